What follows belongs to an exercise in optimizing a design on an open flow for small area; a production flow would make more cautious choices. At most, simulation tests tie the RTL to the original design; equivalence was not proved. Order is by start time. A run may have started before the one above it ended, and the first run may already hold edits. Not every run is shown, and edits may drop behaviour that the tests do not exercise. The RTL of run 1 was laid out without a check of its function. In runs 9 to 20 the design's own scripts or RTL, not TritonCTS, make the clock network. The clock port is modelled as an ideal driver, which makes a skipped or thinned clock tree look cheaper than it is; a real chip needs a root buffer or a tree. Power figures rest on the tool's default switching activity, not on a simulated workload.

`run.sh`:
```
#!/bin/bash
# synth_recipe.tcl (not shown) runs the flow's synth.tcl, then flattens the netlist and writes it again
# the make line also repeats each setting of config.mk as NAME=value (left out here)
make -C /OpenROAD-flow-scripts/flow DESIGN_CONFIG=/design/flow/config.mk WORK_HOME=/design/flow/orfs CLKGATE_MAP_FILE= SYNTH_SCRIPT=/design/flow/synth_recipe.tcl finish
```
`constraint.sdc`:
```
create_clock -name core_clock -period 10.0 [get_ports {clk}]
set_input_delay 2.0000 -clock core_clock [delete_from_list [all_inputs] [get_ports {clk}]]
set_output_delay 2.0000 -clock core_clock [all_outputs]
set_load 0.01 [all_outputs]
```
`config.mk`:
```
export PLATFORM = sky130hd
export DESIGN_NAME = manchester_top
export DESIGN_NICKNAME = manchester_top
export VERILOG_FILES = /design/flow/design.v
export SDC_FILE = /design/flow/constraint.sdc
export NUM_CORES = 4
export LEC_CHECK = 0
export CAP_MARGIN = 20
export CORE_MARGIN = 2
export CORE_UTILIZATION = 40
export PLACE_DENSITY = 0.6
export SLEW_MARGIN = 20
```
`design.v`:
```
module Man_encoder(_input_reg, _output_wire, _clk, _en, _rst, _divide_freq);
  input[8 - 1:0] _input_reg;
  input[31:0] _divide_freq;
  input _clk, _en, _rst;
  output _output_wire;
  reg[1:0] _state;
  reg[1:0] _next_state;
  reg[4:0] _trans_cnt;
  reg _end_of_transfer;
  reg[10 - 1:0] _latch_input;
  reg _latch_output;
  integer _divide_cnt;
  integer _eot_cnt;
  always @ (posedge _clk)
    begin
      if(_rst)
        _state <= 2'b00;
      else
        _state <= _next_state;
    end
  always @ (_rst or _en or _end_of_transfer or _state)
    begin
      _next_state = _state;
      if(_state == 2'b00)
        _next_state = 2'b10;
      else if(_state == 2'b10 && _en && !_end_of_transfer)
        _next_state = 2'b11;
      else if(_state == 2'b11 && _end_of_transfer)
        _next_state = 2'b10;
	  else if(_state != 2'b10 && _state != 2'b00 && _state != 2'b11)
		_next_state = 2'b00;
    end
  always @ (posedge _clk)
    begin
	  case(_state)
		2'b00:
          begin
			_trans_cnt <= 0;
            _latch_input <= 0;
			_divide_cnt <= 0;
			_end_of_transfer <= 0;
			_latch_output <= 0;
		  end
		2'b10:
		  begin
			if(_eot_cnt > 0)
              _eot_cnt <= _eot_cnt - 1;
            else
              _end_of_transfer <= 0;
			_latch_input <= {2'b00, _input_reg};
		  end
		2'b11:
		  begin
			if(_trans_cnt == 0)
              begin
                _trans_cnt <= _trans_cnt + 1;
              end
            else
              begin
                if(_divide_cnt > 0)
                  _divide_cnt <= _divide_cnt - 1;
                else if(_trans_cnt <= 2 * 10)
                  begin
                    if(_trans_cnt != 2 * 10)
                      _divide_cnt <= _divide_freq;
                    _trans_cnt <= _trans_cnt + 1;
                    if(_trans_cnt[0] == 1)
                      begin
                        _latch_output <= _latch_input[10 - 1];
                      end
                    else
                      begin
                        _latch_output <= ~_latch_input[10 - 1];
                        _latch_input <= _latch_input << 1;
                      end
                  end
                else  
                  begin
                    _end_of_transfer <= 1;
                    _trans_cnt <= 0;
                    _eot_cnt <= 10;
                  end
              end
		  end
	  endcase
    end
  assign _output_wire = _latch_output;
endmodule
module Man_decoder(input_wire, output_wire, clk, rst, state_out);
  input input_wire;
  output[8 - 1:0] output_wire;
  input clk, rst;
  output[2:0] state_out;
  reg[2:0] state;
  reg[2:0] next_state;
  reg end_of_convert;
  reg read_one_bit;
  reg clock_last_input;
  reg masked_input;
  integer mask_cnt;
  integer clock_cnt;
  integer decoded_cnt;
  reg[8 - 1:0] latch_output;
  always @ (posedge clk)
    begin
      if(rst)
        state <= 3'b001;
      else
        state <= next_state;
    end
  always @ (state or masked_input or rst or mask_cnt or end_of_convert or read_one_bit)
    begin
      if(state == 3'b001)
        if(!rst)
          next_state = 3'b010;
        else
          next_state = 3'b001;
      else if(state == 3'b010)
        if(masked_input)
          next_state = 3'b010;
        else
          next_state = 3'b100;
      else if(state == 3'b100)
        if(masked_input)
          next_state = 3'b011;
        else
          next_state = 3'b100;
      else if(state == 3'b011)
        if(masked_input)
          next_state = 3'b011;
        else
          next_state = 3'b101;
      else if(state == 3'b101)
        if(masked_input)
          next_state = 3'b110;
        else
          next_state = 3'b101;
      else if(state == 3'b110)
        if(mask_cnt <= 0)
          next_state = 3'b000;
        else
          next_state = 3'b110;
      else if(state == 3'b000)
        if(end_of_convert == 1)
          if(masked_input)
            next_state = 3'b010;
          else
            next_state = 3'b100;
        else if(read_one_bit == 1)
          next_state = 3'b110;
        else
          next_state = 3'b000;
      else
        next_state = 3'b001;
    end
  always @ (posedge clk)
    begin
      case(state)
        3'b001:
          begin
            latch_output <= 0;
            mask_cnt <= 0;
            clock_cnt <= 0;
            decoded_cnt <= 0;
            end_of_convert <= 0;
            read_one_bit <= 0;
          end
        3'b010, 3'b100:
          begin
            read_one_bit <= 0;
            clock_cnt <= 0;
            mask_cnt <= 0;
            decoded_cnt <= 0;
          end
        3'b011, 3'b101:
          begin
            latch_output <= 0;
            end_of_convert <= 0;
            clock_cnt <= clock_cnt + 1;
            mask_cnt <= ((clock_cnt >> 1) + (clock_cnt >> 2));
          end
        3'b110:
          begin
            if(mask_cnt < 0)
              mask_cnt <= 0;
            else if(mask_cnt > 0)
              mask_cnt <= mask_cnt - 1;
            read_one_bit <= 0;
          end
        3'b000:
          begin
            if(read_one_bit == 0)
              begin
                if(clock_last_input != input_wire)
                  begin
                    latch_output <= latch_output << 1;
                    latch_output[0] <= ~input_wire;
                    read_one_bit <= 1;
                    decoded_cnt <= decoded_cnt + 1;
                    if(decoded_cnt == 8 - 1)
                      end_of_convert <= 1;
                    else
                      mask_cnt <= ((clock_cnt >> 1) + (clock_cnt >> 2));
                  end
              end
          end
        default:
          begin
          end
      endcase
      clock_last_input <= input_wire;
    end
  always @ (input_wire)
    begin
      masked_input = input_wire;
    end
  assign output_wire = latch_output;
  assign state_out = ~state;
endmodule
module manchester_top(
  input  wire       clk,
  input  wire       rst,
  input  wire       tx_en,
  input  wire [7:0] tx_data,
  input  wire [7:0] tx_div,
  output wire       line,
  output wire [7:0] rx_data,
  output wire [2:0] rx_state
);
  wire [31:0] divide_freq = {24'd0, tx_div};
  Man_encoder ME(._input_reg(tx_data), ._output_wire(line), ._clk(clk), ._en(tx_en), ._rst(rst), ._divide_freq(divide_freq));
  Man_decoder MD(.input_wire(line), .output_wire(rx_data), .clk(clk), .rst(rst), .state_out(rx_state));
endmodule
```
==> run_results.csv, run 1 <==
group,metric,value,unit
status,status,"timing/DRC/antenna clean",
worst_setup_path,critical_path_required,10.07,ns
final_layout,fin_cells,1613,
floorplanning,start_util,0.4053,
timing,whs,0.4110,ns
worst_setup_path,r2r_end,"ME._latch_input[6]$_DFFE_PP_",
synth,ys.flop_type,"edfxtp_1",
timing,hold_viol,0,
worst_setup_path,critPathTopFamily,"simple AND/OR/NAND/NOR gates",
detailed_routing,wl_per_cell,15.49,microns
synth,synth-async-reset-ratio,0,
timing,relSlewSlack,0.3429,
timing,post-route-period-util,0.3837,
clock_network,post_cts_buffers,0,
worst_setup_path,critPathMaxFanout,20,
hold_path,hold_depth,1,
detailed_routing,ant_nets,0,
clock_network,cts_sinks,193,
synth,seq_area_frac_synth,0.4775,
hold_path,hp-class,"flop to flop",
detailed_routing,viasPerCell,5.438,
clock_network,postCtsHoldBufs,0,
global_route,grt-ovfl-total,0,
hold_path,hold_path_startpoint,"ME._end_of_transfer$_DFFE_PP_",
floorplanning,pin_count,31,
final_layout,drive_above_1_share,0.05315,
synth,syn_area,0.01201,sq mm
detailed_routing,drt-initial-drc-count,606,
worst_setup_path,cp_slowest_cell,"o31ai_2",
clock_network,ctsRootBufferMaster,"clkbuf_16",
synth,avgSynthCellArea,10.00,sq um
worst_setup_path,crit_buf_inv,0,
timing,finalSetupViolCount,0,
synth,synthCells,1201,
placed_design,dp.cells,1580,
detailed_routing,vias,8772,
global_route,grt_pass1_vias,8513,
power,swShare,0.3921,
detailed_routing,drc,0,
detailed_routing,met2WireLength,11.92,mm
global_route,grt_usage,0.1635,
detailed_routing,drt_wl_total,24.99,mm
clock_network,cts_buffers,17,
clock_network,htree_levels,4,
floorplanning,dieArea,0.03143,sq mm
worst_setup_path,reg2reg_slack,6.16,ns
worst_setup_path,startpoint_type,"flop",
global_route,antenna_found_initial,0,
power,p_int,2.064,mW
job,drv_cap,0,
worst_setup_path,critPathMaxStageDelay,0.75,ns
placed_design,dp_hpwl,17.67,mm
clock_network,clk_latency,0.44,ns
worst_setup_path,crit_chain,"or4_1 -> or3_1 -> nor3_1 -> a41oi_2 -> nor2_1 -> nand2_1 -> o31ai_2",
final_layout,final_cell_mix,"187 x edfxtp_1, 185 x nor2_1, 75 x nand2_1, 75 x xnor2_1, 74 x xor2_1",
floorplanning,die_width,177.3,microns
clock_network,cts-resized-gates,0,
power,pwr-share-clk,0.204,
final_layout,layout.cells.most_common,"edfxtp_1",
placed_design,gp_congestion,0.7986,
worst_setup_path,crit_type,"flop to flop",
worst_setup_path,end_kind,"flop",
clock_network,tritoncts,"yes",
detailed_routing,drt-met1-wl,12.27,mm
power,power_switching,1.331,mW
timing,slew_violations,0,
final_layout,syn2layout_area_growth,10.58,%
floorplanning,core_area,0.02964,sq mm
power,pwr_density_cell,255.6,mW/mm^2
detailed_routing,wl_met3,547,microns
final_layout,final_nets,1274,
worst_setup_path,reg2reg_depth,7,
worst_setup_path,rr_startpoint,"ME._divide_cnt[17]$_SDFFCE_PN0P_",
global_route,grt_max_degree,38,
power,p_leak,4.647,nW
synth,yosys_warnings,2,
hold_path,holdPathEnd,"ME._state[0]$_SDFFE_PP0P_",
timing,rsz0062_at_grt,"no",
placed_design,port_buffers,30,
detailed_routing,routed.top_layer,"met4",
power,p_comb_frac,0.382,
synth,synth_edf_count,187,
floorplanning,rows,63,
timing,min_period,3.837,ns
power,peakVddDrop,0.1209,mV
synth,ys_ff_latch,193,
timing,worstMarginPinSlew,0.9834,ns
global_route,grt_pass1_wl,42.24,mm
synth,synth_nets,1265,
timing,fmax,0.2607,GHz
clock_network,cts_buffer_depth,2,
detailed_routing,first_pass_iters,5,
power,seq_power_share,0.414,
timing,fin_skew,0.01239,ns
timing,setup-tns-final,0,ns
worst_setup_path,cp.arrival,3.90,ns
final_layout,diodes,0,
floorplanning,die_h,177.3,microns
synth,synth_cell_types,71,
clock_network,path_clk_slew,0.08,ns
-- worst max-delay path by stage --
| stage | start | cells after the start | slack [ns] | endpoint |
|---|---|---|---|---|
| 4_1_cts | ME._divide_cnt[17]$_SDFFCE_PN0P_ | 7 | 6.17 | ME._latch_input[3]$_DFFE_PP_ |
| 5_1_grt | ME._divide_cnt[17]$_SDFFCE_PN0P_ | 7 | 5.90 | ME._latch_input[3]$_DFFE_PP_ |
| 3_3_place_gp | ME._divide_cnt[17]$_SDFFCE_PN0P_ | 7 | 6.31 | ME._latch_input[3]$_DFFE_PP_ |
| 2_1_floorplan | ME._divide_cnt[9]$_SDFFCE_PN0P_ | 8 | 6.15 | ME._eot_cnt[0]$_SDFFCE_PP0P_ |
| 3_5_place_dp | ME._divide_cnt[17]$_SDFFCE_PN0P_ | 7 | 6.18 | ME._latch_input[3]$_DFFE_PP_ |
| 6_report | ME._divide_cnt[17]$_SDFFCE_PN0P_ | 7 | 6.16 | ME._latch_input[6]$_DFFE_PP_ |
-- state kept, by name (all words and copies together), names as in the netlist --
signal / flops
MD.clock_cnt: 32
MD.decoded_cnt: 32
MD.mask_cnt: 32
ME._divide_cnt: 32
ME._eot_cnt: 32
ME._latch_input: 10
MD.latch_output: 8
ME._trans_cnt: 5
MD.state: 3
ME._state: 2
MD.clock_last_input: 1
MD.end_of_convert: 1
MD.read_one_bit: 1
ME._end_of_transfer: 1
ME._latch_output: 1
-- synth_stat cells, types with 4 or more instances --
master | count | area [sq um]
nor3_1 | 38 | 190.2
clkbuf_1 | 41 | 153.9
nand2_1 | 75 | 281.5
o211ai_1 | 4 | 30.03
o21bai_1 | 4 | 30.03
ha_1 | 43 | 538.0
o21a_1 | 6 | 45.04
nand2b_1 | 6 | 37.54
a31oi_1 | 6 | 37.54
buf_2 | 4 | 20.02
a21oi_1 | 53 | 265.3
and4_1 | 8 | 70.07
nand4_1 | 25 | 156.4
or3_1 | 26 | 162.7
or4_1 | 13 | 97.59
nand3_1 | 44 | 220.2
o21ai_0 | 40 | 200.2
a211oi_1 | 12 | 90.09
inv_1 | 29 | 108.9
nor4_1 | 23 | 143.9
xor2_1 | 74 | 648.1
xnor2_1 | 75 | 656.9
nor2_1 | 186 | 698.2
a21o_1 | 16 | 120.1
o31ai_1 | 6 | 45.04
and2_1 | 24 | 150.1
a31o_2 | 5 | 43.79
edfxtp_1 | 187 | 5615
and3_1 | 19 | 118.9
mux2i_1 | 11 | 110.1
dfxtp_1 | 6 | 120.1
o22ai_1 | 19 | 118.9
nor2b_1 | 9 | 56.30
-- area by class of cell --
type / count / area (sq um)
tap: 390 / 488.0
multi-input combinational: 930 / 5997
sequential: 193 / 5736
inverter: 31 / 116.4
fill: 2904 / 16350
clock buffer: 19 / 442.9
clock inverter: 13 / 143.9
timing repair buffer: 37 / 360.3
-- kinds of logic after synthesis --
group,Yosys count,share of synthesized area
AOI/OAI and AO/OA,209,0.1142
xor gates and xnor gates,149,0.1086
adders and majority gates,45,0.04812
buffers and inverters,78,0.02541
DFF,193,0.4775
muxes,11,0.009166
and+or+nand+nor,516,0.2171
-- worst reg2reg max path, stage by stage, from the launching register on --
cell      delay [ns]
edfxtp_1        0.45
or4_1           0.58
or3_1           0.39
nor3_1          0.32
a41oi_2         0.55
nor2_1          0.32
nand2_1         0.09
o31ai_2         0.75
-- power by group through the flow --
stage / Sequential [mW] / Combinational, mW / Clock, mW
6_report: 1.41 / 1.30 / 0.693
3_3_place_gp: 1.41 / 1.27 / 0
3_5_place_dp: 1.42 / 1.28 / 0
2_1_floorplan: 1.37 / 0.986 / 0
4_1_cts: 1.41 / 1.29 / 0.709
5_1_grt: 1.45 / 1.46 / 0.735
-- layer usage --
metal / up-vias / GRT usage
li1: 4460 / -
met1: 4197 / 0.2244
met2: 93 / 0.2717
met3: 22 / 0.02207
met4: 0 / 0.04406
met5: - / 0
-- stage by stage --
step	instance area, sq um	setup slack, ns	total power, mW	utilization
floorplan	12010	6.150	2.354	-
global placement	12680	6.311	2.686	0.4279
detailed placement	12680	6.176	2.704	0.4279
CTS	13270	6.171	3.411	0.4477
global route	13280	5.903	3.638	0.4482
finish	13280	6.163	3.395	0.4482
==> run 2, diff against run 1 <==
==> design.v (replaced) <==
module Man_encoder(
  input  wire       clk,
  input  wire       rst,
  input  wire       en,
  input  wire [7:0] data_in,
  input  wire [7:0] div,
  output reg        line
);
  localparam [4:0] S_T0  = 5'd0;    
  localparam [4:0] S_T21 = 5'd21;   
  localparam [4:0] S_TX  = 5'd22;   
  localparam [4:0] S_I1  = 5'd23;   
  localparam [4:0] S_I0  = 5'd24;   
  localparam [4:0] S_R   = 5'd25;   
  reg [4:0] s;
  reg [7:0] cnt;
  reg [7:0] sh;
  wire cnt_z = (cnt == 8'd0);
  wire half  = (s >= 5'd1) && (s <= 5'd20);
  wire pre   = (s <= 5'd4);         
  wire bitv  = pre ? 1'b0 : sh[7];
  always @(posedge clk) begin
    if (rst)
      s <= S_R;
    else if (s == S_R)
      s <= S_I0;
    else if (s == S_I0) begin
      if (en) s <= S_T0;
    end else if (s == S_I1) begin
      if (en && cnt_z) s <= 5'd1;
    end else if (s == S_TX)
      s <= S_I1;
    else if (s == S_T0)
      s <= 5'd1;
    else if (s == S_T21)
      s <= S_TX;
    else if (half) begin
      if (cnt_z) s <= s + 5'd1;
    end else
      s <= S_R;
    if (s == S_R) begin
      cnt  <= 8'd0;
      line <= 1'b0;
    end else if (s == S_I0 || s == S_I1) begin
      if (!cnt_z) cnt <= cnt - 8'd1;
      sh <= data_in;
    end else if (s == S_T21)
      cnt <= 8'd11;
    else if (half) begin
      if (!cnt_z)
        cnt <= cnt - 8'd1;
      else begin
        if (s != 5'd20) cnt <= div;
        if (s[0])
          line <= bitv;
        else begin
          line <= ~bitv;
          if (!pre) sh <= {sh[6:0], 1'b0};
        end
      end
    end
  end
endmodule
module Man_decoder(
  input  wire       clk,
  input  wire       rst,
  input  wire       line,
  output reg  [7:0] data_out,
  output wire [2:0] state_out
);
  localparam [2:0] RESET          = 3'b001;
  localparam [2:0] IDLE_HIGH      = 3'b010;
  localparam [2:0] IDLE_LOW       = 3'b100;
  localparam [2:0] CLOCKSYNC_HIGH = 3'b011;
  localparam [2:0] CLOCKSYNC_LOW  = 3'b101;
  localparam [2:0] MASK           = 3'b110;
  localparam [2:0] READ           = 3'b000;
  reg [2:0]  state;
  reg [2:0]  next_state;
  reg [15:0] f;           
  reg [1:0]  c_lo;        
  reg [15:0] mask_cnt;
  reg [3:0]  decoded_cnt;
  reg        read_one_bit;
  reg        last_line;
  wire end_of_convert = decoded_cnt[3];
  wire mask_z = (mask_cnt == 16'd0);
  always @(*) begin
    case (state)
      RESET:          next_state = rst ? RESET : IDLE_HIGH;
      IDLE_HIGH:      next_state = line ? IDLE_HIGH : IDLE_LOW;
      IDLE_LOW:       next_state = line ? CLOCKSYNC_HIGH : IDLE_LOW;
      CLOCKSYNC_HIGH: next_state = line ? CLOCKSYNC_HIGH : CLOCKSYNC_LOW;
      CLOCKSYNC_LOW:  next_state = line ? MASK : CLOCKSYNC_LOW;
      MASK:           next_state = mask_z ? READ : MASK;
      READ:           next_state = end_of_convert ? (line ? IDLE_HIGH : IDLE_LOW)
                                 : read_one_bit ? MASK : READ;
      default:        next_state = RESET;
    endcase
  end
  always @(posedge clk) begin
    if (rst)
      state <= RESET;
    else
      state <= next_state;
    case (state)
      RESET:
        data_out <= 8'd0;
      IDLE_HIGH, IDLE_LOW: begin
        read_one_bit <= 1'b0;
        f <= 16'd0;
        c_lo <= 2'd0;
        decoded_cnt <= 4'd0;
      end
      CLOCKSYNC_HIGH, CLOCKSYNC_LOW: begin
        data_out <= 8'd0;
        c_lo <= c_lo + 2'd1;
        f <= f + {14'd0, c_lo == 2'd3, c_lo == 2'd1};
        mask_cnt <= f;
      end
      MASK: begin
        if (!mask_z) mask_cnt <= mask_cnt - 16'd1;
        read_one_bit <= 1'b0;
      end
      READ:
        if (!read_one_bit && last_line != line) begin
          data_out <= {data_out[6:0], ~line};
          read_one_bit <= 1'b1;
          decoded_cnt <= decoded_cnt + 4'd1;
          if (decoded_cnt != 4'd7) mask_cnt <= f;
        end
      default: ;
    endcase
    last_line <= line;
  end
  assign state_out = ~state;
endmodule
module manchester_top(
  input  wire       clk,
  input  wire       rst,
  input  wire       tx_en,
  input  wire [7:0] tx_data,
  input  wire [7:0] tx_div,
  output wire       line,
  output wire [7:0] rx_data,
  output wire [2:0] rx_state
);
  Man_encoder ME(.clk(clk), .rst(rst), .en(tx_en), .data_in(tx_data), .div(tx_div), .line(line));
  Man_decoder MD(.clk(clk), .rst(rst), .line(line), .data_out(rx_data), .state_out(rx_state));
endmodule
==> run 2 against run 1 <==
Against the previous run: synthesized cell count is 61% lower; fmax is 7.6% higher; area after synthesis down 63%; total power down 51%; worst setup slack gained 0.27 ns; first-iteration DRC count fell by 67%; via count shrank 60%; combinational power decreased by about 40%; critical path type is now flop to output pin; critical endpoint is now rx_state[1]; largest cell class unchanged; highest routed layer unchanged.
==> run_results.csv, run 2 <==
group,metric,value,unit
status,status,"timing/DRC/antenna clean",
synth,synthMuxAreaShare,0.004531,
synth,yosys_warnings,2,
final_layout,layout.cells.most_common,"nand2_1",
timing,fin_ws,6.434,ns
timing,fmax,0.2805,GHz
floorplanning,rows,38,
global_route,antenna_found_initial,0,
synth,avgSynthCellArea,9.321,sq um
synth,synth-async-reset-ratio,0,
clock_network,post_cts_buffers,0,
clock_network,cts_sinks,73,
final_layout,syn2layout_area_growth,12.89,%
floorplanning,dieArea,0.01190,sq mm
placed_design,place_area,0.004820,sq mm
timing,slew_violations,0,
worst_setup_path,startpoint_type,"flop",
timing,rsz0062_at_grt,"no",
timing,worstMarginPinSlew,0.7839,ns
placed_design,gp_congestion,0.8428,
final_layout,final_cell_mix,"69 x nand2_1, 55 x edfxtp_1, 46 x nor2_1",
clock_network,path_clk_slew,0.08,ns
power,p_total,1.652,mW
timing,post-route-period-util,0.3566,
synth,synth_area_leader_cell,"edfxtp_1",
power,power_switching,0.7138,mW
clock_network,ctsRootBufferMaster,"clkbuf_8",
worst_setup_path,critical_path_required,8.00,ns
worst_setup_path,end_kind,"output pin",
worst_setup_path,critPathMaxFanout,8,
job,drv_cap,0,
floorplanning,pin_count,31,
hold_path,hp-class,"flop to flop",
detailed_routing,wl_per_cell,14.86,microns
synth,synth_area_leaders,"edfxtp_1 37%, dfxtp_1 8.2%, nand2_1 5.9%, nor2_1 3.9%, o21ai_0 3.7%",
global_route,grt-ovfl-total,0,
placed_design,dp_worst_setup_slack,6.452,ns
detailed_routing,drt_wl_total,9.512,mm
power,p_leak,1.763,nW
global_route,grt_usage,0.1699,
final_layout,drive_above_1_share,0.05800,
synth,synth-simple-area-share,0.2339,
power,peakVddDrop,0.1099,mV
synth,synth_most_common_cell,"nand2_1",
timing,fin_skew,0.01151,ns
floorplanning,die_h,109.1,microns
timing,relSlewSlack,0.4774,
power,swShare,0.4320,
power,p_int,0.9386,mW
detailed_routing,vias,3536,
global_route,grt_max_degree,35,
final_layout,diodes,0,
timing,finalSetupViolCount,0,
final_layout,final_nets,527,
clock_network,clk_latency,0.35,ns
timing,min_period,3.566,ns
clock_network,cts_buffer_depth,2,
clock_network,htree_levels,3,
detailed_routing,drc,0,
worst_setup_path,cp.arrival,1.57,ns
synth,synth_top_family_by_area,"simple AND/OR/NAND/NOR gates",
floorplanning,die_width,109.1,microns
detailed_routing,first_pass_iters,5,
power,p_comb_frac,0.469,
floorplanning,core_area,0.01079,sq mm
clock_network,tritoncts,"yes",
synth,ys.flop_type,"edfxtp_1",
synth,synthTopCellsByCount,"69 x nand2_1, 55 x edfxtp_1, 46 x nor2_1",
placed_design,port_buffers,30,
synth,synth_edf_count,55,
clock_network,postCtsHoldBufs,0,
synth,synth_adder_area_share,0.03852,
synth,syn_area,0.004418,sq mm
detailed_routing,drt-initial-drc-count,201,
floorplanning,start_util,0.4093,
placed_design,dp_hpwl,6.617,mm
final_layout,utilization,0.4621,
synth,synth_compound_area_frac,0.1637,
global_route,grt_pass1_vias,3357,
final_layout,top_regs,"MD.f x16, MD.mask_cnt x16",
power,seq_power_share,0.412,
detailed_routing,ant_nets,0,
synth,seq_area_frac_synth,0.4554,
clock_network,cts-resized-gates,0,
synth,ys_ff_latch,73,
synth,synth_cell_types,68,
synth,synth_xor_area_frac,0.06344,
synth,synthCells,474,
timing,hold_viol,0,
timing,setup-tns-final,0,ns
synth,synth_top_area_frac,0.3738,
global_route,grt_pass1_wl,15.94,mm
synth,synth_nets,506,
power,pwr_density_cell,331.3,mW/mm^2
detailed_routing,viasPerCell,5.525,
clock_network,cts_buffers,9,
final_layout,fin_area,0.004987,sq mm
worst_setup_path,crit_type,"flop to output pin",
power,pwr-share-clk,0.118,
## run 2: area by class of cell
| cell class | instances | area (sq um) |
|---|---|---|
| clock buffer | 15 | 146.4 |
| clock inverter | 1 | 5.005 |
| fill | 1029 | 5806 |
| inverter | 20 | 75.07 |
| multi-input combinational | 358 | 2251 |
| sequential | 73 | 2012 |
| tap | 140 | 175.2 |
| timing repair buffer | 33 | 322.8 |
## run 2: final timing paths
kind	from	end	slack (ns)	cells past startpoint
setup / recovery	MD.state[1]$_SDFF_PP0_	rx_state[1]	6.43	2
hold / removal	ME.line$_SDFFE_PN0P_	MD.last_line$_DFF_P_	0.50	0
setup reg to reg	ME.s[0]$_SDFFE_PP1P_	ME.sh[3]$_DFFE_PP_	6.85	5
hold reg to reg	ME.line$_SDFFE_PN0P_	MD.last_line$_DFF_P_	0.50	0
## run 2: metal layers
layer | vias up | track usage | wire length, microns
met1 | 1635 | 0.2436 | 4635
met2 | 114 | 0.2480 | 4113
li1 | 1773 | - | -
met3 | 14 | 0.02570 | 588
met5 | - | 0 | 0
met4 | 0 | 0.08516 | 174
## run 2: kinds of logic after synthesis
family / Yosys count
and+or+nand+nor: 204
xor gates and xnor gates: 32
adders and majority gates: 13
buffers and inverters: 43
DFF: 73
AOI/OAI and AO/OA: 107
muxes: 2
## run 2: critical path, stage by stage (launching register included)
cell and delay (ns):
dfxtp_1 0.56, inv_1 0.15, clkdlybuf4s50_1 0.50
## run 2: power by group through the flow
stage | registers (mW) | logic [mW] | clock network [mW]
2_1_floorplan | 0.635 | 0.592 | 0
3_3_place_gp | 0.679 | 0.758 | 0
3_5_place_dp | 0.685 | 0.766 | 0
4_1_cts | 0.679 | 0.772 | 0.202
5_1_grt | 0.708 | 0.874 | 0.213
6_report | 0.681 | 0.775 | 0.196
## run 2: through the flow
| stage | hold WS [ns] | instances |
|---|---|---|
| 6_report | 0.5021 | 640 |
| 4_1_cts | 0.5025 | 640 |
| 5_1_grt | 0.5312 | 640 |
| 3_5_place_dp | 0.4895 | 624 |
| 2_1_floorplan | 0.3922 | 474 |
| 3_3_place_gp | 0.4875 | 624 |
==> run 3, diff against run 2 <==
--- a/design.v
+++ b/design.v
@@ -79,12 +79,20 @@
   reg [2:0]  next_state;
   reg [15:0] f;           
   reg [1:0]  c_lo;        
-  reg [15:0] mask_cnt;
+  reg [15:0] mask_cnt;    
   reg [3:0]  decoded_cnt;
   reg        read_one_bit;
   reg        last_line;
+  function [15:0] lfsr_fwd(input [15:0] x);
+    lfsr_fwd = {x[14:0], ~(x[15] ^ x[14] ^ x[12] ^ x[3])};
+  endfunction
+  function [15:0] lfsr_bwd(input [15:0] x);
+    lfsr_bwd = {~(x[0] ^ x[15] ^ x[13] ^ x[4]), x[15:1]};
+  endfunction
   wire end_of_convert = decoded_cnt[3];
-  wire mask_z = (mask_cnt == 16'd0);
+  wire first  = (decoded_cnt == 4'd0);
+  wire short  = first ? (c_lo == 2'd0) : (c_lo == 2'd3);
+  wire mask_z = (mask_cnt == 16'd0) || (short && mask_cnt == 16'd1);
   always @(*) begin
     case (state)
       RESET:          next_state = rst ? RESET : IDLE_HIGH;
@@ -115,11 +123,11 @@
       CLOCKSYNC_HIGH, CLOCKSYNC_LOW: begin
         data_out <= 8'd0;
         c_lo <= c_lo + 2'd1;
-        f <= f + {14'd0, c_lo == 2'd3, c_lo == 2'd1};
+        if (c_lo != 2'd0) f <= lfsr_fwd(f);
         mask_cnt <= f;
       end
       MASK: begin
-        if (!mask_z) mask_cnt <= mask_cnt - 16'd1;
+        if (mask_cnt != 16'd0) mask_cnt <= lfsr_bwd(mask_cnt);
         read_one_bit <= 1'b0;
       end
       READ:
==> run 3 against run 2 <==
Against the previous run: still clean on timing, DRC and antenna; die area is 9.9% lower; fmax is 7.0% lower; worst setup slack worse by 0.27 ns; final cell count is 16% lower; clock skew is 0.0016 ns higher; utilization is 0.77 points higher; register-to-register slack better by 0.10 ns; flip-flop and latch count stayed put; worst hold slack worse by 0.019 ns; highest routed layer unchanged.
==> run_results.csv, run 3 <==
group,metric,value,unit
power,swShare,0.4058,
synth,synth-async-reset-ratio,0,
timing,finalSetupViolCount,0,
power,pwr_density_cell,340.9,mW/mm^2
power,power_switching,0.6294,mW
synth,synth_nets,409,
power,p_leak,1.703,nW
synth,yosys_warnings,2,
floorplanning,rows,36,
synth,ys.flop_type,"edfxtp_1",
clock_network,ctsRootBufferMaster,"clkbuf_8",
synth,seq_area_frac_synth,0.5073,
floorplanning,start_util,0.4096,
detailed_routing,met2WireLength,3.839,mm
hold_path,hp-class,"flop to flop",
global_route,antenna_found_initial,0,
timing,fin_ws,6.166,ns
worst_setup_path,critical_path_required,8.00,ns
power,p_int,0.9216,mW
placed_design,port_buffers,30,
detailed_routing,first_pass_iters,5,
final_layout,diodes,0,
timing,post-route-period-util,0.3834,
worst_setup_path,end_kind,"output pin",
final_layout,utilization,0.4698,
synth,synth_most_common_cell,"edfxtp_1",
clock_network,post_cts_buffers,0,
global_route,grt-ovfl-total,0,
synth,synth_edf_count,55,
clock_network,tritoncts,"yes",
detailed_routing,routed.top_layer,"met4",
timing,min_period,3.834,ns
hold_path,hold_path_startpoint,"ME.cnt[5]$_SDFFE_PN0P_",
floorplanning,dieArea,0.01073,sq mm
timing,fin_skew,0.01316,ns
floorplanning,core_area,0.009684,sq mm
worst_setup_path,critPathMaxFanout,25,
final_layout,top_regs,"MD.f x16, MD.mask_cnt x16",
detailed_routing,drt-met1-wl,4.051,mm
synth,synth_area_leader_cell,"edfxtp_1",
final_layout,drive_above_1_share,0.1032,
synth,syn_area,0.003966,sq mm
floorplanning,pin_count,31,
synth,ys_ff_latch,73,
detailed_routing,wl_met3,427,microns
detailed_routing,drt-initial-drc-count,213,
final_layout,fin_area,0.004549,sq mm
timing,relSlewSlack,0.3829,
clock_network,cts-resized-gates,0,
synth,avgSynthCellArea,10.44,sq um
detailed_routing,drt_wl_total,8.422,mm
floorplanning,die_h,103.6,microns
detailed_routing,drc,0,
final_layout,syn2layout_area_growth,14.70,%
clock_network,cts_sinks,73,
timing,worstMarginPinSlew,0.9231,ns
clock_network,htree_levels,3,
synth,synth_cell_types,63,
worst_setup_path,cp.arrival,1.83,ns
global_route,grt_pass1_vias,2772,
worst_setup_path,rr_startpoint,"MD.state[0]$_SDFF_PP1_",
clock_network,cts_buffers,9,
power,peakVddDrop,0.1279,mV
timing,rsz0062_at_grt,"no",
global_route,grt_max_degree,26,
placed_design,dp_hpwl,5.805,mm
floorplanning,die_width,103.6,microns
placed_design,gp_congestion,0.8620,
final_layout,final_cell_mix,"55 x edfxtp_1, 44 x nand2_1, 30 x clkdlybuf4s50_1",
power,p_comb_frac,0.437,
global_route,grt_pass1_wl,13.86,mm
synth,synthCells,380,
detailed_routing,ant_nets,0,
synth,synthTopCellsByCount,"55 x edfxtp_1, 44 x nand2_1, 24 x nor2_1",
final_layout,final_nets,431,
worst_setup_path,startpoint_type,"flop",
detailed_routing,viasPerCell,5.526,
power,seq_power_share,0.411,
final_layout,layout.cells.most_common,"edfxtp_1",
status,status,"timing/DRC/antenna clean",
timing,fmax,0.2608,GHz
detailed_routing,vias,2984,
worst_setup_path,critPathLaunch,"MD.state[0]$_SDFF_PP1_",
job,drv_cap,0,
timing,slew_violations,0,
synth,synth_top_area_frac,0.4164,
clock_network,cts_buffer_depth,2,
clock_network,postCtsHoldBufs,0,
detailed_routing,wl_per_cell,15.60,microns
synth,synth_area_leaders,"edfxtp_1 42%, dfxtp_1 9.1%, mux2_2 4.3%, nand2_1 4.2%, ha_1 3.2%",
clock_network,path_clk_slew,0.08,ns
power,pwr-share-clk,0.152,
clock_network,clk_latency,0.34,ns
worst_setup_path,crit_type,"flop to output pin",
timing,setup-tns-final,0,ns
timing,hold_viol,0,
placed_design,dp_worst_setup_slack,6.531,ns
global_route,grt_usage,0.1579,
placed_design,place_area,0.004348,sq mm
[run 3: cell count changes after synthesis, moves of 5 or more]
| cell | delta |
|---|---|
| a21oi_1 | +5 |
| and3_1 | +16 |
| mux2_2 | +15 |
| nand2_1 | -25 |
| nand3_1 | -5 |
| nor2_1 | -22 |
| o21ai_0 | -24 |
| o21ai_1 | +5 |
| xnor2_1 | -5 |
| xor2_1 | -13 |
[run 3: kinds of logic after synthesis]
family	count (synthesis)	synth area share
xor+xnor	14	0.03091
flops	73	0.5073
fa+ha+maj	10	0.03155
mux	16	0.04511
simple gates	145	0.1968
buf+inv	39	0.04227
compound gates	83	0.1461
[run 3: power by group through the flow]
stage / registers (mW) / clock network (mW) / logic, mW
2_1_floorplan: 0.590 / 0 / 0.526
3_3_place_gp: 0.640 / 0 / 0.666
3_5_place_dp: 0.644 / 0 / 0.675
4_1_cts: 0.639 / 0.243 / 0.678
5_1_grt: 0.660 / 0.254 / 0.758
6_report: 0.638 / 0.235 / 0.678
[run 3: path summary, 6_finish.rpt]
kind | to | cells after the start | slack (ns)
worst min register to register | ME.cnt[5]$_SDFFE_PN0P_ | 2 | 0.48
worst min-delay path | ME.cnt[5]$_SDFFE_PN0P_ | 2 | 0.48
worst max register to register | MD.mask_cnt[5]$_DFFE_PP_ | 5 | 6.95
worst max-delay path | rx_state[0] | 2 | 6.17
[run 3: stage by stage]
stage / hold WS [ns] / cells / total power, mW
after CTS: 0.4793 / 540 / 1.561
final: 0.4833 / 540 / 1.551
after detailed placement: 0.4653 / 524 / 1.320
after global placement: 0.4603 / 524 / 1.306
after floorplan: 0.3922 / 380 / 1.116
after global routing: 0.4904 / 540 / 1.671
[run 3: critical path, cell delays in order (launching register included)]
cell             delay, ns
dfxtp_1               0.78
inv_2                 0.16
clkdlybuf4s50_1       0.55
[run 3: final cells by class]
| cell class | count | area, sq um |
|---|---|---|
| Multi-Input combinational cell | 268 | 1787 |
| Timing Repair Buffer | 32 | 315.3 |
| Clock inverter | 7 | 77.57 |
| Sequential cell | 73 | 2012 |
| Tap cell | 133 | 166.4 |
| Clock buffer | 9 | 123.9 |
| Inverter | 18 | 67.56 |
| Fill cell | 933 | 5135 |
[run 3: layer usage]
| layer | track usage | up-vias |
|---|---|---|
| li1 | - | 1472 |
| met1 | 0.2278 | 1420 |
| met2 | 0.2356 | 84 |
| met3 | 0.03021 | 8 |
| met4 | 0.06081 | 0 |
| met5 | 0 | - |
==> run 4, diff against run 3 <==
==> design.v (replaced) <==
module Man_encoder(
  input  wire       clk,
  input  wire       rst,
  input  wire       en,
  input  wire [7:0] data_in,
  input  wire [7:0] div,
  output reg        line
);
  localparam [4:0] S_T21 = 5'd0;    
  localparam [4:0] S_TX  = 5'd1;    
  localparam [4:0] S_I1  = 5'd2;    
  localparam [4:0] S_R   = 5'd9;    
  localparam [4:0] S_I0  = 5'd10;   
  localparam [4:0] S_T0  = 5'd11;   
  localparam [4:0] S_T1  = 5'd12;   
  reg [4:0] s;
  reg [7:0] cnt;
  reg [7:0] data;
  wire cnt_z = (cnt == 8'd0);
  wire [7:0] cnt_dec = cnt - 8'd1;
  wire [4:0] s_inc = s + 5'd1;
  wire st_r   = (s == S_R);
  wire st_i0  = (s == S_I0);
  wire st_i1  = (s == S_I1);
  wire st_t21 = (s == S_T21);
  wire half   = s[4] | (s[3] & s[2]);           
  wire step   = half & cnt_z;
  wire adv    = st_r | (s == S_T0) | st_t21 | (s == S_TX) | (st_i0 & en) | step;
  wire bitv   = s[4] & data[~s[3:1]];
  always @(posedge clk) begin
    if (rst)
      s <= S_R;
    else if (adv)
      s <= s_inc;
    else if (st_i1 && en && cnt_z)
      s <= S_T1;
    if (st_r)
      cnt <= 8'd0;
    else if (st_t21)
      cnt <= 8'd12;
    else if (!cnt_z)
      cnt <= cnt_dec;
    else if (half)
      cnt <= div;
    if (st_i0 || st_i1)
      data <= data_in;
    if (st_r)
      line <= 1'b0;
    else if (step)
      line <= bitv ^ s[0];
  end
endmodule
module Man_decoder(
  input  wire       clk,
  input  wire       rst,
  input  wire       line,
  output reg  [7:0] data_out,
  output wire [2:0] state_out
);
  localparam [2:0] RESET          = 3'b001;
  localparam [2:0] IDLE_HIGH      = 3'b010;
  localparam [2:0] IDLE_LOW       = 3'b100;
  localparam [2:0] CLOCKSYNC_HIGH = 3'b011;
  localparam [2:0] CLOCKSYNC_LOW  = 3'b101;
  localparam [2:0] MASK           = 3'b110;
  localparam [2:0] READ           = 3'b000;
  reg [2:0]  state;
  reg [2:0]  next_state;
  reg [15:0] f;             
  reg [15:0] mask_cnt;      
  reg [3:0]  decoded_cnt;   
  reg        read_one_bit;
  reg        last_line;
  function [15:0] lfsr_fwd(input [15:0] x);
    lfsr_fwd = {x[14:0], ~(x[15] ^ x[14] ^ x[12] ^ x[3])};
  endfunction
  function [15:0] lfsr_bwd(input [15:0] x);
    lfsr_bwd = {~(x[0] ^ x[15] ^ x[13] ^ x[4]), x[15:1]};
  endfunction
  wire end_of_convert = decoded_cnt[3];
  wire [3:0] dc_inc = decoded_cnt + 4'd1;
  wire [1:0] c_lo = decoded_cnt[1:0];
  wire mask_z = (mask_cnt == 16'd0) || (read_one_bit && mask_cnt == 16'd1);
  wire sync = (state == CLOCKSYNC_HIGH) || (state == CLOCKSYNC_LOW);
  wire sync_end = (state == CLOCKSYNC_LOW) && line;
  wire edge_seen = !read_one_bit && last_line != line;
  always @(*) begin
    case (state)
      RESET:          next_state = rst ? RESET : IDLE_HIGH;
      IDLE_HIGH:      next_state = line ? IDLE_HIGH : IDLE_LOW;
      IDLE_LOW:       next_state = line ? CLOCKSYNC_HIGH : IDLE_LOW;
      CLOCKSYNC_HIGH: next_state = line ? CLOCKSYNC_HIGH : CLOCKSYNC_LOW;
      CLOCKSYNC_LOW:  next_state = line ? MASK : CLOCKSYNC_LOW;
      MASK:           next_state = mask_z ? READ : MASK;
      READ:           next_state = end_of_convert ? (line ? IDLE_HIGH : IDLE_LOW)
                                 : read_one_bit ? MASK : READ;
      default:        next_state = RESET;
    endcase
  end
  always @(posedge clk) begin
    if (rst)
      state <= RESET;
    else
      state <= next_state;
    if (state == MASK)
      mask_cnt <= lfsr_bwd(mask_cnt);
    else
      mask_cnt <= f;
    case (state)
      RESET:
        data_out <= 8'd0;
      IDLE_HIGH, IDLE_LOW: begin
        f <= 16'd0;
        decoded_cnt <= 4'd0;
      end
      CLOCKSYNC_HIGH, CLOCKSYNC_LOW: begin
        data_out <= 8'd0;
        decoded_cnt <= sync_end ? 4'd0 : {2'b00, dc_inc[1:0]};
        if (c_lo != 2'd0 && !(sync_end && c_lo == 2'd2)) f <= lfsr_fwd(f);
        read_one_bit <= (c_lo == 2'd3);
      end
      MASK:
        if (mask_z) read_one_bit <= 1'b0;
      READ:
        if (read_one_bit)
          read_one_bit <= 1'b0;
        else if (last_line != line) begin
          data_out <= {data_out[6:0], ~line};
          read_one_bit <= 1'b1;
          decoded_cnt <= dc_inc;
        end
      default: ;
    endcase
    last_line <= line;
  end
  assign state_out = ~state;
endmodule
module manchester_top(
  input  wire       clk,
  input  wire       rst,
  input  wire       tx_en,
  input  wire [7:0] tx_data,
  input  wire [7:0] tx_div,
  output wire       line,
  output wire [7:0] rx_data,
  output wire [2:0] rx_state
);
  Man_encoder ME(.clk(clk), .rst(rst), .en(tx_en), .data_in(tx_data), .div(tx_div), .line(line));
  Man_decoder MD(.clk(clk), .rst(rst), .line(line), .data_out(rx_data), .state_out(rx_state));
endmodule
==> run 4 against run 3 <==
Against the previous run: critical path depth did not move; still clean on timing, DRC and antenna; utilization rose by 0.97 points; wire length fell by 28%; combinational power fell by about 30%; clock power fell by 7%.
==> run_results.csv, run 4 <==
group,metric,value,unit
status,status,"timing/DRC/antenna clean",
placed_design,dp_hpwl,4.176,mm
synth,synth_compound_area_frac,0.1116,
global_route,antenna_found_initial,0,
synth,synth_top_family_by_area,"simple AND/OR/NAND/NOR gates",
detailed_routing,wl_per_cell,14.18,microns
clock_network,cts_buffer_depth,2,
floorplanning,dieArea,0.009132,sq mm
synth,synth_edf_count,37,
global_route,grt_max_degree,28,
global_route,grt_pass1_vias,2204,
power,p_leak,1.482,nW
global_route,grt_usage,0.1456,
synth,avgSynthCellArea,11.77,sq um
synth,ys.flop_type,"edfxtp_1",
synth,synth_cell_types,58,
clock_network,cts_buffers,9,
synth,synthTopCellsByCount,"37 x edfxtp_1, 34 x dfxtp_1, 19 x mux2_2",
synth,synth_area_leader_cell,"edfxtp_1",
worst_setup_path,critPathMaxStageDelay,0.82,ns
floorplanning,start_util,0.4102,
final_layout,multi_input_area,0.001448,sq mm
synth,synth_adder_area_share,0.03358,
synth,synth_area_leaders,"edfxtp_1 33%, dfxtp_1 20%, mux2_2 6.4%, ha_1 3.4%, and3_1 2.8%",
floorplanning,core_area,0.008175,sq mm
detailed_routing,drt-initial-drc-count,49,
clock_network,htree_levels,3,
worst_setup_path,crit_type,"flop to output pin",
clock_network,tritoncts,"yes",
detailed_routing,drt_wl_total,6.042,mm
worst_setup_path,startpoint_type,"flop",
floorplanning,die_width,95.56,microns
synth,ys_ff_latch,71,
timing,hold_viol,0,
worst_setup_path,end_kind,"output pin",
synth,synth-simple-area-share,0.1694,
final_layout,final_nets,344,
timing,fin_ws,6.074,ns
placed_design,dp_worst_setup_slack,6.393,ns
worst_setup_path,cp_slowest_cell,"dfxtp_1",
timing,post-route-period-util,0.3926,
placed_design,gp_congestion,0.7648,
clock_network,cts_sinks,71,
clock_network,path_clk_slew,0.10,ns
final_layout,seq_area,0.001792,sq mm
placed_design,port_buffers,30,
synth,synth_top_area_frac,0.3313,
clock_network,ctsRootBufferMaster,"clkbuf_8",
job,drv_cap,0,
timing,rsz0062_at_grt,"no",
detailed_routing,vias,2222,
floorplanning,rows,33,
final_layout,final_cell_mix,"37 x edfxtp_1, 34 x dfxtp_1, 30 x clkdlybuf4s50_1",
timing,fmax,0.2547,GHz
worst_setup_path,critPathMaxFanout,27,
hold_path,hp-class,"flop to flop",
synth,synthCells,285,
power,pwr_density_cell,322.9,mW/mm^2
timing,worstMarginPinSlew,1.012,ns
worst_setup_path,critical_path_required,8.00,ns
timing,slew_violations,0,
timing,relSlewSlack,0.3229,
final_layout,drive_above_1_share,0.1589,
global_route,grt-ovfl-total,0,
clock_network,cts-resized-gates,0,
floorplanning,die_h,95.56,microns
synth,synth-async-reset-ratio,0,
detailed_routing,drc,0,
worst_setup_path,cp.arrival,1.93,ns
timing,finalSetupViolCount,0,
final_layout,layout.cells.most_common,"edfxtp_1",
synth,synth_nets,313,
global_route,grt_pass1_wl,10.22,mm
clock_network,postCtsHoldBufs,0,
final_layout,fill_cells,753,
clock_network,clk_latency,0.36,ns
final_layout,top_regs,"MD.f x16, MD.mask_cnt x16",
clock_network,post_cts_buffers,0,
synth,synthMuxAreaShare,0.08246,
synth,seq_area_frac_synth,0.5343,
detailed_routing,viasPerCell,5.216,
detailed_routing,first_pass_iters,4,
synth,yosys_warnings,2,
synth,synth_most_common_cell,"edfxtp_1",
final_layout,syn2layout_area_growth,16.90,%
synth,syn_area,0.003353,sq mm
detailed_routing,ant_nets,0,
worst_setup_path,crit_chain,"inv_1 -> clkdlybuf4s50_1",
power,peakVddDrop,0.1476,mV
timing,fin_skew,0.01425,ns
timing,setup-tns-final,0,ns
timing,min_period,3.926,ns
final_layout,diodes,0,
synth,synth_xor_area_frac,0.03134,
floorplanning,pin_count,31,
-- run 4: changes by cell type in the layout (fill, tap and decap cells not counted), moves of 7 or more --
cell      before  now
o21ai_1        7    0
edfxtp_1      55   37
nor2_1        24   12
dfxtp_1       18   34
nand2_1       44    6
a21oi_1       20   13
nor3_1        11    4
-- run 4: where the power goes --
part	internal (mW)	total [mW]	switching (mW)
registers	0.463	0.572	0.108
clock network	0.0954	0.218	0.123
logic	0.236	0.476	0.240
-- run 4: layout make-up --
cell class	instances	share of cell area
multi-input cells	189	0.3693
clock inverters	7	0.01532
well taps	105	0.03351
inverters	12	0.01149
clock buffers	9	0.03160
repair buffers	33	0.08171
flip-flops and latches	71	0.4571
-- run 4: layer usage --
metal  part of all wire  global-route usage
met1               0.48              0.1851
met3              0.036             0.04822
met2               0.47              0.2308
met4              0.015             0.05357
met5                  0                   0
-- run 4: metrics by stage --
step	utilization	instances	cell area (sq um)	power [mW]	hold WS [ns]
after floorplan	-	285	3353	0.9086	0.3922
after global placement	0.4558	409	3726	1.051	0.4699
after detailed placement	0.4564	409	3731	1.057	0.4770
after CTS	0.4789	425	3915	1.278	0.4826
after global routing	0.4795	426	3920	1.362	0.5057
final	0.4795	426	3920	1.266	0.4780
-- run 4: worst max-delay path: cells and delay by family, from the launching register on --
kind	cells	cell delay (ns)
buffers and inverters	2	0.76
DFF	1	0.82
-- run 4: worst paths after layout --
check / from / to / slack (ns) / depth (start not counted)
min: MD.mask_cnt[5]$_DFF_P_ / MD.mask_cnt[4]$_DFF_P_ / 0.48 / 1
min reg2reg: MD.mask_cnt[5]$_DFF_P_ / MD.mask_cnt[4]$_DFF_P_ / 0.48 / 1
max reg2reg: ME.s[0]$_SDFFE_PP1P_ / ME.s[0]$_SDFFE_PP1P_ / 7.72 / 6
max: MD.state[0]$_SDFF_PP1_ / rx_state[0] / 6.07 / 2
-- run 4: kinds of logic after synthesis --
family                   after synthesis
buffers and inverters                 25
AO/OA/AOI/OAI                         54
flip-flops                            71
multiplexers                          24
AND/OR/NAND/NOR                       90
adder cells (fa/ha/maj)                9
XOR/XNOR                              12
==> run 5, diff against run 4 <==
==> flow/run.sh (new file) <==
#!/bin/bash
# Own layout flow: the standard flow (standard.sh) with three changes:
#  - synthesis is the standard synthesis script, but ABC maps the logic with
#    an area-oriented script (flow/abc_area.script) instead of the speed one;
#    registers are untouched (ABC only maps combinational logic);
#  - the port buffers are sky130_fd_sc_hd__buf_1;
#  - clock tree synthesis options from flow/cts_args.txt, if present.
# Each make run's output goes to a log file of its own here; ORFS's per-step
# logs are under orfs/logs/.
set -euo pipefail
here=$(pwd)
script=$here/flow/abc_area.script
{
  echo "proc abc {args} {"
  echo "  set i [lsearch \$args -script]"
  echo "  if {\$i >= 0} { lset args [expr {\$i + 1}] $script }"
  echo "  yosys abc {*}\$args"
  echo "}"
  cat synth_recipe.tcl
} > my_synth.tcl
sed -e "s#SYNTH_SCRIPT=[^ ]*synth_recipe.tcl#SYNTH_SCRIPT=$here/my_synth.tcl#" standard.sh > my_standard.sh
grep -q "SYNTH_SCRIPT=$here/my_synth.tcl" my_standard.sh
export BUFFER_PORTS_ARGS="-buffer_cell sky130_fd_sc_hd__buf_1"
if [[ -f flow/cts_args.txt ]]; then
  export CTS_ARGS="$(cat flow/cts_args.txt)"
fi
bash my_standard.sh synth > synth.log 2>&1
bash my_standard.sh > layout.log 2>&1
==> flow/abc_area.script (new file) <==
strash
dch -f
amap
==> flow/cts_args.txt (new file) <==
-sink_clustering_enable -repair_clock_nets -dont_use_dummy_load
==> standard.sh (new file) <==
#!/bin/bash
# synth_recipe.tcl (not shown) runs the flow's synth.tcl, then flattens the netlist and writes it again
# the make line also repeats each setting of config.mk as NAME=value (left out here)
make -C /OpenROAD-flow-scripts/flow DESIGN_CONFIG=/design/flow/config.mk WORK_HOME=/design/flow/orfs CLKGATE_MAP_FILE= SYNTH_SCRIPT=/design/flow/synth_recipe.tcl "${@:-finish}"
removed: run.sh
==> run 5 against run 4 <==
Against the previous run: via count grew 3.2%; first-iteration DRC count grew 90%; worst setup slack gained 0.78 ns; critical path depth grew 8; combinational power shrank 6.9%; largest power group unchanged.
==> run_results.csv, run 5 <==
group,metric,value,unit
detailed_routing,viasPerCell,5.086,
synth,synthTopCellsByCount,"64 x nor2_1, 48 x clkinv_1, 37 x edfxtp_1",
clock_network,htree_levels,3,
final_layout,syn2layout_area_growth,12.05,%
synth,synth_most_common_cell,"nor2_1",
clock_network,cts_buffers,9,
synth,yosys_warnings,2,
detailed_routing,wl_per_cell,12.28,microns
job,drv_cap,0,
global_route,grt_max_degree,33,
worst_setup_path,cp_slowest_cell,"clkinv_1",
worst_setup_path,reg2reg_slack,7.12,ns
floorplanning,core_area,0.007331,sq mm
hold_path,hold_path_startpoint,"MD.mask_cnt[7]$_DFF_P_",
final_layout,layout.cells.most_common,"nor2_1",
detailed_routing,first_pass_iters,6,
detailed_routing,vias,2294,
global_route,antenna_found_initial,0,
worst_setup_path,crit_chain,"buf_1 -> clkinv_1 -> o22ai_1 -> a21oi_1 -> o311ai_0 -> clkinv_1 -> o41ai_1 -> nor2_1 -> a21oi_1 -> nor2_1",
worst_setup_path,critPathMaxFanout,5,
worst_setup_path,critical_path_required,10.19,ns
timing,setup-tns-final,0,ns
power,p_leak,1.209,nW
timing,fmax,0.3175,GHz
floorplanning,rows,31,
timing,rsz0062_at_grt,"no",
final_layout,diodes,0,
global_route,grt_usage,0.1432,
clock_network,tritoncts,"yes",
synth,syn_area,0.003053,sq mm
power,peakVddDrop,0.1321,mV
worst_setup_path,crit_type,"primary input to flop",
synth,synth_area_leaders,"edfxtp_1 36%, dfxtp_1 22%, nor2_1 7.9%, clkinv_1 5.9%, a21oi_1 4.8%",
global_route,grt_pass1_vias,2063,
synth,synth-async-reset-ratio,0,
floorplanning,die_width,91.37,microns
detailed_routing,drt_wl_total,5.538,mm
synth,synth_area_leader_cell,"edfxtp_1",
status,status,"timing/DRC/antenna clean",
final_layout,fin_area,0.003421,sq mm
timing,whs,0.4676,ns
timing,post-route-period-util,0.3149,
placed_design,dp_worst_setup_slack,6.580,ns
synth,ys.flop_type,"edfxtp_1",
timing,worstMarginPinSlew,0.8074,ns
hold_path,hold_depth,2,
hold_path,holdPathEnd,"MD.mask_cnt[6]$_DFF_P_",
detailed_routing,ant_nets,0,
placed_design,gp_congestion,0.8718,
floorplanning,die_h,91.37,microns
hold_path,hp-class,"flop to flop",
worst_setup_path,crit_buf_inv,3,
clock_network,cts_sinks,71,
synth,avgSynthCellArea,9.785,sq um
floorplanning,pin_count,31,
synth,synth_nets,340,
final_layout,drive_above_1_share,0.02841,
clock_network,path_clk_slew,0.08,ns
clock_network,post_cts_buffers,0,
worst_setup_path,cp.arrival,3.34,ns
synth,ys_ff_latch,71,
clock_network,postCtsHoldBufs,0,
floorplanning,start_util,0.4165,
worst_setup_path,reg2reg_depth,12,
synth,seq_area_frac_synth,0.5869,
timing,hold_viol,0,
placed_design,port_buffers,30,
synth,synth_edf_count,37,
worst_setup_path,critPathTopFamily,"compound AO/OA/AOI/OAI gates",
synth,synth_top_area_frac,0.3639,
worst_setup_path,r2r_end,"ME.s[1]$_SDFFE_PP0P_",
final_layout,final_nets,382,
power,pwr_density_cell,337.2,mW/mm^2
synth,synthCells,312,
clock_network,cts_buffer_depth,2,
timing,finalSetupViolCount,0,
clock_network,clk_latency,0.34,ns
global_route,grt-ovfl-total,0,
floorplanning,dieArea,0.008348,sq mm
detailed_routing,drc,0,
placed_design,dp_hpwl,4.017,mm
clock_network,ctsRootBufferMaster,"clkbuf_8",
timing,fin_ws,6.851,ns
worst_setup_path,startpoint_type,"primary input",
worst_setup_path,end_kind,"flop",
placed_design,place_area,0.003297,sq mm
timing,min_period,3.149,ns
detailed_routing,drt-initial-drc-count,93,
worst_setup_path,rr_startpoint,"ME.s[1]$_SDFFE_PP0P_",
global_route,grt_pass1_wl,9.480,mm
final_layout,top_regs,"MD.f x16, MD.mask_cnt x16",
worst_setup_path,critPathMaxStageDelay,0.26,ns
timing,slew_violations,0,
timing,fin_skew,0.03379,ns
clock_network,cts-resized-gates,0,
timing,relSlewSlack,0.4478,
synth,synth_cell_types,35,
final_layout,final_cell_mix,"64 x nor2_1, 48 x clkinv_1, 37 x edfxtp_1",
## run 5: cells by family (layout without fill, tap and decap cells)
group           count (synthesis)  after routing  share of synthesized area
compound gates                 76             76                     0.1586
simple gates                  107            107                     0.1557
flops                          71             71                     0.5869
xor+xnor                        1              1                   0.002869
fa+ha+maj                       9              9                    0.03689
buf+inv                        48             88                    0.05902
## run 5: worst max path at each step
| stage | start | to | slack (ns) | cells after the start |
|---|---|---|---|---|
| 4_1_cts | tx_en | ME.s[1]$_SDFFE_PP0P_ | 6.90 | 10 |
| 2_1_floorplan | tx_en | ME.s[1]$_SDFFE_PP0P_ | 6.85 | 9 |
| 3_3_place_gp | tx_en | ME.s[1]$_SDFFE_PP0P_ | 6.59 | 10 |
| 6_report | tx_en | ME.s[1]$_SDFFE_PP0P_ | 6.85 | 10 |
| 5_1_grt | tx_en | ME.s[1]$_SDFFE_PP0P_ | 6.72 | 10 |
| 3_5_place_dp | tx_en | ME.s[1]$_SDFFE_PP0P_ | 6.58 | 10 |
## run 5: area by class of cell
type	instances	area [sq um]
Fill cell	714	3910
Sequential cell	71	1792
Multi-Input combinational cell	193	1081
Inverter	48	180.2
Clock buffer	9	123.9
Tap cell	99	123.9
Timing Repair Buffer	31	120.1
## run 5: metal layers
layer / GRT usage / share of wire
met3: 0.05560 / 0.056
met1: 0.1804 / 0.47
met5: 0 / 0
met4: 0.03788 / 0.012
met2: 0.2302 / 0.46
## run 5: worst register-to-register path: stages (launching register included)
cell      delay, ns
dfxtp_1        0.37
clkinv_1       0.17
ha_1           0.18
clkinv_1       0.08
nor4_1         0.48
or2_0          0.45
a21oi_1        0.09
o311ai_0       0.19
clkinv_1       0.26
o41ai_1        0.21
nor2_1         0.09
a21oi_1        0.15
nor2_1         0.05
## run 5: power by group
part	internal [mW]	switching, mW
registers	0.470	0.0740
clock network	0.0800	0.0863
logic	0.161	0.282
## run 5: stage by stage
stage | instances | power, mW | util
after floorplan | 312 | 0.8733 | -
after CTS | 451 | 1.169 | 0.4666
after detailed placement | 442 | 0.9975 | 0.4497
final | 451 | 1.153 | 0.4666
after global routing | 451 | 1.256 | 0.4666
after global placement | 442 | 0.9894 | 0.4497
==> run 6, diff against run 5 <==
removed: flow/cts_args.txt
==> run 6 against run 5 <==
Against the previous run: still clean on timing, DRC and antenna; sequential power about the same; register-to-register slack improved by 0.05 ns; flip-flop and latch count unchanged; critical endpoint is now rx_state[2]; largest power group unchanged; highest routed layer unchanged.
==> run_results.csv, run 6 <==
group,metric,value,unit
placed_design,dp_hpwl,4.017,mm
hold_path,hp-class,"flop to flop",
synth,synth_top_area_frac,0.3639,
synth,synth-async-reset-ratio,0,
global_route,grt_pass1_vias,2050,
clock_network,post_cts_buffers,0,
power,p_leak,1.263,nW
synth,avgSynthCellArea,9.785,sq um
timing,worstMarginPinSlew,0.8398,ns
global_route,antenna_found_initial,0,
detailed_routing,viasPerCell,5.033,
clock_network,postCtsHoldBufs,0,
final_layout,syn2layout_area_growth,15.86,%
detailed_routing,wl_per_cell,12.21,microns
global_route,grt_usage,0.1441,
detailed_routing,vias,2305,
worst_setup_path,critPathMaxFanout,6,
timing,post-route-period-util,0.3121,
placed_design,gp_congestion,0.8718,
synth,ys.flop_type,"edfxtp_1",
floorplanning,die_width,91.37,microns
global_route,grt-ovfl-total,0,
status,status,"timing/DRC/antenna clean",
worst_setup_path,crit_type,"flop to output pin",
detailed_routing,ant_nets,0,
final_layout,final_cell_mix,"64 x nor2_1, 48 x clkinv_1, 37 x edfxtp_1",
detailed_routing,drc,0,
synth,synth_area_leaders,"edfxtp_1 36%, dfxtp_1 22%, nor2_1 7.9%, clkinv_1 5.9%, a21oi_1 4.8%",
worst_setup_path,cp.arrival,1.12,ns
global_route,grt_pass1_wl,9.487,mm
clock_network,ctsRootBufferMaster,"clkbuf_8",
synth,ys_ff_latch,71,
power,p_total,1.249,mW
synth,seq_area_frac_synth,0.5869,
floorplanning,pin_count,31,
timing,hold_viol,0,
timing,relSlewSlack,0.4257,
synth,synth_most_common_cell,"nor2_1",
final_layout,fin_cells,458,
clock_network,cts_buffers,9,
synth,synth_cell_types,35,
clock_network,cts_buffer_depth,2,
timing,slew_violations,0,
timing,setup-tns-final,0,ns
detailed_routing,drt_wl_total,5.593,mm
timing,finalSetupViolCount,0,
clock_network,path_clk_slew,0.08,ns
placed_design,dp.cells,442,
detailed_routing,drt-initial-drc-count,86,
power,peakVddDrop,0.1345,mV
timing,fin_skew,0.008872,ns
synth,syn_area,0.003053,sq mm
detailed_routing,first_pass_iters,4,
floorplanning,start_util,0.4165,
clock_network,cts_sinks,71,
clock_network,tritoncts,"yes",
final_layout,top_regs,"MD.f x16, MD.mask_cnt x16",
synth,synth_nets,340,
final_layout,layout.cells.most_common,"nor2_1",
floorplanning,core_area,0.007331,sq mm
synth,yosys_warnings,2,
clock_network,cts-resized-gates,0,
synth,synth_edf_count,37,
power,pwr_density_cell,353.2,mW/mm^2
placed_design,port_buffers,30,
final_layout,diodes,0,
worst_setup_path,end_kind,"output pin",
clock_network,htree_levels,3,
timing,fmax,0.3204,GHz
floorplanning,die_h,91.37,microns
global_route,grt_max_degree,33,
worst_setup_path,startpoint_type,"flop",
synth,synth_area_leader_cell,"edfxtp_1",
timing,rsz0062_at_grt,"no",
floorplanning,rows,31,
synth,synthTopCellsByCount,"64 x nor2_1, 48 x clkinv_1, 37 x edfxtp_1",
clock_network,clk_latency,0.35,ns
synth,synthCells,312,
worst_setup_path,critical_path_required,8.00,ns
final_layout,final_nets,382,
final_layout,drive_above_1_share,0.04735,
floorplanning,dieArea,0.008348,sq mm
job,drv_cap,0,
timing,min_period,3.121,ns
==> run 6: cells by family (layout without fill, tap and decap cells) <==
family | after synthesis | count (layout) | share of synthesized area
flops | 71 | 71 | 0.5869
buf+inv | 48 | 95 | 0.05902
fa+ha+maj | 9 | 9 | 0.03689
simple gates | 107 | 107 | 0.1557
xor+xnor | 1 | 1 | 0.002869
compound gates | 76 | 76 | 0.1586
==> run 6: worst paths after layout <==
kind                           from                endpoint  slack (ns)  depth (start not counted)
max reg2reg    ME.s[1]$_SDFFE_PP0P_    ME.s[1]$_SDFFE_PP0P_        7.17                         12
min          MD.mask_cnt[7]$_DFF_P_  MD.mask_cnt[6]$_DFF_P_        0.48                          2
max          MD.state[2]$_SDFF_PP0_             rx_state[2]        6.88                          2
min reg2reg  MD.mask_cnt[7]$_DFF_P_  MD.mask_cnt[6]$_DFF_P_        0.48                          2
==> run 6: where the power goes <==
group          total, mW  internal, mW  switching, mW
registers          0.543         0.470         0.0737
logic              0.443         0.161          0.282
clock network      0.263         0.149          0.114
total               1.25         0.780          0.470
==> run 6: worst max-delay path: stages (launching register included) <==
cell	delay [ns]
dfxtp_1	0.39
clkinv_1	0.20
buf_1	0.18
==> run 6: per-stage QoR <==
| step | instance area [sq um] | setup slack (ns) | hold WS, ns | utilization |
|---|---|---|---|---|
| 6_report | 3537 | 6.879 | 0.4778 | 0.4825 |
| 2_1_floorplan | 3053 | 6.849 | 0.4593 | - |
| 3_3_place_gp | 3297 | 6.587 | 0.4694 | 0.4497 |
| 3_5_place_dp | 3297 | 6.580 | 0.4756 | 0.4497 |
| 5_1_grt | 3537 | 6.749 | 0.5016 | 0.4825 |
| 4_1_cts | 3537 | 6.875 | 0.4848 | 0.4825 |
==> run 6: layout make-up <==
type	instances	area, sq um
Inverter	48	180.2
Tap cell	99	123.9
Multi-Input combinational cell	193	1081
Clock inverter	5	66.31
Sequential cell	71	1792
Clock buffer	11	173.9
Fill cell	703	3794
Timing Repair Buffer	31	120.1
==> run 6: per-layer routing <==
layer	global-route usage	part of all wire
met1	0.1815	0.47
met3	0.05311	0.057
met5	0	0
met4	0.04545	0.012
met2	0.2302	0.46
==> run 7, diff against run 6 <==
--- a/design.v
+++ b/design.v
@@ -72,10 +72,10 @@
   reg        read_one_bit;
   reg        last_line;
   function [15:0] lfsr_fwd(input [15:0] x);
-    lfsr_fwd = {x[14:0], ~(x[15] ^ x[14] ^ x[12] ^ x[3])};
+    lfsr_fwd = {x[14:0], ~(x[15] ^ x[8])};
   endfunction
   function [15:0] lfsr_bwd(input [15:0] x);
-    lfsr_bwd = {~(x[0] ^ x[15] ^ x[13] ^ x[4]), x[15:1]};
+    lfsr_bwd = {~(x[0] ^ x[9]), x[15:1]};
   endfunction
   wire end_of_convert = decoded_cnt[3];
   wire [3:0] dc_inc = decoded_cnt + 4'd1;
==> flow/cts_args.txt (new file) <==
-sink_clustering_enable -repair_clock_nets -dont_use_dummy_load -sink_clustering_size 24 -sink_clustering_max_diameter 100
==> run 7 against run 6 <==
Against the previous run: worst hold slack improved by 0.0062 ns; total power decreased by 11%; wire length decreased by 2.5%; final cell count decreased by 2.2%; largest cell class unchanged; still clean; critical endpoint is now rx_state[0]; critical path type unchanged; worst setup slack improved by 0.051 ns; fmax increased by 1.7%; combinational power decreased by 6.8%; clock power decreased by 37%; largest power group unchanged; critical path depth unchanged; sequential share of layout area increased by 2.1 points; synthesized cell count decreased by 1.3%; first-iteration DRC count increased by 52%.
==> run_results.csv, run 7 <==
group,metric,value,unit
synth,synth_area_leaders,"edfxtp_1 37%, dfxtp_1 23%, nor2_1 8.6%, clkinv_1 5.6%, a21oi_1 4.8%",
synth,ys_ff_latch,71,
clock_network,cts-resized-gates,0,
final_layout,drive_above_1_share,0.03152,
worst_setup_path,reg2reg_depth,12,
job,drv_cap,0,
timing,fmax,0.3257,GHz
timing,relSlewSlack,0.4637,
final_layout,top_regs,"MD.f x16, MD.mask_cnt x16",
floorplanning,dieArea,0.008266,sq mm
detailed_routing,first_pass_iters,4,
floorplanning,pin_count,31,
worst_setup_path,end_kind,"output pin",
floorplanning,start_util,0.4144,
global_route,grt_pass1_vias,2106,
final_layout,final_cell_mix,"69 x nor2_1, 45 x clkinv_1, 37 x edfxtp_1",
final_layout,final_nets,379,
synth,synth_cell_types,34,
detailed_routing,wl_per_cell,12.17,microns
global_route,antenna_found_initial,0,
hold_path,hold_depth,2,
synth,avgSynthCellArea,9.811,sq um
power,p_leak,1.227,nW
synth,synth_most_common_cell,"nor2_1",
global_route,grt-ovfl-total,0,
detailed_routing,met2WireLength,2.413,mm
clock_network,htree_levels,3,
worst_setup_path,crit_type,"flop to output pin",
worst_setup_path,critPathMaxFanout,5,
placed_design,dp_hpwl,3.947,mm
synth,ys.flop_type,"edfxtp_1",
timing,slew_violations,0,
timing,rsz0062_at_grt,"no",
global_route,grt_usage,0.1430,
power,pwr_density_cell,328.7,mW/mm^2
clock_network,postCtsHoldBufs,0,
placed_design,dp.cells,439,
timing,worstMarginPinSlew,0.7941,ns
timing,fin_skew,0.01735,ns
final_layout,diodes,0,
synth,synth_top_area_frac,0.3677,
timing,min_period,3.070,ns
final_layout,syn2layout_area_growth,12.42,%
timing,finalSetupViolCount,0,
clock_network,clk_latency,0.34,ns
clock_network,ctsRootBufferMaster,"clkbuf_8",
timing,hold_viol,0,
floorplanning,die_width,90.92,microns
synth,syn_area,0.003022,sq mm
clock_network,tritoncts,"yes",
detailed_routing,ant_nets,0,
final_layout,fill_cells,756,
detailed_routing,drt_wl_total,5.453,mm
placed_design,port_buffers,30,
synth,seq_area_frac_synth,0.5930,
detailed_routing,viasPerCell,4.982,
worst_setup_path,cp.arrival,1.07,ns
final_layout,utilization,0.4659,
timing,setup-tns-final,0,ns
timing,post-route-period-util,0.3070,
floorplanning,die_h,90.92,microns
worst_setup_path,critical_path_required,8.00,ns
synth,synth_area_leader_cell,"edfxtp_1",
floorplanning,core_area,0.007292,sq mm
placed_design,dp_worst_setup_slack,6.733,ns
synth,synth_nets,336,
timing,fin_ws,6.930,ns
placed_design,gp_congestion,0.8517,
clock_network,post_cts_buffers,0,
hold_path,hp-class,"flop to flop",
synth,synth_edf_count,37,
detailed_routing,drt-initial-drc-count,131,
synth,yosys_warnings,2,
clock_network,cts_buffer_depth,2,
detailed_routing,vias,2232,
synth,synth-async-reset-ratio,0,
detailed_routing,wl_met3,198,microns
final_layout,layout.cells.most_common,"nor2_1",
synth,synthTopCellsByCount,"69 x nor2_1, 45 x clkinv_1, 37 x edfxtp_1",
power,p_total,1.116,mW
clock_network,path_clk_slew,0.07,ns
floorplanning,rows,31,
synth,synthCells,308,
clock_network,cts_buffers,9,
detailed_routing,drc,0,
worst_setup_path,reg2reg_slack,7.22,ns
detailed_routing,routed.top_layer,"met4",
worst_setup_path,startpoint_type,"flop",
global_route,grt_max_degree,34,
clock_network,cts_sinks,71,
status,status,"timing/DRC/antenna clean",
detailed_routing,drt-met1-wl,2.727,mm
final_layout,fin_cells,448,
global_route,grt_pass1_wl,9.397,mm
power,peakVddDrop,0.1149,mV
-- run 7: worst paths after layout --
check,start,to
setup / recovery,MD.state[0]$_SDFF_PP1_,rx_state[0]
hold / removal,MD.mask_cnt[14]$_DFF_P_,MD.mask_cnt[13]$_DFF_P_
setup reg to reg,ME.s[1]$_SDFFE_PP0P_,ME.s[1]$_SDFFE_PP0P_
hold reg to reg,MD.mask_cnt[14]$_DFF_P_,MD.mask_cnt[13]$_DFF_P_
-- run 7: metrics by stage --
| stage | hold WS, ns | cell area, sq um |
|---|---|---|
| 2_1_floorplan | 0.4581 | 3022 |
| 3_3_place_gp | 0.4695 | 3273 |
| 3_5_place_dp | 0.4771 | 3273 |
| 4_1_cts | 0.4881 | 3397 |
| 5_1_grt | 0.4969 | 3397 |
| 6_report | 0.4840 | 3397 |
-- run 7: layout make-up --
type	count	area [sq um]	share of cell area
Inverter	45	168.9	0.04972
Multi-Input combinational cell	192	1061	0.3123
Clock buffer	9	123.9	0.03646
Tap cell	99	123.9	0.03646
Sequential cell	71	1792	0.5274
Timing Repair Buffer	32	127.6	0.03757
-- run 7: cells by family (layout without fill, tap and decap cells) --
kind of cell / after synthesis / after routing / synth area share
and+or+nand+nor: 113 / 113 / 0.1652
DFF: 71 / 71 / 0.5930
AOI/OAI and AO/OA: 70 / 70 / 0.1487
buffers and inverters: 45 / 86 / 0.05590
adders and majority gates: 9 / 9 / 0.03727
-- run 7: routing by layer --
layer / track usage / up-vias
met5: 0 / -
met4: 0.07955 / 0
met3: 0.03422 / 8
met2: 0.2158 / 41
met1: 0.1889 / 1017
li1: - / 1166
-- run 7: report_power, final --
part | internal [mW] | switching, mW
Clock | 0.0801 | 0.0867
Combinational | 0.151 | 0.262
Sequential | 0.465 | 0.0717
-- run 7: worst max-delay path, stage by stage, from the launching register on --
cell and delay (ns):
dfxtp_1 0.41, clkinv_1 0.17, buf_1 0.16
==> run 8, diff against run 7 <==
==> flow/cts_args.txt (replaced) <==
-sink_clustering_enable -repair_clock_nets -dont_use_dummy_load
==> run 8 against run 7 <==
Against the previous run: worst hold slack stayed put; combinational power hardly changed; die area stayed put; flip-flop and latch count stayed put; fmax stayed put; wire length stayed put; utilization stayed put; synthesized cell count stayed put; global-route usage stayed put; sequential share of layout area stayed put.
==> run_results.csv, run 8 <==
group,metric,value,unit
worst_setup_path,startpoint_type,"flop",
timing,hold_viol,0,
timing,fin_skew,0.01735,ns
final_layout,top_regs,"MD.f x16, MD.mask_cnt x16",
detailed_routing,drc,0,
floorplanning,die_h,90.92,microns
clock_network,postCtsHoldBufs,0,
power,power_switching,0.4203,mW
timing,min_period,3.070,ns
worst_setup_path,critPathLaunch,"MD.state[0]$_SDFF_PP1_",
status,status,"timing/DRC/antenna clean",
final_layout,fin_cells,448,
global_route,grt_usage,0.1430,
global_route,grt-ovfl-total,0,
power,pwr-share-clk,0.149,
detailed_routing,wl_met3,198,microns
final_layout,utilization,0.4659,
synth,synth-async-reset-ratio,0,
clock_network,ctsRootBufferMaster,"clkbuf_8",
final_layout,final_nets,379,
hold_path,hp-class,"flop to flop",
detailed_routing,ant_nets,0,
final_layout,final_cell_mix,"69 x nor2_1, 45 x clkinv_1, 37 x edfxtp_1",
placed_design,gp_congestion,0.8517,
detailed_routing,viasPerCell,4.982,
clock_network,cts_buffers,9,
global_route,grt_pass1_wl,9.397,mm
clock_network,htree_levels,3,
floorplanning,core_area,0.007292,sq mm
timing,post-route-period-util,0.3070,
global_route,grt_max_degree,34,
synth,synth_most_common_cell,"nor2_1",
power,seq_power_share,0.481,
synth,synth_area_leaders,"edfxtp_1 37%, dfxtp_1 23%, nor2_1 8.6%, clkinv_1 5.6%, a21oi_1 4.8%",
synth,synth_top_area_frac,0.3677,
final_layout,drive_above_1_share,0.03152,
placed_design,dp_hpwl,3.947,mm
power,pwr_density_cell,328.7,mW/mm^2
timing,finalSetupViolCount,0,
worst_setup_path,reg2reg_slack,7.22,ns
worst_setup_path,critPathMaxFanout,5,
worst_setup_path,reg2reg_depth,12,
worst_setup_path,end_kind,"output pin",
placed_design,port_buffers,30,
floorplanning,rows,31,
synth,syn_area,0.003022,sq mm
worst_setup_path,r2r_end,"ME.s[1]$_SDFFE_PP0P_",
clock_network,cts_buffer_depth,2,
synth,synth_cell_types,34,
power,p_int,0.6962,mW
worst_setup_path,rr_startpoint,"ME.s[1]$_SDFFE_PP0P_",
synth,synthTopCellsByCount,"69 x nor2_1, 45 x clkinv_1, 37 x edfxtp_1",
power,p_comb_frac,0.370,
worst_setup_path,cp-endpoint,"rx_state[0]",
global_route,grt_pass1_vias,2106,
job,drv_cap,0,
detailed_routing,routed.top_layer,"met4",
clock_network,path_clk_slew,0.07,ns
final_layout,fin_area,0.003397,sq mm
final_layout,diodes,0,
synth,synthCells,308,
detailed_routing,wl_per_cell,12.17,microns
clock_network,cts-resized-gates,0,
placed_design,dp.cells,439,
placed_design,dp_worst_setup_slack,6.733,ns
floorplanning,dieArea,0.008266,sq mm
synth,ys.flop_type,"edfxtp_1",
synth,synth_edf_count,37,
timing,slew_violations,0,
clock_network,post_cts_buffers,0,
timing,setup-tns-final,0,ns
timing,rsz0062_at_grt,"no",
timing,worstMarginPinSlew,0.7941,ns
hold_path,hold_depth,2,
clock_network,tritoncts,"yes",
timing,relSlewSlack,0.4637,
detailed_routing,vias,2232,
worst_setup_path,critical_path_required,8.00,ns
floorplanning,die_width,90.92,microns
worst_setup_path,cp.arrival,1.07,ns
clock_network,cts_sinks,71,
power,p_leak,1.227,nW
detailed_routing,met2WireLength,2.413,mm
worst_setup_path,crit_type,"flop to output pin",
final_layout,layout.cells.most_common,"nor2_1",
timing,fmax,0.3257,GHz
timing,fin_ws,6.930,ns
floorplanning,start_util,0.4144,
power,peakVddDrop,0.1149,mV
synth,seq_area_frac_synth,0.5930,
synth,synth_area_leader_cell,"edfxtp_1",
detailed_routing,drt-met1-wl,2.727,mm
synth,yosys_warnings,2,
placed_design,place_area,0.003273,sq mm
detailed_routing,first_pass_iters,4,
synth,avgSynthCellArea,9.811,sq um
final_layout,syn2layout_area_growth,12.42,%
synth,synth_nets,336,
synth,ys_ff_latch,71,
floorplanning,pin_count,31,
global_route,antenna_found_initial,0,
detailed_routing,drt_wl_total,5.453,mm
detailed_routing,drt-initial-drc-count,131,
clock_network,clk_latency,0.34,ns
power,swShare,0.3765,
-- run 8: stage by stage --
stage | total power, mW | hold WS [ns]
finish | 1.116 | 0.4840
global route | 1.217 | 0.4969
CTS | 1.133 | 0.4881
detailed placement | 0.9613 | 0.4771
global placement | 0.9511 | 0.4695
floorplan | 0.8386 | 0.4581
-- run 8: power groups by stage --
stage	logic (mW)	registers [mW]	clock network, mW
6_report	0.413	0.536	0.167
2_1_floorplan	0.305	0.534	0
5_1_grt	0.477	0.555	0.186
4_1_cts	0.419	0.539	0.175
3_5_place_dp	0.417	0.544	0
3_3_place_gp	0.409	0.542	0
-- run 8: worst min-delay path by stage --
| stage | from | end | slack, ns |
|---|---|---|---|
| 3_5_place_dp | MD.mask_cnt[1]$_DFF_P_ | MD.mask_cnt[0]$_DFF_P_ | 0.48 |
| 5_1_grt | MD.mask_cnt[2]$_DFF_P_ | MD.mask_cnt[1]$_DFF_P_ | 0.50 |
| 4_1_cts | MD.mask_cnt[1]$_DFF_P_ | MD.mask_cnt[0]$_DFF_P_ | 0.49 |
| 6_report | MD.mask_cnt[14]$_DFF_P_ | MD.mask_cnt[13]$_DFF_P_ | 0.48 |
| 2_1_floorplan | ME.cnt[4]$_SDFFE_PP0P_ | ME.cnt[4]$_SDFFE_PP0P_ | 0.46 |
| 3_3_place_gp | ME.cnt[4]$_SDFFE_PP0P_ | ME.cnt[4]$_SDFFE_PP0P_ | 0.47 |
-- run 8: cell families (layout without fill, tap and decap cells) --
logic type | after synthesis | in the layout | share of synthesized area
AOI/OAI and AO/OA | 70 | 70 | 0.1487
adders and majority gates | 9 | 9 | 0.03727
buffers and inverters | 45 | 86 | 0.05590
DFF | 71 | 71 | 0.5930
and+or+nand+nor | 113 | 113 | 0.1652
-- run 8: worst max-delay path: stages, from the launching register on --
cell and delay (ns):
dfxtp_1 0.41, clkinv_1 0.17, buf_1 0.16
-- run 8: layer usage --
metal	track usage	up-vias
met5	0	-
met4	0.07955	0
met3	0.03422	8
met2	0.2158	41
met1	0.1889	1017
li1	-	1166
-- run 8: cell type report --
cell class	count	area, sq um
Sequential cell	71	1792
Timing Repair Buffer	32	127.6
Fill cell	756	3895
Tap cell	99	123.9
Inverter	45	168.9
Multi-Input combinational cell	192	1061
Clock buffer	9	123.9
==> run 9, diff against run 8 <==
--- a/flow/run.sh
+++ b/flow/run.sh
@@ -4,7 +4,9 @@
 #    an area-oriented script (flow/abc_area.script) instead of the speed one;
 #    registers are untouched (ABC only maps combinational logic);
 #  - the port buffers are sky130_fd_sc_hd__buf_1;
-#  - clock tree synthesis options from flow/cts_args.txt, if present.
+#  - clock tree synthesis options from flow/cts_args.txt, if present;
+#  - after CTS, flow/clock_tree.tcl (ORFS's POST_CTS_TCL hook) replaces the
+#    clock tree with a flat one: one root buffer and 8 leaf buffers.
 # Each make run's output goes to a log file of its own here; ORFS's per-step
 # logs are under orfs/logs/.
 set -euo pipefail
@@ -24,5 +26,6 @@
 if [[ -f flow/cts_args.txt ]]; then
   export CTS_ARGS="$(cat flow/cts_args.txt)"
 fi
+export POST_CTS_TCL=$here/flow/clock_tree.tcl
 bash my_standard.sh synth > synth.log 2>&1
 bash my_standard.sh > layout.log 2>&1
==> flow/clock_tree.tcl (new file) <==
proc ctr_x {it} { set b [[$it getInst] getBBox]; return [expr {([$b xMin] + [$b xMax]) / 2}] }
proc ctr_y {it} { set b [[$it getInst] getBBox]; return [expr {([$b yMin] + [$b yMax]) / 2}] }
proc split_groups {sinks levels axis} {
  if {$levels == 0} { return [list $sinks] }
  set keyed {}
  foreach it $sinks {
    if {$axis eq "x"} { lappend keyed [list [ctr_x $it] $it] } else { lappend keyed [list [ctr_y $it] $it] }
  }
  set sorted {}
  foreach k [lsort -integer -index 0 $keyed] { lappend sorted [lindex $k 1] }
  set h [expr {[llength $sorted] / 2}]
  set next [expr {$axis eq "x" ? "y" : "x"}]
  return [concat [split_groups [lrange $sorted 0 [expr {$h - 1}]] [expr {$levels - 1}] $next] \
                 [split_groups [lrange $sorted $h end] [expr {$levels - 1}] $next]]
}
proc place_at {inst x y} {
  $inst setLocation $x $y
  $inst setPlacementStatus PLACED
}
proc flat_clock_tree { leaf_master levels root_master } {
  set block [ord::get_db_block]
  set db [ord::get_db]
  set clkport [$block findBTerm clk]
  set clknet [$clkport getNet]
  set sinks {}
  set bufs {}
  set nets {}
  set todo [list $clknet]
  while {[llength $todo] > 0} {
    set net [lindex $todo 0]
    set todo [lrange $todo 1 end]
    foreach it [$net getITerms] {
      if {![$it isInputSignal]} { continue }
      set inst [$it getInst]
      set m [[$inst getMaster] getName]
      if {[string match "sky130_fd_sc_hd__clkbuf_*" $m] || [string match "sky130_fd_sc_hd__buf_*" $m]} {
        lappend bufs $inst
        foreach o [$inst getITerms] {
          if {[$o isOutputSignal]} {
            set on [$o getNet]
            if {$on ne "NULL"} { lappend todo $on; lappend nets $on }
          }
        }
      } else {
        lappend sinks $it
      }
    }
  }
  puts "flat_clock_tree: [llength $sinks] sinks, removing [llength $bufs] buffers"
  set groups [split_groups $sinks $levels x]
  foreach it $sinks { $it disconnect }
  foreach inst $bufs { odb::dbInst_destroy $inst }
  foreach net $nets { odb::dbNet_destroy $net }
  set drv $clknet
  if {$root_master ne ""} {
    set rnet [odb::dbNet_create $block clk_root]
    $rnet setSigType CLOCK
    set rbuf [odb::dbInst_create $block [$db findMaster $root_master] clk_root_buf]
    foreach it [$rbuf getITerms] {
      if {[$it isInputSignal]} { $it connect $clknet }
      if {[$it isOutputSignal]} { $it connect $rnet }
    }
    set drv $rnet
  }
  set i 0
  set ax 0; set ay 0
  foreach g $groups {
    set net [odb::dbNet_create $block clk_leaf_$i]
    $net setSigType CLOCK
    set buf [odb::dbInst_create $block [$db findMaster $leaf_master] clk_leaf_buf_$i]
    foreach it [$buf getITerms] {
      if {[$it isInputSignal]} { $it connect $drv }
      if {[$it isOutputSignal]} { $it connect $net }
    }
    set sx 0; set sy 0
    foreach it $g { $it connect $net; set sx [expr {$sx + [ctr_x $it]}]; set sy [expr {$sy + [ctr_y $it]}] }
    set n [llength $g]
    place_at $buf [expr {$sx / $n}] [expr {$sy / $n}]
    set ax [expr {$ax + $sx / $n}]; set ay [expr {$ay + $sy / $n}]
    puts "flat_clock_tree: leaf $i drives $n sinks"
    incr i
  }
  if {$root_master ne ""} { place_at $rbuf [expr {$ax / $i}] [expr {$ay / $i}] }
}

# POST_CTS hook: 8 leaf buffers under one root buffer
flat_clock_tree sky130_fd_sc_hd__clkbuf_4 3 sky130_fd_sc_hd__clkbuf_4
detailed_placement
check_placement -verbose
estimate_parasitics -placement
==> run 9 against run 8 <==
Against the previous run: clock power down 25%; wire length grew 1.3%; total power is 3.6% lower; worst setup slack worse by 0.096 ns; synthesized cell count is the same; utilization fell by 0.77 points; via count is the same; sequential power about the same; register-to-register slack got worse by 0.03 ns; global-route usage shrank 0.68 points; clock skew grew 0.0012 ns; combinational power about the same; largest cell class unchanged.
==> run_results.csv, run 9 <==
group,metric,value,unit
global_route,antenna_found_initial,0,
timing,post-route-period-util,0.3166,
hold_path,hp-class,"flop to flop",
clock_network,path_clk_slew,0.10,ns
worst_setup_path,cp.arrival,1.17,ns
timing,fmax,0.3159,GHz
synth,synth_top_area_frac,0.3677,
floorplanning,core_area,0.007292,sq mm
synth,synth_most_common_cell,"nor2_1",
global_route,grt_usage,0.1362,
final_layout,fin_cells,448,
synth,ys_ff_latch,71,
timing,setup-tns-final,0,ns
timing,relSlewSlack,0.4425,
floorplanning,die_h,90.92,microns
synth,synthTopCellsByCount,"69 x nor2_1, 45 x clkinv_1, 37 x edfxtp_1",
detailed_routing,wl_per_cell,12.33,microns
placed_design,place_area,0.003273,sq mm
worst_setup_path,critPathMaxFanout,5,
worst_setup_path,critical_path_required,8.00,ns
timing,finalSetupViolCount,0,
timing,min_period,3.166,ns
power,peakVddDrop,0.09138,mV
global_route,grt_pass1_wl,9.487,mm
synth,synth_cell_types,34,
status,status,"timing/DRC/antenna clean",
clock_network,cts_sinks,71,
final_layout,layout.cells.most_common,"nor2_1",
power,pwr_density_cell,322.1,mW/mm^2
final_layout,fin_area,0.003341,sq mm
floorplanning,dieArea,0.008266,sq mm
detailed_routing,drc,0,
synth,seq_area_frac_synth,0.5930,
final_layout,seq_area,0.001792,sq mm
floorplanning,start_util,0.4144,
synth,synth_edf_count,37,
timing,fin_ws,6.834,ns
synth,synth_nets,336,
timing,hold_viol,0,
worst_setup_path,end_kind,"output pin",
worst_setup_path,crit_type,"flop to output pin",
final_layout,multi_input_area,0.001061,sq mm
floorplanning,pin_count,31,
detailed_routing,vias,2232,
clock_network,clk_latency,0.41,ns
global_route,grt_max_degree,34,
detailed_routing,ant_nets,0,
detailed_routing,first_pass_iters,4,
timing,whs,0.4810,ns
detailed_routing,viasPerCell,4.982,
timing,rsz0062_at_grt,"no",
synth,syn_area,0.003022,sq mm
synth,synth_area_leader_cell,"edfxtp_1",
global_route,grt_pass1_vias,2114,
placed_design,gp_congestion,0.8517,
placed_design,dp_worst_setup_slack,6.733,ns
placed_design,port_buffers,30,
synth,synth-async-reset-ratio,0,
final_layout,final_nets,379,
floorplanning,die_width,90.92,microns
job,drv_cap,0,
worst_setup_path,startpoint_type,"flop",
timing,worstMarginPinSlew,0.8254,ns
final_layout,top_regs,"MD.f x16, MD.mask_cnt x16",
detailed_routing,drt_wl_total,5.522,mm
final_layout,utilization,0.4581,
synth,yosys_warnings,2,
placed_design,dp.cells,439,
final_layout,diodes,0,
timing,fin_skew,0.01857,ns
global_route,grt-ovfl-total,0,
timing,slew_violations,0,
power,p_total,1.076,mW
final_layout,final_cell_mix,"69 x nor2_1, 45 x clkinv_1, 37 x edfxtp_1",
synth,synthCells,308,
floorplanning,rows,31,
synth,synth_area_leaders,"edfxtp_1 37%, dfxtp_1 23%, nor2_1 8.6%, clkinv_1 5.6%, a21oi_1 4.8%",
detailed_routing,drt-initial-drc-count,126,
final_layout,fill_cells,758,
power,p_leak,1.204,nW
final_layout,syn2layout_area_growth,10.56,%
final_layout,drive_above_1_share,0.03152,
synth,ys.flop_type,"edfxtp_1",
synth,avgSynthCellArea,9.811,sq um
placed_design,dp_hpwl,3.947,mm
## run 9: worst max-delay path: stages (launching register included)
cell and delay [ns]:
dfxtp_1 0.43, clkinv_1 0.17, buf_1 0.16
## run 9: cell families after synthesis
| kind of cell | after synthesis | synth area share |
|---|---|---|
| and+or+nand+nor | 113 | 0.1652 |
| DFF | 71 | 0.5930 |
| AOI/OAI and AO/OA | 70 | 0.1487 |
| buffers and inverters | 45 | 0.05590 |
| adders and majority gates | 9 | 0.03727 |
## run 9: path summary, 6_finish.rpt
| check | startpoint | to | slack (ns) | cells past startpoint |
|---|---|---|---|---|
| worst max-delay path | MD.state[0]$_SDFF_PP1_ | rx_state[0] | 6.83 | 2 |
| worst min-delay path | MD.mask_cnt[14]$_DFF_P_ | MD.mask_cnt[13]$_DFF_P_ | 0.48 | 2 |
| worst max register to register | ME.s[1]$_SDFFE_PP0P_ | ME.s[1]$_SDFFE_PP0P_ | 7.19 | 12 |
| worst min register to register | MD.mask_cnt[14]$_DFF_P_ | MD.mask_cnt[13]$_DFF_P_ | 0.48 | 2 |
## run 9: cell type report
cell class | instances | share of cell area
inverter | 45 | 0.05056
sequential | 71 | 0.5363
buffer | 9 | 0.02022
multi-input combinational | 192 | 0.3176
timing repair buffer | 32 | 0.03820
tap | 99 | 0.03708
## run 9: metal layers
layer / part of all wire / routed length (microns) / GRT usage
met5: 0 / 0 / 0
met4: 0.013 / 70 / 0.02904
met3: 0.057 / 314 / 0.03339
met2: 0.45 / 2466 / 0.2245
met1: 0.48 / 2670 / 0.1830
## run 9: power by group
| part | total [mW] | internal [mW] | leakage, nW | switching (mW) |
|---|---|---|---|---|
| Clock | 0.126 | 0.0418 | 0.0414 | 0.0846 |
| Combinational | 0.414 | 0.151 | 0.515 | 0.263 |
| Sequential | 0.536 | 0.464 | 0.648 | 0.0720 |
| Total | 1.08 | 0.657 | 1.20 | 0.419 |
==> run 10, diff against run 9 <==
==> flow/abc_area.script (replaced) <==
strash
dch -f
amap
strash
&get -n
&deepsyn -T 30
&put
dch -f
amap
==> run 10 against run 9 <==
Against the previous run: final cell count shrank 0.89%; register-to-register slack lost 0.04 ns; area after synthesis shrank 1.1%; worst setup slack lost 0.014 ns; critical path depth is the same; fmax shrank 0.45%; design area shrank 1.2%; first-iteration DRC count shrank 33%; utilization shrank 0.32 points; clock skew shrank 0.010 ns; global-route usage shrank 0.26 points; largest cell class unchanged.
==> run_results.csv, run 10 <==
group,metric,value,unit
timing,hold_viol,0,
synth,ys.flop_type,"edfxtp_1",
detailed_routing,ant_nets,0,
worst_setup_path,critPathMaxFanout,6,
power,p_leak,1.200,nW
floorplanning,rows,31,
global_route,grt_pass1_wl,9.121,mm
synth,synth_edf_count,37,
power,seq_power_share,0.512,
synth,avgSynthCellArea,9.796,sq um
power,pwr_density_cell,314.3,mW/mm^2
timing,setup-tns-final,0,ns
global_route,grt_max_degree,34,
power,pwr-share-clk,0.123,
hold_path,hp-class,"flop to flop",
final_layout,drive_above_1_share,0.02899,
global_route,grt-ovfl-total,0,
clock_network,path_clk_slew,0.09,ns
worst_setup_path,end_kind,"output pin",
final_layout,final_cell_mix,"55 x clkinv_1, 55 x nor2_1, 37 x edfxtp_1",
final_layout,final_nets,375,
timing,fin_skew,0.008564,ns
synth,synth_area_leader_cell,"edfxtp_1",
floorplanning,die_width,90.43,microns
placed_design,port_buffers,30,
final_layout,diodes,0,
global_route,antenna_found_initial,0,
power,p_comb_frac,0.365,
detailed_routing,first_pass_iters,4,
timing,fin_ws,6.820,ns
worst_setup_path,critical_path_required,8.00,ns
detailed_routing,drt-initial-drc-count,84,
placed_design,gp_congestion,0.8044,
power,p_int,0.6376,mW
power,p_total,1.037,mW
final_layout,fill_cells,736,
placed_design,dp_worst_setup_slack,6.412,ns
synth,synth_area_leaders,"edfxtp_1 37%, dfxtp_1 23%, clkinv_1 6.9%, nor2_1 6.9%, ha_1 3.8%",
worst_setup_path,cp.arrival,1.18,ns
synth,synth_top_area_frac,0.3719,
clock_network,cts_sinks,71,
synth,ys_ff_latch,71,
synth,synthCells,305,
hold_path,hold_depth,0,
floorplanning,start_util,0.4119,
floorplanning,core_area,0.007253,sq mm
synth,synth_nets,333,
worst_setup_path,crit_type,"flop to output pin",
synth,yosys_warnings,2,
worst_setup_path,reg2reg_slack,7.15,ns
job,drv_cap,0,
timing,whs,0.3977,ns
hold_path,holdPathEnd,"MD.last_line$_DFF_P_",
timing,slew_violations,0,
worst_setup_path,startpoint_type,"flop",
synth,synthTopCellsByCount,"55 x clkinv_1, 55 x nor2_1, 37 x edfxtp_1",
global_route,grt_usage,0.1336,
worst_setup_path,reg2reg_depth,11,
detailed_routing,drc,0,
status,status,"timing/DRC/antenna clean",
timing,post-route-period-util,0.3180,
worst_setup_path,rr_startpoint,"ME.s[2]$_SDFFE_PP0P_",
power,swShare,0.3852,
worst_setup_path,r2r_end,"ME.s[2]$_SDFFE_PP0P_",
power,peakVddDrop,0.1124,mV
synth,synth-async-reset-ratio,0,
power,power_switching,0.3995,mW
floorplanning,die_h,90.43,microns
timing,relSlewSlack,0.3646,
placed_design,dp_hpwl,3.927,mm
synth,seq_area_frac_synth,0.5997,
detailed_routing,wl_per_cell,12.36,microns
synth,synth_cell_types,31,
detailed_routing,vias,2153,
timing,finalSetupViolCount,0,
detailed_routing,viasPerCell,4.849,
global_route,grt_pass1_vias,1990,
timing,rsz0062_at_grt,"no",
detailed_routing,drt_wl_total,5.489,mm
hold_path,hold_path_startpoint,"ME.line$_SDFFE_PP0P_",
floorplanning,dieArea,0.008177,sq mm
floorplanning,pin_count,31,
timing,min_period,3.180,ns
final_layout,syn2layout_area_growth,10.43,%
synth,syn_area,0.002988,sq mm
clock_network,clk_latency,0.41,ns
timing,fmax,0.3144,GHz
timing,worstMarginPinSlew,0.9508,ns
final_layout,top_regs,"MD.f x16, MD.mask_cnt x16",
==> run 10: through the flow <==
stage | instances | cell area, sq um | utilization
detailed placement | 435 | 3232 | 0.4456
finish | 444 | 3299 | 0.4549
global placement | 435 | 3232 | 0.4456
floorplan | 305 | 2988 | -
global route | 444 | 3299 | 0.4549
==> run 10: power groups by stage <==
stage	combinational, mW	sequential (mW)	clock (mW)
after floorplan	0.274	0.530	0
after global placement	0.370	0.537	0
after detailed placement	0.380	0.539	0
after global routing	0.433	0.547	0.147
final	0.378	0.531	0.128
==> run 10: layout make-up <==
type	count	area, sq um	share of cell area
Sequential cell	71	1792	0.5430
Multi-Input combinational cell	179	989.7	0.3000
Inverter	55	206.4	0.06257
Tap cell	99	123.9	0.03754
Timing Repair Buffer	31	120.1	0.03640
Buffer	9	67.56	0.02048
==> run 10: logic make-up after synthesis <==
family          count (synthesis)  synth area share
simple gates                  106            0.1558
fa+ha+maj                       9           0.03769
flops                          71            0.5997
buf+inv                        55           0.06910
compound gates                 64            0.1378
==> run 10: worst max-delay path: stages (launching register included) <==
cell and delay [ns]:
dfxtp_1 0.39, clkinv_1 0.20, buf_1 0.19
==> run 10: how the worst max path moves through the flow <==
stage / from / end / slack, ns / depth (start not counted)
2_1_floorplan: tx_en / ME.s[2]$_SDFFE_PP0P_ / 6.76 / 7
6_report: MD.state[0]$_SDFF_PP1_ / rx_state[0] / 6.82 / 2
3_3_place_gp: tx_en / ME.s[2]$_SDFFE_PP0P_ / 6.52 / 8
3_5_place_dp: tx_en / ME.s[2]$_SDFFE_PP0P_ / 6.41 / 8
5_1_grt: tx_en / ME.s[2]$_SDFFE_PP0P_ / 6.64 / 8
==> run 10: metal layers <==
metal / share of wire / track usage / wire (microns) / vias up
met5: 0 / 0 / 0 / -
met4: 0.015 / 0.02949 / 80 / 0
met3: 0.044 / 0.03172 / 241 / 6
met2: 0.46 / 0.2168 / 2521 / 32
met1: 0.48 / 0.1825 / 2645 / 975
li1: - / - / - / 1140
==> run 11, diff against run 10 <==
--- a/design.v
+++ b/design.v
@@ -6,26 +6,23 @@
   input  wire [7:0] div,
   output reg        line
 );
-  localparam [4:0] S_T21 = 5'd0;    
-  localparam [4:0] S_TX  = 5'd1;    
-  localparam [4:0] S_I1  = 5'd2;    
-  localparam [4:0] S_R   = 5'd9;    
-  localparam [4:0] S_I0  = 5'd10;   
-  localparam [4:0] S_T0  = 5'd11;   
-  localparam [4:0] S_T1  = 5'd12;   
+  localparam [4:0] S_R  = 5'd9;     
+  localparam [4:0] S_T1 = 5'd12;    
   reg [4:0] s;
   reg [7:0] cnt;
   reg [7:0] data;
   wire cnt_z = (cnt == 8'd0);
   wire [7:0] cnt_dec = cnt - 8'd1;
   wire [4:0] s_inc = s + 5'd1;
-  wire st_r   = (s == S_R);
-  wire st_i0  = (s == S_I0);
-  wire st_i1  = (s == S_I1);
-  wire st_t21 = (s == S_T21);
   wire half   = s[4] | (s[3] & s[2]);           
+  wire low    = ~s[4] & ~s[3];                  
+  wire mid    = ~half & s[3];                   
+  wire st_r   = mid & ~s[1];
+  wire st_t21 = low & ~s[0];
+  wire st_i1  = low & s[0];
+  wire idle   = (mid & s[1] & ~s[0]) | st_i1;   
   wire step   = half & cnt_z;
-  wire adv    = st_r | (s == S_T0) | st_t21 | (s == S_TX) | (st_i0 & en) | step;
+  wire adv    = (mid & (~s[1] | s[0] | en)) | st_t21 | step;
   wire bitv   = s[4] & data[~s[3:1]];
   always @(posedge clk) begin
     if (rst)
@@ -42,7 +39,7 @@
       cnt <= cnt_dec;
     else if (half)
       cnt <= div;
-    if (st_i0 || st_i1)
+    if (idle)
       data <= data_in;
     if (st_r)
       line <= 1'b0;
@@ -81,7 +78,7 @@
   wire [3:0] dc_inc = decoded_cnt + 4'd1;
   wire [1:0] c_lo = decoded_cnt[1:0];
   wire mask_z = (mask_cnt == 16'd0) || (read_one_bit && mask_cnt == 16'd1);
-  wire sync = (state == CLOCKSYNC_HIGH) || (state == CLOCKSYNC_LOW);
+  wire in_mask = state[2] & state[1];
   wire sync_end = (state == CLOCKSYNC_LOW) && line;
   wire edge_seen = !read_one_bit && last_line != line;
   always @(*) begin
@@ -91,10 +88,9 @@
       IDLE_LOW:       next_state = line ? CLOCKSYNC_HIGH : IDLE_LOW;
       CLOCKSYNC_HIGH: next_state = line ? CLOCKSYNC_HIGH : CLOCKSYNC_LOW;
       CLOCKSYNC_LOW:  next_state = line ? MASK : CLOCKSYNC_LOW;
-      MASK:           next_state = mask_z ? READ : MASK;
       READ:           next_state = end_of_convert ? (line ? IDLE_HIGH : IDLE_LOW)
                                  : read_one_bit ? MASK : READ;
-      default:        next_state = RESET;
+      default:        next_state = mask_z ? READ : MASK;      
     endcase
   end
   always @(posedge clk) begin
@@ -102,7 +98,7 @@
       state <= RESET;
     else
       state <= next_state;
-    if (state == MASK)
+    if (in_mask)
       mask_cnt <= lfsr_bwd(mask_cnt);
     else
       mask_cnt <= f;
@@ -119,8 +115,6 @@
         if (c_lo != 2'd0 && !(sync_end && c_lo == 2'd2)) f <= lfsr_fwd(f);
         read_one_bit <= (c_lo == 2'd3);
       end
-      MASK:
-        if (mask_z) read_one_bit <= 1'b0;
       READ:
         if (read_one_bit)
           read_one_bit <= 1'b0;
@@ -129,7 +123,8 @@
           read_one_bit <= 1'b1;
           decoded_cnt <= dc_inc;
         end
-      default: ;
+      default:   
+        if (mask_z) read_one_bit <= 1'b0;
     endcase
     last_line <= line;
   end
==> run 11 against run 10 <==
Against the previous run: largest cell class unchanged; via count up 0.79%; die area down 1.4%; sequential share of layout area up 0.75 points; critical path depth unchanged; still clean on timing, DRC and antenna.
==> run_results.csv, run 11 <==
group,metric,value,unit
global_route,grt_usage,0.1374,
synth,synth_area_leaders,"edfxtp_1 38%, dfxtp_1 23%, nor2_1 6.8%, clkinv_1 6.6%, a21oi_1 3.4%",
synth,synthCells,296,
power,p_total,1.061,mW
global_route,grt_pass1_wl,9.384,mm
synth,syn_area,0.002943,sq mm
timing,worstMarginPinSlew,0.7573,ns
detailed_routing,drc,0,
floorplanning,rows,31,
global_route,grt_max_degree,33,
worst_setup_path,crit_type,"flop to output pin",
clock_network,clk_latency,0.42,ns
clock_network,path_clk_slew,0.08,ns
hold_path,hp-class,"flop to flop",
worst_setup_path,critical_path_required,8.00,ns
synth,synth_area_leader_cell,"edfxtp_1",
power,pwr_density_cell,325.9,mW/mm^2
detailed_routing,vias,2170,
synth,synth_top_area_frac,0.3776,
detailed_routing,drt-met1-wl,2.485,mm
status,status,"timing/DRC/antenna clean",
synth,avgSynthCellArea,9.942,sq um
detailed_routing,routed.top_layer,"met4",
synth,ys.flop_type,"edfxtp_1",
detailed_routing,drt_wl_total,5.300,mm
final_layout,utilization,0.4535,
timing,fmax,0.3189,GHz
worst_setup_path,cp_slowest_cell,"dfxtp_1",
floorplanning,core_area,0.007176,sq mm
timing,whs,0.4595,ns
timing,fin_ws,6.864,ns
worst_setup_path,critPathMaxFanout,6,
timing,relSlewSlack,0.4920,
floorplanning,pin_count,31,
placed_design,dp_worst_setup_slack,6.746,ns
final_layout,multi_input_area,955.9,sq um
synth,synth-async-reset-ratio,0,
final_layout,top_regs,"MD.f x16, MD.mask_cnt x16",
final_layout,fin_area,0.003254,sq mm
floorplanning,die_h,89.78,microns
timing,finalSetupViolCount,0,
final_layout,final_cell_mix,"53 x nor2_1, 52 x clkinv_1, 37 x edfxtp_1",
timing,min_period,3.136,ns
final_layout,layout.cells.most_common,"nor2_1",
final_layout,final_nets,364,
worst_setup_path,cp.arrival,1.14,ns
timing,rsz0062_at_grt,"no",
placed_design,port_buffers,30,
worst_setup_path,crit_chain,"clkinv_1 -> buf_1",
power,p_leak,1.153,nW
job,drv_cap,0,
synth,synthTopCellsByCount,"53 x nor2_1, 52 x clkinv_1, 37 x edfxtp_1",
global_route,antenna_found_initial,0,
final_layout,drive_above_1_share,0.02976,
floorplanning,dieArea,0.008060,sq mm
synth,ys_ff_latch,71,
final_layout,diodes,0,
timing,slew_violations,0,
detailed_routing,viasPerCell,4.989,
timing,fin_skew,0.01349,ns
detailed_routing,wl_met3,383,microns
floorplanning,start_util,0.4101,
detailed_routing,ant_nets,0,
final_layout,fin_cells,435,
detailed_routing,wl_per_cell,12.18,microns
final_layout,seq_area,0.001792,sq mm
placed_design,dp_hpwl,3.680,mm
synth,synth_edf_count,37,
placed_design,dp.cells,426,
worst_setup_path,crit_buf_inv,2,
worst_setup_path,critPathTopFamily,"flip-flops",
synth,synth_cell_types,33,
timing,hold_viol,0,
placed_design,place_area,0.003187,sq mm
worst_setup_path,critPathMaxStageDelay,0.38,ns
final_layout,fill_cells,712,
detailed_routing,drt-initial-drc-count,102,
timing,post-route-period-util,0.3136,
worst_setup_path,end_kind,"output pin",
detailed_routing,met2WireLength,2.332,mm
floorplanning,die_width,89.78,microns
worst_setup_path,startpoint_type,"flop",
synth,synth_nets,322,
placed_design,gp_congestion,0.8449,
power,peakVddDrop,0.1410,mV
clock_network,cts_sinks,71,
detailed_routing,first_pass_iters,4,
global_route,grt-ovfl-total,0,
synth,seq_area_frac_synth,0.6088,
timing,setup-tns-final,0,ns
final_layout,syn2layout_area_growth,10.59,%
global_route,grt_pass1_vias,2066,
synth,yosys_warnings,2,
synth,synth_most_common_cell,"nor2_1",
run 11: path summary, 6_finish.rpt:
kind	end	slack (ns)	cells past startpoint	from
worst max-delay path	rx_state[0]	6.86	2	MD.state[0]$_SDFF_PP1_
worst min-delay path	MD.last_line$_DFF_P_	0.46	0	ME.line$_SDFFE_PP0P_
worst max register to register	MD.f[5]$_SDFFCE_PN0P_	7.34	6	MD.state[1]$_SDFF_PP0_
worst min register to register	MD.last_line$_DFF_P_	0.46	0	ME.line$_SDFFE_PP0P_
run 11: kinds of logic after synthesis:
family,synth area share
AO/OA/AOI/OAI,0.1450
AND/OR/NAND/NOR,0.1501
adder cells (fa/ha/maj),0.02976
buffers and inverters,0.06633
flip-flops,0.6088
run 11: power breakdown:
group          leakage (nW)  switching, mW  total, mW  internal [mW]
clock                0.0414         0.0849      0.127         0.0417
combinational         0.463          0.257      0.391          0.134
sequential            0.649         0.0701      0.543          0.473
run 11: final cells by class:
cell class / count / share of cell area
multi-input cells: 173 / 0.2937
flip-flops and latches: 71 / 0.5506
repair buffers: 31 / 0.03691
well taps: 99 / 0.03806
inverters: 52 / 0.05998
plain buffers: 9 / 0.02076
run 11: metal layers:
| metal | track usage | vias up |
|---|---|---|
| met3 | 0.03856 | 10 |
| li1 | - | 1115 |
| met2 | 0.2172 | 63 |
| met1 | 0.1855 | 982 |
| met5 | 0 | - |
| met4 | 0.04103 | 0 |
==> run 12, diff against run 11 <==
--- a/design.v
+++ b/design.v
@@ -63,8 +63,12 @@
   localparam [2:0] READ           = 3'b000;
   reg [2:0]  state;
   reg [2:0]  next_state;
-  reg [15:0] f;             
-  reg [15:0] mask_cnt;      
+  localparam [15:0] RF = 16'h5555;
+  localparam [15:0] RM = 16'hAAAA;
+  reg [15:0] f_q;           
+  reg [15:0] m_q;           
+  wire [15:0] f = f_q ^ RF;         
+  wire [15:0] mask_cnt = m_q ^ RM;  
   reg [3:0]  decoded_cnt;   
   reg        read_one_bit;
   reg        last_line;
@@ -99,20 +103,20 @@
     else
       state <= next_state;
     if (in_mask)
-      mask_cnt <= lfsr_bwd(mask_cnt);
+      m_q <= lfsr_bwd(mask_cnt) ^ RM;
     else
-      mask_cnt <= f;
+      m_q <= f ^ RM;
     case (state)
       RESET:
         data_out <= 8'd0;
       IDLE_HIGH, IDLE_LOW: begin
-        f <= 16'd0;
+        f_q <= RF;
         decoded_cnt <= 4'd0;
       end
       CLOCKSYNC_HIGH, CLOCKSYNC_LOW: begin
         data_out <= 8'd0;
         decoded_cnt <= sync_end ? 4'd0 : {2'b00, dc_inc[1:0]};
-        if (c_lo != 2'd0 && !(sync_end && c_lo == 2'd2)) f <= lfsr_fwd(f);
+        if (c_lo != 2'd0 && !(sync_end && c_lo == 2'd2)) f_q <= lfsr_fwd(f) ^ RF;
         read_one_bit <= (c_lo == 2'd3);
       end
       READ:
==> run 12 against run 11 <==
Against the previous run: still clean; sequential power fell by 3%; via count down 3.1%; worst hold slack worse by 0.017 ns; global-route usage rose by 0.66 points; register-to-register slack worse by 0.24 ns; design area decreased by 2.2%; flip-flop and latch count did not move; combinational power fell by 6.6%; utilization increased by 0.97 points; sequential share of layout area rose by 1.3 points; final cell count shrank 5.3%; clock power is essentially flat; critical endpoint unchanged; largest cell class unchanged.
==> run_results.csv, run 12 <==
group,metric,value,unit
final_layout,layout.cells.most_common,"nor2_1",
synth,synth_edf_count,37,
synth,synth_most_common_cell,"nor2_1",
final_layout,final_nets,344,
clock_network,cts_sinks,71,
synth,yosys_warnings,2,
synth,synth_top_area_frac,0.3876,
timing,worstMarginPinSlew,0.8078,ns
timing,setup-tns-final,0,ns
worst_setup_path,cp.arrival,1.08,ns
timing,min_period,3.085,ns
synth,synthTopCellsByCount,"46 x nor2_1, 37 x clkinv_1, 37 x edfxtp_1",
detailed_routing,viasPerCell,5.102,
worst_setup_path,reg2reg_depth,11,
synth,avgSynthCellArea,10.42,sq um
worst_setup_path,reg2reg_slack,7.10,ns
detailed_routing,drt-initial-drc-count,105,
final_layout,top_regs,"MD.f_q x16, MD.m_q x16",
timing,rsz0062_at_grt,"no",
worst_setup_path,rr_startpoint,"ME.cnt[4]$_SDFFE_PP0P_",
global_route,grt_max_degree,23,
global_route,grt_pass1_wl,9.073,mm
clock_network,path_clk_slew,0.11,ns
floorplanning,core_area,0.006869,sq mm
global_route,grt-ovfl-total,0,
placed_design,gp_congestion,0.8100,
worst_setup_path,critical_path_required,8.00,ns
worst_setup_path,critPathLaunch,"MD.state[0]$_SDFF_PP1_",
placed_design,port_buffers,30,
timing,fin_ws,6.915,ns
detailed_routing,ant_nets,0,
hold_path,holdPathEnd,"MD.last_line$_DFF_P_",
synth,synth_area_leaders,"edfxtp_1 39%, dfxtp_1 24%, nor2_1 6.0%, clkinv_1 4.8%, o22ai_1 4.4%",
clock_network,clk_latency,0.41,ns
detailed_routing,first_pass_iters,4,
floorplanning,pin_count,31,
hold_path,hold_depth,0,
power,p_leak,1.088,nW
synth,synth_nets,301,
synth,synthCells,275,
power,pwr_density_cell,320.0,mW/mm^2
power,peakVddDrop,0.1222,mV
global_route,antenna_found_initial,0,
placed_design,dp_worst_setup_slack,6.860,ns
final_layout,drive_above_1_share,0.03481,
worst_setup_path,startpoint_type,"flop",
synth,ys_ff_latch,71,
timing,hold_viol,0,
timing,post-route-period-util,0.3085,
status,status,"timing/DRC/antenna clean",
final_layout,diodes,0,
hold_path,hp-class,"flop to flop",
synth,synth-async-reset-ratio,0,
timing,fmax,0.3242,GHz
synth,syn_area,0.002866,sq mm
synth,synth_cell_types,34,
synth,ys.flop_type,"edfxtp_1",
worst_setup_path,r2r_end,"ME.s[4]$_SDFFE_PP0P_",
worst_setup_path,critPathMaxFanout,6,
final_layout,final_cell_mix,"46 x nor2_1, 37 x edfxtp_1, 37 x clkinv_1",
hold_path,hold_path_startpoint,"ME.line$_SDFFE_PP0P_",
floorplanning,die_h,88.66,microns
timing,slew_violations,0,
detailed_routing,vias,2102,
floorplanning,rows,30,
floorplanning,die_width,88.66,microns
floorplanning,start_util,0.4173,
timing,fin_skew,0.01483,ns
global_route,grt_usage,0.1440,
job,drv_cap,0,
final_layout,syn2layout_area_growth,11.00,%
synth,seq_area_frac_synth,0.6251,
global_route,grt_pass1_vias,1948,
worst_setup_path,end_kind,"output pin",
timing,finalSetupViolCount,0,
timing,relSlewSlack,0.4595,
detailed_routing,drt_wl_total,5.325,mm
worst_setup_path,crit_type,"flop to output pin",
detailed_routing,drc,0,
placed_design,dp_hpwl,3.723,mm
synth,synth_area_leader_cell,"edfxtp_1",
detailed_routing,wl_per_cell,12.92,microns
floorplanning,dieArea,0.007860,sq mm
## run 12: cell types whose count changed after synthesis, sizes merged, moves of 3 or more
cell    previous run  this run
nand2             16        22
or3                3         0
o22ai              3        20
a21oi             20         8
clkinv            52        37
nor2              53        46
o21ai             16         6
## run 12: cell families after synthesis
family                     share of synthesized area
and+or+nand+nor                               0.1554
buffers and inverters                        0.04845
AOI/OAI and AO/OA                             0.1406
DFF                                           0.6251
adders and majority gates                    0.03055
## run 12: routing by layer
| metal | routed length, microns | up-vias | track usage |
|---|---|---|---|
| li1 | - | 1071 | - |
| met1 | 2648 | 970 | 0.2056 |
| met2 | 2274 | 51 | 0.2218 |
| met3 | 310 | 10 | 0.03638 |
| met4 | 91 | 0 | 0.03168 |
| met5 | 0 | - | 0 |
## run 12: worst max-delay path by stage
stage	endpoint	depth (start not counted)	slack, ns
finish	rx_state[0]	2	6.92
global route	ME.s[4]$_SDFFE_PP0P_	11	6.69
detailed placement	ME.s[4]$_SDFFE_PP0P_	9	6.86
global placement	ME.s[0]$_SDFFE_PP1P_	8	6.90
floorplan	ME.s[0]$_SDFFE_PP1P_	7	7.07
## run 12: layout make-up
type	count	area, sq um
inverter	37	138.9
multi-input combinational	167	935.9
buffer	9	67.56
timing repair buffer	32	127.6
tap	96	120.1
fill	662	3687
sequential	71	1792
## run 12: worst max-delay path, cell delays in order (launching register included)
cell	delay [ns]
dfxtp_1	0.33
clkinv_1	0.17
buf_1	0.18
## run 12: where the power goes
group	internal, mW	leakage [nW]	switching, mW
clock network	0.0418	0.0414	0.0857
logic	0.132	0.413	0.233
registers	0.457	0.634	0.0692
## run 12: metrics by stage
stage                       util  hold slack [ns]  total power, mW  instance area [sq um]  instances
final                     0.4632           0.4420            1.018                   3182        412
after global placement    0.4534           0.4343           0.8955                   3114        403
after global routing      0.4632           0.4610            1.109                   3182        412
after floorplan                -           0.4164           0.7881                   2867        275
after detailed placement  0.4534           0.4369           0.8997                   3114        403
==> run 13, diff against run 12 <==
--- a/config.mk
+++ b/config.mk
@@ -7,6 +7,6 @@
 export LEC_CHECK = 0
 export CAP_MARGIN = 20
 export CORE_MARGIN = 2
-export CORE_UTILIZATION = 40
-export PLACE_DENSITY = 0.6
+export CORE_UTILIZATION = 65
+export PLACE_DENSITY = 0.85
 export SLEW_MARGIN = 20
==> run 13 against run 12 <==
Against the previous run: area after synthesis stayed put; still clean on timing, DRC and antenna; register-to-register slack is essentially flat; sequential power grew 0.8%; largest cell class unchanged; wire length increased by 2.7%; critical path type unchanged; largest power group unchanged; via count increased by 5.5%; sequential share of layout area increased by 0.99 points; worst setup slack got worse by 0.0052 ns; fmax decreased by 0.17%.
==> run_results.csv, run 13 <==
group,metric,value,unit
floorplanning,rows,24,
worst_setup_path,crit_type,"flop to output pin",
timing,setup-tns-final,0,ns
final_layout,layout.cells.most_common,"nor2_1",
floorplanning,start_util,0.6675,
synth,synthCells,275,
worst_setup_path,cp.arrival,1.09,ns
final_layout,top_regs,"MD.f_q x16, MD.m_q x16",
synth,synthTopCellsByCount,"46 x nor2_1, 37 x clkinv_1, 37 x edfxtp_1",
final_layout,final_cell_mix,"46 x nor2_1, 37 x edfxtp_1, 37 x clkinv_1",
worst_setup_path,startpoint_type,"flop",
worst_setup_path,rr_startpoint,"ME.cnt[4]$_SDFFE_PP0P_",
synth,synth_edf_count,37,
detailed_routing,first_pass_iters,5,
timing,fin_skew,0.01348,ns
timing,fmax,0.3236,GHz
synth,synth-async-reset-ratio,0,
worst_setup_path,end_kind,"output pin",
synth,synth_area_leaders,"edfxtp_1 39%, dfxtp_1 24%, nor2_1 6.0%, clkinv_1 4.8%, o22ai_1 4.4%",
final_layout,seq_area,0.001792,sq mm
clock_network,cts_sinks,71,
job,drv_cap,0,
power,peakVddDrop,0.1691,mV
timing,finalSetupViolCount,0,
synth,avgSynthCellArea,10.42,sq um
floorplanning,pin_count,31,
floorplanning,die_h,70.41,microns
global_route,grt_pass1_vias,2127,
timing,rsz0062_at_grt,"no",
detailed_routing,drc,0,
worst_setup_path,critPathMaxFanout,6,
synth,seq_area_frac_synth,0.6251,
power,pwr_density_cell,326.8,mW/mm^2
timing,min_period,3.090,ns
floorplanning,core_area,0.004294,sq mm
final_layout,drive_above_1_share,0.03481,
placed_design,dp_hpwl,3.985,mm
detailed_routing,wl_per_cell,14.87,microns
timing,post-route-period-util,0.3090,
global_route,antenna_found_initial,0,
timing,worstMarginPinSlew,0.7542,ns
floorplanning,dieArea,0.004957,sq mm
final_layout,final_nets,344,
final_layout,multi_input_area,935.9,sq um
synth,synth_area_leader_cell,"edfxtp_1",
final_layout,diodes,0,
hold_path,hp-class,"flop to flop",
placed_design,gp_congestion,0.8339,
synth,yosys_warnings,2,
detailed_routing,drt-initial-drc-count,213,
global_route,grt-ovfl-total,0,
timing,hold_viol,0,
hold_path,hold_path_startpoint,"ME.line$_SDFFE_PP0P_",
detailed_routing,vias,2218,
power,p_total,1.022,mW
worst_setup_path,critPathLaunch,"MD.state[0]$_SDFF_PP1_",
synth,ys_ff_latch,71,
final_layout,fill_cells,320,
worst_setup_path,critical_path_required,8.00,ns
synth,syn_area,0.002866,sq mm
clock_network,clk_latency,0.40,ns
detailed_routing,ant_nets,0,
synth,synth_nets,301,
timing,relSlewSlack,0.4961,
floorplanning,die_width,70.41,microns
global_route,grt_max_degree,23,
final_layout,syn2layout_area_growth,9.079,%
synth,synth_most_common_cell,"nor2_1",
synth,ys.flop_type,"edfxtp_1",
global_route,grt_usage,0.2435,
clock_network,path_clk_slew,0.09,ns
global_route,grt_pass1_wl,9.597,mm
timing,slew_violations,0,
placed_design,port_buffers,30,
detailed_routing,viasPerCell,6.027,
power,p_leak,1.088,nW
status,status,"timing/DRC/antenna clean",
synth,synth_cell_types,34,
detailed_routing,drt_wl_total,5.471,mm
synth,synth_top_area_frac,0.3876,
[run 13: cell counts after synthesis]
Identical to the previous run, type by type.
[run 13: path summary, 6_finish.rpt]
check	slack, ns	cells past startpoint	endpoint
hold / removal	0.45	0	MD.last_line$_DFF_P_
setup / recovery	6.91	2	rx_state[0]
setup reg to reg	7.09	11	ME.s[4]$_SDFFE_PP0P_
hold reg to reg	0.45	0	MD.last_line$_DFF_P_
[run 13: layer usage]
metal | routed length (microns) | share of wire | track usage
met5 | 0 | 0 | 0
met4 | 166 | 0.030 | 0.1004
met1 | 2186 | 0.40 | 0.3040
met2 | 2694 | 0.49 | 0.4088
met3 | 424 | 0.077 | 0.05483
[run 13: cell type report]
cell class / count / share of cell area
Buffer: 9 / 0.02161
Inverter: 37 / 0.04442
Multi-Input combinational cell: 167 / 0.2993
Sequential cell: 71 / 0.5730
Tap cell: 52 / 0.02081
Timing Repair Buffer: 32 / 0.04082
[run 13: report_power, final]
part / internal [mW] / leakage, nW / total [mW] / switching, mW
clock: 0.0418 / 0.0414 / 0.124 / 0.0818
combinational: 0.131 / 0.413 / 0.368 / 0.237
sequential: 0.457 / 0.634 / 0.530 / 0.0731
[run 13: cell families (layout without fill, tap and decap cells)]
family	Yosys count	count (layout)	synth area share
compound gates	60	60	0.1406
fa+ha+maj	7	7	0.03055
buf+inv	37	78	0.04845
flops	71	71	0.6251
simple gates	100	100	0.1554
[run 13: metrics by stage]
step                setup WS, ns  cell area [sq um]    util  cells  hold slack (ns)
floorplan                  7.068               2867       -    275           0.4164
global placement           6.933               3059  0.7124    359           0.4293
detailed placement         6.787               3059  0.7124    359           0.4369
global route               6.671               3127  0.7281    368           0.4689
finish                     6.910               3127  0.7281    368           0.4501
[run 13: worst max-delay path, stage by stage (launching register included)]
cell and delay (ns):
dfxtp_1 0.32, clkinv_1 0.18, buf_1 0.19
==> run 14, diff against run 13 <==
--- a/flow/run.sh
+++ b/flow/run.sh
@@ -1,7 +1,8 @@
 #!/bin/bash
-# Own layout flow: the standard flow (standard.sh) with three changes:
-#  - synthesis is the standard synthesis script, but ABC maps the logic with
-#    an area-oriented script (flow/abc_area.script) instead of the speed one;
+# Own layout flow: the standard flow (standard.sh) with these changes:
+#  - synthesis is the standard synthesis script, but its final ABC mapping
+#    is tried with each of the area-oriented scripts flow/abc*.script and
+#    the one with the smallest cell area is kept (flow/abc_best.tcl);
 #    registers are untouched (ABC only maps combinational logic);
 #  - the port buffers are sky130_fd_sc_hd__buf_1;
 #  - clock tree synthesis options from flow/cts_args.txt, if present;
@@ -11,13 +12,9 @@
 # logs are under orfs/logs/.
 set -euo pipefail
 here=$(pwd)
-script=$here/flow/abc_area.script
 {
-  echo "proc abc {args} {"
-  echo "  set i [lsearch \$args -script]"
-  echo "  if {\$i >= 0} { lset args [expr {\$i + 1}] $script }"
-  echo "  yosys abc {*}\$args"
-  echo "}"
+  echo "set ::abc_scripts [list $(ls $here/flow/abc*.script | tr '\n' ' ')]"
+  echo "source $here/flow/abc_best.tcl"
   cat synth_recipe.tcl
 } > my_synth.tcl
 sed -e "s#SYNTH_SCRIPT=[^ ]*synth_recipe.tcl#SYNTH_SCRIPT=$here/my_synth.tcl#" standard.sh > my_standard.sh
==> flow/abc1.script (new file) <==
strash
dch -f
amap
==> flow/abc2.script (new file) <==
strash
dch -f
amap
strash
&get -n
&deepsyn -T 30
&put
dch -f
amap
==> flow/abc3.script (new file) <==
strash
dch -f
amap
strash
&get -n
&deepsyn -T 30
&put
&get -n
&dch -f
&nf -a -R 1000
&put
==> flow/abc4.script (new file) <==
strash
&get -n
&deepsyn -T 20
&put
&get -n
&dch -f
&nf -a -R 1000
&put
==> flow/abc5.script (new file) <==
strash
dch -f
amap
strash
&get -n
&deepsyn -T 30 -S 1
&put
dch -f
amap
==> flow/abc6.script (new file) <==
strash
dch -f
amap
strash
&get -n
&deepsyn -T 30 -S 2
&put
&get -n
&dch -f
&nf -a -R 1000
&put
==> flow/abc_best.tcl (new file) <==
# Replaces Yosys's abc command for the standard synthesis script: the
# logic is mapped with each ABC script in ::abc_scripts and the mapping with
# the smallest cell area is kept. Only combinational logic is mapped; the
# registers are left as the standard synthesis made them.
proc abc {args} {
  set i [lsearch $args -script]
  set libs {}
  for {set k 0} {$k < [llength $args]} {incr k} {
    if {[lindex $args $k] eq "-liberty"} { lappend libs -liberty [lindex $args [expr {$k + 1}]] }
  }
  yosys design -save abc_before
  set best -1
  set best_area 0
  set k 0
  foreach script $::abc_scripts {
    yosys design -load abc_before
    lset args [expr {$i + 1}] $script
    yosys abc {*}$args
    set report [yosys tee -q -s result.string stat {*}$libs]
    set area 1e18
    regexp {Chip area for module '[^']*': ([0-9.]+)} $report -> area
    puts "abc_best: $script area $area"
    yosys design -save abc_result_$k
    if {$best < 0 || $area < $best_area} { set best $k; set best_area $area }
    incr k
  }
  puts "abc_best: keeping [lindex $::abc_scripts $best] ($best_area)"
  yosys design -load abc_result_$best
}
--- a/flow/clock_tree.tcl
+++ b/flow/clock_tree.tcl
@@ -83,8 +83,8 @@
   if {$root_master ne ""} { place_at $rbuf [expr {$ax / $i}] [expr {$ay / $i}] }
 }
 
-# POST_CTS hook: 8 leaf buffers under one root buffer
-flat_clock_tree sky130_fd_sc_hd__clkbuf_4 3 sky130_fd_sc_hd__clkbuf_4
+# POST_CTS hook: 8 leaf buffers (buf_4) under one root buffer (buf_2)
+flat_clock_tree sky130_fd_sc_hd__buf_4 3 sky130_fd_sc_hd__buf_2
 detailed_placement
 check_placement -verbose
 estimate_parasitics -placement
removed: flow/abc_area.script
==> run 14 against run 13 <==
Against the previous run: final cell count fell by 1.9%; synthesized cell count fell by 2.9%; area after synthesis fell by 0.17%; sequential share of layout area did not move; worst setup slack got worse by 0.066 ns; first-iteration DRC count fell by 39%; utilization did not move; design area did not move; register-to-register slack improved by 0.21 ns; fmax fell by 2.1%; total power rose by 1.9%; largest cell class unchanged.
==> run_results.csv, run 14 <==
group,metric,value,unit
timing,post-route-period-util,0.3156,
hold_path,hp-class,"flop to flop",
timing,slew_violations,0,
synth,synth_edf_count,37,
timing,min_period,3.156,ns
floorplanning,start_util,0.6664,
final_layout,diodes,0,
synth,seq_area_frac_synth,0.6261,
synth,yosys_warnings,2,
placed_design,port_buffers,30,
worst_setup_path,startpoint_type,"flop",
worst_setup_path,end_kind,"output pin",
synth,synth-async-reset-ratio,0,
timing,rsz0062_at_grt,"no",
detailed_routing,ant_nets,0,
timing,fmax,0.3169,GHz
final_layout,syn2layout_area_growth,9.270,%
worst_setup_path,r2r_end,"ME.s[0]$_SDFFE_PP1P_",
synth,synth_area_leader_cell,"edfxtp_1",
final_layout,fill_cells,303,
power,p_leak,1.077,nW
final_layout,final_nets,337,
worst_setup_path,reg2reg_slack,7.30,ns
global_route,grt_pass1_wl,9.025,mm
final_layout,final_cell_mix,"39 x nor2_1, 37 x edfxtp_1, 37 x clkinv_1",
clock_network,clk_latency,0.43,ns
floorplanning,die_h,70.35,microns
synth,synthCells,267,
global_route,antenna_found_initial,0,
timing,worstMarginPinSlew,0.6929,ns
hold_path,hold_path_startpoint,"MD.m_q[2]$_DFF_P_",
job,drv_cap,0,
detailed_routing,vias,2067,
power,peakVddDrop,0.1724,mV
worst_setup_path,reg2reg_depth,11,
floorplanning,die_width,70.35,microns
clock_network,path_clk_slew,0.10,ns
worst_setup_path,cp.arrival,1.16,ns
detailed_routing,viasPerCell,5.726,
placed_design,dp_hpwl,3.644,mm
worst_setup_path,critPathMaxFanout,6,
floorplanning,core_area,0.004294,sq mm
synth,avgSynthCellArea,10.72,sq um
synth,synth_most_common_cell,"nor2_1",
placed_design,gp_congestion,0.9395,
global_route,grt_usage,0.2251,
timing,relSlewSlack,0.5364,
hold_path,hold_depth,1,
timing,fin_skew,0.01875,ns
final_layout,fin_area,0.003127,sq mm
worst_setup_path,critical_path_required,8.00,ns
final_layout,top_regs,"MD.f_q x16, MD.m_q x16",
placed_design,place_area,0.003062,sq mm
worst_setup_path,rr_startpoint,"ME.cnt[0]$_SDFFE_PP0P_",
synth,synthTopCellsByCount,"39 x nor2_1, 37 x clkinv_1, 37 x edfxtp_1",
synth,synth_cell_types,36,
synth,synth_area_leaders,"edfxtp_1 39%, dfxtp_1 24%, nor2_1 5.1%, clkinv_1 4.9%, o22ai_1 3.7%",
floorplanning,dieArea,0.004949,sq mm
worst_setup_path,crit_type,"flop to output pin",
global_route,grt-ovfl-total,0,
detailed_routing,drt-initial-drc-count,129,
final_layout,drive_above_1_share,0.03883,
detailed_routing,drt_wl_total,5.226,mm
floorplanning,pin_count,31,
power,pwr_density_cell,332.9,mW/mm^2
status,status,"timing/DRC/antenna clean",
floorplanning,rows,24,
clock_network,cts_sinks,71,
synth,synth_top_area_frac,0.3883,
final_layout,layout.cells.most_common,"nor2_1",
timing,hold_viol,0,
detailed_routing,first_pass_iters,4,
global_route,grt_max_degree,20,
detailed_routing,drc,0,
global_route,grt_pass1_vias,2027,
hold_path,holdPathEnd,"MD.m_q[1]$_DFF_P_",
detailed_routing,wl_per_cell,14.48,microns
synth,ys.flop_type,"edfxtp_1",
timing,finalSetupViolCount,0,
synth,ys_ff_latch,71,
synth,syn_area,0.002861,sq mm
synth,synth_nets,293,
timing,setup-tns-final,0,ns
## run 14: kinds of logic (layout without fill, tap and decap cells)
group           count (synthesis)  count (layout)  share of synthesized area
compound gates                 63              63                     0.1517
flops                          71              71                     0.6261
buf+inv                        37              79                    0.04853
simple gates                   89              89                     0.1430
fa+ha+maj                       7               7                    0.03061
## run 14: metal layers
| metal | track usage | up-vias | share of wire |
|---|---|---|---|
| met5 | 0 | - | 0 |
| met2 | 0.3826 | 70 | 0.47 |
| li1 | - | 1055 | - |
| met1 | 0.2935 | 933 | 0.44 |
| met3 | 0.04473 | 9 | 0.061 |
| met4 | 0.06410 | 0 | 0.020 |
## run 14: final cells by class
class | instances | area [sq um] | share of cell area
plain buffers | 9 | 65.06 | 0.02081
inverters | 37 | 138.9 | 0.04442
multi-input cells | 159 | 930.9 | 0.2977
flip-flops and latches | 71 | 1792 | 0.5730
well taps | 52 | 65.06 | 0.02081
repair buffers | 33 | 135.1 | 0.04322
## run 14: how the worst max path moves through the flow
stage,start,endpoint,slack [ns],cells after the start
floorplan,tx_en,ME.s[0]$_SDFFE_PP1P_,7.01,7
global placement,tx_en,ME.s[0]$_SDFFE_PP1P_,6.86,8
detailed placement,tx_en,ME.s[0]$_SDFFE_PP1P_,6.79,8
global route,MD.state[0]$_SDFF_PP1_,rx_state[0],6.72,2
finish,MD.state[0]$_SDFF_PP1_,rx_state[0],6.84,2
## run 14: power breakdown
group	switching (mW)	internal, mW	leakage (nW)
clock network	0.0827	0.0429	0.0424
registers	0.0764	0.463	0.633
logic	0.240	0.136	0.402
total	0.399	0.642	1.08
## run 14: metrics by stage
step                      std cells    util  power [mW]  setup WS [ns]  hold slack [ns]
after global routing            361  0.7281       1.126          6.718           0.4754
after detailed placement        352  0.7130      0.9169          6.793           0.4369
after global placement          352  0.7130      0.8983          6.864           0.4323
after floorplan                 267       -      0.7970          7.009           0.4164
final                           361  0.7281       1.041          6.844           0.4516
## run 14: critical path: stages (launching register included)
cell and delay, ns:
dfxtp_1 0.39, clkinv_1 0.17, buf_1 0.17
==> run 15, diff against run 14 <==
--- a/design.v
+++ b/design.v
@@ -31,14 +31,10 @@
       s <= s_inc;
     else if (st_i1 && en && cnt_z)
       s <= S_T1;
-    if (st_r)
-      cnt <= 8'd0;
-    else if (st_t21)
-      cnt <= 8'd12;
-    else if (!cnt_z)
+    if (!cnt_z && !st_r && !st_t21)
       cnt <= cnt_dec;
-    else if (half)
-      cnt <= div;
+    else
+      cnt <= ({8{half}} & div) | (st_t21 ? 8'd12 : 8'd0);
     if (idle)
       data <= data_in;
     if (st_r)
@@ -83,6 +79,9 @@
   wire [1:0] c_lo = decoded_cnt[1:0];
   wire mask_z = (mask_cnt == 16'd0) || (read_one_bit && mask_cnt == 16'd1);
   wire in_mask = state[2] & state[1];
+  wire st_sync = state[0] & (state[1] ^ state[2]);    
+  wire st_idle = ~state[0] & (state[1] ^ state[2]);   
+  wire st_read = ~|state;
   wire sync_end = (state == CLOCKSYNC_LOW) && line;
   wire edge_seen = !read_one_bit && last_line != line;
   always @(*) begin
@@ -106,30 +105,24 @@
       m_q <= lfsr_bwd(mask_cnt) ^ RM;
     else
       m_q <= f ^ RM;
-    case (state)
-      RESET:
-        data_out <= 8'd0;
-      IDLE_HIGH, IDLE_LOW: begin
-        f_q <= RF;
-        decoded_cnt <= 4'd0;
-      end
-      CLOCKSYNC_HIGH, CLOCKSYNC_LOW: begin
-        data_out <= 8'd0;
-        decoded_cnt <= sync_end ? 4'd0 : {2'b00, dc_inc[1:0]};
-        if (c_lo != 2'd0 && !(sync_end && c_lo == 2'd2)) f_q <= lfsr_fwd(f) ^ RF;
-        read_one_bit <= (c_lo == 2'd3);
-      end
-      READ:
-        if (read_one_bit)
-          read_one_bit <= 1'b0;
-        else if (last_line != line) begin
-          data_out <= {data_out[6:0], ~line};
-          read_one_bit <= 1'b1;
-          decoded_cnt <= dc_inc;
-        end
-      default:   
-        if (mask_z) read_one_bit <= 1'b0;
-    endcase
+    if (state[0])
+      data_out <= 8'd0;
+    else if (st_read && edge_seen)
+      data_out <= {data_out[6:0], ~line};
+    if (st_idle) begin
+      f_q <= RF;
+      decoded_cnt <= 4'd0;
+    end else if (st_sync) begin
+      decoded_cnt <= sync_end ? 4'd0 : {2'b00, dc_inc[1:0]};
+      if (c_lo != 2'd0 && !(sync_end && c_lo == 2'd2)) f_q <= lfsr_fwd(f) ^ RF;
+    end else if (st_read && edge_seen)
+      decoded_cnt <= dc_inc;
+    if (st_sync)
+      read_one_bit <= (c_lo == 2'd3);
+    else if (in_mask)
+      read_one_bit <= read_one_bit && !mask_z;
+    else
+      read_one_bit <= edge_seen;
     last_line <= line;
   end
   assign state_out = ~state;
==> run 15 against run 14 <==
Against the previous run: global-route usage rose by 0.31 points; critical path type unchanged; worst setup slack got worse by 0.22 ns; register-to-register slack improved by 0.24 ns; die area fell by 5.3%; still clean on timing, DRC and antenna; sequential power fell by 24%; final cell count rose by 5.0%.
==> run_results.csv, run 15 <==
group,metric,value,unit
status,status,"timing/DRC/antenna clean",
placed_design,dp_hpwl,3.524,mm
worst_setup_path,crit_chain,"clkinv_1 -> buf_1",
timing,relSlewSlack,0.5599,
power,peakVddDrop,0.1465,mV
synth,synth_cell_types,30,
power,pwr-share-clk,0.148,
detailed_routing,first_pass_iters,4,
power,p_int,0.5160,mW
timing,setup-tns-final,0,ns
worst_setup_path,startpoint_type,"flop",
power,swShare,0.3868,
synth,synthTopCellsByCount,"63 x dfxtp_1, 41 x clkinv_1, 31 x nor2_1",
timing,min_period,3.378,ns
job,drv_cap,0,
synth,synth-async-reset-ratio,0,
final_layout,final_cell_mix,"63 x dfxtp_1, 41 x clkinv_1, 31 x nor2_1",
global_route,busiest_layer,"met2",
synth,synthCells,288,
floorplanning,die_width,68.47,microns
worst_setup_path,cp.arrival,1.38,ns
synth,synth_edf_count,8,
floorplanning,pin_count,31,
timing,slew_violations,0,
detailed_routing,viasPerCell,5.799,
global_route,grt_usage,0.2282,
timing,worstMarginPinSlew,0.6601,ns
synth,avgSynthCellArea,9.380,sq um
synth,ys.flop_type,"dfxtp_1",
final_layout,drive_above_1_share,0.03647,
worst_setup_path,critical_path_required,8.00,ns
timing,fin_skew,0.01688,ns
floorplanning,rows,23,
timing,finalSetupViolCount,0,
power,seq_power_share,0.483,
final_layout,diodes,0,
final_layout,syn2layout_area_growth,9.727,%
power,p_leak,1.058,nW
final_layout,fill_cells,314,
detailed_routing,wl_per_cell,13.35,microns
floorplanning,dieArea,0.004687,sq mm
global_route,grtUsageMet1,0.2939,
clock_network,clk_latency,0.43,ns
global_route,grt_max_degree,19,
floorplanning,core_area,0.004000,sq mm
hold_path,hold_path_startpoint,"MD.m_q[13]$_DFF_P_",
global_route,grt_pass1_wl,8.280,mm
placed_design,gp_congestion,0.8988,
detailed_routing,ant_nets,0,
synth,synth_area_leader_cell,"dfxtp_1",
worst_setup_path,crit_type,"flop to output pin",
detailed_routing,drt_wl_total,5.060,mm
worst_setup_path,reg2reg_depth,7,
synth,seq_area_frac_synth,0.5558,
placed_design,dp.cells,370,
detailed_routing,vias,2198,
final_layout,layout.cells.most_common,"dfxtp_1",
synth,synth_nets,315,
detailed_routing,drt-initial-drc-count,125,
power,p_total,0.8415,mW
worst_setup_path,crit_buf_inv,2,
timing,hold_viol,0,
hold_path,hp-class,"flop to flop",
power,power_switching,0.3255,mW
worst_setup_path,end_kind,"output pin",
synth,syn_area,0.002701,sq mm
global_route,met3_usage,0.04934,
global_route,grt_use_met2,0.3894,
worst_setup_path,critPathTopFamily,"buffers and inverters",
global_route,grt-ovfl-total,0,
final_layout,fin_cells,379,
worst_setup_path,cp_slowest_cell,"dfxtp_1",
synth,ys_ff_latch,71,
final_layout,final_nets,358,
synth,synth_area_leaders,"dfxtp_1 47%, edfxtp_1 8.9%, o22ai_1 5.8%, clkinv_1 5.7%, nor2_1 4.3%",
timing,post-route-period-util,0.3378,
synth,synth_most_common_cell,"dfxtp_1",
power,p_comb_frac,0.368,
power,pwr_density_cell,283.9,mW/mm^2
timing,rsz0062_at_grt,"no",
timing,fmax,0.2960,GHz
global_route,grt_pass1_vias,1947,
placed_design,port_buffers,30,
floorplanning,start_util,0.6753,
floorplanning,die_h,68.47,microns
worst_setup_path,crit_cells,2,
clock_network,path_clk_slew,0.09,ns
detailed_routing,drc,0,
synth,synth_top_area_frac,0.4669,
synth,yosys_warnings,2,
clock_network,cts_sinks,71,
global_route,antenna_found_initial,0,
worst_setup_path,critPathMaxStageDelay,0.42,ns
worst_setup_path,critPathLaunch,"MD.state[0]$_SDFF_PP1_",
worst_setup_path,rr_startpoint,"ME.line$_SDFFE_PP0P_",
worst_setup_path,critPathMaxFanout,13,
final_layout,top_regs,"MD.f_q x16, MD.m_q x16",
hold_path,hold_depth,1,
run 15: layer usage:
metal / vias up / wire length, microns
li1: 1133 / -
met1: 995 / 2271
met2: 64 / 2411
met3: 6 / 316
met4: 0 / 61
met5: - / 0
run 15: through the flow:
stage          worst slack [ns]  utilization  cell area, sq um  hold slack [ns]
3_5_place_dp              6.766       0.7229              2892           0.4200
3_3_place_gp              6.819       0.7229              2892           0.4172
5_1_grt                   6.492       0.7410              2964           0.4593
6_report                  6.622       0.7410              2964           0.4307
2_1_floorplan             7.008            -              2701           0.4033
run 15: logic make-up after synthesis:
| kind of cell | synth area share |
|---|---|
| AOI/OAI and AO/OA | 0.2233 |
| and+or+nand+nor | 0.1269 |
| DFF | 0.5558 |
| buffers and inverters | 0.05697 |
| adders and majority gates | 0.03706 |
run 15: power groups by stage:
stage | logic (mW) | clock network, mW | registers (mW)
2_1_floorplan | 0.234 | 0 | 0.401
3_3_place_gp | 0.291 | 0 | 0.410
3_5_place_dp | 0.303 | 0 | 0.412
5_1_grt | 0.354 | 0.139 | 0.416
6_report | 0.310 | 0.125 | 0.407
run 15: worst register-to-register path, cell delays in order (launching register included):
cell and delay (ns):
dfxtp_1 0.44, clkinv_1 0.15, nor3_1 0.50, a211oi_1 0.16
buf_4 0.20, clkinv_1 0.20, nand2_1 0.38, o22a_1 0.33
run 15: worst paths after layout:
kind                                 end  slack, ns
setup / recovery             rx_state[0]       6.62
hold reg to reg       MD.m_q[12]$_DFF_P_       0.43
hold / removal        MD.m_q[12]$_DFF_P_       0.43
setup reg to reg  MD.f_q[0]$_SDFFE_PP1P_       7.54
run 15: cell type report:
cell class / count / area [sq um] / share of cell area
Buffer: 9 / 65.06 / 0.02195
Inverter: 41 / 153.9 / 0.05192
Multi-Input combinational cell: 176 / 1054 / 0.3554
Sequential cell: 71 / 1501 / 0.5065
Tap cell: 50 / 62.56 / 0.02111
Timing Repair Buffer: 32 / 127.6 / 0.04306
==> run 16, diff against run 15 <==
--- a/design.v
+++ b/design.v
@@ -20,7 +20,7 @@
   wire st_r   = mid & ~s[1];
   wire st_t21 = low & ~s[0];
   wire st_i1  = low & s[0];
-  wire idle   = (mid & s[1] & ~s[0]) | st_i1;   
+  wire load   = ~half & ~(s[3] & s[1] & s[0]);
   wire step   = half & cnt_z;
   wire adv    = (mid & (~s[1] | s[0] | en)) | st_t21 | step;
   wire bitv   = s[4] & data[~s[3:1]];
@@ -35,7 +35,7 @@
       cnt <= cnt_dec;
     else
       cnt <= ({8{half}} & div) | (st_t21 ? 8'd12 : 8'd0);
-    if (idle)
+    if (load)
       data <= data_in;
     if (st_r)
       line <= 1'b0;
@@ -82,11 +82,11 @@
   wire st_sync = state[0] & (state[1] ^ state[2]);    
   wire st_idle = ~state[0] & (state[1] ^ state[2]);   
   wire st_read = ~|state;
-  wire sync_end = (state == CLOCKSYNC_LOW) && line;
+  wire sync_end = state[2] && line;    
   wire edge_seen = !read_one_bit && last_line != line;
   always @(*) begin
     case (state)
-      RESET:          next_state = rst ? RESET : IDLE_HIGH;
+      RESET:          next_state = IDLE_HIGH;    
       IDLE_HIGH:      next_state = line ? IDLE_HIGH : IDLE_LOW;
       IDLE_LOW:       next_state = line ? CLOCKSYNC_HIGH : IDLE_LOW;
       CLOCKSYNC_HIGH: next_state = line ? CLOCKSYNC_HIGH : CLOCKSYNC_LOW;
==> run 16 against run 15 <==
Against the previous run: final cell count down 4.0%; total power grew 2.4%; combinational power is 3% higher; flip-flop and latch count unchanged; wire length rose by 2.5%; critical path depth did not move; synthesized cell count is 4.5% lower; register-to-register slack got worse by 0.20 ns; die area shrank 0.96%; fmax up 1.9%; highest routed layer unchanged.
==> run_results.csv, run 16 <==
group,metric,value,unit
final_layout,final_cell_mix,"63 x dfxtp_1, 37 x clkinv_1, 30 x buf_1",
global_route,grt_max_degree,20,
final_layout,top_regs,"MD.f_q x16, MD.m_q x16",
timing,relSlewSlack,0.5438,
detailed_routing,ant_nets,0,
timing,slew_violations,0,
synth,synth_nets,302,
clock_network,path_clk_slew,0.08,ns
synth,synthTopCellsByCount,"63 x dfxtp_1, 37 x clkinv_1, 26 x o22ai_1",
timing,fmax,0.3017,GHz
final_layout,utilization,0.7344,
worst_setup_path,critical_path_required,8.00,ns
final_layout,layout.cells.most_common,"dfxtp_1",
global_route,grt_pass1_wl,8.335,mm
timing,post-route-period-util,0.3315,
placed_design,port_buffers,30,
synth,synth-async-reset-ratio,0,
synth,avgSynthCellArea,9.723,sq um
global_route,grt_pass1_vias,1923,
timing,whs,0.4264,ns
worst_setup_path,startpoint_type,"flop",
worst_setup_path,crit_type,"flop to output pin",
detailed_routing,met2WireLength,2.518,mm
worst_setup_path,cp.arrival,1.31,ns
detailed_routing,drc,0,
job,drv_cap,0,
synth,seq_area_frac_synth,0.5615,
synth,yosys_warnings,2,
clock_network,clk_latency,0.43,ns
synth,ys.flop_type,"dfxtp_1",
final_layout,fill_cells,312,
worst_setup_path,crit_buf_inv,2,
worst_setup_path,critPathMaxFanout,15,
synth,syn_area,0.002674,sq mm
floorplanning,rows,23,
clock_network,cts_sinks,71,
status,status,"timing/DRC/antenna clean",
floorplanning,die_width,68.14,microns
detailed_routing,drt-met1-wl,2.380,mm
timing,worstMarginPinSlew,0.6843,ns
placed_design,gp_congestion,0.7626,
worst_setup_path,end_kind,"output pin",
detailed_routing,drt-initial-drc-count,132,
synth,synth_area_leader_cell,"dfxtp_1",
synth,ys_ff_latch,71,
timing,setup-tns-final,0,ns
detailed_routing,wl_met3,230,microns
worst_setup_path,crit_chain,"clkinv_1 -> buf_1",
power,peakVddDrop,0.2156,mV
synth,synth_edf_count,8,
detailed_routing,first_pass_iters,4,
detailed_routing,vias,2137,
synth,synth_top_area_frac,0.4717,
worst_setup_path,critPathTopFamily,"buffers and inverters",
global_route,grt-ovfl-total,0,
detailed_routing,viasPerCell,5.871,
floorplanning,dieArea,0.004642,sq mm
final_layout,diodes,0,
floorplanning,core_area,0.003971,sq mm
final_layout,syn2layout_area_growth,9.078,%
global_route,antenna_found_initial,0,
timing,fin_skew,0.01193,ns
detailed_routing,wl_per_cell,14.24,microns
timing,hold_viol,0,
timing,finalSetupViolCount,0,
hold_path,hp-class,"flop to flop",
synth,synth_cell_types,32,
synth,synth_most_common_cell,"dfxtp_1",
floorplanning,pin_count,31,
placed_design,dp_hpwl,3.588,mm
synth,synth_area_leaders,"dfxtp_1 47%, edfxtp_1 9.0%, o22ai_1 6.1%, clkinv_1 5.2%, ha_1 3.7%",
floorplanning,die_h,68.14,microns
power,pwr_density_cell,295.5,mW/mm^2
detailed_routing,drt_wl_total,5.184,mm
detailed_routing,routed.top_layer,"met4",
timing,rsz0062_at_grt,"no",
floorplanning,start_util,0.6733,
timing,min_period,3.315,ns
worst_setup_path,cp_slowest_cell,"clkinv_1",
synth,synthCells,275,
final_layout,final_nets,343,
power,p_leak,1.039,nW
final_layout,drive_above_1_share,0.03185,
worst_setup_path,critPathMaxStageDelay,0.33,ns
global_route,grt_usage,0.2278,
## run 16: area by class of cell
class                   count  area (sq um)  area share
plain buffers               9         65.06     0.02231
flip-flops and latches     71          1501      0.5148
inverters                  37         138.9     0.04762
repair buffers             30         112.6     0.03861
multi-input cells         167          1036      0.3552
well taps                  50         62.56     0.02145
## run 16: logic make-up (layout without fill, tap and decap cells)
logic type | count (synthesis) | count (layout) | synth area share
DFF | 71 | 71 | 0.5615
AOI/OAI and AO/OA | 93 | 93 | 0.2363
adders and majority gates | 8 | 8 | 0.03744
and+or+nand+nor | 66 | 66 | 0.1128
buffers and inverters | 37 | 76 | 0.05194
## run 16: worst paths after layout
path / slack [ns] / endpoint / start / depth (start not counted)
setup / recovery: 6.69 / rx_state[0] / MD.state[0]$_SDFF_PP1_ / 2
hold / removal: 0.43 / MD.last_line$_DFF_P_ / ME.line$_SDFFE_PP0P_ / 0
setup reg to reg: 7.34 / ME.s[3]$_SDFFE_PP1P_ / ME.cnt[0]$_DFF_P_ / 9
hold reg to reg: 0.43 / MD.last_line$_DFF_P_ / ME.line$_SDFFE_PP0P_ / 0
## run 16: power by group
group / switching (mW) / internal, mW
Combinational: 0.202 / 0.118
Clock: 0.0809 / 0.0429
Sequential: 0.0509 / 0.367
Total: 0.334 / 0.528
## run 16: layer usage
layer,track usage,vias to the layer above
li1,-,1093
met5,0,-
met4,0.04250,0
met2,0.3932,43
met3,0.04441,5
met1,0.2994,996
## run 16: metrics by stage
step	power (mW)	instance area, sq um	setup slack (ns)	cells
after global placement	0.7252	2849	6.846	355
after detailed placement	0.7370	2849	6.766	355
after floorplan	0.6563	2674	7.025	275
final	0.8618	2917	6.685	364
after global routing	0.9273	2917	6.561	364
==> run 17, diff against run 16 <==
--- a/design.v
+++ b/design.v
@@ -23,7 +23,7 @@
   wire load   = ~half & ~(s[3] & s[1] & s[0]);
   wire step   = half & cnt_z;
   wire adv    = (mid & (~s[1] | s[0] | en)) | st_t21 | step;
-  wire bitv   = s[4] & data[~s[3:1]];
+  wire bitv   = s[4] & data[7];
   always @(posedge clk) begin
     if (rst)
       s <= S_R;
@@ -37,6 +37,8 @@
       cnt <= ({8{half}} & div) | (st_t21 ? 8'd12 : 8'd0);
     if (load)
       data <= data_in;
+    else if (step && s[4] && s[0])
+      data <= {data[6:0], 1'b0};    
     if (st_r)
       line <= 1'b0;
     else if (step)
==> run 17 against run 16 <==
Against the previous run: area after synthesis fell by 0.80%; synthesized cell count fell by 2.2%; via count is 0.37% lower; first-iteration DRC count grew 0.76%; clock skew is essentially flat; die area shrank 0.75%; flip-flop and latch count stayed put; total power grew 4.7%; largest cell class unchanged; sequential power is 4% higher; global-route usage down 0.74 points.
==> run_results.csv, run 17 <==
group,metric,value,unit
power,p_total,0.9023,mW
global_route,grt_pass1_wl,8.045,mm
global_route,antenna_found_initial,0,
detailed_routing,first_pass_iters,4,
final_layout,top_regs,"MD.f_q x16, MD.m_q x16",
clock_network,clk_latency,0.42,ns
timing,fmax,0.3014,GHz
timing,finalSetupViolCount,0,
timing,rsz0062_at_grt,"no",
synth,avgSynthCellArea,9.861,sq um
placed_design,place_area,0.002828,sq mm
final_layout,final_nets,337,
synth,yosys_warnings,2,
global_route,grt_pass1_vias,1894,
timing,hold_viol,0,
synth,seq_area_frac_synth,0.5660,
synth,synth_area_leaders,"dfxtp_1 48%, edfxtp_1 9.1%, o22ai_1 5.9%, clkinv_1 5.1%, ha_1 3.3%",
synth,synth_edf_count,8,
final_layout,drive_above_1_share,0.03560,
power,p_comb_frac,0.380,
power,peakVddDrop,0.1959,mV
timing,slew_violations,0,
power,power_switching,0.3526,mW
worst_setup_path,end_kind,"output pin",
floorplanning,pin_count,31,
synth,synth_top_area_frac,0.4755,
worst_setup_path,cp.arrival,1.32,ns
floorplanning,rows,23,
final_layout,diodes,0,
final_layout,fin_area,0.002903,sq mm
hold_path,hold_depth,1,
timing,setup-tns-final,0,ns
global_route,grt_max_degree,19,
final_layout,syn2layout_area_growth,9.434,%
floorplanning,start_util,0.6679,
clock_network,cts_sinks,71,
timing,worstMarginPinSlew,1.005,ns
power,swShare,0.3908,
detailed_routing,drt_wl_total,5.135,mm
hold_path,hold_path_startpoint,"MD.m_q[8]$_DFF_P_",
synth,synth-async-reset-ratio,0,
detailed_routing,viasPerCell,5.930,
worst_setup_path,startpoint_type,"flop",
floorplanning,die_h,67.88,microns
clock_network,path_clk_slew,0.08,ns
synth,synthTopCellsByCount,"63 x dfxtp_1, 36 x clkinv_1, 25 x o22ai_1",
synth,syn_area,0.002653,sq mm
synth,synth_cell_types,30,
global_route,grt-ovfl-total,0,
detailed_routing,wl_per_cell,14.30,microns
synth,synth_nets,295,
synth,synth_most_common_cell,"dfxtp_1",
power,p_int,0.5497,mW
final_layout,final_cell_mix,"63 x dfxtp_1, 36 x clkinv_1, 30 x buf_1",
floorplanning,core_area,0.003971,sq mm
detailed_routing,vias,2129,
worst_setup_path,rr_startpoint,"ME.cnt[0]$_DFF_P_",
status,status,"timing/DRC/antenna clean",
power,p_leak,1.039,nW
timing,fin_skew,0.01210,ns
worst_setup_path,reg2reg_depth,12,
synth,synthCells,269,
timing,min_period,3.317,ns
final_layout,utilization,0.7309,
placed_design,port_buffers,30,
placed_design,gp_congestion,0.8594,
worst_setup_path,critical_path_required,8.00,ns
detailed_routing,ant_nets,0,
synth,ys_ff_latch,71,
detailed_routing,drc,0,
hold_path,hp-class,"flop to flop",
power,seq_power_share,0.481,
timing,whs,0.4311,ns
placed_design,dp_hpwl,3.570,mm
synth,ys.flop_type,"dfxtp_1",
worst_setup_path,critPathLaunch,"MD.state[0]$_SDFF_PP1_",
floorplanning,die_width,67.88,microns
power,pwr-share-clk,0.139,
worst_setup_path,critPathMaxFanout,14,
job,drv_cap,0,
power,pwr_density_cell,310.8,mW/mm^2
global_route,grt_usage,0.2203,
timing,relSlewSlack,0.3274,
synth,synth_area_leader_cell,"dfxtp_1",
final_layout,layout.cells.most_common,"dfxtp_1",
worst_setup_path,crit_type,"flop to output pin",
detailed_routing,drt-initial-drc-count,133,
floorplanning,dieArea,0.004608,sq mm
timing,post-route-period-util,0.3317,
==> run 17: cell types whose count changed after synthesis, sizes merged, moves of 4 or more <==
cell | before | now
nor3 | 11 | 6
o21ai | 19 | 15
a22o | 0 | 7
or3 | 1 | 5
a21oi | 9 | 15
==> run 17: cell type report <==
type	count	area (sq um)
Buffer	9	65.06
Fill cell	314	1069
Inverter	36	135.1
Multi-Input combinational cell	162	1021
Sequential cell	71	1501
Tap cell	50	62.56
Timing Repair Buffer	31	117.6
==> run 17: through the flow <==
stage,worst slack (ns),instances
floorplan,6.964,269
global placement,6.783,349
detailed placement,6.668,349
global route,6.556,359
finish,6.683,359
==> run 17: metal layers <==
metal / share of wire / vias up / global-route usage
met3: 0.049 / 6 / 0.04276
met1: 0.45 / 984 / 0.2732
met2: 0.50 / 53 / 0.3971
li1: - / 1086 / -
met5: 0 / - / 0
met4: 0.0076 / 0 / 0.05000
==> run 17: path summary, 6_finish.rpt <==
path	endpoint	slack, ns
max	rx_state[0]	6.68
min	MD.m_q[7]$_DFF_P_	0.43
max reg2reg	ME.s[2]$_SDFFE_PP0P_	6.93
min reg2reg	MD.m_q[7]$_DFF_P_	0.43
==> run 17: logic make-up (layout without fill, tap and decap cells) <==
kind of cell             Yosys count  after routing  share of synthesized area
buffers and inverters             36             76                    0.05094
AO/OA/AOI/OAI                     97             97                     0.2533
flip-flops                        71             71                     0.5660
adder cells (fa/ha/maj)            7              7                    0.03302
AND/OR/NAND/NOR                   58             58                    0.09670
==> run 17: critical path, stage by stage (launching register included) <==
cell	delay (ns)
dfxtp_1	0.34
clkinv_1	0.32
buf_1	0.24
==> run 17: power groups by stage <==
stage | logic (mW) | registers [mW] | clock network, mW
2_1_floorplan | 0.263 | 0.425 | 0
3_3_place_gp | 0.323 | 0.436 | 0
3_5_place_dp | 0.336 | 0.440 | 0
5_1_grt | 0.385 | 0.443 | 0.140
6_report | 0.343 | 0.434 | 0.125
==> run 18, diff against run 17 <==
--- a/flow/clock_tree.tcl
+++ b/flow/clock_tree.tcl
@@ -1,23 +1,30 @@
 proc ctr_x {it} { set b [[$it getInst] getBBox]; return [expr {([$b xMin] + [$b xMax]) / 2}] }
 proc ctr_y {it} { set b [[$it getInst] getBBox]; return [expr {([$b yMin] + [$b yMax]) / 2}] }
-proc split_groups {sinks levels axis} {
-  if {$levels == 0} { return [list $sinks] }
+proc split_groups {sinks factors axis} {
+  if {[llength $factors] == 0} { return [list $sinks] }
+  set f [lindex $factors 0]
+  set rest [lrange $factors 1 end]
   set keyed {}
   foreach it $sinks {
     if {$axis eq "x"} { lappend keyed [list [ctr_x $it] $it] } else { lappend keyed [list [ctr_y $it] $it] }
   }
   set sorted {}
   foreach k [lsort -integer -index 0 $keyed] { lappend sorted [lindex $k 1] }
-  set h [expr {[llength $sorted] / 2}]
   set next [expr {$axis eq "x" ? "y" : "x"}]
-  return [concat [split_groups [lrange $sorted 0 [expr {$h - 1}]] [expr {$levels - 1}] $next] \
-                 [split_groups [lrange $sorted $h end] [expr {$levels - 1}] $next]]
+  set n [llength $sorted]
+  set out {}
+  for {set j 0} {$j < $f} {incr j} {
+    set a [expr {($j * $n) / $f}]
+    set b [expr {(($j + 1) * $n) / $f - 1}]
+    set out [concat $out [split_groups [lrange $sorted $a $b] $rest $next]]
+  }
+  return $out
 }
 proc place_at {inst x y} {
   $inst setLocation $x $y
   $inst setPlacementStatus PLACED
 }
-proc flat_clock_tree { leaf_master levels root_master } {
+proc flat_clock_tree { leaf_master factors root_master } {
   set block [ord::get_db_block]
   set db [ord::get_db]
   set clkport [$block findBTerm clk]
@@ -33,7 +40,7 @@
       if {![$it isInputSignal]} { continue }
       set inst [$it getInst]
       set m [[$inst getMaster] getName]
-      if {[string match "sky130_fd_sc_hd__clkbuf_*" $m] || [string match "sky130_fd_sc_hd__buf_*" $m]} {
+      if {[string match "sky130_fd_sc_hd__clkbuf_*" $m]} {
         lappend bufs $inst
         foreach o [$inst getITerms] {
           if {[$o isOutputSignal]} {
@@ -47,7 +54,7 @@
     }
   }
   puts "flat_clock_tree: [llength $sinks] sinks, removing [llength $bufs] buffers"
-  set groups [split_groups $sinks $levels x]
+  set groups [split_groups $sinks $factors x]
   foreach it $sinks { $it disconnect }
   foreach inst $bufs { odb::dbInst_destroy $inst }
   foreach net $nets { odb::dbNet_destroy $net }
@@ -83,8 +90,8 @@
   if {$root_master ne ""} { place_at $rbuf [expr {$ax / $i}] [expr {$ay / $i}] }
 }
 
-# POST_CTS hook: 8 leaf buffers (buf_4) under one root buffer (buf_2)
-flat_clock_tree sky130_fd_sc_hd__buf_4 3 sky130_fd_sc_hd__buf_2
+# POST_CTS hook: 6 leaf buffers (buf_4) under one root buffer (buf_2)
+flat_clock_tree sky130_fd_sc_hd__buf_4 {2 3} sky130_fd_sc_hd__buf_2
 detailed_placement
 check_placement -verbose
 estimate_parasitics -placement
--- a/config.mk
+++ b/config.mk
@@ -7,6 +7,6 @@
 export LEC_CHECK = 0
 export CAP_MARGIN = 20
 export CORE_MARGIN = 2
-export CORE_UTILIZATION = 65
-export PLACE_DENSITY = 0.85
+export CORE_UTILIZATION = 75
+export PLACE_DENSITY = 0.92
 export SLEW_MARGIN = 20
==> run 18 against run 17 <==
Against the previous run: worst hold slack improved by 0.0070 ns; utilization increased by 13 points; clock skew increased by 0.0038 ns; combinational power increased by 1%; critical path type unchanged; largest cell class unchanged.
==> run_results.csv, run 18 <==
group,metric,value,unit
clock_network,cts_sinks,71,
final_layout,seq_area,0.001501,sq mm
synth,ys_ff_latch,71,
final_layout,syn2layout_area_growth,8.679,%
final_layout,final_nets,334,
placed_design,gp_congestion,0.8648,
final_layout,layout.cells.most_common,"dfxtp_1",
synth,synth_most_common_cell,"dfxtp_1",
timing,rsz0062_at_grt,"no",
synth,synthTopCellsByCount,"63 x dfxtp_1, 36 x clkinv_1, 25 x o22ai_1",
floorplanning,core_area,0.003363,sq mm
final_layout,diodes,0,
global_route,grt_pass1_wl,9.066,mm
synth,yosys_warnings,2,
detailed_routing,viasPerCell,6.088,
timing,fin_skew,0.01591,ns
status,status,"timing/DRC/antenna clean",
power,p_total,0.8950,mW
timing,setup-tns-final,0,ns
hold_path,hp-class,"flop to flop",
global_route,grt_max_degree,19,
floorplanning,die_width,63.47,microns
floorplanning,rows,21,
global_route,antenna_found_initial,0,
timing,worstMarginPinSlew,1.055,ns
worst_setup_path,critical_path_required,8.00,ns
final_layout,fill_cells,189,
global_route,grt-ovfl-total,0,
floorplanning,pin_count,31,
job,drv_cap,0,
global_route,grt_usage,0.2769,
timing,fmax,0.3014,GHz
power,p_leak,1.025,nW
synth,synth-async-reset-ratio,0,
placed_design,port_buffers,30,
detailed_routing,drt-initial-drc-count,233,
floorplanning,die_h,63.47,microns
clock_network,clk_latency,0.40,ns
floorplanning,start_util,0.7887,
worst_setup_path,crit_type,"flop to output pin",
worst_setup_path,end_kind,"output pin",
detailed_routing,drt_wl_total,5.311,mm
synth,syn_area,0.002653,sq mm
timing,post-route-period-util,0.3318,
synth,synth_top_area_frac,0.4755,
detailed_routing,wl_per_cell,15.09,microns
worst_setup_path,cp_slowest_cell,"dfxtp_1",
synth,synth_area_leaders,"dfxtp_1 48%, edfxtp_1 9.1%, o22ai_1 5.9%, clkinv_1 5.1%, ha_1 3.3%",
power,peakVddDrop,0.2246,mV
timing,hold_viol,0,
timing,min_period,3.318,ns
final_layout,fin_area,0.002883,sq mm
final_layout,drive_above_1_share,0.02941,
placed_design,dp_hpwl,3.702,mm
worst_setup_path,crit_buf_inv,2,
synth,synth_nets,295,
power,pwr_density_cell,310.5,mW/mm^2
timing,relSlewSlack,0.2938,
timing,slew_violations,0,
synth,synthCells,269,
synth,synth_edf_count,8,
worst_setup_path,critPathMaxFanout,14,
final_layout,top_regs,"MD.f_q x16, MD.m_q x16",
worst_setup_path,crit_chain,"clkinv_1 -> buf_1",
detailed_routing,ant_nets,0,
final_layout,final_cell_mix,"63 x dfxtp_1, 36 x clkinv_1, 30 x buf_1",
detailed_routing,vias,2143,
timing,finalSetupViolCount,0,
worst_setup_path,critPathMaxStageDelay,0.36,ns
synth,avgSynthCellArea,9.861,sq um
global_route,grt_pass1_vias,2155,
worst_setup_path,cp.arrival,1.32,ns
floorplanning,dieArea,0.004028,sq mm
final_layout,multi_input_area,0.001026,sq mm
placed_design,place_area,0.002823,sq mm
detailed_routing,first_pass_iters,4,
synth,ys.flop_type,"dfxtp_1",
synth,synth_cell_types,30,
synth,seq_area_frac_synth,0.5660,
worst_setup_path,critPathTopFamily,"buffers and inverters",
synth,synth_area_leader_cell,"dfxtp_1",
clock_network,path_clk_slew,0.11,ns
detailed_routing,drc,0,
worst_setup_path,startpoint_type,"flop",
==> run 18: cell type report <==
type | instances | share of cell area
buffer | 7 | 0.01736
tap | 46 | 0.01997
inverter | 36 | 0.04688
multi-input combinational | 162 | 0.3559
sequential | 71 | 0.5208
timing repair buffer | 30 | 0.03906
==> run 18: cells by family after synthesis <==
kind of cell    count (synthesis)  synth area share
compound gates                 97            0.2533
fa+ha+maj                       7           0.03302
buf+inv                        36           0.05094
flops                          71            0.5660
simple gates                   58           0.09670
==> run 18: path summary, 6_finish.rpt <==
path                     startpoint              endpoint  slack (ns)  depth (start not counted)
max reg2reg       ME.cnt[0]$_DFF_P_  ME.s[2]$_SDFFE_PP0P_        6.85                         12
max          MD.state[0]$_SDFF_PP1_           rx_state[0]        6.68                          2
min reg2reg       MD.m_q[2]$_DFF_P_     MD.m_q[1]$_DFF_P_        0.44                          1
min               MD.m_q[2]$_DFF_P_     MD.m_q[1]$_DFF_P_        0.44                          1
==> run 18: per-layer routing <==
layer  global-route usage  vias up  routed length (microns)
li1                     -     1080                        -
met1               0.3531      999                     2340
met2               0.4868       50                     2645
met3              0.03393       14                      217
met4              0.09239        0                      107
met5                    0        -                        0
==> run 18: where the power goes <==
group          total, mW  leakage [nW]  internal (mW)  switching [mW]
registers          0.435         0.597          0.378          0.0565
logic              0.347         0.395          0.129           0.218
clock network      0.113        0.0328         0.0333          0.0798
==> run 18: through the flow <==
| stage | utilization | std cells | worst slack [ns] | hold slack (ns) |
|---|---|---|---|---|
| 3_3_place_gp | 0.8393 | 345 | 6.783 | 0.4176 |
| 5_1_grt | 0.8571 | 352 | 6.483 | 0.4514 |
| 3_5_place_dp | 0.8393 | 345 | 6.650 | 0.4305 |
| 2_1_floorplan | - | 269 | 6.964 | 0.4033 |
| 6_report | 0.8571 | 352 | 6.682 | 0.4381 |
==> run 19, diff against run 18 <==
--- a/flow/run.sh
+++ b/flow/run.sh
@@ -7,7 +7,7 @@
 #  - the port buffers are sky130_fd_sc_hd__buf_1;
 #  - clock tree synthesis options from flow/cts_args.txt, if present;
 #  - after CTS, flow/clock_tree.tcl (ORFS's POST_CTS_TCL hook) replaces the
-#    clock tree with a flat one: one root buffer and 8 leaf buffers.
+#    clock tree with a flat one: one root buffer and 6 leaf buffers.
 # Each make run's output goes to a log file of its own here; ORFS's per-step
 # logs are under orfs/logs/.
 set -euo pipefail
==> flow/abc7.script (new file) <==
strash
dch -f
amap
strash
&get -n
&deepsyn -T 60 -S 3
&put
dch -f
amap
==> flow/abc8.script (new file) <==
strash
dch -f
amap
strash
&get -n
&deepsyn -T 30 -S 1
&put
dch -f
amap
strash
&get -n
&deepsyn -T 30 -S 2
&put
dch -f
amap
==> run 19 against run 18 <==
Against the previous run: critical path type unchanged; wire length down 0.49%; clock skew is 0.00072 ns higher; largest power group unchanged; die area is 0.17% lower; worst hold slack got worse by 0.040 ns; design area decreased by 0.35%; still clean; critical endpoint unchanged; global-route usage down 1.1 points; largest cell class unchanged.
==> run_results.csv, run 19 <==
group,metric,value,unit
status,status,"timing/DRC/antenna clean",
synth,yosys_warnings,2,
final_layout,diodes,0,
detailed_routing,drc,0,
detailed_routing,drt_wl_total,5.285,mm
floorplanning,pin_count,31,
synth,synth_area_leaders,"dfxtp_1 48%, edfxtp_1 9.1%, o22ai_1 6.4%, clkinv_1 4.7%, o21ai_0 3.8%",
hold_path,holdPathEnd,"MD.last_line$_DFF_P_",
worst_setup_path,r2r_end,"ME.s[3]$_SDFFE_PP1P_",
final_layout,syn2layout_area_growth,8.507,%
final_layout,final_nets,335,
floorplanning,die_width,63.42,microns
worst_setup_path,cp.arrival,1.35,ns
floorplanning,start_util,0.7872,
placed_design,place_area,0.002818,sq mm
timing,hold_viol,0,
synth,synth_nets,296,
worst_setup_path,rr_startpoint,"ME.cnt[0]$_DFF_P_",
detailed_routing,wl_per_cell,14.97,microns
timing,rsz0062_at_grt,"no",
power,pwr_density_cell,326.5,mW/mm^2
final_layout,fin_area,0.002873,sq mm
worst_setup_path,crit_type,"flop to output pin",
synth,synth_cell_types,28,
timing,fin_skew,0.01663,ns
detailed_routing,vias,2122,
global_route,grt_usage,0.2656,
job,drv_cap,0,
timing,finalSetupViolCount,0,
worst_setup_path,reg2reg_slack,6.90,ns
placed_design,gp_congestion,0.8894,
synth,synth_area_leader_cell,"dfxtp_1",
clock_network,path_clk_slew,0.11,ns
hold_path,hold_path_startpoint,"ME.line$_SDFFE_PP0P_",
placed_design,dp_hpwl,3.738,mm
clock_network,clk_latency,0.39,ns
final_layout,drive_above_1_share,0.02606,
final_layout,fill_cells,205,
global_route,antenna_found_initial,0,
detailed_routing,ant_nets,0,
power,peakVddDrop,0.2070,mV
worst_setup_path,critPathMaxFanout,12,
timing,setup-tns-final,0,ns
synth,synth_top_area_frac,0.4764,
hold_path,hp-class,"flop to flop",
timing,fmax,0.2986,GHz
power,p_leak,1.035,nW
timing,slew_violations,0,
synth,synthTopCellsByCount,"63 x dfxtp_1, 33 x clkinv_1, 27 x o22ai_1",
synth,synth_most_common_cell,"dfxtp_1",
worst_setup_path,critPathLaunch,"MD.state[0]$_SDFF_PP1_",
synth,seq_area_frac_synth,0.5671,
synth,synth-async-reset-ratio,0,
hold_path,hold_depth,0,
placed_design,port_buffers,30,
detailed_routing,viasPerCell,6.011,
global_route,grt_pass1_vias,1948,
global_route,grt-ovfl-total,0,
global_route,grt_max_degree,20,
worst_setup_path,startpoint_type,"flop",
detailed_routing,first_pass_iters,4,
timing,relSlewSlack,0.5044,
detailed_routing,drt-initial-drc-count,138,
timing,post-route-period-util,0.3349,
floorplanning,core_area,0.003363,sq mm
floorplanning,die_h,63.42,microns
worst_setup_path,end_kind,"output pin",
floorplanning,rows,21,
worst_setup_path,critical_path_required,8.00,ns
final_layout,top_regs,"MD.f_q x16, MD.m_q x16",
final_layout,layout.cells.most_common,"dfxtp_1",
clock_network,cts_sinks,71,
synth,synthCells,270,
synth,synth_edf_count,8,
final_layout,final_cell_mix,"63 x dfxtp_1, 33 x clkinv_1, 30 x buf_1",
worst_setup_path,reg2reg_depth,13,
global_route,grt_pass1_wl,8.687,mm
synth,syn_area,0.002648,sq mm
synth,ys_ff_latch,71,
floorplanning,dieArea,0.004021,sq mm
timing,min_period,3.349,ns
synth,avgSynthCellArea,9.806,sq um
synth,ys.flop_type,"dfxtp_1",
timing,worstMarginPinSlew,0.7390,ns
## run 19: changes by cell type after synthesis, moves of 2 or more
cell      previous run  this run
o21ai_0             15        20
a21oi_1             15        11
clkinv_1            36        33
nand2_1             17        20
nor2_1              22        19
a211oi_1             2         4
a311oi_1             3         1
o22ai_1             25        27
## run 19: layout make-up
class,instances,area [sq um],share of cell area
inverters,33,123.9,0.04312
well taps,46,57.56,0.02003
multi-input cells,166,1027,0.3576
flip-flops and latches,71,1501,0.5226
plain buffers,7,50.05,0.01742
repair buffers,30,112.6,0.03920
## run 19: metrics by stage
step	total power, mW	setup slack (ns)	utilization	hold WS, ns	std cells
2_1_floorplan	0.7219	6.990	-	0.3968	270
3_3_place_gp	0.7966	6.813	0.8378	0.3782	346
3_5_place_dp	0.8212	6.640	0.8378	0.3790	346
5_1_grt	1.005	6.507	0.8542	0.4109	353
6_report	0.9379	6.651	0.8542	0.3985	353
## run 19: layer usage
layer | part of all wire | global-route usage | wire length (microns)
met5 | 0 | 0 | 0
met4 | 0.013 | 0.05435 | 70
met3 | 0.047 | 0.03929 | 246
met2 | 0.49 | 0.4737 | 2610
met1 | 0.45 | 0.3432 | 2358
## run 19: cells by family (layout without fill, tap and decap cells)
family,after synthesis,in the layout,share of synthesized area
AND/OR/NAND/NOR,63,63,0.1078
flip-flops,71,71,0.5671
buffers and inverters,33,70,0.04679
AO/OA/AOI/OAI,96,96,0.2453
adder cells (fa/ha/maj),7,7,0.03308
## run 19: worst max-delay path by stage
stage               cells past startpoint                    to  slack [ns]
floorplan                               7  ME.s[3]$_SDFFE_PP1P_        6.99
detailed placement                      8  ME.s[3]$_SDFFE_PP1P_        6.64
global placement                        8  ME.s[3]$_SDFFE_PP1P_        6.81
finish                                  2           rx_state[0]        6.65
global route                            2           rx_state[0]        6.51
## run 19: worst max-delay path: stages (launching register included)
cell      delay [ns]
dfxtp_1         0.42
clkinv_1        0.32
buf_1           0.22
## run 19: power breakdown
group	leakage (nW)	switching, mW	total, mW	internal [mW]
registers	0.598	0.0583	0.447	0.389
logic	0.404	0.237	0.376	0.139
clock network	0.0328	0.0808	0.114	0.0334
==> run 20, diff against run 19 <==
--- a/design.v
+++ b/design.v
@@ -59,7 +59,8 @@
   localparam [2:0] CLOCKSYNC_LOW  = 3'b101;
   localparam [2:0] MASK           = 3'b110;
   localparam [2:0] READ           = 3'b000;
-  reg [2:0]  state;
+  reg [2:0]  state_n;        
+  wire [2:0] state = ~state_n;
   reg [2:0]  next_state;
   localparam [15:0] RF = 16'h5555;
   localparam [15:0] RM = 16'hAAAA;
@@ -100,9 +101,9 @@
   end
   always @(posedge clk) begin
     if (rst)
-      state <= RESET;
+      state_n <= ~(RESET);
     else
-      state <= next_state;
+      state_n <= ~(next_state);
     if (in_mask)
       m_q <= lfsr_bwd(mask_cnt) ^ RM;
     else
@@ -127,7 +128,7 @@
       read_one_bit <= edge_seen;
     last_line <= line;
   end
-  assign state_out = ~state;
+  assign state_out = state_n;
 endmodule
 module manchester_top(
   input  wire       clk,
==> run 20 against run 19 <==
Against the previous run: global-route usage up 0.22 points; total power decreased by 4.4%; critical path type unchanged; synthesized cell count decreased by 0.74%; sequential power fell by 1%; fmax up 3.4%; critical endpoint unchanged; utilization is 0.074 points higher; die area stayed put; largest power group unchanged; first-iteration DRC count fell by 26%; clock skew decreased by 0.0013 ns; final cell count down 0.28%; register-to-register slack lost 0.02 ns; combinational power fell by 8.8%; still clean on timing, DRC and antenna.
==> run_results.csv, run 20 <==
group,metric,value,unit
power,swShare,0.3960,
floorplanning,core_area,0.003363,sq mm
placed_design,place_area,0.002818,sq mm
worst_setup_path,cp_slowest_cell,"dfxtp_1",
power,p_comb_frac,0.382,
detailed_routing,drc,0,
timing,fmax,0.3088,GHz
timing,finalSetupViolCount,0,
detailed_routing,ant_nets,0,
synth,ys_ff_latch,71,
placed_design,dp.cells,344,
worst_setup_path,critPathTopFamily,"flip-flops",
clock_network,path_clk_slew,0.11,ns
synth,synth_most_common_cell,"dfxtp_1",
worst_setup_path,crit_chain,"buf_1",
detailed_routing,wl_per_cell,14.89,microns
global_route,grt_pass1_vias,2066,
final_layout,fin_cells,352,
job,drv_cap,0,
synth,avgSynthCellArea,9.879,sq um
final_layout,diodes,0,
timing,whs,0.4066,ns
synth,ys.flop_type,"dfxtp_1",
final_layout,fin_area,0.002875,sq mm
floorplanning,pin_count,31,
power,p_int,0.5415,mW
synth,synthTopCellsByCount,"63 x dfxtp_1, 29 x clkinv_1, 25 x o22ai_1",
worst_setup_path,cp.arrival,1.24,ns
timing,fin_skew,0.01531,ns
synth,synth_area_leader_cell,"dfxtp_1",
detailed_routing,vias,2171,
clock_network,clk_latency,0.39,ns
placed_design,port_buffers,30,
global_route,grt_pass1_wl,8.756,mm
power,peakVddDrop,0.1786,mV
detailed_routing,drt-met1-wl,2.287,mm
worst_setup_path,startpoint_type,"flop",
final_layout,top_regs,"MD.f_q x16, MD.m_q x16",
placed_design,dp_worst_setup_slack,6.597,ns
worst_setup_path,crit_type,"flop to output pin",
power,p_total,0.8965,mW
detailed_routing,drt-initial-drc-count,102,
hold_path,hp-class,"flop to flop",
global_route,grt_usage,0.2679,
synth,synth_nets,294,
detailed_routing,wl_met3,254,microns
timing,post-route-period-util,0.3238,
timing,rsz0062_at_grt,"no",
timing,slew_violations,0,
final_layout,layout.cells.most_common,"dfxtp_1",
global_route,antenna_found_initial,0,
detailed_routing,first_pass_iters,4,
status,status,"timing/DRC/antenna clean",
placed_design,gp_congestion,0.8569,
final_layout,syn2layout_area_growth,8.601,%
detailed_routing,drt_wl_total,5.241,mm
detailed_routing,routed.top_layer,"met4",
timing,fin_ws,6.762,ns
final_layout,final_cell_mix,"63 x dfxtp_1, 30 x buf_1, 29 x clkinv_1",
timing,worstMarginPinSlew,0.7019,ns
global_route,grt-ovfl-total,0,
timing,hold_viol,0,
synth,synthCells,268,
power,pwr_density_cell,311.8,mW/mm^2
timing,setup-tns-final,0,ns
final_layout,utilization,0.8549,
worst_setup_path,critical_path_required,8.00,ns
floorplanning,dieArea,0.004021,sq mm
power,seq_power_share,0.492,
detailed_routing,viasPerCell,6.168,
timing,relSlewSlack,0.5299,
synth,synth_top_area_frac,0.4764,
synth,synth_cell_types,32,
worst_setup_path,crit_buf_inv,1,
worst_setup_path,critPathMaxStageDelay,0.65,ns
floorplanning,rows,21,
floorplanning,die_width,63.42,microns
synth,synth-async-reset-ratio,0,
hold_path,hold_path_startpoint,"ME.line$_SDFFE_PP0P_",
worst_setup_path,rr_startpoint,"ME.cnt[0]$_DFF_P_",
detailed_routing,met2WireLength,2.567,mm
final_layout,fill_cells,195,
worst_setup_path,critPathLaunch,"MD.state_n[0]$_SDFF_PP0_",
floorplanning,die_h,63.42,microns
power,power_switching,0.3550,mW
synth,synth_edf_count,8,
synth,synth_area_leaders,"dfxtp_1 48%, edfxtp_1 9.1%, o22ai_1 5.9%, clkinv_1 4.1%, ha_1 3.3%",
placed_design,dp_hpwl,3.712,mm
timing,min_period,3.238,ns
global_route,grt_max_degree,19,
synth,syn_area,0.002648,sq mm
worst_setup_path,end_kind,"output pin",
clock_network,cts_sinks,71,
power,p_leak,1.049,nW
synth,seq_area_frac_synth,0.5671,
final_layout,final_nets,334,
power,pwr-share-clk,0.126,
worst_setup_path,critPathMaxFanout,16,
final_layout,drive_above_1_share,0.02614,
floorplanning,start_util,0.7872,
synth,yosys_warnings,2,
run 20: worst paths after layout:
| kind | to | slack, ns | cells past startpoint |
|---|---|---|---|
| setup / recovery | rx_state[0] | 6.76 | 1 |
| hold / removal | MD.last_line$_DFF_P_ | 0.41 | 0 |
| setup reg to reg | ME.s[2]$_SDFFE_PP0P_ | 6.88 | 12 |
| hold reg to reg | MD.last_line$_DFF_P_ | 0.41 | 0 |
run 20: final cells by class:
| cell class | count | area (sq um) | area share |
|---|---|---|---|
| Multi-Input combinational cell | 168 | 1037 | 0.3607 |
| Timing Repair Buffer | 31 | 120.1 | 0.04178 |
| Tap cell | 46 | 57.56 | 0.02002 |
| Inverter | 29 | 108.9 | 0.03786 |
| Sequential cell | 71 | 1501 | 0.5222 |
| Buffer | 7 | 50.05 | 0.01741 |
run 20: per-layer routing:
layer  GRT usage  vias up
li1            -     1073
met1      0.3492     1009
met2      0.4618       74
met3     0.03036       15
met4     0.09511        0
met5           0        -
run 20: cell families (layout without fill, tap and decap cells):
family,Yosys count,count (layout),share of synthesized area
compound gates,94,94,0.2448
flops,71,71,0.5671
buf+inv,29,67,0.04111
simple gates,67,67,0.1139
fa+ha+maj,7,7,0.03308
run 20: power by group through the flow:
stage / registers, mW / logic [mW] / clock network [mW]
2_1_floorplan: 0.432 / 0.256 / 0
5_1_grt: 0.452 / 0.387 / 0.121
6_report: 0.441 / 0.343 / 0.113
3_5_place_dp: 0.446 / 0.331 / 0
3_3_place_gp: 0.442 / 0.316 / 0
run 20: worst reg2reg max path, cell delays in order, from the launching register on:
cell and delay (ns):
dfxtp_1 0.34, clkinv_1 0.05, ha_1 0.14, clkinv_1 0.10
or3_1 0.40, or3_1 0.41, nor3_1 0.44, nand2_1 0.13
clkinv_1 0.20, nor3_1 0.12, o21ai_0 0.27, clkinv_1 0.13
o311a_1 0.29

## static timing again, ports no longer ideal
In the flow no input, the clock included, has a driving cell. The finished layouts below were timed again as built, in two steps. Step 1: set_driving_cell puts a clkbuf_16 on clk and a buf_2 on each other input, an assumption about the parent block. Step 2 also shifts input and output timing later by t, the mid clock arrival at the registers, as if the neighbouring blocks saw the same clock. Three values: no drivers, after step 1, after step 2; two values: the first two.
run	shift t [ns]	setup slack, ns	slew at the worst register clock pin (ns)	worst data-port slew with drivers (ns)
run 1	0.481	6.163 / 6.163 / 6.163	0.08 / 0.08	0.04
run 2	0.377	6.434 / 6.402 / 6.722	0.08 / 0.08	0.03
run 3	0.369	6.166 / 6.133 / 6.503	0.09 / 0.09	0.04
run 4	0.379	6.074 / 6.043 / 6.384	0.10 / 0.10	0.03
run 5	0.354	6.851 / 6.855 / 6.501	0.08 / 0.08	0.04
run 6	0.371	6.879 / 6.851 / 6.536	0.08 / 0.08	0.04
run 7	0.354	6.930 / 6.900 / 6.752	0.08 / 0.08	0.03
run 8	0.354	6.930 / 6.900 / 6.752	0.08 / 0.08	0.03
run 9	0.427	6.834 / 6.809 / 6.736	0.10 / 0.10	0.03
run 10	0.432	6.820 / 6.790 / 6.431	0.10 / 0.10	0.03
run 11	0.438	6.864 / 6.836 / 6.712	0.10 / 0.10	0.03
run 12	0.430	6.915 / 6.886 / 6.838	0.11 / 0.11	0.03
run 13	0.421	6.910 / 6.882 / 6.762	0.10 / 0.10	0.03
run 14	0.448	6.844 / 6.818 / 6.771	0.10 / 0.10	0.03
run 15	0.443	6.622 / 6.596 / 6.727	0.09 / 0.09	0.03
run 16	0.444	6.685 / 6.659 / 6.695	0.09 / 0.09	0.03
run 17	0.445	6.683 / 6.656 / 6.551	0.09 / 0.09	0.04
run 18	0.422	6.682 / 6.657 / 6.548	0.11 / 0.11	0.03
run 19	0.410	6.651 / 6.627 / 6.550	0.11 / 0.11	0.03
run 20	0.407	6.762 / 6.735 / 6.564	0.11 / 0.11	0.03
After both steps every run listed still meets setup and hold. For run 10, which loses most, drivers alone change the setup slack by -0.030 ns; drivers and shift together by -0.389 ns.
